This is an optimization exercise on Yosys and OpenROAD, whose aim is small area and a short achievable clock period, not a production implementation. The RTL was checked by simulation tests, not by an equivalence proof against the original design. The runs stand in the order in which they began. Some may have run side by side, so a run need not build on the results above it, and the first need not be the original design. Some runs may be left out. An edit can pass the tests and still lose a function that they never use. Power is estimated from default activity; no workload was simulated.

==> flow/design.v <==
module hdl_cpu(
	input clock,
	input nreset,
	output [13:0] prog_mem_addra,
	input [31:0] prog_mem_douta,
	input [7:0] prog_mem_doutb,
	output [15:0] addr_in,
	output [11:0] data_in,
	output main_mem_wen,
	input [7:0] main_mem_dout,
	output fb_wena,
	input [11:0] fb_douta,
	output call_stk_wen,
	output [7:0] call_stk_addr,
	output [13:0] call_stk_din,
	input [13:0] call_stk_dout,
	input vblank_int,
	input [7:0] prta_in,
	output [7:0] led,
	output [7:0] prta_out,
	output [7:0] prtb_out
);
	wire call_stk_en;
	wire main_mem_en;
	wire fb_en;
	wire prog_mem_en;
	wire mem_wen;
	wire [11:0] data_out;
	memory_io mem_buffer(
		.call_stk_en(call_stk_en),
		.main_mem_en(main_mem_en),
		.prog_mem_en(prog_mem_en),
		.fb_en(fb_en),
		.mem_wen(mem_wen),
		.data_out(data_out),
		.call_stk_wen(call_stk_wen),
		.main_mem_wen(main_mem_wen),
		.main_mem_dout(main_mem_dout),
		.prog_mem_doutb(prog_mem_doutb),
		.frame_buf_wena(fb_wena),
		.frame_buf_douta(fb_douta)
	);
	wire [71:0] sfr_input;
	wire [111:0] sfr_output;
	assign sfr_input[7:0] = prta_in;
	assign prta_out = sfr_output[103:96];
	assign prtb_out = sfr_output[95:88];
	wire interrupt;
	wire [13:0] interrupt_vector_address;
	wire [3:0] hazard_control_unit_state;
	wire illegal_opcode_exception;
	wire timer_compare_match;
	interrupt_controller int_controller(
		.clock(clock),
		.nreset(nreset),
		.vblank_int(vblank_int),
		.illegal_opcode_exception(illegal_opcode_exception),
		.timer_compare_match(1'b0),
		.hazard_unit_state(hazard_control_unit_state),
		.interrupt(interrupt),
		.int_vec_addr(interrupt_vector_address),
		.control_reg(sfr_output[15:8]),
		.mask_reg(sfr_output[23:16])
	);
	wire ret;
	wire halt;
	wire fetch_stl_req;
	wire dec_stl_req;
	wire take_branch_target;
	wire stall_fetch;
	wire stall_decode;
	wire [3:0] prog_cntr_load_sel;
	wire inst_word_sel;
	wire [31:0] hazard_instruction;
	wire [13:0] hazard_int_addr;
	hazard_control_unit hazard_unit(
		.clock(clock),
		.nreset(nreset),
		.ret(ret),
		.halt(halt),
		.fetch_stl_req(fetch_stl_req),
		.dec_stl_req(dec_stl_req),
		.take_branch_target(take_branch_target),
		.interrupt(interrupt),
		.interrupt_vector_address(interrupt_vector_address),
		.stall_fetch(stall_fetch),
		.stall_decode(stall_decode),
		.prog_cntr_load_sel(prog_cntr_load_sel),
		.inst_word_sel(inst_word_sel),
		.new_inst_word(hazard_instruction),
		.prog_cntr_int_addr(hazard_int_addr),
		.control_state(hazard_control_unit_state)
	);
	timer hardware_timer(
		.clock(clock),
		.nreset(nreset),
		.control_reg(sfr_output[111:104]),
		.timer_compare_value(sfr_output[87:24]),
		.timer_compare_match(timer_compare_match),
		.timer_value(sfr_input[71:8])
	);
	wire [15:0] memwb_data;
	wire [7:0] mem_wb_opcode;
	wire [1:0] reg_file_wen;
	wire mem_wb_reti_bit;
	datapath pipeline(
		.clock(clock),
		.nreset(nreset),
		.mem_wb_opcode(mem_wb_opcode),
		.mem_wb_reti_bit(mem_wb_reti_bit),
		.memwb_data(memwb_data),
		.reg_file_wen_ext(reg_file_wen),
		.prog_cntr_val(prog_mem_addra),
		.mem_fetch_instruction(prog_mem_douta),
		.main_mem_en(main_mem_en),
		.prog_mem_en(prog_mem_en),
		.fb_en(fb_en),
		.call_stk_en(call_stk_en),
		.mem_wen(mem_wen),
		.mem_addr(addr_in),
		.call_stk_addr(call_stk_addr),
		.write_data(data_in),
		.read_data(data_out),
		.call_stk_write_data(call_stk_din),
		.call_stk_read_data(call_stk_dout),
		.stall_fetch(stall_fetch),
		.stall_decode(stall_decode),
		.hazard_prog_cntr_sel(prog_cntr_load_sel),
		.inst_word_sel(inst_word_sel),
		.hazard_inst_word(hazard_instruction),
		.prog_cntr_int_addr(hazard_int_addr),
		.stall_fetch_req(fetch_stl_req),
		.stall_decode_req(dec_stl_req),
		.halt(halt),
		.take_branch_target(take_branch_target),
		.illegal_opcode_exception(illegal_opcode_exception),
		.return_in_pipeline(ret),
		.sfr_file_in(sfr_input),
		.sfr_file_out(sfr_output)
	);
	assign led = sfr_output[7:0];
endmodule
module memory_io(
	input call_stk_en,
	input main_mem_en,
	input prog_mem_en,
	input fb_en,
	input mem_wen,
	output reg [11:0] data_out,
	output call_stk_wen,
	output main_mem_wen,
	input [7:0] main_mem_dout,
	input [7:0] prog_mem_doutb, 	 
	output frame_buf_wena,
	input [11:0] frame_buf_douta
);
	assign call_stk_wen = mem_wen & call_stk_en;
	assign main_mem_wen = mem_wen & main_mem_en;
	assign frame_buf_wena = mem_wen & fb_en;
	always @ (*)
	begin
		if(main_mem_en == 1'b1)
		begin
			data_out[7:0] <= main_mem_dout;
		end
		else if(prog_mem_en == 1'b1)
		begin
			data_out[7:0] <= prog_mem_doutb;
		end
		else if(fb_en == 1'b1)
		begin
			data_out[7:0] <= frame_buf_douta[7:0];
		end
		else
		begin
			data_out[7:0] <= 8'h00;
		end
	end
	always @ (*)
	begin
		if(fb_en == 1'b1)
		begin
			data_out[11:8] <= frame_buf_douta[11:8];
		end
		else
		begin
        		data_out[11:8] <= 4'h0;
		end
	end
endmodule
module interrupt_controller(
	input clock,
	input nreset,
	input vblank_int,
	input illegal_opcode_exception,
	input timer_compare_match,
	input [3:0] hazard_unit_state,
	output reg interrupt,
	output reg [13:0] int_vec_addr,
	input [7:0] control_reg,
	input [7:0] mask_reg
);
	reg vblankint_t;
	reg vblankint_tm1;
	reg ioeint_t;
	reg ioeint_tm1;
	reg tcmint_t;
	reg tcmint_tm1;
	reg state;
	always @ (posedge clock)
	begin
		if(nreset == 1'b0)
		begin
			ioeint_tm1 <= 0;
			ioeint_t <= 0;
			vblankint_tm1 <= 0;
			vblankint_t <= 0;
			tcmint_t <= 0;
			tcmint_tm1 <= 0;
			interrupt <= 0;
			int_vec_addr <= 0;
			state <= 0;
		end
		else
		begin
			ioeint_tm1 = ioeint_t;
			ioeint_t = illegal_opcode_exception;
			vblankint_tm1 = vblankint_t;
			vblankint_t = vblank_int;
			if(control_reg[0] == 1'b1 && state == 1'b0)
			begin
				if(vblankint_t == 1'b1 && vblankint_tm1 == 1'b0 && mask_reg[0] == 1'b1)
				begin
					state <= 1;
					interrupt <= 1;
					int_vec_addr <= 14'h0001;
				end
				else if(ioeint_t == 1'b1 && ioeint_tm1 == 1'b0 && mask_reg[1] == 1'b1)
				begin
					state <= 1;
					interrupt <= 1;
					int_vec_addr <= 14'h0002;
				end
				else if(tcmint_t == 1'b1 && tcmint_t == 1'b0 && mask_reg[2] == 1'b1)
				begin
					state <= 1;
					interrupt <= 1;
					int_vec_addr <= 14'h0003;
				end
				else
				begin
					state <= 0;
					interrupt <= 0;
					int_vec_addr <= 14'h0000;
				end
			end
			else if(control_reg[0] == 1'b1 && state == 1'b1 && hazard_unit_state != 4'b0010)
			begin
				state <= state;
				interrupt <= interrupt;
				int_vec_addr <= int_vec_addr;
			end
			else
			begin
				state <= 0;
				interrupt <= 0;
				int_vec_addr <= 14'h0000;
			end
		end
	end
endmodule
module hazard_control_unit(
	input clock,
	input nreset,
	input ret,
	input halt,
	input fetch_stl_req,
	input dec_stl_req,
	input take_branch_target,
	input interrupt,
	input [13:0] interrupt_vector_address,
	output reg stall_fetch,
	output reg stall_decode,
	output reg [3:0] prog_cntr_load_sel,
	output reg inst_word_sel,
	output reg [31:0] new_inst_word,
	output reg [13:0] prog_cntr_int_addr,
	output [3:0] control_state
);
	reg [3:0] state, next_state;
	always @ (negedge clock)
	begin
		if(nreset == 1'b0)
		begin
			state <= 0;
		end
		else
		begin
			state <= next_state;
		end
	end
	always @ (*)
	begin
		case(state)
			4'h0 :
			begin
				stall_fetch <= 1'b0;
				stall_decode <= 1'b0;
				prog_cntr_load_sel <= 4'b0010;
				inst_word_sel <= 1'b0;
				new_inst_word <= 32'h00000000;
				prog_cntr_int_addr <= 14'h0000;
				if(ret == 1'b1)
				begin
					next_state <= 4'b0101;
				end
				else if(halt == 1'b1)
				begin
					next_state <= 4'b0001;
				end
				else if(take_branch_target == 1'b1)
				begin
					next_state <= 4'b1001;
				end
				else if(fetch_stl_req == 1'b1)
				begin
					next_state <= 4'b0011;
				end
				else if(dec_stl_req == 1'b1)
				begin
					next_state <= 4'b0100;
				end
				else if(interrupt == 1'b1)
				begin
					next_state <= 4'b0010;
				end
				else
				begin
					next_state <= 4'b0000;
				end
			end
			4'h1 :
			begin
				stall_fetch <= 1'b1;
				stall_decode <= 1'b0;
				prog_cntr_load_sel <= 4'b0010;
				inst_word_sel <= 1'b1;
				new_inst_word <= 32'h00000000;
				prog_cntr_int_addr <= 14'h0000;
				if(interrupt == 1'b1)
				begin
					next_state <= 4'b0010;
				end
				else
				begin
					next_state <= 4'b0001;
				end
			end
			4'h2 :
			begin
				stall_fetch <= 1'b0;
				stall_decode <= 1'b0;
				prog_cntr_load_sel <= 4'b0100;
				inst_word_sel <= 1'b1;
				new_inst_word[31:18] <= interrupt_vector_address;
				new_inst_word[17:0] <= 18'h00042;
				prog_cntr_int_addr <= interrupt_vector_address;
				next_state <= 4'b0000;
			end
			4'h3 :
			begin
				stall_fetch <= 1'b1;
				stall_decode <= 1'b0;
				prog_cntr_load_sel <= 4'b0010;
				inst_word_sel <= 1'b1;
				new_inst_word <= 32'h00000000;
				prog_cntr_int_addr <= 14'h0000;
				if(interrupt == 1'b1)
				begin
					next_state <= 4'b0010;
				end
				else
				begin
					next_state <= 4'b0000;
				end
			end
			4'h4 :
			begin
				stall_fetch <= 1'b1;
				stall_decode <= 1'b1;
				prog_cntr_load_sel <= 4'b0010;
				inst_word_sel <= 1'b0;
				new_inst_word <= 32'h00000000;
				prog_cntr_int_addr <= 14'h0000;
				if(interrupt == 1'b1)
				begin
					next_state <= 4'b0010;
				end
				else
				begin
					next_state <= 4'b0000;
				end
			end
			4'h5 :
			begin
				stall_fetch <= 1'b1;
				stall_decode <= 1'b0;
				prog_cntr_load_sel <= 4'b0010;
				inst_word_sel <= 1'b1;
				new_inst_word <= 32'h00000000;
				prog_cntr_int_addr <= 14'h0000;
				next_state <= 4'b0110;
			end
			4'h6 :
			begin
				stall_fetch <= 1'b1;
				stall_decode <= 1'b0;
				prog_cntr_load_sel <= 4'b0010;
				inst_word_sel <= 1'b1;
				new_inst_word <= 32'h00000000;
				prog_cntr_int_addr <= 14'h0000;
				next_state <= 4'b0111;
			end
			4'h7 :
			begin
				stall_fetch <= 1'b1;
				stall_decode <= 1'b0;
				prog_cntr_load_sel <= 4'b0010;
				inst_word_sel <= 1'b1;
				new_inst_word <= 32'h00000000;
				prog_cntr_int_addr <= 14'h0000;
				next_state <= 4'b1000;
			end
			4'h8 :
			begin
				stall_fetch <= 1'b0;
				stall_decode <= 1'b0;
				prog_cntr_load_sel <= 4'b1000;
				inst_word_sel <= 1'b1;
				new_inst_word <= 32'h00000000;
				prog_cntr_int_addr <= 14'h0000;
				next_state <= 4'b0000;
			end
			4'h9 :
			begin
				stall_fetch <= 1'b0;
				stall_decode <= 1'b0;
				prog_cntr_load_sel <= 4'b0001;
				inst_word_sel <= 1'b1;
				new_inst_word <= 32'h00000000;
				prog_cntr_int_addr <= 14'h0000;
				next_state <= 4'b0000;
			end
			default
			begin
				stall_fetch <= 1'b0;
				stall_decode <= 1'b0;
				prog_cntr_load_sel <= 4'b0010;
				inst_word_sel <= 1'b0;
				new_inst_word <= 32'h00000000;
				prog_cntr_int_addr <= 14'h0000;
				next_state <= 4'b0000;
			end
		endcase
	end
	assign control_state = state;
endmodule
module timer(
	input clock,
	input nreset,
	input [7:0] control_reg,  
	input [63:0] timer_compare_value,
	output reg timer_compare_match,
	output reg [63:0] timer_value
);
	wire [63:0] timer_inc;
	always @ (posedge clock)
	begin
		if(nreset == 1'b0 || control_reg[1] == 1'b1)
		begin
			timer_value <= 0;
		end
		else if(control_reg[0] == 1'b1)
		begin
			timer_value <= timer_inc;
		end
		else
		begin
		    timer_value <= timer_value;
		end
		if(timer_value == timer_compare_value)
		begin
			timer_compare_match <= 1'b1;
		end
		else
		begin
			timer_compare_match <= 1'b0;
		end
	end
	assign timer_inc = timer_value + 1;
endmodule
module datapath(
	input clock,
	input nreset,
	output [7:0] mem_wb_opcode,
	output mem_wb_reti_bit,
	output [15:0] memwb_data,
	output [1:0] reg_file_wen_ext,
	output [13:0] prog_cntr_val,
	input [31:0] mem_fetch_instruction,
	output main_mem_en,
	output prog_mem_en,
	output fb_en,
	output call_stk_en,
	output mem_wen,
	output [15:0] mem_addr,
	output [7:0] call_stk_addr,
	output [11:0] write_data,
	input [11:0] read_data,
	output [13:0] call_stk_write_data,
	input [13:0] call_stk_read_data,
	input stall_fetch,
	input stall_decode,
	input [3:0] hazard_prog_cntr_sel,
	input inst_word_sel,
	input [31:0] hazard_inst_word,
	input [13:0] prog_cntr_int_addr,
	output stall_fetch_req,
	output stall_decode_req,
	output halt,
	output take_branch_target,
	output illegal_opcode_exception,
	output return_in_pipeline,
	input [71:0] sfr_file_in,
	output [111:0] sfr_file_out
);
	wire [1:0] reg_file_wen;
	wire [1:0] reg_file_ren;
	wire [15:0] reg_file_rd_data;
	wire [15:0] reg_file_wr_data;
	wire [9:0] reg_file_rd_addr;
	wire [9:0] reg_file_wr_addr;
	register_file reg_file(
		.clock(clock),
		.nreset(nreset),
		.wr_en(reg_file_wen),
		.rd_en(reg_file_ren),
		.wr_addr(reg_file_wr_addr),
		.rd_addr(reg_file_rd_addr),
		.data_in(reg_file_wr_data),
		.data_out(reg_file_rd_data)
	);
	wire [31:0] if_id_inst;
	inst_word_sel_mux fetch_inst_word_sel_mux(
		.sel(inst_word_sel),
		.mem_inst_word(mem_fetch_instruction),
		.hazard_unit_inst_word(hazard_inst_word),
		.inst_word_out(if_id_inst)
	);
	wire [13:0] fetch_return_address;
	wire [13:0] ret_addr_wb;
	fetch fetch_stage(
		.clock(clock),
		.nreset(nreset),
		.stall(stall_fetch),
		.prog_mem_fetch_read_addr(prog_cntr_val),
		.prog_cntr_input_sel(hazard_prog_cntr_sel),
		.branch_target_address(if_id_inst_out[31:18]),
		.interrupt_branch_addr(prog_cntr_int_addr),
		.ret_addr_mem(ret_addr_wb),
		.ret_addr_out(fetch_return_address)
	);
	wire [31:0] if_id_inst_out;
	wire [13:0] if_id_ret_addr;
	wire stall_ifid;
	assign stall_ifid = stall_fetch & ~inst_word_sel;
	if_id if_id_register(
		.clock(clock),
		.nreset(nreset),
		.stall(stall_ifid),
		.instruction_in(if_id_inst),
		.instruction_out(if_id_inst_out),
		.return_addr_in(fetch_return_address),
		.return_addr_out(if_id_ret_addr)
	);
	assign reg_file_rd_addr = if_id_inst_out[17:8];
	wire [31:0] id_ex_instruction_out;
	wire [31:0] ex_mem_instruction_out;
	wire [31:0] mem_wb_instruction_out;
	wire [2:0] alu_flags;
	wire [4:0] alu_top_sel;
	wire [4:0] alu_bot_sel;
	wire [1:0] ex_mem_data_input_sel_dec;
	wire mem_wen_dec;
	wire main_mem_en_dec;
	wire fb_en_dec;
	wire call_stk_en_dec;
	wire prog_mem_en_dec;
	wire [6:0] mem_ptr_ctl_dec;
	wire [1:0] reg_file_wen_dec;
	wire [1:0] sfr_wren_dec;
	wire [15:0] id_ex_data;
	decode decode_stage(
		.clock(clock),
		.nreset(nreset),
		.reg_file_ren(reg_file_ren),
		.reg_file_data_top(reg_file_rd_data[15:8]),
		.reg_file_data_bot(reg_file_rd_data[7:0]),
		.take_branch_target(take_branch_target),
		.instruction_word(if_id_inst_out),
		.id_ex_instruction(id_ex_instruction_out),
		.ex_mem_instruction(ex_mem_instruction_out),
		.alu_flags(alu_flags),
		.alu_top_sel(alu_top_sel),
		.alu_bot_sel(alu_bot_sel),
		.ex_mem_data_input_sel(ex_mem_data_input_sel_dec),
		.mem_wen(mem_wen_decode),
		.main_memory_en(main_mem_en_dec),
		.fb_en(fb_en_dec),
		.call_stack_en(call_stk_en_dec),
		.prog_mem_en(prog_mem_en_dec),
		.mem_ptr_ctl(mem_ptr_ctl_dec),
		.reg_file_wen(reg_file_wen_dec),
		.sfr_file_wren(sfr_wren_dec),
		.id_ex_data_top(id_ex_data[15:8]),
		.id_ex_data_bot(id_ex_data[7:0]),
		.stall_fetch(stall_fetch_req),
		.stall_decode(stall_decode_req),
		.halt(halt),
		.illegal_opcode_exception(illegal_opcode_exception),
		.return_in_pipeline(return_in_pipeline)
	);
	wire [4:0] alu_top_sel_out;
	wire [4:0] alu_bot_sel_out;
	wire mem_wen_id_ex;
	wire main_mem_en_idex;
	wire fb_en_idex;
	wire call_stk_en_idex;
	wire prog_mem_en_idex;
	wire [6:0] mem_ptr_ctl_idex;
	wire call_stk_addr_sel_idex;
	wire stk_addr_sel_idex;
	wire [1:0] ex_mem_data_input_sel_idex;
	wire [1:0] reg_file_wen_idex;
	wire [1:0] sfr_wren_idex;
	wire [15:0] id_ex_data_out;
	wire [13:0] ret_addr_idex;
	id_ex id_ex_register(
		.clock(clock),
		.nreset(nreset),
		.stall(stall_decode),
		.alu_top_select_in(alu_top_sel),
		.alu_top_select_out(alu_top_sel_out),
		.alu_bot_select_in(alu_bot_sel),
		.alu_bot_select_out(alu_bot_sel_out),
		.id_ex_top_in(id_ex_data[15:8]),
		.id_ex_top_out(id_ex_data_out[15:8]),
		.id_ex_bot_in(id_ex_data[7:0]),
		.id_ex_bot_out(id_ex_data_out[7:0]),
		.instruction_in(if_id_inst_out),
		.instruction_out(id_ex_instruction_out),
		.mem_wen_in(mem_wen_decode),
		.mem_wen_out(mem_wen_id_ex),
		.main_memory_enable_in(main_mem_en_dec),
		.main_memory_enable_out(main_mem_en_idex),
		.frame_buffer_enable_in(fb_en_dec),
		.frame_buffer_enable_out(fb_en_idex),
		.call_stack_enable_in(call_stk_en_dec),
		.call_stack_enable_out(call_stk_en_idex),
		.prog_mem_enable_in(prog_mem_en_dec),
		.prog_mem_enable_out(prog_mem_en_idex),
		.mem_ptr_ctl_in(mem_ptr_ctl_dec),
		.mem_ptr_ctl_out(mem_ptr_ctl_idex),
		.stk_addr_sel_in(mem_ptr_ctl_dec[1]),
		.stk_addr_sel_out(stk_addr_sel_idex),
		.call_stk_addr_sel_in(mem_ptr_ctl_dec[2]),
		.call_stk_addr_sel_out(call_stk_addr_sel_idex),
		.ex_mem_data_input_sel_in(ex_mem_data_input_sel_dec),
		.ex_mem_data_input_sel_out(ex_mem_data_input_sel_idex),
		.reg_file_wen_in(reg_file_wen_dec),
		.reg_file_wen_out(reg_file_wen_idex),
		.sfr_file_wren_in(sfr_wren_dec),
		.sfr_file_wren_out(sfr_wren_idex),
		.call_addr_in(if_id_ret_addr),
		.call_addr_out(ret_addr_idex)
	);
	wire [15:0] ex_mem_data_out;
	wire [15:0] execute_data_out;
	wire [4:0] sfr_input_sel_ex;
	wire [4:0] mem_str_data_sel_top_ex;
	wire [4:0] mem_str_data_sel_bot_ex;
	wire [3:0] mem_wb_data_sel_top_ex;
	wire [6:0] mem_wb_data_sel_bot_ex;
	execute execute_stage(
		.clock(clock),
		.nreset(nreset),
		.alu_top_sel(alu_top_sel_out),
		.alu_bot_sel(alu_bot_sel_out),
		.data_in_top(id_ex_data_out[15:8]),
		.data_in_bot(id_ex_data_out[7:0]),
		.instruction(id_ex_instruction_out),
		.ex_mem_data_input_sel(ex_mem_data_input_sel_idex),
		.flags_out(alu_flags),
		.ex_mem_operation(ex_mem_instruction_out),
		.mem_wb_operation(mem_wb_instruction_out),
		.ex_mem_data_top(ex_mem_data_out[15:8]),
		.ex_mem_data_bot(ex_mem_data_out[7:0]),
		.mem_wb_data_top(mem_wb_data_out[15:8]),  
		.mem_wb_data_bot(mem_wb_data_out[7:0]),
		.data_out_top(execute_data_out[15:8]),
		.data_out_bot(execute_data_out[7:0]),
		.sfr_input_sel(sfr_input_sel_ex),
		.mem_str_data_sel_top(mem_str_data_sel_top_ex),
		.mem_str_data_sel_bot(mem_str_data_sel_bot_ex),
		.mem_wb_data_sel_top(mem_wb_data_sel_top_ex),
		.mem_wb_data_sel_bot(mem_wb_data_sel_bot_ex)
	);
	wire [6:0] mem_ptr_ctl_exmem;
	wire call_stk_addr_sel_exmem;
	wire stk_addr_sel_exmem;
	wire [1:0] reg_file_wen_exmem;
	wire [1:0] sfr_wren_exmem;
	wire [4:0] sfr_input_sel_exmem;
	wire [4:0] mem_str_data_sel_top_exmem;
	wire [4:0] mem_str_data_sel_bot_exmem;
	wire [3:0] mem_wb_data_sel_top_exmem;
	wire [6:0] mem_wb_data_sel_bot_exmem;
	ex_mem ex_mem_register(
		.clock(clock),
		.nreset(nreset),
		.data_top_in(execute_data_out[15:8]),
		.data_top_out(ex_mem_data_out[15:8]),
		.data_bot_in(execute_data_out[7:0]),
		.data_bot_out(ex_mem_data_out[7:0]),
		.instruction_in(id_ex_instruction_out),
		.instruction_out(ex_mem_instruction_out),
		.mem_wen_in(mem_wen_id_ex),
		.mem_wen_out(mem_wen),
		.main_memory_enable_in(main_mem_en_idex),
		.main_memory_enable_out(main_mem_en),
		.frame_buffer_enable_in(fb_en_idex),
		.frame_buffer_enable_out(fb_en),
		.call_stack_enable_in(call_stk_en_idex),
		.call_stack_enable_out(call_stk_en),
		.prog_mem_enable_in(prog_mem_en_idex),
		.prog_mem_enable_out(prog_mem_en),
		.mem_ptr_ctl_in(mem_ptr_ctl_idex),
		.mem_ptr_ctl_out(mem_ptr_ctl_exmem),
		.call_stk_addr_sel_in(call_stk_addr_sel_idex),
		.call_stk_addr_sel_out(call_stk_addr_sel_exmem),
		.stk_addr_sel_in(stk_addr_sel_idex),
		.stk_addr_sel_out(stk_addr_sel_exmem),
		.mem_wb_data_sel_top_in(mem_wb_data_sel_top_ex),
		.mem_wb_data_sel_top_out(mem_wb_data_sel_top_exmem),
		.mem_wb_data_sel_bot_in(mem_wb_data_sel_bot_ex),
		.mem_wb_data_sel_bot_out(mem_wb_data_sel_bot_exmem),
		.sfr_file_input_sel_in(sfr_input_sel_ex),
		.sfr_file_input_sel_out(sfr_input_sel_exmem),
		.mem_str_data_sel_top_in(mem_str_data_sel_top_ex),
		.mem_str_data_sel_top_out(mem_str_data_sel_top_exmem),
		.mem_str_data_sel_bot_in(mem_str_data_sel_bot_ex),
		.mem_str_data_sel_bot_out(mem_str_data_sel_bot_exmem),
		.reg_file_wen_in(reg_file_wen_idex),
		.reg_file_wen_out(reg_file_wen_exmem),
		.sfr_file_wren_in(sfr_wren_idex),
		.sfr_file_wren_out(sfr_wren_exmem),
		.call_addr_in(ret_addr_idex),
		.call_addr_out(call_stk_write_data)
	);
	wire [15:0] memory_data_out;
	wire [15:0] mem_wb_tm1_data_out;
	memory memory_stage(
		.clock(clock),
		.nreset(nreset),
		.data_in_top(ex_mem_data_out[15:8]),
		.data_in_bot(ex_mem_data_out[7:0]),
		.instruction(ex_mem_instruction_out),
		.mem_wb_data_input_sel_top(mem_wb_data_sel_top_exmem),
		.mem_wb_data_input_sel_bot(mem_wb_data_sel_bot_exmem),
		.sfr_file_input_sel(sfr_input_sel_exmem),
		.mem_ptr_ctl(mem_ptr_ctl_exmem),
		.call_stk_addr_sel(call_stk_addr_sel_exmem),
		.stk_addr_sel(stk_addr_sel_exmem),
		.mem_str_data_input_sel_top(mem_str_data_sel_top_exmem),
		.mem_str_data_input_sel_bot(mem_str_data_sel_bot_exmem),
		.sfr_file_wren(sfr_wren_exmem),
		.data_out_top(memory_data_out[15:8]),
		.data_out_bot(memory_data_out[7:0]),
		.mem_wb_top(mem_wb_data_out[15:8]),
		.mem_wb_bot(mem_wb_data_out[7:0]),
		.mem_wb_tm1_top(mem_wb_tm1_data_out[15:8]),
		.mem_wb_tm1_bot(mem_wb_tm1_data_out[7:0]),
		.address(mem_addr),
		.call_stack_ptr(call_stk_addr),
		.mem_read_data(read_data),
		.mem_write_data(write_data),
		.sfr_file_in(sfr_file_in), 					 
		.sfr_file_out(sfr_file_out)
	);
	wire [15:0] mem_wb_data_out;
	mem_wb mem_wb_register(
		.clock(clock),
		.nreset(nreset),
		.data_top_in(memory_data_out[15:8]),
		.data_top_out(mem_wb_data_out[15:8]),
		.data_bot_in(memory_data_out[7:0]),
		.data_bot_out(mem_wb_data_out[7:0]),
		.data_tm1_top(mem_wb_tm1_data_out[15:8]),
		.data_tm1_bot(mem_wb_tm1_data_out[7:0]),
		.instruction_in(ex_mem_instruction_out),
		.instruction_out(mem_wb_instruction_out),
		.reg_file_wen_in(reg_file_wen_exmem),
		.reg_file_wen_out(reg_file_wen),
		.ret_addr_in(call_stk_read_data), 				 
		.ret_addr_out(ret_addr_wb)
	);
	assign reg_file_wr_data = mem_wb_data_out;
	assign memwb_data = mem_wb_data_out;
	assign reg_file_wen_ext = reg_file_wen; 
	assign reg_file_wr_addr = mem_wb_instruction_out[17:8];
	assign mem_wb_opcode = mem_wb_instruction_out[7:0];
	assign mem_wb_reti_bit = mem_wb_instruction_out[20];
endmodule
module register_file(
	input clock,
	input nreset,
	input [1:0] wr_en,
	input [1:0] rd_en,
	input [9:0] wr_addr,
	input [9:0] rd_addr,
	input [15:0] data_in,
	output [15:0] data_out
);
	integer i;
	reg [7:0] reg_file [0:31];
	always @ (negedge clock)
	begin
		if(nreset == 1'b0)
		begin
			for(i=0;i<32;i=i+1)
			begin
				reg_file[i] <= 0;
			end
		end
		else
		begin
			if(wr_en[0] == 1'b1)
			begin
				reg_file[wr_addr[4:0]] <= data_in[7:0];
			end
			if(wr_en[1] == 1'b1)
			begin
				reg_file[wr_addr[9:5]] <= data_in[15:8];
			end
		end
	end
	assign data_out[7:0] = rd_en[0] ? reg_file[rd_addr[4:0]] : 8'h00;
	assign data_out[15:8] = rd_en[1] ? reg_file[rd_addr[9:5]] : 8'h00;
endmodule
module inst_word_sel_mux(
	input sel,
	input [31:0] mem_inst_word,
	input [31:0] hazard_unit_inst_word,
	output reg [31:0] inst_word_out
);
	always @ (*)
	begin
		if(sel == 1'b1)
		begin
			inst_word_out <= hazard_unit_inst_word;
		end
		else
		begin
			inst_word_out <= mem_inst_word;
		end
	end
endmodule
module fetch(
	input clock,
	input nreset,
	input stall,
	output [13:0] prog_mem_fetch_read_addr,
	input [3:0] prog_cntr_input_sel,   		 
	input [13:0] branch_target_address,
	input [13:0] interrupt_branch_addr,
	input [13:0] ret_addr_mem,
	output [13:0] ret_addr_out
);
	wire [13:0] next_prog_cntr;
	wire [13:0] prog_cntr_load_val;
	prog_cntr_input_sel_mux	input_mux(
		.sel_signals(prog_cntr_input_sel),
		.next_prog_cntr(next_prog_cntr),
		.branch_target_addr(branch_target_address),
		.int_branch_addr(interrupt_branch_addr),
		.ret_addr(ret_addr_mem),
		.prog_cntr_load_val(prog_cntr_load_val)
	);
	program_counter prog_cntr(
		.clock(clock),
		.nreset(nreset),
		.stall(stall),
		.load_value(prog_cntr_load_val),
		.next_prog_cntr(next_prog_cntr),
		.prog_mem_addr_fetch(prog_mem_fetch_read_addr)
	);
	assign ret_addr_out = next_prog_cntr;
endmodule
module prog_cntr_input_sel_mux(
	input [3:0] sel_signals,
	input [13:0] next_prog_cntr,
	input [13:0] branch_target_addr,
	input [13:0] int_branch_addr,
	input [13:0] ret_addr,
	output reg [13:0] prog_cntr_load_val
);
	always @ (*)
	begin
		if(sel_signals == 4'b0001)
		begin
			prog_cntr_load_val <= branch_target_addr;
		end
		else if(sel_signals == 4'b0010)
		begin
			prog_cntr_load_val <= next_prog_cntr;
		end
		else if(sel_signals == 4'b0100)
		begin
			prog_cntr_load_val <= int_branch_addr;
		end
		else if(sel_signals == 4'b1000)
		begin
			prog_cntr_load_val <= ret_addr;
		end
		else
		begin
			prog_cntr_load_val <= next_prog_cntr;
		end
	end
endmodule
module program_counter(
	input clock,
	input nreset,
	input stall,
	input [13:0] load_value,
	output [13:0] next_prog_cntr,
	output [13:0] prog_mem_addr_fetch
);
	reg [13:0] value;
	wire [13:0] next_value;
	always @ (posedge clock)
	begin
		if(nreset == 1'b0)
		begin
			value <= 0;
		end
		else if(stall == 1'b0)
		begin
			value <= load_value;
		end
		else
		begin
			value <= value;
		end
	end
    assign next_value = value + 1;
    assign next_prog_cntr = next_value;
	assign prog_mem_addr_fetch = value;
endmodule
module if_id(
	input clock,
	input nreset,
	input stall,
	input [31:0] instruction_in,
	output reg [31:0] instruction_out,
	input [13:0] return_addr_in,
	output reg [13:0] return_addr_out
);
	always @ (posedge clock)
	begin
		if(nreset == 1'b0)
		begin
			instruction_out <= 32'h00000000;
			return_addr_out <= 0;
		end
		else if(stall == 1'b0)
		begin
			instruction_out <= instruction_in;
			return_addr_out <= return_addr_in;
		end
	end
endmodule
module decode(
	input clock,
	input nreset,
	output [1:0] reg_file_ren,
	input [7:0] reg_file_data_top,
	input [7:0] reg_file_data_bot,
	output take_branch_target,
	input [31:0] instruction_word,
	input [31:0] id_ex_instruction,
	input [31:0] ex_mem_instruction,
	input [2:0] alu_flags,
	output [4:0] alu_top_sel,
	output [4:0] alu_bot_sel,
	output [1:0] ex_mem_data_input_sel,
	output mem_wen,
	output main_memory_en,
	output fb_en,
	output call_stack_en,
	output prog_mem_en,
	output [6:0] mem_ptr_ctl,
	output [1:0] reg_file_wen,
	output [1:0] sfr_file_wren,
	output [7:0] id_ex_data_top,
	output [7:0] id_ex_data_bot,
	output stall_fetch,
	output stall_decode,
	output halt,
	output illegal_opcode_exception,
	output return_in_pipeline					 
);
	wire idex_data_sel;
	decode_logic inst_decoder(
		.instruction(instruction_word),
		.reg_file_ren(reg_file_ren),
		.id_ex_data_input_sel(idex_data_sel),
		.ex_mem_data_input_sel(ex_mem_data_input_sel),
		.main_memory_enable(main_memory_en),
		.frame_buffer_enable(fb_en),
		.call_stack_enable(call_stack_en),
		.prog_mem_enable(prog_mem_en),
		.mem_ptr_ctl(mem_ptr_ctl),
		.sfr_wren(sfr_file_wren),
		.mem_wen(mem_wen),
		.reg_file_wen(reg_file_wen),
		.return_in_pipeline(return_in_pipeline),
		.stall_fetch(stall_fetch),
		.illegal_opcode_exception(illegal_opcode_exception),
		.halt(halt)
	);
	branch_resolution_logic branch_resolver(
		.operation(instruction_word),
		.flags(alu_flags),
		.take_branch_target(take_branch_target)
	);
	alu_forwarding_logic forward_alu(
		.instruction(instruction_word),
		.ex_mem_instruction(ex_mem_instruction),
		.id_ex_instruction(id_ex_instruction),
		.alu_top_sel(alu_top_sel),
		.alu_bot_sel(alu_bot_sel),
		.stall_decode(stall_decode)
	);
	id_ex_data_input_mux id_ex_mux(
		.sel_signal(idex_data_sel),
		.immeadiate_data(instruction_word[31:24]),
		.reg_file_top(reg_file_data_top),
		.reg_file_bot(reg_file_data_bot),
		.id_ex_data_input_top(id_ex_data_top),
		.id_ex_data_input_bot(id_ex_data_bot)
	);
endmodule
module decode_logic(
	input [31:0] instruction,
	output reg [1:0] reg_file_ren,
	output reg id_ex_data_input_sel,
	output reg [1:0] ex_mem_data_input_sel,
	output reg main_memory_enable,
	output reg frame_buffer_enable,
	output reg call_stack_enable,
	output reg prog_mem_enable,
	output reg [6:0] mem_ptr_ctl,
	output reg [1:0] sfr_wren,
	output reg mem_wen,
	output reg [1:0] reg_file_wen,
	output reg return_in_pipeline, 			 
	output reg stall_fetch, 			 
	output reg illegal_opcode_exception, 		 
	output reg halt 
);
	always @ (*)
	begin
		case(instruction[7:0])
			8'h00 :
			begin
				reg_file_ren <= 2'b00;
				id_ex_data_input_sel <= 1'b0;
				ex_mem_data_input_sel <= 2'b00;
				main_memory_enable <= 1'b0;
				frame_buffer_enable <= 1'b0;
				call_stack_enable <= 1'b0;
				prog_mem_enable <= 1'b0;
				mem_ptr_ctl <= 7'b0000000;
				sfr_wren <= 2'b00;
				mem_wen <= 1'b0;
				reg_file_wen <= 2'b00;
				return_in_pipeline <= 1'b0;
				stall_fetch <= 1'b0;
				illegal_opcode_exception <= 1'b0;
				halt <= 1'b0;
			end
			8'hBC :
			begin
				reg_file_ren <= 2'b01; 			 
				id_ex_data_input_sel <= 1'b1; 		 
				ex_mem_data_input_sel <= 2'b10; 	 
				main_memory_enable <= 1'b0; 		 
				frame_buffer_enable <= 1'b0;
				call_stack_enable <= 1'b0;
				prog_mem_enable <= 1'b0;
				mem_ptr_ctl <= 7'b0000000;
				sfr_wren <= 2'b00;
				mem_wen <= 1'b0;
				reg_file_wen[0] <= instruction[21];
				reg_file_wen[1] <= 0;
				return_in_pipeline <= 1'b0;
				stall_fetch <= 1'b0;
				illegal_opcode_exception <= 1'b0;
				halt <= 1'b0;
			end
			8'h80 :
			begin
				reg_file_ren <= 2'b11;
				id_ex_data_input_sel <= 1'b0; 		 
				ex_mem_data_input_sel <= 2'b10; 	 
				main_memory_enable <= 1'b0; 		 
				frame_buffer_enable <= 1'b0;
				call_stack_enable <= 1'b0;
				prog_mem_enable <= 1'b0;
				mem_ptr_ctl <= 7'b0000000;
				sfr_wren <= 2'b00;
				mem_wen <= 1'b0;
				reg_file_wen[0] <= instruction[21];
				reg_file_wen[1] <= 0;
				return_in_pipeline <= 1'b0;
				stall_fetch <= 1'b0;
				illegal_opcode_exception <= 1'b0;
				halt <= 1'b0;
			end
			8'h8E :
			begin
				reg_file_ren <= 2'b11;
				id_ex_data_input_sel <= 1'b0; 		 
				ex_mem_data_input_sel <= 2'b11; 	 
				main_memory_enable <= 1'b0; 		 
				frame_buffer_enable <= 1'b0;
				call_stack_enable <= 1'b0;
				prog_mem_enable <= 1'b0;
				mem_ptr_ctl <= 7'b0000000;
				sfr_wren <= 2'b00;
				mem_wen <= 1'b0;
				reg_file_wen[0] <= instruction[21];
				reg_file_wen[1] <= instruction[21];
				return_in_pipeline <= 1'b0;
				stall_fetch <= 1'b0;
				illegal_opcode_exception <= 1'b0;
				halt <= 1'b0;
			end
			8'h9E :
			begin
				reg_file_ren <= 2'b01;
				id_ex_data_input_sel <= 1'b1; 		 
				ex_mem_data_input_sel <= 2'b11; 	 
				main_memory_enable <= 1'b0; 		 
				frame_buffer_enable <= 1'b0;
				call_stack_enable <= 1'b0;
				prog_mem_enable <= 1'b0;
				mem_ptr_ctl <= 7'b0000000;
				sfr_wren <= 2'b00;
				mem_wen <= 1'b0;
				reg_file_wen[0] <= instruction[21];
				reg_file_wen[1] <= instruction[21];
				return_in_pipeline <= 1'b0;
				stall_fetch <= 1'b0;
				illegal_opcode_exception <= 1'b0;
				halt <= 1'b0;
			end
			8'h97 :
			begin
				reg_file_ren <= 2'b11;
				id_ex_data_input_sel <= 1'b0; 		 
				ex_mem_data_input_sel <= 2'b10; 	 
				main_memory_enable <= 1'b0; 		 
				frame_buffer_enable <= 1'b0;
				call_stack_enable <= 1'b0;
				prog_mem_enable <= 1'b0;
				mem_ptr_ctl <= 7'b0000000;
				sfr_wren <= 2'b00;
				mem_wen <= 1'b0;
				reg_file_wen[0] <= instruction[21];
				reg_file_wen[1] <= 0;
				return_in_pipeline <= 1'b0;
				stall_fetch <= 1'b0;
				illegal_opcode_exception <= 1'b0;
				halt <= 1'b0;
			end
			8'h9B :
			begin
				reg_file_ren <= 2'b01;
				id_ex_data_input_sel <= 1'b1; 		 
				ex_mem_data_input_sel <= 2'b10; 	 
				main_memory_enable <= 1'b0; 		 
				frame_buffer_enable <= 1'b0;
				call_stack_enable <= 1'b0;
				prog_mem_enable <= 1'b0;
				mem_ptr_ctl <= 7'b0000000;
				sfr_wren <= 2'b00;
				mem_wen <= 1'b0;
				reg_file_wen[0] <= instruction[21];
				reg_file_wen[1] <= 0;
				return_in_pipeline <= 1'b0;
				stall_fetch <= 1'b0;
				illegal_opcode_exception <= 1'b0;
				halt <= 1'b0;
			end
			8'hA5 :
			begin
				reg_file_ren <= 2'b01;
				id_ex_data_input_sel <= 1'b0; 		 
				ex_mem_data_input_sel <= 2'b10; 	 
				main_memory_enable <= 1'b0; 		 
				frame_buffer_enable <= 1'b0;
				call_stack_enable <= 1'b0;
				prog_mem_enable <= 1'b0;
				mem_ptr_ctl <= 7'b0000000;
				sfr_wren <= 2'b00;
				mem_wen <= 1'b0;
				reg_file_wen[0] <= instruction[21];
				reg_file_wen[1] <= 0;
				return_in_pipeline <= 1'b0;
				stall_fetch <= 1'b0;
				illegal_opcode_exception <= 1'b0;
				halt <= 1'b0;
			end
			8'hFB :
			begin
				reg_file_ren <= 2'b00;
				id_ex_data_input_sel <= 1'b0;
				ex_mem_data_input_sel <= 2'b00;
				main_memory_enable <= instruction[20];  		 
				frame_buffer_enable <= ~instruction[20];
				call_stack_enable <= 1'b0;
				prog_mem_enable <= 1'b0;
				case(instruction[19:18])
					2'b00 :
					begin
						mem_ptr_ctl <= 7'b0000010; 				 
					end
					2'b01 :
					begin
						if(instruction[22] == 1'b1)
						begin
							mem_ptr_ctl <= 7'b0010000;  			 
						end
						else
						begin
							mem_ptr_ctl <= 7'b0000000;
						end
					end
					2'b10 :
					begin
						if(instruction[22] == 1'b1)
						begin
							mem_ptr_ctl <= 7'b0100000;  			 
						end
						else
						begin
							mem_ptr_ctl <= 7'b0000000;
						end
					end
					2'b11 :
					begin
						if(instruction[22] == 1'b1)
						begin
							mem_ptr_ctl <= 7'b1000000; 			 
						end
						else
						begin
							mem_ptr_ctl <= 7'b0000000;
						end
					end
				endcase
				sfr_wren <= 2'b00;
				mem_wen <= 1'b0;
				reg_file_wen[0] <= instruction[21];  					 
				reg_file_wen[1] <= (~instruction[20] & instruction[21]);  		 
				return_in_pipeline <= 1'b0;
				stall_fetch <= 1'b0;
				illegal_opcode_exception <= 1'b0;
				halt <= 1'b0;
			end
			8'hC6 :
			begin
				reg_file_ren[0] <= ~instruction[20];  					 
				reg_file_ren[1] <= 1'b1;  						 
				id_ex_data_input_sel <= 1'b0;
				ex_mem_data_input_sel <= 2'b00;
				main_memory_enable <= instruction[20];  		 
				frame_buffer_enable <= ~instruction[20];
				call_stack_enable <= 1'b0;
				prog_mem_enable <= 1'b0;
				case(instruction[19:18])
					2'b00 :
					begin
						mem_ptr_ctl <= 7'b0000001; 				 
					end
					2'b01 :
					begin
						if(instruction[22] == 1'b1)
						begin
							mem_ptr_ctl <= 7'b0010000;  			 
						end
						else
						begin
							mem_ptr_ctl <= 7'b0000000;
						end
					end
					2'b10 :
					begin
						if(instruction[22] == 1'b1)
						begin
							mem_ptr_ctl <= 7'b0100000;  			 
						end
						else
						begin
							mem_ptr_ctl <= 7'b0000000;
						end
					end
					2'b11 :
					begin
						if(instruction[22] == 1'b1)
						begin
							mem_ptr_ctl <= 7'b1000000; 			 
						end
						else
						begin
							mem_ptr_ctl <= 7'b0000000;
						end
					end
				endcase
				sfr_wren <= 2'b00;
				mem_wen <= 1'b1;
				reg_file_wen <= 2'b00;
				return_in_pipeline <= 1'b0;
				stall_fetch <= 1'b0;
				illegal_opcode_exception <= 1'b0;
				halt <= 1'b0;
			end
			8'hF8 :
			begin
				reg_file_ren <= 2'b00;
				id_ex_data_input_sel <= 1'b1; 		 
				ex_mem_data_input_sel <= 2'b00; 	 
				main_memory_enable <= 1'b0; 		 
				frame_buffer_enable <= 1'b0;
				call_stack_enable <= 1'b0;
				prog_mem_enable <= 1'b0;
				mem_ptr_ctl <= 7'b0000000;
				sfr_wren <= 2'b00;
				mem_wen <= 1'b0;
				reg_file_wen[0] <= instruction[21];
				reg_file_wen[1] <= 1'b0;
				return_in_pipeline <= 1'b0;
				stall_fetch <= 1'b0;
				illegal_opcode_exception <= 1'b0;
				halt <= 1'b0;
			end
			8'h9C :
			begin
				if(instruction[19:18] == 2'b00)
				begin
					reg_file_ren <= 2'b10; 		 
					sfr_wren <= 2'b00;
					reg_file_wen <= 2'b01;  		 
				end
				else if(instruction[19:18] == 2'b10)
				begin
					reg_file_ren <= 2'b00; 		 
					sfr_wren <= 2'b10;
					reg_file_wen <= 2'b01;  		 
				end
				else if(instruction[19:18] == 2'b01)
				begin
					reg_file_ren <= 2'b10; 		 
					sfr_wren <= 2'b01;
					reg_file_wen <= 2'b00;  		 
				end
				else
				begin
					reg_file_ren <= 2'b00; 		 
					sfr_wren <= 2'b00;
					reg_file_wen <= 2'b00;  		 
				end
				id_ex_data_input_sel <= 1'b0; 		 
				ex_mem_data_input_sel <= 2'b00; 	 
				main_memory_enable <= 1'b0; 		 
				frame_buffer_enable <= 1'b0;
				call_stack_enable <= 1'b0;
				prog_mem_enable <= 1'b0;
				mem_ptr_ctl <= 7'b0000000;
				mem_wen <= 1'b0;
				return_in_pipeline <= 1'b0;
				stall_fetch <= 1'b0;
				illegal_opcode_exception <= 1'b0;
				halt <= 1'b0;
			end
			8'h38 :
			begin
				reg_file_ren <= 2'b00;
				id_ex_data_input_sel <= 1'b0;
				ex_mem_data_input_sel <= 2'b00;
				main_memory_enable <= 1'b0;
				frame_buffer_enable <= 1'b0;
				call_stack_enable <= 1'b0;
				prog_mem_enable <= 1'b0;
				mem_ptr_ctl <= 7'b0000000;
				sfr_wren <= 2'b00;
				mem_wen <= 1'b0;
				reg_file_wen <= 2'b00;
				return_in_pipeline <= 1'b0;
				stall_fetch <= 1'b0;
				illegal_opcode_exception <= 1'b0;
				halt <= 1'b0;
			end
			8'h42 :
			begin
				reg_file_ren <= 2'b00;
				id_ex_data_input_sel <= 1'b0;
				ex_mem_data_input_sel <= 2'b00;
				main_memory_enable <= 1'b0;
				frame_buffer_enable <= 1'b0;
				call_stack_enable <= 1'b1;
				prog_mem_enable <= 1'b0;
				mem_ptr_ctl <= 7'b0001000;  			 
				sfr_wren <= 2'b00;
				mem_wen <= 1'b1;
				reg_file_wen <= 2'b00;
				return_in_pipeline <= 1'b0;
				stall_fetch <= 1'b1; 				 
				illegal_opcode_exception <= 1'b0;
				halt <= 1'b0;
			end
			8'h43 :
			begin
				reg_file_ren <= 2'b00;
				id_ex_data_input_sel <= 1'b0;
				ex_mem_data_input_sel <= 2'b00;
				main_memory_enable <= 1'b0;
				frame_buffer_enable <= 1'b0;
				call_stack_enable <= 1'b1;
				prog_mem_enable <= 1'b0;
				mem_ptr_ctl <= 7'b0000100;  			 
				sfr_wren <= 2'b00;
				mem_wen <= 1'b0;
				reg_file_wen <= 2'b00;
				return_in_pipeline <= 1'b1;
				stall_fetch <= 1'b0;
				illegal_opcode_exception <= 1'b0;
				halt <= 1'b0;
			end
			8'hF9 :
			begin
				reg_file_ren <= 2'b00;
				id_ex_data_input_sel <= 1'b0;  			 
				ex_mem_data_input_sel <= 2'b00; 		 
				main_memory_enable <= 1'b0;
				frame_buffer_enable <= 1'b0;
				call_stack_enable <= 1'b0;
				prog_mem_enable <= 1'b1;
				if(instruction[19:18] == 2'b01)
				begin
					if(instruction[22] == 1'b1)
					begin
						mem_ptr_ctl <= 7'b0010000; 		 
					end
					else
					begin
						mem_ptr_ctl <= 7'b0000000;
					end
				end
				else if(instruction[19:18] == 2'b10)
				begin
					if(instruction[22] == 1'b1)
					begin
						mem_ptr_ctl <= 7'b0100000; 		 
					end
					else
					begin
						mem_ptr_ctl <= 7'b0000000;
					end
				end
				else if(instruction[19:18] == 2'b11)
				begin
					if(instruction[22] == 1'b1)
					begin
						mem_ptr_ctl <= 7'b1000000; 		 
					end
					else
					begin
						mem_ptr_ctl <= 7'b0000000;
					end
				end
				else
				begin
					if(instruction[22] == 1'b1)
					begin
						mem_ptr_ctl <= 7'b0000000;  		 
					end
					else
					begin
						mem_ptr_ctl <= 7'b0000000;
					end
				end
				sfr_wren <= 2'b00;
				mem_wen <= 1'b0;
				reg_file_wen[0] <= instruction[21];
				reg_file_wen[1] <= 0;
				return_in_pipeline <= 1'b0;
				stall_fetch <= 1'b0;
				illegal_opcode_exception <= 1'b0;
				halt <= 1'b0;
			end
			8'h1F :
			begin
				reg_file_ren <= 2'b00;
				id_ex_data_input_sel <= 1'b0;
				ex_mem_data_input_sel <= 2'b00;
				main_memory_enable <= 1'b0;
				frame_buffer_enable <= 1'b0;
				call_stack_enable <= 1'b0;
				prog_mem_enable <= 1'b0;
				mem_ptr_ctl <= 7'b0000000;
				sfr_wren <= 2'b00;
				mem_wen <= 1'b0;
				reg_file_wen <= 2'b00;
				return_in_pipeline <= 1'b0;
				stall_fetch <= 1'b0;
				illegal_opcode_exception <= 1'b0;
				halt <= 1'b1;
			end
			default
			begin
				reg_file_ren <= 2'b00;
				id_ex_data_input_sel <= 1'b0;
				ex_mem_data_input_sel <= 2'b00;
				main_memory_enable <= 1'b0;
				frame_buffer_enable <= 1'b0;
				call_stack_enable <= 1'b0;
				prog_mem_enable <= 1'b0;
				mem_ptr_ctl <= 7'b0000000;
				sfr_wren <= 2'b00;
				mem_wen <= 1'b0;
				reg_file_wen <= 2'b00;
				return_in_pipeline <= 1'b0;
				stall_fetch <= 1'b0;
				illegal_opcode_exception <= 1'b1;
				halt <= 1'b0;
			end
		endcase
	end
endmodule
module branch_resolution_logic(
	input [31:0] operation,
	input [2:0] flags,
	output reg take_branch_target
);
	always @ (*)
	begin
		if(operation[7:0] == 8'b00111000)
		begin
			if(operation[9:8] == 2'b01)
			begin
				if(flags[2] == 1'b1 && operation[10] == 1'b1)
				begin
					take_branch_target <= 1;
				end
				else if(flags[2] == 1'b0 && operation[10] == 1'b0)
				begin
					take_branch_target <= 1;
				end
				else
				begin
					take_branch_target <= 0;
				end
			end
			else if(operation[9:8] == 2'b10)
			begin
				if(flags[0] == 1'b1 && operation[10] == 1'b1)
				begin
					take_branch_target <= 1;
				end
				else if(flags[0] == 1'b0 && operation[10] == 1'b0)
				begin
					take_branch_target <= 1;
				end
				else
				begin
					take_branch_target <= 0;
				end
			end
			else if(operation[9:8] == 2'b11)
			begin
				if(flags[1] == 1'b1 && operation[10] == 1'b1)
				begin
					take_branch_target <= 1;
				end
				else if(flags[1] == 1'b0 && operation[10] == 1'b0)
				begin
					take_branch_target <= 1;
				end
				else
				begin
					take_branch_target <= 0;
				end
			end
			else
			begin
				take_branch_target <= 1;
			end
		end
		else if(operation[7:0] == 8'h42)
		begin
			take_branch_target <= 1;
		end
		else
		begin
			take_branch_target <= 0;
		end
	end
endmodule
module alu_forwarding_logic(
		input [31:0] instruction,
		input [31:0] ex_mem_instruction,
		input [31:0] id_ex_instruction,
		output reg [4:0] alu_top_sel,
		output reg [4:0] alu_bot_sel,
		output reg stall_decode
);
	always @ (*)
	begin
		alu_top_sel <= 5'b00001;
		alu_bot_sel <= 5'b00001;
		stall_decode <= 1'b0;
		case(instruction[7:0])
			8'hBC, 8'h9E, 8'h9B, 8'hA5 :
			begin
				if(id_ex_instruction[7:0] == 8'hFB)
				begin
					if(id_ex_instruction[20] == 1'b1)
					begin
						if(instruction[12:8] == id_ex_instruction[12:8])
						begin
							alu_top_sel <= 5'b10000;
							alu_bot_sel <= 5'b00001;
							stall_decode <= 1'b1;
						end
						else
						begin
							alu_top_sel <= 5'b00001;
							alu_bot_sel <= 5'b00001;
							stall_decode <= 1'b0;
						end
					end
					else
					begin
						if(instruction[12:8] == id_ex_instruction[12:8])
						begin
							alu_top_sel <= 5'b10000;
							alu_bot_sel <= 5'b00001;
							stall_decode <= 1'b1;
						end
						else if(instruction[12:8] == id_ex_instruction[17:13])
						begin
							alu_top_sel <= 5'b01000;
							alu_bot_sel <= 5'b00001;
							stall_decode <= 1'b1;
						end
						else
						begin
							alu_top_sel <= 5'b00001;
							alu_bot_sel <= 5'b00001;
							stall_decode <= 1'b0;
						end
					end
				end
				else if(id_ex_instruction[7:0] == 8'hF8)
				begin
					if(instruction[12:8] == id_ex_instruction[12:8])
					begin
						alu_top_sel <= 5'b00100;
						alu_bot_sel <= 5'b00001;
						stall_decode <= 1'b0;
					end
					else
					begin
						alu_top_sel <= 5'b00001;
						alu_bot_sel <= 5'b00001;
						stall_decode <= 1'b0;
					end
				end
				else if(id_ex_instruction[7:0] == 8'hF9)
				begin
					if(instruction[12:8] == id_ex_instruction[12:8])
					begin
						alu_top_sel <= 5'b10000;
						alu_bot_sel <= 5'b00001;
						stall_decode <= 1'b1;
					end
					else
					begin
						alu_top_sel <= 5'b00001;
						alu_bot_sel <= 5'b00001;
						stall_decode <= 1'b0;
					end
				end
				else if( id_ex_instruction[7:0] == 8'h9C && id_ex_instruction[19:18] == 2'b10)
				begin
					if(instruction[12:8] == id_ex_instruction[12:8])
					begin
						alu_top_sel <= 5'b10000;
						alu_bot_sel <= 5'b00001;
						stall_decode <= 1'b1;
					end
					else
					begin
						alu_top_sel <= 5'b00001;
						alu_bot_sel <= 5'b00001;
						stall_decode <= 1'b0;
					end
				end
				else if( id_ex_instruction[7:0] == 8'h9C && id_ex_instruction[19:18] == 2'b00)
				begin
					if(instruction[12:8] == id_ex_instruction[12:8])
					begin
						alu_top_sel <= 5'b00100;
						alu_bot_sel <= 5'b00001;
						stall_decode <= 1'b0;
					end
					else
					begin
						alu_top_sel <= 5'b00001;
						alu_bot_sel <= 5'b00001;
						stall_decode <= 1'b0;
					end
				end
				else if(id_ex_instruction[7:0] == 8'hBC && id_ex_instruction[21] == 1'b1)
				begin
					if(instruction[12:8] == id_ex_instruction[12:8])
					begin
						alu_top_sel <= 5'b00100;
						alu_bot_sel <= 5'b00001;
						stall_decode <= 1'b0;
					end
					else
					begin
						alu_top_sel <= 5'b00001;
						alu_bot_sel <= 5'b00001;
						stall_decode <= 1'b0;
					end
				end
				else if(id_ex_instruction[7:0] == 8'h80 && id_ex_instruction[21] == 1'b1)
				begin
					if(instruction[12:8] == id_ex_instruction[12:8])
					begin
						alu_top_sel <= 5'b00100;
						alu_bot_sel <= 5'b00001;
						stall_decode <= 1'b0;
					end
					else
					begin
						alu_top_sel <= 5'b00001;
						alu_bot_sel <= 5'b00001;
						stall_decode <= 1'b0;
					end
				end
				else if(id_ex_instruction[7:0] == 8'h8E || id_ex_instruction[7:0] == 8'h9E)
				begin
					if(instruction[12:8] == id_ex_instruction[12:8])
					begin
						alu_top_sel <= 5'b00100;
						alu_bot_sel <= 5'b00001;
						stall_decode <= 1'b0;
					end
					else if(instruction[12:8] == id_ex_instruction[17:13])
					begin
						alu_top_sel <= 5'b00010;
						alu_bot_sel <= 5'b00001;
						stall_decode <= 1'b0;
					end
					else
					begin
						alu_top_sel <= 5'b00001;
						alu_bot_sel <= 5'b00001;
						stall_decode <= 1'b0;
					end
				end
				else if(id_ex_instruction[7:0] == 8'h97)
				begin
					if(instruction[12:8] == id_ex_instruction[12:8])
					begin
						alu_top_sel <= 5'b00100;
						alu_bot_sel <= 5'b00001;
						stall_decode <= 1'b0;
					end
					else
					begin
						alu_top_sel <= 5'b00001;
						alu_bot_sel <= 5'b00001;
						stall_decode <= 1'b0;
					end
				end
				else if(id_ex_instruction[7:0] == 8'h9B)
				begin
					if(instruction[12:8] == id_ex_instruction[12:8])
					begin
						alu_top_sel <= 5'b00100;
						alu_bot_sel <= 5'b00001;
						stall_decode <= 1'b0;
					end
					else
					begin
						alu_top_sel <= 5'b00001;
						alu_bot_sel <= 5'b00001;
						stall_decode <= 1'b0;
					end
				end
				else if(id_ex_instruction[7:0] == 8'hA5)
				begin
					if(instruction[12:8] == id_ex_instruction[12:8])
					begin
						alu_top_sel <= 5'b00100;
						alu_bot_sel <= 5'b00001;
						stall_decode <= 1'b0;
					end
					else
					begin
						alu_top_sel <= 5'b00001;
						alu_bot_sel <= 5'b00001;
						stall_decode <= 1'b0;
					end
				end
				else if(ex_mem_instruction[7:0] == 8'hFB)
				begin
					if(ex_mem_instruction[20] == 1'b1)
					begin
						if(instruction[12:8] == ex_mem_instruction[12:8])
						begin
							alu_top_sel <= 5'b10000;
							alu_bot_sel <= 5'b00001;
							stall_decode <= 1'b0;
						end
						else
						begin
							alu_top_sel <= 5'b00001;
							alu_bot_sel <= 5'b00001;
							stall_decode <= 1'b0;
						end
					end
					else
					begin
						if(instruction[12:8] == ex_mem_instruction[12:8])
						begin
							alu_top_sel <= 5'b10000;
							alu_bot_sel <= 5'b00001;
							stall_decode <= 1'b0;
						end
						else if(instruction[12:8] == ex_mem_instruction[17:13])
						begin
							alu_top_sel <= 5'b01000;
							alu_bot_sel <= 5'b00001;
							stall_decode <= 1'b0;
						end
						else
						begin
							alu_top_sel <= 5'b00001;
							alu_bot_sel <= 5'b00001;
							stall_decode <= 1'b0;
						end
					end
				end
				else if(ex_mem_instruction[7:0] == 8'hF8)
				begin
					if(instruction[12:8] == ex_mem_instruction[12:8])
					begin
						alu_top_sel <= 5'b10000;
						alu_bot_sel <= 5'b00001;
						stall_decode <= 1'b0;
					end
					else
					begin
						alu_top_sel <= 5'b00001;
						alu_bot_sel <= 5'b00001;
						stall_decode <= 1'b0;
					end
				end
				else if(ex_mem_instruction[7:0] == 8'hF9)
				begin
					if(instruction[12:8] == ex_mem_instruction[12:8])
					begin
						alu_top_sel <= 5'b10000;
						alu_bot_sel <= 5'b00001;
						stall_decode <= 1'b0;
					end
					else
					begin
						alu_top_sel <= 5'b00001;
						alu_bot_sel <= 5'b00001;
						stall_decode <= 1'b0;
					end
				end
				else if( ex_mem_instruction[7:0] == 8'h9C && (ex_mem_instruction[19:18] == 2'b10 || ex_mem_instruction[19:18] == 2'b00))
				begin
					if(instruction[12:8] == ex_mem_instruction[12:8])
					begin
						alu_top_sel <= 5'b10000;
						alu_bot_sel <= 5'b00001;
						stall_decode <= 1'b0;
					end
					else
					begin
						alu_top_sel <= 5'b00001;
						alu_bot_sel <= 5'b00001;
						stall_decode <= 1'b0;
					end
				end
				else
				begin
					alu_top_sel <= 5'b00001;
					alu_bot_sel <= 5'b00001;
					stall_decode <= 1'b0;
				end
			end
			8'h80, 8'h8E, 8'h97 :
			begin
				if(id_ex_instruction[7:0] == 8'hFB)
				begin
					if(id_ex_instruction[20] == 1'b1)
					begin
						if(instruction[12:8] == id_ex_instruction[12:8])
						begin
							alu_top_sel <= 5'b10000;
							alu_bot_sel <= 5'b00001;
							stall_decode <= 1'b1;
						end
						else if(instruction[17:13] == id_ex_instruction[12:8])
						begin
							alu_top_sel <= 5'b00001;
							alu_bot_sel <= 5'b10000;
							stall_decode <= 1'b1;
						end
						else
						begin
							alu_top_sel <= 5'b00001;
							alu_bot_sel <= 5'b00001;
							stall_decode <= 1'b0;
						end
					end
					else
					begin
						if(instruction[12:8] == id_ex_instruction[12:8])
						begin
							if(instruction[17:13] == id_ex_instruction[17:13])
							begin
								alu_top_sel <= 5'b10000;
								alu_bot_sel <= 5'b01000;
								stall_decode <= 1'b1;
							end
							else
							begin
								alu_top_sel <= 5'b10000;
								alu_bot_sel <= 5'b00001;
								stall_decode <= 1'b1;
							end
						end
						else if(instruction[12:8] == id_ex_instruction[17:13])
						begin
							if(instruction[17:13] == id_ex_instruction[12:8])
							begin
								alu_top_sel <= 5'b10000;
								alu_bot_sel <= 5'b01000;
								stall_decode <= 1'b1;
							end
							else
							begin
								alu_top_sel <= 5'b01000;
								alu_bot_sel <= 5'b00001;
								stall_decode <= 1'b1;
							end
						end
						else if(instruction[17:13] == id_ex_instruction[12:8])
						begin
							alu_top_sel <= 5'b00001;
							alu_bot_sel <= 5'b10000;
							stall_decode <= 1'b1;
						end
						else if(instruction[17:13] == id_ex_instruction[17:13])
						begin
							alu_top_sel <= 5'b00001;
							alu_bot_sel <= 5'b01000;
							stall_decode <= 1'b1;
						end
						else
						begin
							alu_top_sel <= 5'b00001;
							alu_bot_sel <= 5'b00001;
							stall_decode <= 1'b0;
						end
					end
				end
				else if(id_ex_instruction[7:0] == 8'hF8)
				begin
					if(instruction[12:8] == id_ex_instruction[12:8])
					begin
						alu_top_sel <= 5'b00100;
						alu_bot_sel <= 5'b00001;
						stall_decode <= 1'b0;
					end
					else if(instruction[17:13] == id_ex_instruction[12:8])
					begin
						alu_top_sel <= 5'b00001;
						alu_bot_sel <= 5'b00100;
						stall_decode <= 1'b0;
					end
					else
					begin
						alu_top_sel <= 5'b00001;
						alu_bot_sel <= 5'b00001;
						stall_decode <= 1'b0;
					end
				end
				else if(id_ex_instruction[7:0] == 8'hF9)
				begin
					if(instruction[12:8] == id_ex_instruction[12:8])
					begin
						alu_top_sel <= 5'b10000;
						alu_bot_sel <= 5'b00001;
						stall_decode <= 1'b1;
					end
					else if(instruction[17:13] == id_ex_instruction[12:8])
					begin
						alu_top_sel <= 5'b00001;
						alu_bot_sel <= 5'b01000;
						stall_decode <= 1'b1;
					end
					else
					begin
						alu_top_sel <= 5'b00001;
						alu_bot_sel <= 5'b00001;
						stall_decode <= 1'b0;
					end
				end
				else if( id_ex_instruction[7:0] == 8'h9C && id_ex_instruction[19:18] == 2'b10)
				begin
					if(instruction[12:8] == id_ex_instruction[12:8])
					begin
						alu_top_sel <= 5'b10000;
						alu_bot_sel <= 5'b00001;
						stall_decode <= 1'b1;
					end
					else if (instruction[17:13] == id_ex_instruction[12:8])
					begin
						alu_top_sel <= 5'b00001;
						alu_bot_sel <= 5'b10000;
						stall_decode <= 1'b1;
					end
					else
					begin
						alu_top_sel <= 5'b00001;
						alu_bot_sel <= 5'b00001;
						stall_decode <= 1'b0;
					end
				end
				else if( id_ex_instruction[7:0] == 8'h9C && id_ex_instruction[19:18] == 2'b00)
				begin
					if(instruction[12:8] == id_ex_instruction[12:8])
					begin
						alu_top_sel <= 5'b00100;
						alu_bot_sel <= 5'b00001;
						stall_decode <= 1'b0;
					end
					else if (instruction[17:13] == id_ex_instruction[12:8])
					begin
						alu_top_sel <= 5'b00001;
						alu_bot_sel <= 5'b00100;
						stall_decode <= 1'b0;
					end
					else
					begin
						alu_top_sel <= 5'b00001;
						alu_bot_sel <= 5'b00001;
						stall_decode <= 1'b0;
					end
				end
				else if(id_ex_instruction[7:0] == 8'hBC && id_ex_instruction[21] == 1'b1)
				begin
					if(instruction[12:8] == id_ex_instruction[12:8])
					begin
						alu_top_sel <= 5'b00100;
						alu_bot_sel <= 5'b00001;
						stall_decode <= 1'b0;
					end
					else if(instruction[17:13] == id_ex_instruction[12:8])
					begin
						alu_top_sel <= 5'b00001;
						alu_bot_sel <= 5'b00100;
						stall_decode <= 1'b0;
					end
					else
					begin
						alu_top_sel <= 5'b00001;
						alu_bot_sel <= 5'b00001;
						stall_decode <= 1'b0;
					end
				end
				else if(id_ex_instruction[7:0] == 8'h80 && id_ex_instruction[21] == 1'b1)
				begin
					if(instruction[12:8] == id_ex_instruction[12:8])
					begin
						alu_top_sel <= 5'b00100;
						alu_bot_sel <= 5'b00001;
						stall_decode <= 1'b0;
					end
					else if(instruction[17:13] == id_ex_instruction[12:8])
					begin
						alu_top_sel <= 5'b00001;
						alu_bot_sel <= 5'b00100;
						stall_decode <= 1'b0;
					end
					else
					begin
						alu_top_sel <= 5'b00001;
						alu_bot_sel <= 5'b00001;
						stall_decode <= 1'b0;
					end
				end
				else if(id_ex_instruction[7:0] == 8'h8E || id_ex_instruction[7:0] == 8'h9E)
				begin
					if(instruction[12:8] == id_ex_instruction[12:8])
					begin
						if(instruction[17:13] == id_ex_instruction[17:13])
						begin
							alu_top_sel <= 5'b00100;
							alu_bot_sel <= 5'b00010;
							stall_decode <= 1'b0;
						end
						else
						begin
							alu_top_sel <= 5'b00100;
							alu_bot_sel <= 5'b00001;
							stall_decode <= 1'b0;
						end
					end
					else if(instruction[12:8] == id_ex_instruction[17:13])
					begin
						if(instruction[17:13] == id_ex_instruction[12:8])
						begin
							alu_top_sel <= 5'b00010;
							alu_bot_sel <= 5'b00100;
							stall_decode <= 1'b0;
						end
						else
						begin
							alu_top_sel <= 5'b00010;
							alu_bot_sel <= 5'b00001;
							stall_decode <= 1'b0;
						end
					end
					else if(instruction[17:13] == id_ex_instruction[12:8])
					begin
						alu_top_sel <= 5'b00001;
						alu_bot_sel <= 5'b00001;
						stall_decode <= 1'b0;
					end
					else if(instruction[17:13] == id_ex_instruction[17:13])
					begin
					end
					else
					begin
						alu_top_sel <= 5'b00001;
						alu_bot_sel <= 5'b00001;
						stall_decode <= 1'b0;
					end
				end
				else if(id_ex_instruction[7:0] == 8'h97)
				begin
					if(instruction[12:8] == id_ex_instruction[12:8])
					begin
						alu_top_sel <= 5'b00100;
						alu_bot_sel <= 5'b00001;
						stall_decode <= 1'b0;
					end
					else if(instruction[17:13] == id_ex_instruction[12:8])
					begin
						alu_top_sel <= 5'b00001;
						alu_bot_sel <= 5'b00100;
						stall_decode <= 1'b0;
					end
					else
					begin
						alu_top_sel <= 5'b00001;
						alu_bot_sel <= 5'b00001;
						stall_decode <= 1'b0;
					end
				end
				else if(id_ex_instruction[7:0] == 8'h9B)
				begin
					if(instruction[12:8] == id_ex_instruction[12:8])
					begin
						alu_top_sel <= 5'b00100;
						alu_bot_sel <= 5'b00001;
						stall_decode <= 1'b0;
					end
					else if(instruction[17:13] == id_ex_instruction[12:8])
					begin
						alu_top_sel <= 5'b00001;
						alu_bot_sel <= 5'b00100;
						stall_decode <= 1'b0;
					end
					else
					begin
						alu_top_sel <= 5'b00001;
						alu_bot_sel <= 5'b00001;
						stall_decode <= 1'b0;
					end
				end
				else if(id_ex_instruction[7:0] == 8'hA5)
				begin
					if(instruction[12:8] == id_ex_instruction[12:8])
					begin
						alu_top_sel <= 5'b00100;
						alu_bot_sel <= 5'b00001;
						stall_decode <= 1'b0;
					end
					else if(instruction[17:13] == id_ex_instruction[12:8])
					begin
						alu_top_sel <= 5'b00001;
						alu_bot_sel <= 5'b00100;
						stall_decode <= 1'b0;
					end
					else
					begin
						alu_top_sel <= 5'b00001;
						alu_bot_sel <= 5'b00001;
						stall_decode <= 1'b0;
					end
				end
				else if(ex_mem_instruction[7:0] == 8'hFB)
				begin
					if(ex_mem_instruction[20] == 1'b1)
					begin
						if(instruction[12:8] == ex_mem_instruction[12:8])
						begin
							alu_top_sel <= 5'b10000;
							alu_bot_sel <= 5'b00001;
							stall_decode <= 1'b0;
						end
						else if(instruction[17:13] == ex_mem_instruction[12:8])
						begin
							alu_top_sel <= 5'b00001;
							alu_bot_sel <= 5'b10000;
							stall_decode <= 1'b0;
						end
						else
						begin
							alu_top_sel <= 5'b00001;
							alu_bot_sel <= 5'b00001;
							stall_decode <= 1'b0;
						end
					end
					else
					begin
						if(instruction[12:8] == ex_mem_instruction[12:8])
						begin
							if(instruction[17:13] == ex_mem_instruction[17:13])
							begin
								alu_top_sel <= 5'b10000;
								alu_bot_sel <= 5'b01000;
								stall_decode <= 1'b0;
							end
							else
							begin
								alu_top_sel <= 5'b10000;
								alu_bot_sel <= 5'b00001;
								stall_decode <= 1'b0;
							end
						end
						else if(instruction[12:8] == ex_mem_instruction[17:13])
						begin
							if(instruction[17:13] == ex_mem_instruction[12:8])
							begin
								alu_top_sel <= 5'b10000;
								alu_bot_sel <= 5'b01000;
								stall_decode <= 1'b0;
							end
							else
							begin
								alu_top_sel <= 5'b01000;
								alu_bot_sel <= 5'b00001;
								stall_decode <= 1'b0;
							end
						end
						else if(instruction[17:13] == ex_mem_instruction[12:8])
						begin
 							alu_top_sel <= 5'b00001;
							alu_bot_sel <= 5'b10000;
							stall_decode <= 1'b0;
						end
						else if(instruction[17:13] == ex_mem_instruction[17:13])
						begin
							alu_top_sel <= 5'b01000;
							alu_bot_sel <= 5'b00001;
							stall_decode <= 1'b0;
						end
						else
						begin
							alu_top_sel <= 5'b00001;
							alu_bot_sel <= 5'b00001;
							stall_decode <= 1'b0;
						end
					end
				end
				else if(ex_mem_instruction[7:0] == 8'hF8)
				begin
					if(instruction[12:8] == ex_mem_instruction[12:8])
					begin
						alu_top_sel <= 5'b10000;
						alu_bot_sel <= 5'b00001;
						stall_decode <= 1'b0;
					end
					else if(instruction[17:13] == ex_mem_instruction[12:8])
					begin
						alu_top_sel <= 5'b00001;
						alu_bot_sel <= 5'b10000;
						stall_decode <= 1'b0;
					end
					else
					begin
						alu_top_sel <= 5'b00001;
						alu_bot_sel <= 5'b00001;
						stall_decode <= 1'b0;
					end
				end
				else if(ex_mem_instruction[7:0] == 8'hF9)
				begin
					if(instruction[12:8] == ex_mem_instruction[12:8])
					begin
						alu_top_sel <= 5'b10000;
						alu_bot_sel <= 5'b00001;
						stall_decode <= 1'b0;
					end
					else if(instruction[17:13] == ex_mem_instruction[12:8])
					begin
						alu_top_sel <= 5'b00001;
						alu_bot_sel <= 5'b00100;
						stall_decode <= 1'b0;
					end
					else
					begin
						alu_top_sel <= 5'b00001;
						alu_bot_sel <= 5'b00001;
						stall_decode <= 1'b0;
					end
				end
				else if( ex_mem_instruction[7:0] == 8'h9C && (ex_mem_instruction[19:18] == 2'b10 || ex_mem_instruction[19:18] == 2'b00))
				begin
					if(instruction[12:8] == ex_mem_instruction[12:8])
					begin
						alu_top_sel <= 5'b10000;
						alu_bot_sel <= 5'b00001;
						stall_decode <= 1'b0;
					end
					else if(instruction[17:13] == ex_mem_instruction[12:8])
					begin
						alu_top_sel <= 5'b00001;
						alu_bot_sel <= 5'b10000;
						stall_decode <= 1'b0;
					end
					else
					begin
						alu_top_sel <= 5'b00001;
						alu_bot_sel <= 5'b00001;
						stall_decode <= 1'b0;
					end
				end
				else
				begin
					alu_top_sel <= 5'b00001;
					alu_bot_sel <= 5'b00001;
					stall_decode <= 1'b0;
				end
			end
			default
			begin
				alu_top_sel <= 5'b00001;
				alu_bot_sel <= 5'b00001;
				stall_decode <= 1'b0;
			end
		endcase
	end
endmodule
module id_ex_data_input_mux(
		input sel_signal,
		input [7:0] immeadiate_data,
		input [7:0] reg_file_top,
		input [7:0] reg_file_bot,
		output [7:0] id_ex_data_input_top,
		output reg [7:0] id_ex_data_input_bot
);
	always @ (*)
	begin
		if(sel_signal == 1'b1)
		begin
			id_ex_data_input_bot <= immeadiate_data;
		end
		else
		begin
			id_ex_data_input_bot <= reg_file_top;
		end
	end
	assign id_ex_data_input_top = reg_file_bot;
endmodule
module id_ex(
	input clock, 				 
	input nreset, 				 
	input stall,
	input [4:0] alu_top_select_in,  	 
	output reg [4:0] alu_top_select_out,
	input [4:0] alu_bot_select_in, 		 
	output reg [4:0] alu_bot_select_out,
	input [7:0] id_ex_top_in, 		 
	output reg [7:0] id_ex_top_out,
	input [7:0] id_ex_bot_in, 		 
	output reg [7:0] id_ex_bot_out,
	input [31:0] instruction_in, 		 
	output reg [31:0] instruction_out,
	input mem_wen_in, 					 
	output reg mem_wen_out,
	input main_memory_enable_in, 				 
	output reg main_memory_enable_out,
	input frame_buffer_enable_in, 				 
	output reg frame_buffer_enable_out,
	input call_stack_enable_in, 				 
	output reg call_stack_enable_out,
	input prog_mem_enable_in, 				 
	output reg prog_mem_enable_out,
	input [6:0] mem_ptr_ctl_in, 				 
	output reg [6:0] mem_ptr_ctl_out,
	input call_stk_addr_sel_in, 				 
	output reg call_stk_addr_sel_out,
	input stk_addr_sel_in, 					 
	output reg stk_addr_sel_out,
	input [1:0] ex_mem_data_input_sel_in, 			 
	output reg [1:0] ex_mem_data_input_sel_out,
	input [1:0] reg_file_wen_in, 				 
	output reg [1:0] reg_file_wen_out,
	input [1:0] sfr_file_wren_in, 				 
	output reg [1:0] sfr_file_wren_out,
	input [13:0] call_addr_in, 				 
	output reg [13:0] call_addr_out
);
    reg [6:0] mem_ptr_ctl_signals;
	always @ (posedge clock)
	begin
		if(nreset == 1'b0)
			mem_ptr_ctl_signals <= 0;
		else if(stall == 1'b0)
			mem_ptr_ctl_signals <= mem_ptr_ctl_in;
	end
	always @ (posedge clock)
	begin
		if(nreset == 1'b0 || stall == 1'b1)
		begin
			ex_mem_data_input_sel_out <= 0;
			alu_top_select_out <= 0;
			alu_bot_select_out <= 0;
			id_ex_top_out <= 0;
			id_ex_bot_out <= 0;
			instruction_out <= 0;
			mem_wen_out <= 0;
			main_memory_enable_out <= 0;
			frame_buffer_enable_out <= 0;
			call_stack_enable_out <= 0;
			prog_mem_enable_out <= 0;
        		mem_ptr_ctl_out <= 0;
			call_stk_addr_sel_out <= 0;
			stk_addr_sel_out <= 0;
			reg_file_wen_out <= 0;
			sfr_file_wren_out <= 0;
			call_addr_out <= 0;
		end
		else
		begin
			ex_mem_data_input_sel_out <= ex_mem_data_input_sel_in;
			alu_top_select_out <= alu_top_select_in;
			alu_bot_select_out <= alu_bot_select_in;
			id_ex_top_out <= id_ex_top_in;
			id_ex_bot_out <= id_ex_bot_in;
			instruction_out <= instruction_in;
			mem_wen_out <= mem_wen_in;
			main_memory_enable_out <= main_memory_enable_in;
			frame_buffer_enable_out <= frame_buffer_enable_in;
			call_stack_enable_out <= call_stack_enable_in;
			prog_mem_enable_out <= prog_mem_enable_in;
			mem_ptr_ctl_out <= mem_ptr_ctl_signals;
			call_stk_addr_sel_out <= call_stk_addr_sel_in;
			stk_addr_sel_out <= stk_addr_sel_in;
			reg_file_wen_out <= reg_file_wen_in;
			sfr_file_wren_out <= sfr_file_wren_in;
			call_addr_out <= call_addr_in;
		end
	end
endmodule
module execute(
	input clock,
	input nreset,
	input [4:0] alu_top_sel,
	input [4:0] alu_bot_sel,
	input [7:0] data_in_top,
	input [7:0] data_in_bot,
	input [31:0] instruction,
	input [1:0] ex_mem_data_input_sel,
	output [2:0] flags_out,
	input [31:0] ex_mem_operation,
	input [31:0] mem_wb_operation,
	input [7:0] ex_mem_data_top,
	input [7:0] ex_mem_data_bot,
	input [7:0] mem_wb_data_top,  
	input [7:0] mem_wb_data_bot,
	output [7:0] data_out_top,
	output [7:0] data_out_bot,
	output [4:0] sfr_input_sel,
	output [4:0] mem_str_data_sel_top,
	output [4:0] mem_str_data_sel_bot,
	output [3:0] mem_wb_data_sel_top,
	output [6:0] mem_wb_data_sel_bot
);
	wire [7:0] alu_data_in_top;
	wire [7:0] alu_data_in_bot;
	wire [7:0] alu_data_top_inv;
	alu_input_mux alu_mux(
		.alu_input_sel_top(alu_top_sel),
		.alu_input_sel_bot(alu_bot_sel),
		.id_ex_data_top(data_in_top),
		.id_ex_data_bot(data_in_bot),
		.ex_mem_top(ex_mem_data_top),
		.ex_mem_bot(ex_mem_data_bot),
		.mem_wb_top(mem_wb_data_top),
		.mem_wb_bot(mem_wb_data_bot),
		.alu_data_input_top(alu_data_in_top),
		.alu_data_input_bot(alu_data_in_bot)
	);
	assign alu_data_top_inv[0] = (instruction[20] & ~alu_data_in_top[0]) | (alu_data_in_top[0] & ~instruction[20]);
	assign alu_data_top_inv[1] = (instruction[20] & ~alu_data_in_top[1]) | (alu_data_in_top[1] & ~instruction[20]);
	assign alu_data_top_inv[2] = (instruction[20] & ~alu_data_in_top[2]) | (alu_data_in_top[2] & ~instruction[20]);
	assign alu_data_top_inv[3] = (instruction[20] & ~alu_data_in_top[3]) | (alu_data_in_top[3] & ~instruction[20]);
	assign alu_data_top_inv[4] = (instruction[20] & ~alu_data_in_top[4]) | (alu_data_in_top[4] & ~instruction[20]);
	assign alu_data_top_inv[5] = (instruction[20] & ~alu_data_in_top[5]) | (alu_data_in_top[5] & ~instruction[20]);
	assign alu_data_top_inv[6] = (instruction[20] & ~alu_data_in_top[6]) | (alu_data_in_top[6] & ~instruction[20]);
	assign alu_data_top_inv[7] = (instruction[20] & ~alu_data_in_top[7]) | (alu_data_in_top[7] & ~instruction[20]);
	wire [15:0] alu_out;
	wire [2:0] alu_flags_out;
	alu alu(
		.clock(clock),
		.nreset(nreset),
		.alu_operation_select(instruction[18]),
		.alu_operation(instruction[1:0]),
		.top_operand(alu_data_top_inv),
		.bottom_operand(alu_data_in_bot),
		.alu_flags(alu_flags_out),
		.alu_out(alu_out)
	);
	assign flags_out = alu_flags_out;
	ex_mem_data_input_mux ex_mem_input_mux(
		.sel_signals(ex_mem_data_input_sel),
		.id_ex_top(data_in_top),
		.id_ex_bot(data_in_bot),
		.alu_res_top(alu_out[15:8]),
		.alu_res_bot(alu_out[7:0]),
		.ex_data_out_top(data_out_top),
		.ex_data_out_bot(data_out_bot)
	);
	memory_forwarding_logic mem_frwd(
		.instruction(instruction),
		.ex_mem_instruction(ex_mem_operation),
		.mem_wb_instruction(mem_wb_operation),
		.sfr_input_sel(sfr_input_sel),
		.mem_wb_data_sel_top(mem_wb_data_sel_top),
		.mem_wb_data_sel_bot(mem_wb_data_sel_bot),
		.mem_write_data_sel_top(mem_str_data_sel_top),
		.mem_write_data_sel_bot(mem_str_data_sel_bot)
	);
	wire [2:0] cur_flags;
	flags_register flags_reg(
		.clock(clock),
		.nreset(nreset),
		.new_flags(alu_flags_out),
		.cur_flags(cur_flags)
	);
endmodule
module alu_input_mux(
	input [4:0] alu_input_sel_top,
	input [4:0] alu_input_sel_bot,
	input [7:0] id_ex_data_top,
	input [7:0] id_ex_data_bot,
	input [7:0] ex_mem_top,
	input [7:0] ex_mem_bot,
	input [7:0] mem_wb_top,
	input [7:0] mem_wb_bot,
	output reg [7:0] alu_data_input_top,
	output reg [7:0] alu_data_input_bot
);
	always @ (*)
	begin
		if(alu_input_sel_top == 5'b00001)
		begin
			alu_data_input_top <= id_ex_data_top;
		end
		else if(alu_input_sel_top == 5'b00010)
		begin
			alu_data_input_top <= ex_mem_top;
		end
		else if(alu_input_sel_top == 5'b00100)
		begin
			alu_data_input_top <= ex_mem_bot;
		end
		else if(alu_input_sel_top == 5'b01000)
		begin
			alu_data_input_top <= mem_wb_top;
		end
		else if(alu_input_sel_top == 5'b10000)
		begin
			alu_data_input_top <= mem_wb_bot;
		end
		else
		begin
			alu_data_input_top <= 8'h00;
		end
	end
	always @ (*)
	begin
		if(alu_input_sel_bot == 5'b00001)
		begin
			alu_data_input_bot <= id_ex_data_bot;
		end
		else if(alu_input_sel_bot == 5'b00010)
		begin
			alu_data_input_bot <= ex_mem_top;
		end
		else if(alu_input_sel_bot == 5'b00100)
		begin
			alu_data_input_bot <= ex_mem_bot;
		end
		else if(alu_input_sel_bot == 5'b01000)
		begin
			alu_data_input_bot <= mem_wb_top;
		end
		else if(alu_input_sel_bot == 5'b10000)
		begin
			alu_data_input_bot <= mem_wb_bot;
		end
		else
		begin
			alu_data_input_bot <= 8'h00;
		end
	end
endmodule
module alu(
	input clock,
	input nreset,
	input alu_operation_select,
	input [1:0] alu_operation,
	input [7:0] top_operand,
	input [7:0] bottom_operand,
	output [2:0] alu_flags,
	output [15:0] alu_out
	);
	wire [3:0] fu_oe;
	wire [2:0] add_flags, mul_flags, shf_flags, bit_flags;
	wire [7:0] add_result, shf_result, bit_result;
	wire [15:0] mul_result;
	assign alu_flags = add_flags | mul_flags | shf_flags | bit_flags;
	assign alu_out = mul_result | {8'h00, add_result | shf_result | bit_result};
	adder add_unit(
		.clock(clock),
		.nreset(nreset),
		.add_sub(alu_operation_select),
		.oe(fu_oe[0]),
		.primary_operand(top_operand),
		.secondary_operand(bottom_operand),
		.flags(add_flags),
		.result(add_result)
		);
	multiplier multiply_unit(
		.clock(clock),
		.nreset(nreset),
		.oe(fu_oe[1]),
		.primary_operand(top_operand),
		.secondary_operand(bottom_operand),
		.flags(mul_flags),
		.mult_out(mul_result)
		);
	bit_shifter shifter(
		.clock(clock),
		.nreset(nreset),
		.oe(fu_oe[2]),
		.right_left(alu_operation_select),
		.primary_operand(top_operand),
		.flags(shf_flags),
		.result(shf_result)
		);
	bitwise_logic_unit bitwise(
		.clock(clock),
		.nreset(nreset),
		.oe(fu_oe[3]),
		.and_or(alu_operation_select),
		.primary_operand(top_operand),
		.secondary_operand(bottom_operand),
		.flags(bit_flags),
		.result(bit_result)
		);
	assign fu_oe[0] = ~alu_operation[0] & ~alu_operation[1];
	assign fu_oe[1] = ~alu_operation[0] & alu_operation[1];
	assign fu_oe[2] = alu_operation[0] & ~alu_operation[1];
	assign fu_oe[3] = alu_operation[0] & alu_operation[1];
endmodule
module adder(
	input clock,
	input nreset,
	input add_sub,
	input oe,
	input [7:0] primary_operand,
	input [7:0] secondary_operand,
	output [2:0] flags,
	output [7:0] result
);
	wire [2:0] flag_result;
	reg [8:0] value;
	always @ (*)
	begin
		if(add_sub == 1'b1)
		begin
			value <= primary_operand + secondary_operand;
		end
		else
		begin
			value <= primary_operand - secondary_operand;
		end
	end
    assign flag_result[0] = (value[7:0] == 8'h00) ? 1'b1 : 1'b0;
    assign flag_result[1] = value[7] ? 1'b1 : 1'b0;
    assign flag_result[2] = value[8];
	assign flags = oe ? flag_result : 3'b000;
	assign result = oe ? value[7:0] : 8'h00;
endmodule
module multiplier(
	input clock,
	input nreset,
	input [7:0] primary_operand,
	input [7:0] secondary_operand,
	input oe,
	output [2:0] flags,
	output [15:0] mult_out
);
	reg [15:0] result;
	wire [2:0] flags_result;
	always @ (*)
	begin
		result <= primary_operand * secondary_operand;
	end
    assign flags_result[0] = (result == 16'h0000) ? 1'b1 : 1'b0;
    assign flags_result[1] = result[15] ? 1'b1 : 1'b0;
    assign flags_result[2] = 0;
	assign flags = oe ? flags_result : 3'b000;
	assign mult_out = oe ? result : 16'h0000;  
endmodule
module bit_shifter(
	input clock,
	input nreset,
	inout oe,
	input right_left,
	input [7:0] primary_operand,
	output [2:0] flags,
	output [7:0] result
);
    integer Index;
	wire [2:0] flags_value;
	reg [7:0] value;
	always @ (*)
	begin
		if(right_left == 1'b1)
		begin
			value[6:0] <= primary_operand[7:1];
			value[7] <= 1'b0;
		end
		else
		begin
			value[7:1] <= primary_operand[6:0];
			value[0] <= 1'b0;
		end
	end
    assign flags_value[0] = (value[7:0] == 8'h00) ? 1'b1 : 1'b0;
    assign flags_value[1] = value[7] ? 1'b1 : 1'b0;
    assign flags_value[2] = (primary_operand[7] & ~right_left) | (primary_operand[0] & right_left);
	assign result = oe ? value : 8'h00;
	assign flags = oe ? flags_value : 3'b000;
endmodule
module bitwise_logic_unit(
		input clock,
		input nreset,
		input oe,
		input and_or,
		input [7:0] primary_operand,
		input [7:0] secondary_operand,
		output [2:0] flags,
		output [7:0] result
);
	reg [7:0] value;
	wire [2:0] flags_result;
	always @ (*)
	begin
		if(and_or == 1'b1)
		begin
			value = primary_operand & secondary_operand;
		end
		else
		begin
			value = primary_operand | secondary_operand;
		end
	end
    assign flags_result[0] = (value == 8'h00) ? 1'b1 : 1'b0;
    assign flags_result[1] = value[7] ? 1'b1 : 1'b0;
    assign flags_result[2] = 0;   
	assign result = oe ? value : 8'h00;
	assign flags = oe ? flags_result : 3'b000;
endmodule
module ex_mem_data_input_mux(
	input [1:0] sel_signals, 		 
	input [7:0] id_ex_top,
	input [7:0] id_ex_bot,
	input [7:0] alu_res_top,
	input [7:0] alu_res_bot,
	output reg [7:0] ex_data_out_top,
	output reg [7:0] ex_data_out_bot
);
	always @ (*)
	begin
		if(sel_signals[0] == 1'b1)
		begin
			ex_data_out_top <= alu_res_top;
		end
		else
		begin
			ex_data_out_top <= id_ex_top;
		end
	end
	always @ (*)
	begin
		if(sel_signals[1] == 1'b1)
		begin
			ex_data_out_bot <= alu_res_bot;
		end
		else
		begin
			ex_data_out_bot <= id_ex_bot;
		end
	end
endmodule
module flags_register(
	input clock,
	input nreset,
	input [2:0] new_flags,
	output reg [2:0] cur_flags
);
	always @ (posedge clock)
	begin
		if(nreset == 1'b0)
		begin
			cur_flags <= 0;
		end
		else
		begin
			cur_flags <= new_flags;  
		end
	end
endmodule
module memory_forwarding_logic(
	input [31:0] instruction,
	input [31:0] ex_mem_instruction,
	input [31:0] mem_wb_instruction,
	output reg [4:0] sfr_input_sel,
	output reg [3:0] mem_wb_data_sel_top,
	output reg [6:0] mem_wb_data_sel_bot,
	output reg [4:0] mem_write_data_sel_top,
	output reg [4:0] mem_write_data_sel_bot
);
	always @ (*)
	begin
		case(instruction[7:0])
			8'hFB :
			begin
				sfr_input_sel <= 5'b00001;
				mem_write_data_sel_top <= 5'b00001;
				mem_write_data_sel_bot <= 5'b00001;
				mem_wb_data_sel_top <= 4'b0010;  		 
				mem_wb_data_sel_bot <= 7'b0000100;
			end
			8'hF9 :
			begin
				sfr_input_sel <= 5'b00001;
				mem_write_data_sel_top <= 5'b00001;
				mem_write_data_sel_bot <= 5'b00001;
				mem_wb_data_sel_top <= 4'b0001;  		 
				mem_wb_data_sel_bot <= 7'b0000100;
			end
			8'hC6 :
			begin
				if(instruction[20] == 1'b1)
				begin
					if((ex_mem_instruction[7:0] == 8'hBC) || (ex_mem_instruction[7:0] == 8'h80) || (ex_mem_instruction[7:0] == 8'h97) || (ex_mem_instruction[7:0] == 8'h9B) || (ex_mem_instruction[7:0] == 8'hA5) || (ex_mem_instruction[7:0] == 8'hFB && ex_mem_instruction[20] == 1'b1) || (ex_mem_instruction[7:0] == 8'hF9) || (ex_mem_instruction[7:0] == 8'hF8) || (ex_mem_instruction[7:0] == 8'h9C && ex_mem_instruction[19:18] == 2'b00) || (ex_mem_instruction[7:0] == 8'h9C && ex_mem_instruction[19:18] == 2'b10))
					begin
						if(instruction[17:13] == ex_mem_instruction[12:8])
						begin
							sfr_input_sel <= 5'b00001;
							mem_write_data_sel_top <= 5'b00001;
							mem_write_data_sel_bot <= 5'b00100;
							mem_wb_data_sel_top <= 4'b0001;  		 
							mem_wb_data_sel_bot <= 7'b0000010;
						end
						else
						begin
							sfr_input_sel <= 5'b00001;
							mem_write_data_sel_top <= 5'b00001;
							mem_write_data_sel_bot <= 5'b00001;
							mem_wb_data_sel_top <= 4'b0001;  		 
							mem_wb_data_sel_bot <= 7'b0000010;
						end
					end
					else if((ex_mem_instruction[7:0] == 8'hFB && ex_mem_instruction[20] == 1'b0) || (ex_mem_instruction[7:0] ==  8'h8E) || (ex_mem_instruction[7:0] == 8'h9E))
					begin
						if(instruction[17:13] == ex_mem_instruction[12:8])
						begin
  							sfr_input_sel <= 5'b00001;
							mem_write_data_sel_top <= 5'b00001;
							mem_write_data_sel_bot <= 5'b00100;
							mem_wb_data_sel_top <= 4'b0001;  		 
							mem_wb_data_sel_bot <= 7'b0000010;
						end
						else if(instruction[17:13] == ex_mem_instruction[17:13])
						begin
							sfr_input_sel <= 5'b00001;
							mem_write_data_sel_top <= 5'b00001;
							mem_write_data_sel_bot <= 5'b00010;
							mem_wb_data_sel_top <= 4'b0001;  		 
							mem_wb_data_sel_bot <= 7'b0000010;
						end
						else
						begin
							sfr_input_sel <= 5'b00001;
							mem_write_data_sel_top <= 5'b00001;
							mem_write_data_sel_bot <= 5'b00001;
							mem_wb_data_sel_top <= 4'b0001;  		 
							mem_wb_data_sel_bot <= 7'b0000010;
						end
					end
					else if((mem_wb_instruction[7:0] == 8'hBC) || (mem_wb_instruction[7:0] == 8'h80) || (mem_wb_instruction[7:0] == 8'h97) || (mem_wb_instruction[7:0] == 8'h9B) || (mem_wb_instruction[7:0] == 8'hA5) || (mem_wb_instruction[7:0] == 8'hFB && mem_wb_instruction[20] == 1'b1) || (mem_wb_instruction[7:0] == 8'hF9) || (mem_wb_instruction[7:0] == 8'hF8) || (mem_wb_instruction[7:0] == 8'h9C && mem_wb_instruction[19:18] == 2'b00) || (mem_wb_instruction[7:0] == 8'h9C && mem_wb_instruction[19:18] == 2'b10))
					begin
						if(instruction[17:13] == mem_wb_instruction[12:8])
						begin
							sfr_input_sel <= 5'b00001;
							mem_write_data_sel_top <= 5'b00001;
							mem_write_data_sel_bot <= 5'b10000;
							mem_wb_data_sel_top <= 4'b0001;  		 
							mem_wb_data_sel_bot <= 7'b0000010;
						end
						else
						begin
							sfr_input_sel <= 5'b00001;
							mem_write_data_sel_top <= 5'b00001;
							mem_write_data_sel_bot <= 5'b00001;
							mem_wb_data_sel_top <= 4'b0001;  		 
							mem_wb_data_sel_bot <= 7'b0000010;
						end
					end
					else if((mem_wb_instruction[7:0] == 8'hFB && mem_wb_instruction[20] == 1'b0) || (mem_wb_instruction[7:0] ==  8'h8E) || (mem_wb_instruction[7:0] == 8'h9E))
					begin
						if(instruction[17:13] == mem_wb_instruction[12:8])
						begin
							sfr_input_sel <= 5'b00001;
							mem_write_data_sel_top <= 5'b00001;
							mem_write_data_sel_bot <= 5'b10000;
							mem_wb_data_sel_top <= 4'b0001;  		 
							mem_wb_data_sel_bot <= 7'b0000010;
						end
						else if(instruction[17:13] == mem_wb_instruction[17:13])
						begin
							sfr_input_sel <= 5'b00001;
							mem_write_data_sel_top <= 5'b00001;
							mem_write_data_sel_bot <= 5'b01000;
							mem_wb_data_sel_top <= 4'b0001;  		 
							mem_wb_data_sel_bot <= 7'b0000010;
						end
						else
						begin
							sfr_input_sel <= 5'b00001;
							mem_write_data_sel_top <= 5'b00001;
							mem_write_data_sel_bot <= 5'b00001;
							mem_wb_data_sel_top <= 4'b0001;  		 
							mem_wb_data_sel_bot <= 7'b0000010;
						end
					end
					else
					begin
						sfr_input_sel <= 5'b00001;
						mem_write_data_sel_top <= 5'b00001;
						mem_write_data_sel_bot <= 5'b00001;
						mem_wb_data_sel_top <= 4'b0001;  		 
						mem_wb_data_sel_bot <= 7'b0000010;
					end
				end
				else
				begin
					if((ex_mem_instruction[7:0] == 8'hBC) || (ex_mem_instruction[7:0] == 8'h80) || (ex_mem_instruction[7:0] == 8'h97) || (ex_mem_instruction[7:0] == 8'h9B) || (ex_mem_instruction[7:0] == 8'hA5) || (ex_mem_instruction[7:0] == 8'hFB && ex_mem_instruction[20] == 1'b1) || (ex_mem_instruction[7:0] == 8'hF9) || (ex_mem_instruction[7:0] == 8'hF8) || (ex_mem_instruction[7:0] == 8'h9C && ex_mem_instruction[19:18] == 2'b00) || (ex_mem_instruction[7:0] == 8'h9C && ex_mem_instruction[19:18] == 2'b10))
					begin
						if(instruction[12:8] == ex_mem_instruction[12:8])
						begin
							sfr_input_sel <= 5'b00001;
							mem_write_data_sel_top <= 5'b00001;
							mem_write_data_sel_bot <= 5'b00100;
							mem_wb_data_sel_top <= 4'b0001;  		 
							mem_wb_data_sel_bot <= 7'b0000010;
						end
						else if(instruction[17:13] == ex_mem_instruction[12:8])
						begin
							sfr_input_sel <= 5'b00001;
							mem_write_data_sel_top <= 5'b00100;
							mem_write_data_sel_bot <= 5'b00001;
							mem_wb_data_sel_top <= 4'b0001;  		 
							mem_wb_data_sel_bot <= 7'b0000010;
						end
						else
						begin
							sfr_input_sel <= 5'b00001;
							mem_write_data_sel_top <= 5'b00001;
							mem_write_data_sel_bot <= 5'b00001;
							mem_wb_data_sel_top <= 4'b0001;  		 
							mem_wb_data_sel_bot <= 7'b0000010;
						end
					end
					else if((ex_mem_instruction[7:0] == 8'hFB && ex_mem_instruction[20] == 1'b0) || (ex_mem_instruction[7:0] ==  8'h8E) || (ex_mem_instruction[7:0] == 8'h9E))
					begin
						if(instruction[12:8] == ex_mem_instruction[12:8])
						begin
							if(instruction[17:13] == ex_mem_instruction[17:13])
							begin
								sfr_input_sel <= 5'b00001;
								mem_write_data_sel_top <= 5'b00010;
								mem_write_data_sel_bot <= 5'b00100;
								mem_wb_data_sel_top <= 4'b0001;  		 
								mem_wb_data_sel_bot <= 7'b0000010;
							end
							else
							begin
								sfr_input_sel <= 5'b00001;
								mem_write_data_sel_top <= 5'b00001;
								mem_write_data_sel_bot <= 5'b00100;
								mem_wb_data_sel_top <= 4'b0001;  		 
								mem_wb_data_sel_bot <= 7'b0000010;
							end
						end
						else if(instruction[12:8] == ex_mem_instruction[17:13])
						begin
							if(instruction[17:13] == ex_mem_instruction[12:8])
							begin
								sfr_input_sel <= 5'b00001;
								mem_write_data_sel_top <= 5'b00100;
								mem_write_data_sel_bot <= 5'b00010;
								mem_wb_data_sel_top <= 4'b0001;  		 
								mem_wb_data_sel_bot <= 7'b0000010;
							end
							else
							begin
								sfr_input_sel <= 5'b00001;
								mem_write_data_sel_top <= 5'b00001;
								mem_write_data_sel_bot <= 5'b00010;
								mem_wb_data_sel_top <= 4'b0001;  		 
								mem_wb_data_sel_bot <= 7'b0000010;
							end
						end
						else if(instruction[17:13] == ex_mem_instruction[12:8])
						begin
							sfr_input_sel <= 5'b00001;
							mem_write_data_sel_top <= 5'b00100;
							mem_write_data_sel_bot <= 5'b00001;
							mem_wb_data_sel_top <= 4'b0001;  		 
							mem_wb_data_sel_bot <= 7'b0000010;
						end
						else if(instruction[17:13] == ex_mem_instruction[17:13])
						begin
							sfr_input_sel <= 5'b00001;
							mem_write_data_sel_top <= 5'b00010;
							mem_write_data_sel_bot <= 5'b00001;
							mem_wb_data_sel_top <= 4'b0001;  		 
							mem_wb_data_sel_bot <= 7'b0000010;
						end
						else
						begin
							sfr_input_sel <= 5'b00001;
							mem_write_data_sel_top <= 5'b00001;
							mem_write_data_sel_bot <= 5'b00001;
							mem_wb_data_sel_top <= 4'b0001;  		 
							mem_wb_data_sel_bot <= 7'b0000010;
						end
					end
					else if((mem_wb_instruction[7:0] == 8'hBC) || (mem_wb_instruction[7:0] == 8'h80) || (mem_wb_instruction[7:0] == 8'h97) || (mem_wb_instruction[7:0] == 8'h9B) || (mem_wb_instruction[7:0] == 8'hA5) || (mem_wb_instruction[7:0] == 8'hFB && mem_wb_instruction[20] == 1'b1) || (mem_wb_instruction[7:0] == 8'hF9) || (mem_wb_instruction[7:0] == 8'hF8) || (mem_wb_instruction[7:0] == 8'h9C && mem_wb_instruction[19:18] == 2'b00) || (mem_wb_instruction[7:0] == 8'h9C && mem_wb_instruction[19:18] == 2'b10))
					begin
					    if(instruction[12:8] == mem_wb_instruction[12:8])
						begin
							sfr_input_sel <= 5'b00001;
							mem_write_data_sel_top <= 5'b00001;
							mem_write_data_sel_bot <= 5'b10000;
							mem_wb_data_sel_top <= 4'b0001;  		 
							mem_wb_data_sel_bot <= 7'b0000010;
						end
						else if(instruction[17:13] == mem_wb_instruction[12:8])
						begin
							sfr_input_sel <= 5'b00001;
							mem_write_data_sel_top <= 5'b10000;
							mem_write_data_sel_bot <= 5'b00001;
							mem_wb_data_sel_top <= 4'b0001;  		 
							mem_wb_data_sel_bot <= 7'b0000010;
						end
						else
						begin
							sfr_input_sel <= 5'b00001;
							mem_write_data_sel_top <= 5'b00001;
							mem_write_data_sel_bot <= 5'b00001;
							mem_wb_data_sel_top <= 4'b0001;  		 
							mem_wb_data_sel_bot <= 7'b0000010;
						end
					end
					else if((mem_wb_instruction[7:0] == 8'hFB && mem_wb_instruction[20] == 1'b0) || (mem_wb_instruction[7:0] ==  8'h8E) || (mem_wb_instruction[7:0] == 8'h9E))
					begin
						if(instruction[12:8] == mem_wb_instruction[12:8])
						begin
							if(instruction[17:13] == mem_wb_instruction[17:13])
							begin
								sfr_input_sel <= 5'b00001;
								mem_write_data_sel_top <= 5'b01000;
								mem_write_data_sel_bot <= 5'b10000;
								mem_wb_data_sel_top <= 4'b0001;  		 
								mem_wb_data_sel_bot <= 7'b0000010;
							end
							else
							begin
								sfr_input_sel <= 5'b00001;
								mem_write_data_sel_top <= 5'b00001;
								mem_write_data_sel_bot <= 5'b10000;
								mem_wb_data_sel_top <= 4'b0001;  		 
								mem_wb_data_sel_bot <= 7'b0000010;
							end
						end
						else if(instruction[12:8] == mem_wb_instruction[17:13])
						begin
							if(instruction[17:13] == mem_wb_instruction[12:8])
							begin
								sfr_input_sel <= 5'b00001;
								mem_write_data_sel_top <= 5'b10001;
								mem_write_data_sel_bot <= 5'b01000;
								mem_wb_data_sel_top <= 4'b0001;  		 
								mem_wb_data_sel_bot <= 7'b0000010;
							end
							else
							begin
								sfr_input_sel <= 5'b00001;
								mem_write_data_sel_top <= 5'b00001;
								mem_write_data_sel_bot <= 5'b01000;
								mem_wb_data_sel_top <= 4'b0001;  		 
								mem_wb_data_sel_bot <= 7'b0000010;
							end
						end
						else if(instruction[17:13] == mem_wb_instruction[12:8])
						begin
							sfr_input_sel <= 5'b00001;
							mem_write_data_sel_top <= 5'b10000;
							mem_write_data_sel_bot <= 5'b00001;
							mem_wb_data_sel_top <= 4'b0001;  		 
							mem_wb_data_sel_bot <= 7'b0000010;
						end
						else if(instruction[17:13] == mem_wb_instruction[17:13])
						begin
							sfr_input_sel <= 5'b00001;
							mem_write_data_sel_top <= 5'b00001;
							mem_write_data_sel_bot <= 5'b10000;
							mem_wb_data_sel_top <= 4'b0001;  		 
							mem_wb_data_sel_bot <= 7'b0000010;
						end
						else
						begin
							sfr_input_sel <= 5'b00001;
							mem_write_data_sel_top <= 5'b00001;
							mem_write_data_sel_bot <= 5'b00001;
							mem_wb_data_sel_top <= 4'b0001;  		 
							mem_wb_data_sel_bot <= 7'b0000010;
						end
					end
					else
					begin
						sfr_input_sel <= 5'b00001;
						mem_write_data_sel_top <= 5'b00001;
						mem_write_data_sel_bot <= 5'b00001;
						mem_wb_data_sel_top <= 4'b0001;  		 
						mem_wb_data_sel_bot <= 7'b0000010;
					end
				end
			end
			8'h9C :
			begin
				if(instruction[19:18] == 2'b10)
				begin
					sfr_input_sel <= 5'b00001;
					mem_write_data_sel_top <= 5'b00001;
					mem_write_data_sel_bot <= 5'b00001;
					mem_wb_data_sel_top <= 4'b0001;  		 
					mem_wb_data_sel_bot <= 7'b0000001; 		 
				end
				else if(instruction[19:18] == 2'b01)
				begin
					if((ex_mem_instruction[7:0] == 8'hBC) || (ex_mem_instruction[7:0] == 8'h80) || (ex_mem_instruction[7:0] == 8'h97) || (ex_mem_instruction[7:0] == 8'h9B) || (ex_mem_instruction[7:0] == 8'hA5) || (ex_mem_instruction[7:0] == 8'hFB && ex_mem_instruction[20] == 1'b1) || (ex_mem_instruction[7:0] == 8'hF9) || (ex_mem_instruction[7:0] == 8'hF8) || (ex_mem_instruction[7:0] == 8'h9C && ex_mem_instruction[19:18] == 2'b00) || (ex_mem_instruction[7:0] == 8'h9C && ex_mem_instruction[19:18] == 2'b10))
					begin
						if(instruction[17:13] == ex_mem_instruction[12:8])
						begin
							sfr_input_sel <= 5'b00100;
							mem_write_data_sel_top <= 5'b00001;
							mem_write_data_sel_bot <= 5'b00001;
							mem_wb_data_sel_top <= 4'b0001;  		 
							mem_wb_data_sel_bot <= 7'b0000010;
						end
						else
						begin
							sfr_input_sel <= 5'b00001;
							mem_write_data_sel_top <= 5'b00001;
							mem_write_data_sel_bot <= 5'b00001;
							mem_wb_data_sel_top <= 4'b0001;  		 
							mem_wb_data_sel_bot <= 7'b0000010;
						end
					end
					else if((ex_mem_instruction[7:0] == 8'hFB && ex_mem_instruction[20] == 1'b0) || (ex_mem_instruction[7:0] ==  8'h8E) || (ex_mem_instruction[7:0] == 8'h9E))
					begin
						if(instruction[17:13] == ex_mem_instruction[12:8])
						begin
							sfr_input_sel <= 5'b00100;
							mem_write_data_sel_top <= 5'b00001;
							mem_write_data_sel_bot <= 5'b00001;
							mem_wb_data_sel_top <= 4'b0001;  		 
							mem_wb_data_sel_bot <= 7'b0000010;
						end
						else if(instruction[17:13] == ex_mem_instruction[17:13])
						begin
							sfr_input_sel <= 5'b00010;
							mem_write_data_sel_top <= 5'b00001;
							mem_write_data_sel_bot <= 5'b00001;
							mem_wb_data_sel_top <= 4'b0001;  		 
							mem_wb_data_sel_bot <= 7'b0000010;
						end
						else
						begin
							sfr_input_sel <= 5'b00001;
							mem_write_data_sel_top <= 5'b00001;
							mem_write_data_sel_bot <= 5'b00001;
							mem_wb_data_sel_top <= 4'b0001;  		 
							mem_wb_data_sel_bot <= 7'b0000010;
						end
					end
					else if((mem_wb_instruction[7:0] == 8'hBC) || (mem_wb_instruction[7:0] == 8'h80) || (mem_wb_instruction[7:0] == 8'h97) || (mem_wb_instruction[7:0] == 8'h9B) || (mem_wb_instruction[7:0] == 8'hA5) || (mem_wb_instruction[7:0] == 8'hFB && mem_wb_instruction[20] == 1'b1) || (mem_wb_instruction[7:0] == 8'hF9) || (mem_wb_instruction[7:0] == 8'hF8) || (mem_wb_instruction[7:0] == 8'h9C && mem_wb_instruction[19:18] == 2'b00) || (mem_wb_instruction[7:0] == 8'h9C && mem_wb_instruction[19:18] == 2'b10))
					begin
						if(instruction[17:13] == mem_wb_instruction[12:8])
						begin
							sfr_input_sel <= 5'b10000;
							mem_write_data_sel_top <= 5'b00001;
							mem_write_data_sel_bot <= 5'b00001;
							mem_wb_data_sel_top <= 4'b0001;  		 
							mem_wb_data_sel_bot <= 7'b0000010;
						end
						else
						begin
							sfr_input_sel <= 5'b00001;
							mem_write_data_sel_top <= 5'b00001;
							mem_write_data_sel_bot <= 5'b00001;
							mem_wb_data_sel_top <= 4'b0001;  		 
							mem_wb_data_sel_bot <= 7'b0000010;
						end
					end
					else if((mem_wb_instruction[7:0] == 8'hFB && mem_wb_instruction[20] == 1'b0) || (mem_wb_instruction[7:0] ==  8'h8E) || (mem_wb_instruction[7:0] == 8'h9E))
					begin
						if(instruction[17:13] == mem_wb_instruction[12:8])
						begin
							sfr_input_sel <= 5'b10000;
							mem_write_data_sel_top <= 5'b00001;
							mem_write_data_sel_bot <= 5'b00001;
							mem_wb_data_sel_top <= 4'b0001;  		 
							mem_wb_data_sel_bot <= 7'b0000010;
						end
						else if(instruction[17:13] == mem_wb_instruction[17:13])
						begin
							sfr_input_sel <= 5'b01000;
							mem_write_data_sel_top <= 5'b00001;
							mem_write_data_sel_bot <= 5'b00001;
							mem_wb_data_sel_top <= 4'b0001;  		 
							mem_wb_data_sel_bot <= 7'b0000010;
						end
						else
						begin
							sfr_input_sel <= 5'b00001;
							mem_write_data_sel_top <= 5'b00001;
							mem_write_data_sel_bot <= 5'b00001;
							mem_wb_data_sel_top <= 4'b0001;  		 
							mem_wb_data_sel_bot <= 7'b0000010;
						end
					end
					else
					begin
						sfr_input_sel <= 5'b00001;
						mem_write_data_sel_top <= 5'b00001;
						mem_write_data_sel_bot <= 5'b00001;
						mem_wb_data_sel_top <= 4'b0001;  		 
						mem_wb_data_sel_bot <= 7'b0000010;
					end
				end
				else if(instruction[19:18] == 2'b00)
				begin
					if((ex_mem_instruction[7:0] == 8'hBC) || (ex_mem_instruction[7:0] == 8'h80) || (ex_mem_instruction[7:0] == 8'h97) || (ex_mem_instruction[7:0] == 8'h9B) || (ex_mem_instruction[7:0] == 8'hA5) || (ex_mem_instruction[7:0] == 8'hFB && ex_mem_instruction[20] == 1'b1) || (ex_mem_instruction[7:0] == 8'hF9) || (ex_mem_instruction[7:0] == 8'hF8) || (ex_mem_instruction[7:0] == 8'h9C && ex_mem_instruction[19:18] == 2'b00) || (ex_mem_instruction[7:0] == 8'h9C && ex_mem_instruction[19:18] == 2'b10))
					begin
						if(instruction[17:13] == ex_mem_instruction[12:8])
						begin
							sfr_input_sel <= 5'b00001;
							mem_write_data_sel_top <= 5'b00001;
							mem_write_data_sel_bot <= 5'b00001;
							mem_wb_data_sel_top <= 4'b0001;  		 
							mem_wb_data_sel_bot <= 7'b0010000;
						end
						else
						begin
							sfr_input_sel <= 5'b00001;
							mem_write_data_sel_top <= 5'b00001;
							mem_write_data_sel_bot <= 5'b00001;
							mem_wb_data_sel_top <= 4'b0001;  		 
							mem_wb_data_sel_bot <= 7'b0000010;
						end
					end
					else if((ex_mem_instruction[7:0] == 8'hFB && ex_mem_instruction[20] == 1'b0) || (ex_mem_instruction[7:0] ==  8'h8E) || (ex_mem_instruction[7:0] == 8'h9E))
					begin
						if(instruction[17:13] == ex_mem_instruction[12:8])
						begin
							sfr_input_sel <= 5'b00001;
							mem_write_data_sel_top <= 5'b00001;
							mem_write_data_sel_bot <= 5'b00001;
							mem_wb_data_sel_top <= 4'b0001;  		 
							mem_wb_data_sel_bot <= 7'b0010000;
						end
						else if(instruction[17:13] == ex_mem_instruction[17:13])
						begin
							sfr_input_sel <= 5'b00001;
							mem_write_data_sel_top <= 5'b00001;
							mem_write_data_sel_bot <= 5'b00001;
							mem_wb_data_sel_top <= 4'b0001;  		 
							mem_wb_data_sel_bot <= 7'b0001000;
						end
						else
						begin
							sfr_input_sel <= 5'b00001;
							mem_write_data_sel_top <= 5'b00001;
							mem_write_data_sel_bot <= 5'b00001;
							mem_wb_data_sel_top <= 4'b0001;  		 
							mem_wb_data_sel_bot <= 7'b0000010;
						end
					end
					else if((mem_wb_instruction[7:0] == 8'hBC) || (mem_wb_instruction[7:0] == 8'h80) || (mem_wb_instruction[7:0] == 8'h97) || (mem_wb_instruction[7:0] == 8'h9B) || (mem_wb_instruction[7:0] == 8'hA5) || (mem_wb_instruction[7:0] == 8'hFB && mem_wb_instruction[20] == 1'b1) || (mem_wb_instruction[7:0] == 8'hF9) || (mem_wb_instruction[7:0] == 8'hF8) || (mem_wb_instruction[7:0] == 8'h9C && mem_wb_instruction[19:18] == 2'b00) || (mem_wb_instruction[7:0] == 8'h9C && mem_wb_instruction[19:18] == 2'b10))
					begin
						if(instruction[17:13] == mem_wb_instruction[12:8])
						begin
							sfr_input_sel <= 5'b00001;
							mem_write_data_sel_top <= 5'b00001;
							mem_write_data_sel_bot <= 5'b00001;
							mem_wb_data_sel_top <= 4'b0001;  		 
							mem_wb_data_sel_bot <= 7'b1000000;
						end
						else
						begin
							sfr_input_sel <= 5'b00001;
							mem_write_data_sel_top <= 5'b00001;
							mem_write_data_sel_bot <= 5'b00001;
							mem_wb_data_sel_top <= 4'b0001;  		 
							mem_wb_data_sel_bot <= 7'b0000010;
						end
					end
					else if((mem_wb_instruction[7:0] == 8'hFB && mem_wb_instruction[20] == 1'b0) || (mem_wb_instruction[7:0] ==  8'h8E) || (mem_wb_instruction[7:0] == 8'h9E))
					begin
						if(instruction[17:13] == mem_wb_instruction[12:8])
						begin
							sfr_input_sel <= 5'b00001;
							mem_write_data_sel_top <= 5'b00001;
							mem_write_data_sel_bot <= 5'b00001;
							mem_wb_data_sel_top <= 4'b0001;  		 
							mem_wb_data_sel_bot <= 7'b1000000;
						end
						else if(instruction[17:13] == mem_wb_instruction[17:13])
						begin
							sfr_input_sel <= 5'b00001;
							mem_write_data_sel_top <= 5'b00001;
							mem_write_data_sel_bot <= 5'b00001;
							mem_wb_data_sel_top <= 4'b0001;  		 
							mem_wb_data_sel_bot <= 7'b0100000;
						end
						else
						begin
							sfr_input_sel <= 5'b00001;
							mem_write_data_sel_top <= 5'b00001;
							mem_write_data_sel_bot <= 5'b00001;
							mem_wb_data_sel_top <= 4'b0001;  		 
							mem_wb_data_sel_bot <= 7'b0000010;
						end
					end
					else
					begin
						sfr_input_sel <= 5'b00001;
						mem_write_data_sel_top <= 5'b00001;
						mem_write_data_sel_bot <= 5'b00001;
						mem_wb_data_sel_top <= 4'b0001;  		 
						mem_wb_data_sel_bot <= 7'b0000010;
					end
				end
				else
				begin
					sfr_input_sel <= 5'b00001;
					mem_write_data_sel_top <= 5'b00001;
					mem_write_data_sel_bot <= 5'b00001;
					mem_wb_data_sel_top <= 4'b0001;  		 
					mem_wb_data_sel_bot <= 7'b0000010;
				end
			end
			default
			begin
				sfr_input_sel <= 5'b00001;
				mem_write_data_sel_top <= 5'b00001;
				mem_write_data_sel_bot <= 5'b00001;
				mem_wb_data_sel_top <= 4'b0001;  		 
				mem_wb_data_sel_bot <= 7'b0000010;
			end
		endcase
	end
endmodule
module ex_mem(
	input clock, 				 
	input nreset, 				 
	input [7:0] data_top_in, 		 
	output reg [7:0] data_top_out,
	input [7:0] data_bot_in, 		 
	output reg [7:0] data_bot_out,
	input [31:0] instruction_in, 		 
	output reg [31:0] instruction_out,
	input mem_wen_in,
	output reg mem_wen_out,
	input main_memory_enable_in, 		 
	output reg main_memory_enable_out,
	input frame_buffer_enable_in, 		 
	output reg frame_buffer_enable_out,
	input call_stack_enable_in, 		 
	output reg call_stack_enable_out,  		 
	input prog_mem_enable_in, 		 
	output reg prog_mem_enable_out,
	input [6:0] mem_ptr_ctl_in, 			 
	output reg [6:0] mem_ptr_ctl_out,
	input call_stk_addr_sel_in, 		 
	output reg call_stk_addr_sel_out,
	input stk_addr_sel_in, 			 
	output reg stk_addr_sel_out,
	input [3:0] mem_wb_data_sel_top_in, 	 
	output reg [3:0] mem_wb_data_sel_top_out,
	input [6:0] mem_wb_data_sel_bot_in, 	 
	output reg [6:0] mem_wb_data_sel_bot_out,
	input [4:0] sfr_file_input_sel_in, 		 
	output reg [4:0] sfr_file_input_sel_out,
	input [4:0] mem_str_data_sel_top_in,  	 
	output reg [4:0] mem_str_data_sel_top_out,
	input [4:0] mem_str_data_sel_bot_in, 	 
	output reg [4:0] mem_str_data_sel_bot_out,
	input [1:0] reg_file_wen_in, 			 
	output reg [1:0] reg_file_wen_out,
	input [1:0] sfr_file_wren_in, 			 
	output reg [1:0] sfr_file_wren_out,
	input [13:0] call_addr_in, 		 
	output reg [13:0] call_addr_out
);
	always @ (posedge clock)
	begin
		if(nreset == 1'b0)
		begin
			data_top_out <= 0;
			data_bot_out <= 0;
			instruction_out <= 0;
			mem_wen_out <= 0;
			main_memory_enable_out <= 0;
			frame_buffer_enable_out <= 0;
			call_stack_enable_out <= 0;
			prog_mem_enable_out <= 0;
			mem_ptr_ctl_out <= 0;
			call_stk_addr_sel_out <= 0;
			stk_addr_sel_out <= 0;
			mem_wb_data_sel_top_out <= 0;
			mem_wb_data_sel_bot_out <= 0;
			mem_str_data_sel_top_out <= 0;
			mem_str_data_sel_bot_out <= 0;
			sfr_file_input_sel_out <= 0;
			sfr_file_wren_out <= 0;
			reg_file_wen_out <= 0;
			call_addr_out <= 0;
		end
		else
		begin
			data_top_out <= data_top_in;
			data_bot_out <= data_bot_in;
			instruction_out <= instruction_in;
			mem_wen_out <= mem_wen_in;
			main_memory_enable_out <= main_memory_enable_in;
			frame_buffer_enable_out <= frame_buffer_enable_in;
			call_stack_enable_out <= call_stack_enable_in;
			prog_mem_enable_out <= prog_mem_enable_in;
			mem_ptr_ctl_out <= mem_ptr_ctl_in;
			call_stk_addr_sel_out <= call_stk_addr_sel_in;
			stk_addr_sel_out <= stk_addr_sel_in;
			mem_wb_data_sel_top_out <= mem_wb_data_sel_top_in;
			mem_wb_data_sel_bot_out <= mem_wb_data_sel_bot_in;
			mem_str_data_sel_top_out <= mem_str_data_sel_top_in;
			mem_str_data_sel_bot_out <= mem_str_data_sel_bot_in;
			sfr_file_input_sel_out <= sfr_file_input_sel_in;
			sfr_file_wren_out <= sfr_file_wren_in;
			reg_file_wen_out <= reg_file_wen_in;
			call_addr_out <= call_addr_in;
		end
	end
endmodule
module memory(
	input clock,
	input nreset,
	input [7:0] data_in_top,
	input [7:0] data_in_bot,
	input [31:0] instruction,
	input [3:0] mem_wb_data_input_sel_top,
	input [6:0] mem_wb_data_input_sel_bot,
	input [4:0] sfr_file_input_sel,
	input [6:0] mem_ptr_ctl,
	input call_stk_addr_sel,
	input stk_addr_sel,
	input [4:0] mem_str_data_input_sel_top,
	input [4:0] mem_str_data_input_sel_bot,
	input [1:0] sfr_file_wren,
	output [7:0] data_out_top,
	output [7:0] data_out_bot,
	input [7:0] mem_wb_top,
	input [7:0] mem_wb_bot,
	input [7:0] mem_wb_tm1_top,
	input [7:0] mem_wb_tm1_bot,
	output [15:0] address,
	output [7:0] call_stack_ptr,
	input [11:0] mem_read_data, 		 
	output [11:0] mem_write_data,
	input [71:0] sfr_file_in,
	output [111:0] sfr_file_out
);
	wire [7:0] sfr_input;
	sfr_sel_mux sfr_in_sel(
		.sel_signals(sfr_file_input_sel),
		.ex_mem_data_bot(data_in_bot),
		.mem_wb_data_top(mem_wb_top),
		.mem_wb_data_bot(mem_wb_bot),
		.mem_wb_tm1_data_top(mem_wb_tm1_top),
		.mem_wb_tm1_data_bot(mem_wb_tm1_bot),
		.sfr_data_input(sfr_input)
	);
	wire [7:0] sfr_output;
	wire [15:0] x_ptr;
	wire [15:0] y_ptr;
	wire [15:0] z_ptr;
	wire [15:0] stack_ptr;
	sfr_file sf_reg_file(
		.clock(clock),
		.nreset(nreset),
		.mem_ptr_ctl_signals(mem_ptr_ctl), 	 
		.call_stk_addr_sel(call_stk_addr_sel),
		.stk_addr_sel(stk_addr_sel),
		.wren(sfr_file_wren),
		.wr_addr(instruction[12:8]),
		.write_data(sfr_input),
		.rd_addr(instruction[17:13]),
		.read_data(sfr_output),
		.stack_ptr(stack_ptr),
		.x_ptr(x_ptr),
		.y_ptr(y_ptr),
		.z_ptr(z_ptr),
		.call_stk_ptr(call_stack_ptr),
		.sfr_file_in(sfr_file_in),
		.sfr_file_out(sfr_file_out)
	);
	mem_str_data_sel_mux mem_data_in_mux(
		.sel_signal_top(mem_str_data_input_sel_top),
		.sel_signal_bot(mem_str_data_input_sel_bot),
		.ex_mem_data_top(data_in_top),
		.ex_mem_data_bot(data_in_bot),
		.mem_wb_data_top(mem_wb_top),		 
		.mem_wb_data_bot(mem_wb_bot),
		.mem_wb_tm1_data_top(mem_wb_tm1_top),
		.mem_wb_tm1_data_bot(mem_wb_tm1_bot),
		.mem_data(mem_write_data)
	);
	mem_addr_sel_mux mem_addr_in_mux(
		.sel_signals(instruction[19:18]),
		.x_ptr(x_ptr),
		.y_ptr(y_ptr),
		.z_ptr(z_ptr),
		.stack_ptr(stack_ptr),
		.mem_addr(address)
	);
	mem_wb_data_input_mux mem_wb_input_mux(
			.sel_signals_top(mem_wb_data_input_sel_top),
			.sel_signals_bot(mem_wb_data_input_sel_bot),
			.sfr_data(sfr_output),
			.ex_mem_data_top(data_in_top),
			.ex_mem_data_bot(data_in_bot),
			.ld_res_top(mem_read_data[11:8]),
			.ld_res_bot(mem_read_data[7:0]),
			.mem_wb_top(mem_wb_top),
			.mem_wb_bot(mem_wb_bot),
			.mem_wb_tm1_top(mem_wb_tm1_top),
			.mem_wb_tm1_bot(mem_wb_tm1_bot),
			.mem_data_out_top(data_out_top),
			.mem_data_out_bot(data_out_bot)
		);
endmodule
module mem_addr_sel_mux(
	input [1:0] sel_signals,
	input [15:0] x_ptr,
	input [15:0] y_ptr,
	input [15:0] z_ptr,
	input [15:0] stack_ptr,
	output reg [15:0] mem_addr
);
	always @(*)
	begin
		if(sel_signals == 2'b00)
		begin
			mem_addr <= stack_ptr;
		end
		else if(sel_signals == 2'b01)
		begin
			mem_addr <= x_ptr;
		end
		else if(sel_signals == 2'b10)
		begin
			mem_addr <= y_ptr;
		end
		else
		begin
			mem_addr <= z_ptr;
		end
	end
endmodule
module mem_str_data_sel_mux(
	input [4:0] sel_signal_top,
	input [4:0] sel_signal_bot,
	input [7:0] ex_mem_data_top,
	input [7:0] ex_mem_data_bot,
	input [7:0] mem_wb_data_top,
	input [7:0] mem_wb_data_bot,
	input [7:0] mem_wb_tm1_data_top,
	input [7:0] mem_wb_tm1_data_bot,
	output reg [11:0] mem_data
);
	always @ (*)
	begin
		if(sel_signal_top == 5'b00001)
		begin
			mem_data[11:8] <= ex_mem_data_top[3:0];
		end
		else if(sel_signal_top == 5'b00010)
		begin
			mem_data[11:8] <= mem_wb_data_top[3:0];
		end
		else if(sel_signal_top == 5'b00100)
		begin
			mem_data[11:8] <= mem_wb_data_bot[3:0];
		end
		else if(sel_signal_top == 5'b01000)
		begin
			mem_data[11:8] <= mem_wb_tm1_data_top[3:0];
		end
		else if(sel_signal_top == 5'b10000)
		begin
			mem_data[11:8] <= mem_wb_tm1_data_bot[3:0];
		end
		else
		begin
			mem_data[11:8] <= 0;
		end
	end
	always @ (*)
	begin
		if(sel_signal_bot == 5'b00001)
		begin
			mem_data[7:0] <= ex_mem_data_bot;
		end
		else if(sel_signal_bot == 5'b00010)
		begin
			mem_data[7:0] <= mem_wb_data_top;
		end
		else if(sel_signal_bot == 5'b00100)
		begin
			mem_data[7:0] <= mem_wb_data_bot;
		end
		else if(sel_signal_bot == 5'b01000)
		begin
			mem_data[7:0] <= mem_wb_tm1_data_top;
		end
		else if(sel_signal_bot == 5'b10000)
		begin
			mem_data[7:0] <= mem_wb_tm1_data_bot;
		end
		else
		begin
			mem_data[7:0] <= 0;
		end
	end
endmodule
module mem_wb_data_input_mux(
	input [3:0] sel_signals_top,
	input [6:0] sel_signals_bot,
	input [7:0] sfr_data, 			 
	input [7:0] ex_mem_data_top,
	input [7:0] ex_mem_data_bot,
	input [3:0] ld_res_top,
	input [7:0] ld_res_bot,
	input [7:0] mem_wb_top,
	input [7:0] mem_wb_bot,
	input [7:0] mem_wb_tm1_top,
	input [7:0] mem_wb_tm1_bot,
	output reg [7:0] mem_data_out_top,
	output reg [7:0] mem_data_out_bot
);
	always @ (*)
	begin
		if(sel_signals_top == 4'b0001)
		begin
			mem_data_out_top <= ex_mem_data_top;
		end
		else if(sel_signals_top == 4'b0010)
		begin
			mem_data_out_top[3:0] <= ld_res_top;
			mem_data_out_top[7:4] <= 4'h0;
		end
		else if(sel_signals_top == 4'b0100)
		begin
			mem_data_out_top <= mem_wb_tm1_top;
		end
		else if(sel_signals_top == 4'b1000)
		begin
			mem_data_out_top <= mem_wb_tm1_bot;
		end
		else
		begin
			mem_data_out_top <= 8'h00;
		end
	end
	always @ (*)
	begin
		if(sel_signals_bot == 7'b0000001)
		begin
			mem_data_out_bot <= sfr_data;
		end
		else if(sel_signals_bot == 7'b0000010)
		begin
			mem_data_out_bot <= ex_mem_data_bot;
		end
		else if(sel_signals_bot == 7'b0000100)
		begin
			mem_data_out_bot <= ld_res_bot;
		end
		else if(sel_signals_bot == 7'b0001000)
		begin
			mem_data_out_bot <= mem_wb_top;
		end
		else if(sel_signals_bot == 7'b0010000)
		begin
			mem_data_out_bot <= mem_wb_bot;
		end
		else if(sel_signals_bot == 7'b0100000)
		begin
			mem_data_out_bot <= mem_wb_tm1_top;
		end
		else if(sel_signals_bot == 7'b1000000)
		begin
			mem_data_out_bot <= mem_wb_tm1_bot;
		end
		else
		begin
			mem_data_out_bot <= 8'h00;
		end
	end
endmodule
module sfr_file(
	input clock,
	input nreset,
	input [6:0] mem_ptr_ctl_signals,  	 
	input call_stk_addr_sel,
	input stk_addr_sel,
	input [1:0] wren,
	input [4:0] wr_addr,
	input [7:0] write_data,
	input [4:0] rd_addr,
	output [7:0] read_data,
	output [15:0] stack_ptr,
	output [15:0] x_ptr,
	output [15:0] y_ptr,
	output [15:0] z_ptr,
	output [7:0] call_stk_ptr,
	input [71:0] sfr_file_in,
	output [111:0] sfr_file_out
);
	integer i;
	reg [7:0] sfr_array [0:31];
	reg [7:0] out_data;
	wire [15:0] x_intermediate;
	assign x_intermediate[15:8] = sfr_array[3];
	assign x_intermediate[7:0] = sfr_array[2];
	wire [15:0] x_inc;
	wire [15:0] y_intermediate;
	assign y_intermediate[15:8] = sfr_array[5];
	assign y_intermediate[7:0] = sfr_array[4];
	wire [15:0] y_inc;
	wire [15:0] z_intermediate;
	assign z_intermediate[15:8] = sfr_array[7];
	assign z_intermediate[7:0] = sfr_array[6];
	wire [15:0] z_inc;
	wire [15:0] stk_ptr_intermediate;
	assign stk_ptr_intermediate[15:8] = sfr_array[1];
	assign stk_ptr_intermediate[7:0] = sfr_array[0];
	wire [15:0] stk_ptr_dec;
	wire [15:0] stk_ptr_inc;
	wire [7:0] call_stk_inc;
	wire [7:0] call_stk_dec;
	always @ (negedge clock)
	begin
		if(nreset == 1'b0)
		begin
			for(i=0;i<32;i=i+1)
			begin
				sfr_array[i] <= 0;
			end
			out_data <= 8'h00;
		end
		else
		begin
			if(wren[0] == 1'b1)
			begin
				sfr_array[wr_addr] <= write_data;
			end
			else
			begin
				if(mem_ptr_ctl_signals == 7'b0000010 && wren[0] == 1'b0)
				begin
					sfr_array[0] <= stk_ptr_inc[7:0];
					sfr_array[1] <= stk_ptr_inc[15:8];
				end
				else if(mem_ptr_ctl_signals == 7'b0000001 && wren[0] == 1'b0)
				begin
					sfr_array[0] <= stk_ptr_dec[7:0];
					sfr_array[1] <= stk_ptr_dec[15:8];
				end
				else if(mem_ptr_ctl_signals == 7'b0000100 && wren[0] == 1'b0)
				begin
					sfr_array[9] <= call_stk_dec;
				end
				else if(mem_ptr_ctl_signals == 7'b0001000 && wren[0] == 1'b0)
				begin
					sfr_array[9] <= call_stk_inc;
				end
				else if(mem_ptr_ctl_signals == 7'b0010000 && wren[0] == 1'b0)
				begin
					sfr_array[2] <= x_inc[7:0];
					sfr_array[3] <= x_inc[15:8];
				end
				else if(mem_ptr_ctl_signals == 7'b0100000 && wren[0] == 1'b0)
				begin
					sfr_array[4] <= y_inc[7:0];
					sfr_array[5] <= y_inc[15:8];
				end
				else if(mem_ptr_ctl_signals == 7'b1000000 && wren[0] == 1'b0)
				begin
					sfr_array[6] <= z_inc[7:0];
					sfr_array[7] <= z_inc[15:8];
				end
				sfr_array[23] <= sfr_file_in[7:0]; 	 
				sfr_array[24] <= sfr_file_in[15:8]; 	 
				sfr_array[25] <= sfr_file_in[23:16]; 	 
				sfr_array[26] <= sfr_file_in[31:24]; 	 
				sfr_array[27] <= sfr_file_in[39:32]; 	 
				sfr_array[28] <= sfr_file_in[47:40]; 	 
				sfr_array[29] <= sfr_file_in[55:48]; 	 
				sfr_array[30] <= sfr_file_in[63:56]; 	 
				sfr_array[31] <= sfr_file_in[71:64]; 	 
			end
			if(wren[1] == 1'b1)
			begin
				out_data <= sfr_array[rd_addr];
			end
			else
			begin
				out_data <= 8'h00;
			end
		end
	end
	assign stack_ptr[7:0] = stk_addr_sel ? stk_ptr_inc : sfr_array[0];
	assign stack_ptr[15:8] = stk_addr_sel ? stk_ptr_inc : sfr_array[1];
	assign x_ptr[7:0] = sfr_array[2];
	assign x_ptr[15:8] = sfr_array[3];
	assign y_ptr[7:0] = sfr_array[4];
	assign y_ptr[15:8] = sfr_array[5];
	assign z_ptr[7:0] = sfr_array[6];
	assign z_ptr[15:8] = sfr_array[7];
	assign x_inc = x_intermediate + 1;
	assign y_inc = y_intermediate + 1;
	assign z_inc = z_intermediate + 1;
	assign stk_ptr_inc = stk_ptr_intermediate + 1;
	assign stk_ptr_dec = stk_ptr_intermediate - 1;
	assign call_stk_inc = sfr_array[9] + 1;
	assign call_stk_dec = sfr_array[9] - 1;
	assign call_stk_ptr = call_stk_addr_sel ? call_stk_dec : sfr_array[9];
	assign sfr_file_out[7:0] = sfr_array[10]; 	 
	assign sfr_file_out[15:8] = sfr_array[11];
	assign sfr_file_out[23:16] = sfr_array[12];
	assign sfr_file_out[31:24] = sfr_array[13]; 	 
	assign sfr_file_out[40:32] = sfr_array[14]; 	 
	assign sfr_file_out[48:41] = sfr_array[15]; 	 
	assign sfr_file_out[56:49] = sfr_array[16]; 	 
	assign sfr_file_out[63:57] = sfr_array[17]; 	 
	assign sfr_file_out[71:64] = sfr_array[18]; 	 
	assign sfr_file_out[79:72] = sfr_array[19]; 	 
	assign sfr_file_out[87:80] = sfr_array[20]; 	 
	assign sfr_file_out[95:88] = sfr_array[21];
	assign sfr_file_out[103:96] = sfr_array[22]; 	 
	assign sfr_file_out[111:104] = sfr_array[8]; 	 
	assign read_data = out_data;
endmodule
module sfr_sel_mux(
	input [4:0] sel_signals,
	input [7:0] ex_mem_data_bot,
	input [7:0] mem_wb_data_top,
	input [7:0] mem_wb_data_bot,
	input [7:0] mem_wb_tm1_data_top,
	input [7:0] mem_wb_tm1_data_bot,
	output reg [7:0] sfr_data_input
);
	always @ (*)
	begin
		if(sel_signals == 5'b00001)
		begin
			sfr_data_input <= ex_mem_data_bot;
		end
		else if(sel_signals == 5'b00010)
		begin
			sfr_data_input <= mem_wb_data_top;
		end
		else if(sel_signals == 5'b00100)
		begin
			sfr_data_input <= mem_wb_data_bot;
		end
		else if(sel_signals == 5'b01000)
		begin
			sfr_data_input <= mem_wb_tm1_data_top;
		end
		else if(sel_signals == 5'b10000)
		begin
			sfr_data_input <= mem_wb_tm1_data_bot;
		end
		else
		begin
			sfr_data_input <= 8'h00;
		end
	end
endmodule
module mem_wb(
	input clock, 				 
	input nreset, 				 
	input [7:0] data_top_in, 		 
	output reg [7:0] data_top_out,
	input [7:0] data_bot_in, 		 
	output reg [7:0] data_bot_out,
	output reg [7:0] data_tm1_top,
	output reg [7:0] data_tm1_bot,
	input [31:0] instruction_in, 		 
	output reg [31:0] instruction_out,
	input [1:0] reg_file_wen_in, 			 
	output reg [1:0] reg_file_wen_out,
	input [13:0] ret_addr_in, 			 
	output reg [13:0] ret_addr_out
);
	always @ (posedge clock)
	begin
		if(nreset == 1'b0)
		begin
			data_top_out <= 0;
			data_bot_out <= 0;
			instruction_out <= 0;
			reg_file_wen_out <= 0;
			ret_addr_out <= 0;
			data_tm1_top <= 0;
			data_tm1_bot <= 0;
		end
		else
		begin
			data_top_out <= data_top_in;
			data_bot_out <= data_bot_in;
			instruction_out <= instruction_in;
			reg_file_wen_out <= reg_file_wen_in;
			ret_addr_out <= ret_addr_in;
			data_tm1_top <= data_top_out;
			data_tm1_bot <= data_bot_out;
		end
	end
endmodule
==> flow/run.sh <==
#!/bin/bash
# synth_recipe.tcl (not shown) runs the flow's synth.tcl, then flattens the netlist and writes it again
# the make line also repeats each setting of config.mk as NAME=value (left out here)
make -C /OpenROAD-flow-scripts/flow DESIGN_CONFIG=/design/flow/config.mk WORK_HOME=/design/flow/orfs CLKGATE_MAP_FILE= SYNTH_SCRIPT=/design/flow/synth_recipe.tcl finish
==> flow/config.mk <==
export PLATFORM = sky130hd
export DESIGN_NAME = hdl_cpu
export DESIGN_NICKNAME = hdl_cpu
export VERILOG_FILES = /design/flow/design.v
export SDC_FILE = /design/flow/constraint.sdc
export NUM_CORES = 4
export LEC_CHECK = 0
export CAP_MARGIN = 20
export CORE_MARGIN = 2
export CORE_UTILIZATION = 40
export SLEW_MARGIN = 20
==> flow/constraint.sdc <==
create_clock -name core_clock -period 20.0 [get_ports {clock}]
set_input_delay 4.0000 -clock core_clock [delete_from_list [all_inputs] [get_ports {clock}]]
set_output_delay 4.0000 -clock core_clock [all_outputs]
set_load 0.01 [all_outputs]
==> summary.txt, run 1 <==
Worst hold path
  • Hold crit path type: flop to flop

Synthesis
  • Synth Instances: 4576
  • Number of distinct library cells after synthesis: 88
  • Mean Syn Cell Area: ~11 sq um
  • Synth Area in Compound Gates: 14.1%
  • Synth top area share: 31.0%
  • Post-synthesis mux area share: 12.5%
  • Most used DFF post-synth: edfxtp_1
  • Post-Synth Adder-Cell Area: approximately 2.9%
  • Number of synthesized flops with an enable pin: 512
  • Commonest cells in the netlist: 518 x nor2_1, 512 x edfxtp_1, 393 x nand2_1
  • Asr flop ratio synth: 0%
  • Synth Warn #: 30
  • Most common cell in the netlist: nor2_1
  • Largest family of logic cells by synthesized area: simple AND/OR/NAND/NOR gates
  • Area leader, netlist: edfxtp_1
  • Post-Synth Simple-Gate Area: 15.6%
  • Seq/Total Area, Yosys: ~47%
  • Syn Nets: 4753
  • Synthesized flop and latch total: 903
  • XOR/XNOR Fraction of Synth Area: 4.67%
  • Syn Std Cell Area: just under 50000 sq um
  • Leading post-synthesis cells by cell area: edfxtp_1 31%, dfxtp_1 16%, mux4_2 12%

Clock network
  • Clk buf depth: 3
  • # resized after CTS: 0
  • CTS Hold Bufs: 0
  • Htree depth: 3
  • Clock Sinks: 903
  • CTS tree: done
  • Post-CTS Setup Inserts: 0
  • Root Buffer: clkbuf_16
  • CTS buffer count: between 90 and 100
  • Reg clk slew, reported paths: 0.06 ns
  • Clock Latency Late Sink: 0.74 ns

Worst setup path
  • Worst R2R Setup Slack: 2.46 ns
  • Worst setup EP type: primary output
  • Worst setup SP type: flop
  • CP Max Fanout: 9
  • CP max stage delay: 0.63 ns
  • Crit-path slowest cell: edfxtp_1
  • Worst path cell trace: ha_1 -> nand3_1 -> nor2_1 -> nand2_1 -> xnor2_1 -> mux4_2 -> clkdlybuf4s50_1
  • Worst EP arrival: around 14 ns
  • CP Buf/Inv Count: 1
  • Setup Crit Path Kind: flop to primary output
  • CP delay by family, top: simple AND/OR/NAND/NOR gates
  • Required @ worst endpoint: 16.00 ns

STA
  • Final worst slack: 2.23 ns
  • Fin. Hold Viols: 0
  • Unrepaired setup endpoints after global routing: no
  • Fin Clk Skew: 0.0805 ns
  • Slew Limit Fails: 0
  • Slew headroom: between 10% and 20%
  • Final setup vio count: 0
  • Total negative slack: 0 ns
  • Slew @ Worst Pin: roughly 1.3 ns

Floorplanning
  • # rows: 129
  • Die Ht: 356 um
  • Core ar.: roughly 120000 sq um
  • Overall die width: 356 um
  • DIE AREA: about 130000 sq um
  • Starting Density: 40.2%
  • # IOs: 176

GRT
  • Largest net degree at the start of global routing: 142
  • First-pass GRT wire length: 250000 um
  • Number of global-route vias before repair: 39500
  • GRT Util Overall: between 20% and 30%
  • Antenna violations before repair: 6
  • Total gr overflow: 0

Drt
  • Initial DRT Pass Iterations: 9
  • Final ANT Viol Nets: 0
  • # DRC: 0
  • Drt initial violations: 4838
  • WL/cell: between 20 and 25 um
  • Routed WL: roughly 170000 um
  • Post-DR vias/cell: 6.03
  • Routed vias: slightly above 40000

Pwr
  • P_leak: 22.8 nW
  • Pwr Density: around 83 nW/um^2
  • Peak supply drop: a little under 80 uV

Run
  • Maxcap violations: 0

Place
  • Setup slack at placement: 2.00 ns
  • I/O Buffers: 175
  • Global placement routability congestion: 0.925
  • Final HPWL DP: 115000 um
  • Placed cells: a little over 6000

Outcome
  • Outcome: finished clean

Final layout
  • Util after Layout: 47.1%
  • Fraction of layout cells with a size suffix above 1: 10.8%
  • Syn-to-layout area delta: 17.2%
  • Cell Count, Final, Fillers Out: 6814
  • Fill cells: between 10000 and 15000
  • Nets: 5270
==> logic make-up after synthesis <==
group | Yosys count
fa+ha+maj | 92
flops | 903
mux | 297
simple gates | 1589
xor+xnor | 254
buf+inv | 459
compound gates | 982
==> worst paths after layout <==
| kind | start | to | cells past startpoint |
|---|---|---|---|
| setup reg to reg | pipeline.mem_wb_register.data_top_out[7]$_SDFF_PN0_ | hazard_unit.state[1]$_SDFF_NN0_ | 21 |
| setup / recovery | pipeline.memory_stage.sf_reg_file.sfr_array[0][0]$_DFFE_NP_ | addr_in[6] | 7 |
| hold / removal | pipeline.id_ex_register.call_addr_out[0]$_SDFF_PP0_ | pipeline.ex_mem_register.call_addr_out[0]$_SDFF_PN0_ | 1 |
| hold reg to reg | pipeline.id_ex_register.call_addr_out[0]$_SDFF_PP0_ | pipeline.ex_mem_register.call_addr_out[0]$_SDFF_PN0_ | 1 |
==> power by group <==
group | switching [mW] | leakage (nW) | internal [mW] | total, mW
Combinational | 0.236 | 9.70 | 0.179 | 0.414
Clock | 1.11 | 4.45 | 1.24 | 2.35
Sequential | 0.0623 | 8.61 | 2.01 | 2.08
Total | 1.41 | 22.8 | 3.43 | 4.84
==> final cells by class <==
| class | count | area, sq um | area share [%] |
|---|---|---|---|
| repair buffers | 242 | 2270 | 3.91 |
| flip-flops and latches | 903 | 23200 | 40.0 |
| clock inverters | 584 | 2660 | 4.57 |
| well taps | 1637 | 2050 | 3.53 |
| clock buffers | 124 | 2720 | 4.67 |
| multi-input cells | 3214 | 24800 | 42.6 |
| inverters | 109 | 409 | 0.704 |
| diodes | 1 | 2.50 | 0.00431 |
==> cell usage in the layout (no fill, tap or decap), drive strengths merged, types with 33 or more instances in the layout <==
cell type and instances:
clkdlybuf4s50 174, mux4 256, fa 37, xnor2 129, xor2 125, clkbuf 124
o21ai 178, o22ai 79, buf 68, edfxtp 512, nand4 41, and2 125
and3 102, nand3 99, inv 644, nand3b 38, dfxtp 391, nor3 66
nor2 519, or3 33, nand2 393, a21oi 146, ha 55, a22oi 86
a22o 286
==> through the flow <==
step | area, sq um | hold WS, ns | power, mW
floorplan | 49600 | 0.412 | 2.50
global placement | 52700 | 0.415 | 2.66
CTS | 58100 | 0.429 | 4.86
detailed placement | 52700 | 0.418 | 2.67
global route | 58100 | 0.444 | 5.04
finish | 58100 | 0.424 | 4.84
==> worst reg2reg max path: cells and delay by family, from the launching register on <==
kind / cells / cell delay [ns]
adders and majority gates: 5 / 2.45
AOI/OAI and AO/OA: 6 / 1.74
and+or+nand+nor: 6 / 1.70
DFF: 1 / 0.84
buffers and inverters: 2 / 0.49
xor gates and xnor gates: 1 / 0.18
muxes: 1 / 0.09
==> routing by layer <==
metal,vias up,global-route usage (%),share of wire [%]
met2,2347,39.9,45
met5,-,0,0.012
met4,4,10.4,3.6
met1,20200,35.7,41
li1,18200,-,-
met3,363,6.26,11
==> flip-flops by register name (all words and copies together) (netlist names), 8 cells and up <==
signal                                       cells
pipeline.ex_mem_register.data_top_out            8
pipeline.if_id_register.instruction_out         32
pipeline.memory_stage.sf_reg_file.out_data       8
pipeline.mem_wb_register.data_tm1_top            8
pipeline.ex_mem_register.data_bot_out            8
pipeline.id_ex_register.id_ex_top_out            8
pipeline.mem_wb_register.data_bot_out            8
pipeline.mem_wb_register.data_tm1_bot            8
pipeline.reg_file.reg_file                     256
pipeline.id_ex_register.id_ex_bot_out            8
pipeline.mem_wb_register.data_top_out            8
pipeline.memory_stage.sf_reg_file.sfr_array    256
pipeline.ex_mem_register.call_addr_out          14
pipeline.mem_wb_register.ret_addr_out           14
pipeline.if_id_register.return_addr_out         14
hardware_timer.timer_value                      64
pipeline.fetch_stage.prog_cntr.value            14
pipeline.id_ex_register.instruction_out         22
pipeline.mem_wb_register.instruction_out        20
pipeline.ex_mem_register.instruction_out        21
pipeline.id_ex_register.call_addr_out           14
==> run 2, diff against run 1 <==
--- a/flow/design.v
+++ b/flow/design.v
@@ -22,2 +22,10 @@
 );
+	reg nreset_d;
+	reg [7:0] prta_d;
+	always @ (posedge clock)
+	begin
+		nreset_d <= nreset;
+		prta_d <= prta_in;
+	end
+	wire [23:0] sfr_ctrl_next;
 	wire call_stk_en;
@@ -44,3 +52,3 @@
 	wire [111:0] sfr_output;
-	assign sfr_input[7:0] = prta_in;
+	assign sfr_input[7:0] = prta_d;
 	assign prta_out = sfr_output[103:96];
@@ -61,4 +69,4 @@
 		.int_vec_addr(interrupt_vector_address),
-		.control_reg(sfr_output[15:8]),
-		.mask_reg(sfr_output[23:16])
+		.control_reg(sfr_ctrl_next[15:8]),
+		.mask_reg(sfr_ctrl_next[23:16])
 	);
@@ -78,2 +86,3 @@
 		.nreset(nreset),
+		.nreset_d(nreset_d),
 		.ret(ret),
@@ -96,3 +105,3 @@
 		.nreset(nreset),
-		.control_reg(sfr_output[111:104]),
+		.control_reg(sfr_ctrl_next[7:0]),
 		.timer_compare_value(sfr_output[87:24]),
@@ -108,2 +117,4 @@
 		.nreset(nreset),
+		.nreset_d(nreset_d),
+		.sfr_ctrl_next(sfr_ctrl_next),
 		.mem_wb_opcode(mem_wb_opcode),
@@ -274,2 +285,3 @@
 	input nreset,
+	input nreset_d,
 	input ret,
@@ -289,13 +301,24 @@
 );
-	reg [3:0] state, next_state;
-	always @ (negedge clock)
+	reg [3:0] state_q, next_state;
+	wire [3:0] state = nreset_d ? next_state : 4'h0;
+	always @ (posedge clock)
+		state_q <= state;
+	always @ (*)
 	begin
-		if(nreset == 1'b0)
-		begin
-			state <= 0;
-		end
-		else
-		begin
-			state <= next_state;
-		end
+		case(state_q)
+			4'h0 :
+				if(ret) next_state = 4'h5;
+				else if(halt) next_state = 4'h1;
+				else if(take_branch_target) next_state = 4'h9;
+				else if(fetch_stl_req) next_state = 4'h3;
+				else if(dec_stl_req) next_state = 4'h4;
+				else if(interrupt) next_state = 4'h2;
+				else next_state = 4'h0;
+			4'h1 : next_state = interrupt ? 4'h2 : 4'h1;
+			4'h3, 4'h4 : next_state = interrupt ? 4'h2 : 4'h0;
+			4'h5 : next_state = 4'h6;
+			4'h6 : next_state = 4'h7;
+			4'h7 : next_state = 4'h8;
+			default : next_state = 4'h0;
+		endcase
 	end
@@ -303,56 +326,13 @@
 	begin
+		stall_fetch = 1'b0;
+		stall_decode = 1'b0;
+		prog_cntr_load_sel = 4'b0010;
+		inst_word_sel = 1'b0;
+		new_inst_word = 32'h00000000;
+		prog_cntr_int_addr = 14'h0000;
 		case(state)
-			4'h0 :
-			begin
-				stall_fetch <= 1'b0;
-				stall_decode <= 1'b0;
-				prog_cntr_load_sel <= 4'b0010;
-				inst_word_sel <= 1'b0;
-				new_inst_word <= 32'h00000000;
-				prog_cntr_int_addr <= 14'h0000;
-				if(ret == 1'b1)
-				begin
-					next_state <= 4'b0101;
-				end
-				else if(halt == 1'b1)
-				begin
-					next_state <= 4'b0001;
-				end
-				else if(take_branch_target == 1'b1)
-				begin
-					next_state <= 4'b1001;
-				end
-				else if(fetch_stl_req == 1'b1)
-				begin
-					next_state <= 4'b0011;
-				end
-				else if(dec_stl_req == 1'b1)
-				begin
-					next_state <= 4'b0100;
-				end
-				else if(interrupt == 1'b1)
-				begin
-					next_state <= 4'b0010;
-				end
-				else
-				begin
-					next_state <= 4'b0000;
-				end
-			end
-			4'h1 :
+			4'h1, 4'h3, 4'h5, 4'h6, 4'h7 :
 			begin
-				stall_fetch <= 1'b1;
-				stall_decode <= 1'b0;
-				prog_cntr_load_sel <= 4'b0010;
-				inst_word_sel <= 1'b1;
-				new_inst_word <= 32'h00000000;
-				prog_cntr_int_addr <= 14'h0000;
-				if(interrupt == 1'b1)
-				begin
-					next_state <= 4'b0010;
-				end
-				else
-				begin
-					next_state <= 4'b0001;
-				end
+				stall_fetch = 1'b1;
+				inst_word_sel = 1'b1;
 			end
@@ -360,27 +340,6 @@
 			begin
-				stall_fetch <= 1'b0;
-				stall_decode <= 1'b0;
-				prog_cntr_load_sel <= 4'b0100;
-				inst_word_sel <= 1'b1;
-				new_inst_word[31:18] <= interrupt_vector_address;
-				new_inst_word[17:0] <= 18'h00042;
-				prog_cntr_int_addr <= interrupt_vector_address;
-				next_state <= 4'b0000;
-			end
-			4'h3 :
-			begin
-				stall_fetch <= 1'b1;
-				stall_decode <= 1'b0;
-				prog_cntr_load_sel <= 4'b0010;
-				inst_word_sel <= 1'b1;
-				new_inst_word <= 32'h00000000;
-				prog_cntr_int_addr <= 14'h0000;
-				if(interrupt == 1'b1)
-				begin
-					next_state <= 4'b0010;
-				end
-				else
-				begin
-					next_state <= 4'b0000;
-				end
+				prog_cntr_load_sel = 4'b0100;
+				inst_word_sel = 1'b1;
+				new_inst_word = {interrupt_vector_address, 18'h00042};
+				prog_cntr_int_addr = interrupt_vector_address;
 			end
@@ -388,46 +347,4 @@
 			begin
-				stall_fetch <= 1'b1;
-				stall_decode <= 1'b1;
-				prog_cntr_load_sel <= 4'b0010;
-				inst_word_sel <= 1'b0;
-				new_inst_word <= 32'h00000000;
-				prog_cntr_int_addr <= 14'h0000;
-				if(interrupt == 1'b1)
-				begin
-					next_state <= 4'b0010;
-				end
-				else
-				begin
-					next_state <= 4'b0000;
-				end
-			end
-			4'h5 :
-			begin
-				stall_fetch <= 1'b1;
-				stall_decode <= 1'b0;
-				prog_cntr_load_sel <= 4'b0010;
-				inst_word_sel <= 1'b1;
-				new_inst_word <= 32'h00000000;
-				prog_cntr_int_addr <= 14'h0000;
-				next_state <= 4'b0110;
-			end
-			4'h6 :
-			begin
-				stall_fetch <= 1'b1;
-				stall_decode <= 1'b0;
-				prog_cntr_load_sel <= 4'b0010;
-				inst_word_sel <= 1'b1;
-				new_inst_word <= 32'h00000000;
-				prog_cntr_int_addr <= 14'h0000;
-				next_state <= 4'b0111;
-			end
-			4'h7 :
-			begin
-				stall_fetch <= 1'b1;
-				stall_decode <= 1'b0;
-				prog_cntr_load_sel <= 4'b0010;
-				inst_word_sel <= 1'b1;
-				new_inst_word <= 32'h00000000;
-				prog_cntr_int_addr <= 14'h0000;
-				next_state <= 4'b1000;
+				stall_fetch = 1'b1;
+				stall_decode = 1'b1;
 			end
@@ -435,9 +352,4 @@
 			begin
-				stall_fetch <= 1'b0;
-				stall_decode <= 1'b0;
-				prog_cntr_load_sel <= 4'b1000;
-				inst_word_sel <= 1'b1;
-				new_inst_word <= 32'h00000000;
-				prog_cntr_int_addr <= 14'h0000;
-				next_state <= 4'b0000;
+				prog_cntr_load_sel = 4'b1000;
+				inst_word_sel = 1'b1;
 			end
@@ -445,20 +357,6 @@
 			begin
-				stall_fetch <= 1'b0;
-				stall_decode <= 1'b0;
-				prog_cntr_load_sel <= 4'b0001;
-				inst_word_sel <= 1'b1;
-				new_inst_word <= 32'h00000000;
-				prog_cntr_int_addr <= 14'h0000;
-				next_state <= 4'b0000;
-			end
-			default
-			begin
-				stall_fetch <= 1'b0;
-				stall_decode <= 1'b0;
-				prog_cntr_load_sel <= 4'b0010;
-				inst_word_sel <= 1'b0;
-				new_inst_word <= 32'h00000000;
-				prog_cntr_int_addr <= 14'h0000;
-				next_state <= 4'b0000;
+				prog_cntr_load_sel = 4'b0001;
+				inst_word_sel = 1'b1;
 			end
+			default : ;
 		endcase
@@ -504,2 +402,4 @@
 	input nreset,
+	input nreset_d,
+	output [23:0] sfr_ctrl_next,
 	output [7:0] mem_wb_opcode,
@@ -537,2 +437,3 @@
 	wire [1:0] reg_file_wen;
+	wire [1:0] reg_file_wen_exmem;
 	wire [1:0] reg_file_ren;
@@ -545,3 +446,3 @@
 		.nreset(nreset),
-		.wr_en(reg_file_wen),
+		.wr_en(reg_file_wen_exmem),
 		.rd_en(reg_file_ren),
@@ -720,3 +621,2 @@
 	wire stk_addr_sel_exmem;
-	wire [1:0] reg_file_wen_exmem;
 	wire [1:0] sfr_wren_exmem;
@@ -797,3 +697,5 @@
 		.sfr_file_in(sfr_file_in), 					 
-		.sfr_file_out(sfr_file_out)
+		.sfr_file_out(sfr_file_out),
+		.nreset_d(nreset_d),
+		.sfr_ctrl_next(sfr_ctrl_next)
 	);
@@ -816,6 +718,6 @@
 	);
-	assign reg_file_wr_data = mem_wb_data_out;
+	assign reg_file_wr_data = memory_data_out;
 	assign memwb_data = mem_wb_data_out;
 	assign reg_file_wen_ext = reg_file_wen; 
-	assign reg_file_wr_addr = mem_wb_instruction_out[17:8];
+	assign reg_file_wr_addr = ex_mem_instruction_out[17:8];
 	assign mem_wb_opcode = mem_wb_instruction_out[7:0];
@@ -835,3 +737,3 @@
 	reg [7:0] reg_file [0:31];
-	always @ (negedge clock)
+	always @ (posedge clock)
 	begin
@@ -3545,2 +3447,4 @@
 	input nreset,
+	input nreset_d,
+	output [23:0] sfr_ctrl_next,
 	input [7:0] data_in_top,
@@ -3588,2 +3492,3 @@
 		.nreset(nreset),
+		.nreset_d(nreset_d),
 		.mem_ptr_ctl_signals(mem_ptr_ctl), 	 
@@ -3602,3 +3507,4 @@
 		.sfr_file_in(sfr_file_in),
-		.sfr_file_out(sfr_file_out)
+		.sfr_file_out(sfr_file_out),
+		.ctrl_next(sfr_ctrl_next)
 	);
@@ -3811,2 +3717,3 @@
 	input nreset,
+	input nreset_d,
 	input [6:0] mem_ptr_ctl_signals,  	 
@@ -3825,3 +3732,4 @@
 	input [71:0] sfr_file_in,
-	output [111:0] sfr_file_out
+	output [111:0] sfr_file_out,
+	output [23:0] ctrl_next
 );
@@ -3829,3 +3737,2 @@
 	reg [7:0] sfr_array [0:31];
-	reg [7:0] out_data;
 	wire [15:0] x_intermediate;
@@ -3849,5 +3756,5 @@
 	wire [7:0] call_stk_dec;
-	always @ (negedge clock)
+	always @ (posedge clock)
 	begin
-		if(nreset == 1'b0)
+		if(nreset_d == 1'b0)
 		begin
@@ -3857,3 +3764,2 @@
 			end
-			out_data <= 8'h00;
 		end
@@ -3910,10 +3816,2 @@
 			end
-			if(wren[1] == 1'b1)
-			begin
-				out_data <= sfr_array[rd_addr];
-			end
-			else
-			begin
-				out_data <= 8'h00;
-			end
 		end
@@ -3950,3 +3848,6 @@
 	assign sfr_file_out[111:104] = sfr_array[8]; 	 
-	assign read_data = out_data;
+	assign read_data = wren[1] ? sfr_array[rd_addr] : 8'h00;
+	assign ctrl_next[7:0] = ~nreset_d ? 8'h00 : (wren[0] && wr_addr == 5'd8) ? write_data : sfr_array[8];
+	assign ctrl_next[15:8] = ~nreset_d ? 8'h00 : (wren[0] && wr_addr == 5'd11) ? write_data : sfr_array[11];
+	assign ctrl_next[23:16] = ~nreset_d ? 8'h00 : (wren[0] && wr_addr == 5'd12) ? write_data : sfr_array[12];
 endmodule
==> summary.txt, run 2 <==
Worst setup path
  • Worst Setup SP: pipeline.id_ex_register.instruction_out[20]$_SDFF_PP0_
  • CP Buf/Inv Count: 3
  • Setup Crit Path Kind: flop to flop
  • FF-to-FF Start: pipeline.id_ex_register.instruction_out[20]$_SDFF_PP0_
  • Required @ worst endpoint: 20.69 ns
  • CP delay by family, top: simple AND/OR/NAND/NOR gates
  • CP max stage delay: 0.77 ns
  • Worst setup SP type: flop
  • Crit-path slowest cell: dfxtp_1
  • CP Max Fanout: 48
  • CP dominant cell by count: fa_1
  • Worst EP arrival: 10.53 ns
  • Worst setup EP type: flop

Drt
  • Drt initial violations: 5086
  • Final ANT Viol Nets: 0
  • WL/cell: 27.1 um
  • Routed WL: 172000 um
  • # DRC: 0
  • Routed vias: slightly below 40000
  • Initial DRT Pass Iterations: 7
  • Post-DR vias/cell: 6.26

Floorplanning
  • # IOs: 176
  • # rows: 128
  • DIE AREA: 126000 sq um
  • Core ar.: between 100000 and 150000 sq um
  • Starting Density: 40.4%
  • Overall die width: between 300 and 400 um
  • Die Ht: 355 um

GRT
  • Number of global-route vias before repair: 37500
  • GRT Util Overall: 26.7%
  • First-pass GRT wire length: 252000 um
  • Largest net degree at the start of global routing: between 80 and 90
  • Antenna violations before repair: 4
  • Total gr overflow: 0

Clock network
  • Clock Sinks: 907
  • Clk buf depth: 3
  • Htree depth: 3
  • # resized after CTS: 0
  • Root Buffer: clkbuf_16
  • CTS Hold Bufs: 0
  • CTS buffer count: 101
  • Reg clk slew, reported paths: 0.06 ns
  • Clock Latency Late Sink: approximately 0.76 ns
  • Post-CTS Setup Inserts: 0
  • CTS tree: done

Synthesis
  • Synth Instances: 4602
  • Synthesized flop and latch total: 907
  • Synth top area share: roughly 31%
  • Asr flop ratio synth: 0%
  • Synth Warn #: 31
  • Area leader, netlist: edfxtp_1
  • Most common cell in the netlist: edfxtp_1
  • Syn Nets: 4779
  • Seq/Total Area, Yosys: a little under half
  • Number of synthesized flops with an enable pin: 512
  • Commonest cells in the netlist: 512 x edfxtp_1, 461 x nor2_1, 409 x nand2_1
  • Most used DFF post-synth: edfxtp_1
  • Mean Syn Cell Area: 10.7 sq um
  • Number of distinct library cells after synthesis: 107
  • Syn Std Cell Area: 49200 sq um
  • Leading post-synthesis cells by cell area: edfxtp_1 31%, dfxtp_1 16%, mux4_2 11%

STA
  • Post-layout min period: slightly below 10 ns
  • Slew Limit Fails: 0
  • Unrepaired setup endpoints after global routing: no
  • Final setup vio count: 0
  • Slew @ Worst Pin: 1.17 ns
  • Total negative slack: 0 ns
  • Tcrit/Tclk final: 49.2%
  • Slew headroom: roughly 21%
  • Fin Clk Skew: 0.0570 ns
  • Highest clock rate: 0.102 GHz
  • Fin. Hold Viols: 0

Final layout
  • Commonest non-fill, non-tap cell in the layout: edfxtp_1
  • Util after Layout: 46.1%
  • Top flop regs: pipeline.memory_stage.sf_reg_file.sfr_array x256, pipeline.reg_file.reg_file x256, hardware_timer.timer_value x64
  • Fraction of layout cells with a size suffix above 1: 13.3%
  • Fill cells: 11200
  • Syn-to-layout area delta: 14.2%
  • Commonest cells after routing, fill and taps aside: 512 x edfxtp_1, 460 x nor2_1, 408 x nand2_1, 388 x dfxtp_1, 334 x o22ai_1
  • Ant diodes: 0
  • Post-route cell area: between 50000 and 60000 sq um
  • Nets: 4805

Place
  • I/O Buffers: 175
  • Final HPWL DP: ~120000 um
  • Placed Area: ~53000 sq um
  • Global placement routability congestion: 0.972

Pwr
  • Share of power burned in registers: 46.1%
  • P_leak: 19.5 nW
  • Pint: 3.34 mW
  • Pwr Density: 80.4 nW/um^2
  • Comb pwr share: a little over a tenth
  • Clk network pwr share: 43.5%
  • Peak supply drop: a little over 70 uV
  • Psw: around 1.2 mW
  • Sw Ratio: about a quarter

Outcome
  • Outcome: finished clean

Worst hold path
  • Hold Crit Start: pipeline.id_ex_register.mem_wen_out$_SDFF_PP0_
  • Hold crit path type: flop to flop

Run
  • Maxcap violations: 0
==> run 2: cell types whose count changed after synthesis, moves of 17 or more <==
cell / delta
nor2_1: -57
nand3_1: +62
o22ai_1: +259
xnor2_1: +17
clkbuf_1: -22
a22o_1: -257
a211oi_1: -20
nand3b_1: -20
==> run 2: power groups by stage <==
stage,sequential [mW],clock (mW),combinational (mW)
floorplan,2.07,0,0.314
global placement,2.12,0,0.457
detailed placement,2.12,0,0.459
CTS,2.08,1.98,0.461
global route,2.09,2.06,0.497
finish,2.08,1.97,0.468
==> run 2: area by class of cell <==
cell class	instances	area, sq um	area share [%]
flip-flops and latches	907	23300	41.5
clock buffers	130	2850	5.08
clock inverters	62	682	1.21
multi-input cells	3241	24500	43.6
well taps	1625	2030	3.62
inverters	118	443	0.788
repair buffers	259	2380	4.24
==> run 2: stage by stage <==
| stage | hold slack (ns) | power (mW) | cells | worst slack (ns) |
|---|---|---|---|---|
| floorplan | 0.412 | 2.39 | 4602 | 12.33 |
| global placement | 0.417 | 2.57 | 6150 | 10.52 |
| detailed placement | 0.419 | 2.58 | 6150 | 10.29 |
| CTS | 0.432 | 4.52 | 6342 | 10.27 |
| global route | 0.445 | 4.64 | 6342 | 9.61 |
| finish | 0.431 | 4.52 | 6342 | 10.16 |
==> run 2: cells by family (layout without fill, tap and decap cells) <==
kind of cell,after synthesis,in the layout,synth area share [%]
fa+ha+maj,93,93,2.93
buf+inv,454,569,3.60
compound gates,960,960,12.8
xor+xnor,257,257,4.59
flops,907,907,47.3
simple gates,1626,1626,16.3
mux,305,305,12.4
==> run 2: per-layer routing <==
metal	GRT usage, %	vias to the layer above	part of all wire, %
li1	-	17400	-
met4	9.96	6	3.8
met5	0	-	0.017
met3	6.24	330	11
met1	36.8	19700	40
met2	41.1	2318	45
==> run 2: worst paths after layout <==
path                                                                  to  slack, ns  cells after the start
min                      pipeline.ex_mem_register.mem_wen_out$_SDFF_PN0_       0.43                      1
max reg2reg  pipeline.id_ex_register.mem_ptr_ctl_signals[1]$_SDFFE_PN0N_      10.16                     25
min reg2reg              pipeline.ex_mem_register.mem_wen_out$_SDFF_PN0_       0.43                      1
max          pipeline.id_ex_register.mem_ptr_ctl_signals[1]$_SDFFE_PN0N_      10.16                     25
==> run 3, diff against run 2 <==
--- a/flow/design.v
+++ b/flow/design.v
@@ -72,2 +72,4 @@
 	);
+	wire [10:0] if_id_inst_low;
+	wire [2:0] alu_flags;
 	wire ret;
@@ -87,7 +89,5 @@
 		.nreset_d(nreset_d),
-		.ret(ret),
-		.halt(halt),
-		.fetch_stl_req(fetch_stl_req),
+		.if_id_inst(if_id_inst_low),
+		.alu_flags(alu_flags),
 		.dec_stl_req(dec_stl_req),
-		.take_branch_target(take_branch_target),
 		.interrupt(interrupt),
@@ -119,2 +119,4 @@
 		.sfr_ctrl_next(sfr_ctrl_next),
+		.if_id_inst_low(if_id_inst_low),
+		.alu_flags_out(alu_flags),
 		.mem_wb_opcode(mem_wb_opcode),
@@ -286,7 +288,5 @@
 	input nreset_d,
-	input ret,
-	input halt,
-	input fetch_stl_req,
+	input [10:0] if_id_inst,
+	input [2:0] alu_flags,
 	input dec_stl_req,
-	input take_branch_target,
 	input interrupt,
@@ -301,4 +301,6 @@
 );
-	reg [3:0] state_q, next_state;
-	wire [3:0] state = nreset_d ? next_state : 4'h0;
+	reg [3:0] state_q;
+	reg [3:0] base_state;
+	reg cond;
+	wire [7:0] op = if_id_inst[7:0];
 	always @ (posedge clock)
@@ -309,15 +311,14 @@
 			4'h0 :
-				if(ret) next_state = 4'h5;
-				else if(halt) next_state = 4'h1;
-				else if(take_branch_target) next_state = 4'h9;
-				else if(fetch_stl_req) next_state = 4'h3;
-				else if(dec_stl_req) next_state = 4'h4;
-				else if(interrupt) next_state = 4'h2;
-				else next_state = 4'h0;
-			4'h1 : next_state = interrupt ? 4'h2 : 4'h1;
-			4'h3, 4'h4 : next_state = interrupt ? 4'h2 : 4'h0;
-			4'h5 : next_state = 4'h6;
-			4'h6 : next_state = 4'h7;
-			4'h7 : next_state = 4'h8;
-			default : next_state = 4'h0;
+				if(op == 8'h43) base_state = 4'h5;
+				else if(op == 8'h1F) base_state = 4'h1;
+				else if(op == 8'h42) base_state = 4'h9;
+				else if(dec_stl_req) base_state = 4'h4;
+				else if(interrupt) base_state = 4'h2;
+				else base_state = 4'h0;
+			4'h1 : base_state = interrupt ? 4'h2 : 4'h1;
+			4'h3, 4'h4 : base_state = interrupt ? 4'h2 : 4'h0;
+			4'h5 : base_state = 4'h6;
+			4'h6 : base_state = 4'h7;
+			4'h7 : base_state = 4'h8;
+			default : base_state = 4'h0;
 		endcase
@@ -326,2 +327,13 @@
 	begin
+		case(if_id_inst[9:8])
+			2'b00 : cond = 1'b1;
+			2'b01 : cond = alu_flags[2] == if_id_inst[10];
+			2'b10 : cond = alu_flags[0] == if_id_inst[10];
+			default : cond = alu_flags[1] == if_id_inst[10];
+		endcase
+	end
+	wire take = (state_q == 4'h0) && (op == 8'h38) && cond;
+	wire [3:0] state = ~nreset_d ? 4'h0 : take ? 4'h9 : base_state;
+	always @ (*)
+	begin
 		stall_fetch = 1'b0;
@@ -404,2 +416,4 @@
 	output [23:0] sfr_ctrl_next,
+	output [10:0] if_id_inst_low,
+	output [2:0] alu_flags_out,
 	output [7:0] mem_wb_opcode,
@@ -438,2 +452,4 @@
 	wire [1:0] reg_file_wen_exmem;
+	wire [15:0] execute_data_out;
+	wire [15:0] memory_data_out;
 	wire [1:0] reg_file_ren;
@@ -588,3 +604,31 @@
 	wire [15:0] ex_mem_data_out;
-	wire [15:0] execute_data_out;
+	wire [7:0] alu_opa_next;
+	wire [7:0] alu_opb_next;
+	alu_input_mux alu_mux_next(
+		.alu_input_sel_top(alu_top_sel),
+		.alu_input_sel_bot(alu_bot_sel),
+		.id_ex_data_top(id_ex_data[15:8]),
+		.id_ex_data_bot(id_ex_data[7:0]),
+		.ex_mem_top(execute_data_out[15:8]),
+		.ex_mem_bot(execute_data_out[7:0]),
+		.mem_wb_top(memory_data_out[15:8]),
+		.mem_wb_bot(memory_data_out[7:0]),
+		.alu_data_input_top(alu_opa_next),
+		.alu_data_input_bot(alu_opb_next)
+	);
+	reg [7:0] alu_opa;
+	reg [7:0] alu_opb;
+	always @ (posedge clock)
+	begin
+		if(nreset == 1'b0 || stall_decode == 1'b1)
+		begin
+			alu_opa <= 8'h00;
+			alu_opb <= 8'h00;
+		end
+		else
+		begin
+			alu_opa <= alu_opa_next ^ {8{if_id_inst_out[20]}};
+			alu_opb <= alu_opb_next;
+		end
+	end
 	wire [4:0] sfr_input_sel_ex;
@@ -597,4 +641,4 @@
 		.nreset(nreset),
-		.alu_top_sel(alu_top_sel_out),
-		.alu_bot_sel(alu_bot_sel_out),
+		.alu_opa(alu_opa),
+		.alu_opb(alu_opb),
 		.data_in_top(id_ex_data_out[15:8]),
@@ -669,3 +713,2 @@
 	);
-	wire [15:0] memory_data_out;
 	wire [15:0] mem_wb_tm1_data_out;
@@ -718,2 +761,4 @@
 	);
+	assign if_id_inst_low = if_id_inst_out[10:0];
+	assign alu_flags_out = alu_flags;
 	assign reg_file_wr_data = memory_data_out;
@@ -758,4 +803,15 @@
 	end
-	assign data_out[7:0] = rd_en[0] ? reg_file[rd_addr[4:0]] : 8'h00;
-	assign data_out[15:8] = rd_en[1] ? reg_file[rd_addr[9:5]] : 8'h00;
+	reg [7:0] rd_bot, rd_top;
+	always @ (*)
+	begin
+		rd_bot = 8'h00;
+		rd_top = 8'h00;
+		for(i=0;i<32;i=i+1)
+		begin
+			rd_bot = rd_bot | (reg_file[i] & {8{rd_en[0] && rd_addr[4:0] == i}});
+			rd_top = rd_top | (reg_file[i] & {8{rd_en[1] && rd_addr[9:5] == i}});
+		end
+	end
+	assign data_out[7:0] = rd_bot;
+	assign data_out[15:8] = rd_top;
 endmodule
@@ -2418,4 +2474,4 @@
 	input nreset,
-	input [4:0] alu_top_sel,
-	input [4:0] alu_bot_sel,
+	input [7:0] alu_opa,
+	input [7:0] alu_opb,
 	input [7:0] data_in_top,
@@ -2442,22 +2498,5 @@
 	wire [7:0] alu_data_top_inv;
-	alu_input_mux alu_mux(
-		.alu_input_sel_top(alu_top_sel),
-		.alu_input_sel_bot(alu_bot_sel),
-		.id_ex_data_top(data_in_top),
-		.id_ex_data_bot(data_in_bot),
-		.ex_mem_top(ex_mem_data_top),
-		.ex_mem_bot(ex_mem_data_bot),
-		.mem_wb_top(mem_wb_data_top),
-		.mem_wb_bot(mem_wb_data_bot),
-		.alu_data_input_top(alu_data_in_top),
-		.alu_data_input_bot(alu_data_in_bot)
-	);
-	assign alu_data_top_inv[0] = (instruction[20] & ~alu_data_in_top[0]) | (alu_data_in_top[0] & ~instruction[20]);
-	assign alu_data_top_inv[1] = (instruction[20] & ~alu_data_in_top[1]) | (alu_data_in_top[1] & ~instruction[20]);
-	assign alu_data_top_inv[2] = (instruction[20] & ~alu_data_in_top[2]) | (alu_data_in_top[2] & ~instruction[20]);
-	assign alu_data_top_inv[3] = (instruction[20] & ~alu_data_in_top[3]) | (alu_data_in_top[3] & ~instruction[20]);
-	assign alu_data_top_inv[4] = (instruction[20] & ~alu_data_in_top[4]) | (alu_data_in_top[4] & ~instruction[20]);
-	assign alu_data_top_inv[5] = (instruction[20] & ~alu_data_in_top[5]) | (alu_data_in_top[5] & ~instruction[20]);
-	assign alu_data_top_inv[6] = (instruction[20] & ~alu_data_in_top[6]) | (alu_data_in_top[6] & ~instruction[20]);
-	assign alu_data_top_inv[7] = (instruction[20] & ~alu_data_in_top[7]) | (alu_data_in_top[7] & ~instruction[20]);
+	assign alu_data_in_top = alu_opa;
+	assign alu_data_in_bot = alu_opb;
+	assign alu_data_top_inv = alu_data_in_top;
 	wire [15:0] alu_out;
@@ -2668,5 +2707,11 @@
 	wire [2:0] flags_result;
+	wire [15:0] product;
+	multiplier_core mul_core(
+		.a(primary_operand),
+		.b(secondary_operand),
+		.p(product)
+	);
 	always @ (*)
 	begin
-		result <= primary_operand * secondary_operand;
+		result = product;
 	end
@@ -2678,2 +2723,159 @@
 endmodule
+module multiplier_core(
+	input [7:0] a,
+	input [7:0] b,
+	output [15:0] p
+);
+	wire pp_0_0 = a[0] & b[0];
+	wire pp_0_1 = a[1] & b[0];
+	wire pp_0_2 = a[2] & b[0];
+	wire pp_0_3 = a[3] & b[0];
+	wire pp_0_4 = a[4] & b[0];
+	wire pp_0_5 = a[5] & b[0];
+	wire pp_0_6 = a[6] & b[0];
+	wire pp_0_7 = a[7] & b[0];
+	wire pp_1_0 = a[0] & b[1];
+	wire pp_1_1 = a[1] & b[1];
+	wire pp_1_2 = a[2] & b[1];
+	wire pp_1_3 = a[3] & b[1];
+	wire pp_1_4 = a[4] & b[1];
+	wire pp_1_5 = a[5] & b[1];
+	wire pp_1_6 = a[6] & b[1];
+	wire pp_1_7 = a[7] & b[1];
+	wire pp_2_0 = a[0] & b[2];
+	wire pp_2_1 = a[1] & b[2];
+	wire pp_2_2 = a[2] & b[2];
+	wire pp_2_3 = a[3] & b[2];
+	wire pp_2_4 = a[4] & b[2];
+	wire pp_2_5 = a[5] & b[2];
+	wire pp_2_6 = a[6] & b[2];
+	wire pp_2_7 = a[7] & b[2];
+	wire pp_3_0 = a[0] & b[3];
+	wire pp_3_1 = a[1] & b[3];
+	wire pp_3_2 = a[2] & b[3];
+	wire pp_3_3 = a[3] & b[3];
+	wire pp_3_4 = a[4] & b[3];
+	wire pp_3_5 = a[5] & b[3];
+	wire pp_3_6 = a[6] & b[3];
+	wire pp_3_7 = a[7] & b[3];
+	wire pp_4_0 = a[0] & b[4];
+	wire pp_4_1 = a[1] & b[4];
+	wire pp_4_2 = a[2] & b[4];
+	wire pp_4_3 = a[3] & b[4];
+	wire pp_4_4 = a[4] & b[4];
+	wire pp_4_5 = a[5] & b[4];
+	wire pp_4_6 = a[6] & b[4];
+	wire pp_4_7 = a[7] & b[4];
+	wire pp_5_0 = a[0] & b[5];
+	wire pp_5_1 = a[1] & b[5];
+	wire pp_5_2 = a[2] & b[5];
+	wire pp_5_3 = a[3] & b[5];
+	wire pp_5_4 = a[4] & b[5];
+	wire pp_5_5 = a[5] & b[5];
+	wire pp_5_6 = a[6] & b[5];
+	wire pp_5_7 = a[7] & b[5];
+	wire pp_6_0 = a[0] & b[6];
+	wire pp_6_1 = a[1] & b[6];
+	wire pp_6_2 = a[2] & b[6];
+	wire pp_6_3 = a[3] & b[6];
+	wire pp_6_4 = a[4] & b[6];
+	wire pp_6_5 = a[5] & b[6];
+	wire pp_6_6 = a[6] & b[6];
+	wire pp_6_7 = a[7] & b[6];
+	wire pp_7_0 = a[0] & b[7];
+	wire pp_7_1 = a[1] & b[7];
+	wire pp_7_2 = a[2] & b[7];
+	wire pp_7_3 = a[3] & b[7];
+	wire pp_7_4 = a[4] & b[7];
+	wire pp_7_5 = a[5] & b[7];
+	wire pp_7_6 = a[6] & b[7];
+	wire pp_7_7 = a[7] & b[7];
+	wire s1 = pp_0_6 ^ pp_1_5;
+	wire c2 = pp_0_6 & pp_1_5;
+	wire s3 = pp_0_7 ^ pp_1_6 ^ pp_2_5;
+	wire c4 = (pp_0_7 & pp_1_6) | (pp_0_7 & pp_2_5) | (pp_1_6 & pp_2_5);
+	wire s5 = pp_3_4 ^ pp_4_3;
+	wire c6 = pp_3_4 & pp_4_3;
+	wire s7 = pp_1_7 ^ pp_2_6 ^ pp_3_5;
+	wire c8 = (pp_1_7 & pp_2_6) | (pp_1_7 & pp_3_5) | (pp_2_6 & pp_3_5);
+	wire s9 = pp_4_4 ^ pp_5_3;
+	wire c10 = pp_4_4 & pp_5_3;
+	wire s11 = pp_2_7 ^ pp_3_6 ^ pp_4_5;
+	wire c12 = (pp_2_7 & pp_3_6) | (pp_2_7 & pp_4_5) | (pp_3_6 & pp_4_5);
+	wire s13 = pp_0_4 ^ pp_1_3;
+	wire c14 = pp_0_4 & pp_1_3;
+	wire s15 = pp_0_5 ^ pp_1_4 ^ pp_2_3;
+	wire c16 = (pp_0_5 & pp_1_4) | (pp_0_5 & pp_2_3) | (pp_1_4 & pp_2_3);
+	wire s17 = pp_3_2 ^ pp_4_1;
+	wire c18 = pp_3_2 & pp_4_1;
+	wire s19 = pp_2_4 ^ pp_3_3 ^ pp_4_2;
+	wire c20 = (pp_2_4 & pp_3_3) | (pp_2_4 & pp_4_2) | (pp_3_3 & pp_4_2);
+	wire s21 = pp_5_1 ^ pp_6_0 ^ s1;
+	wire c22 = (pp_5_1 & pp_6_0) | (pp_5_1 & s1) | (pp_6_0 & s1);
+	wire s23 = pp_5_2 ^ pp_6_1 ^ pp_7_0;
+	wire c24 = (pp_5_2 & pp_6_1) | (pp_5_2 & pp_7_0) | (pp_6_1 & pp_7_0);
+	wire s25 = s3 ^ s5 ^ c2;
+	wire c26 = (s3 & s5) | (s3 & c2) | (s5 & c2);
+	wire s27 = pp_6_2 ^ pp_7_1 ^ s7;
+	wire c28 = (pp_6_2 & pp_7_1) | (pp_6_2 & s7) | (pp_7_1 & s7);
+	wire s29 = s9 ^ c4 ^ c6;
+	wire c30 = (s9 & c4) | (s9 & c6) | (c4 & c6);
+	wire s31 = pp_5_4 ^ pp_6_3 ^ pp_7_2;
+	wire c32 = (pp_5_4 & pp_6_3) | (pp_5_4 & pp_7_2) | (pp_6_3 & pp_7_2);
+	wire s33 = s11 ^ c8 ^ c10;
+	wire c34 = (s11 & c8) | (s11 & c10) | (c8 & c10);
+	wire s35 = pp_3_7 ^ pp_4_6 ^ pp_5_5;
+	wire c36 = (pp_3_7 & pp_4_6) | (pp_3_7 & pp_5_5) | (pp_4_6 & pp_5_5);
+	wire s37 = pp_6_4 ^ pp_7_3 ^ c12;
+	wire c38 = (pp_6_4 & pp_7_3) | (pp_6_4 & c12) | (pp_7_3 & c12);
+	wire s39 = pp_4_7 ^ pp_5_6 ^ pp_6_5;
+	wire c40 = (pp_4_7 & pp_5_6) | (pp_4_7 & pp_6_5) | (pp_5_6 & pp_6_5);
+	wire s41 = pp_0_3 ^ pp_1_2;
+	wire c42 = pp_0_3 & pp_1_2;
+	wire s43 = pp_2_2 ^ pp_3_1 ^ pp_4_0;
+	wire c44 = (pp_2_2 & pp_3_1) | (pp_2_2 & pp_4_0) | (pp_3_1 & pp_4_0);
+	wire s45 = pp_5_0 ^ s15 ^ s17;
+	wire c46 = (pp_5_0 & s15) | (pp_5_0 & s17) | (s15 & s17);
+	wire s47 = s19 ^ s21 ^ c16;
+	wire c48 = (s19 & s21) | (s19 & c16) | (s21 & c16);
+	wire s49 = s23 ^ s25 ^ c20;
+	wire c50 = (s23 & s25) | (s23 & c20) | (s25 & c20);
+	wire s51 = s27 ^ s29 ^ c24;
+	wire c52 = (s27 & s29) | (s27 & c24) | (s29 & c24);
+	wire s53 = s31 ^ s33 ^ c28;
+	wire c54 = (s31 & s33) | (s31 & c28) | (s33 & c28);
+	wire s55 = s35 ^ s37 ^ c32;
+	wire c56 = (s35 & s37) | (s35 & c32) | (s37 & c32);
+	wire s57 = pp_7_4 ^ s39 ^ c36;
+	wire c58 = (pp_7_4 & s39) | (pp_7_4 & c36) | (s39 & c36);
+	wire s59 = pp_5_7 ^ pp_6_6 ^ pp_7_5;
+	wire c60 = (pp_5_7 & pp_6_6) | (pp_5_7 & pp_7_5) | (pp_6_6 & pp_7_5);
+	wire s61 = pp_0_2 ^ pp_1_1;
+	wire c62 = pp_0_2 & pp_1_1;
+	wire s63 = pp_2_1 ^ pp_3_0 ^ s41;
+	wire c64 = (pp_2_1 & pp_3_0) | (pp_2_1 & s41) | (pp_3_0 & s41);
+	wire s65 = s13 ^ s43 ^ c42;
+	wire c66 = (s13 & s43) | (s13 & c42) | (s43 & c42);
+	wire s67 = c14 ^ s45 ^ c44;
+	wire c68 = (c14 & s45) | (c14 & c44) | (s45 & c44);
+	wire s69 = c18 ^ s47 ^ c46;
+	wire c70 = (c18 & s47) | (c18 & c46) | (s47 & c46);
+	wire s71 = c22 ^ s49 ^ c48;
+	wire c72 = (c22 & s49) | (c22 & c48) | (s49 & c48);
+	wire s73 = c26 ^ s51 ^ c50;
+	wire c74 = (c26 & s51) | (c26 & c50) | (s51 & c50);
+	wire s75 = c30 ^ s53 ^ c52;
+	wire c76 = (c30 & s53) | (c30 & c52) | (s53 & c52);
+	wire s77 = c34 ^ s55 ^ c54;
+	wire c78 = (c34 & s55) | (c34 & c54) | (s55 & c54);
+	wire s79 = c38 ^ s57 ^ c56;
+	wire c80 = (c38 & s57) | (c38 & c56) | (s57 & c56);
+	wire s81 = c40 ^ s59 ^ c58;
+	wire c82 = (c40 & s59) | (c40 & c58) | (s59 & c58);
+	wire s83 = pp_6_7 ^ pp_7_6 ^ c60;
+	wire c84 = (pp_6_7 & pp_7_6) | (pp_6_7 & c60) | (pp_7_6 & c60);
+	wire [15:0] row_a = {1'b0, pp_7_7, s83, s81, s79, s77, s75, s73, s71, s69, s67, s65, s63, pp_2_0, pp_0_1, pp_0_0};
+	wire [15:0] row_b = {1'b0, c84, c82, c80, c78, c76, c74, c72, c70, c68, c66, c64, c62, s61, pp_1_0, 1'b0};
+	assign p = row_a + row_b;
+endmodule
 module bit_shifter(
@@ -3848,3 +4050,10 @@
 	assign sfr_file_out[111:104] = sfr_array[8]; 	 
-	assign read_data = wren[1] ? sfr_array[rd_addr] : 8'h00;
+	reg [7:0] rd_data;
+	always @ (*)
+	begin
+		rd_data = 8'h00;
+		for(i=0;i<32;i=i+1)
+			rd_data = rd_data | (sfr_array[i] & {8{wren[1] && rd_addr == i}});
+	end
+	assign read_data = rd_data;
 	assign ctrl_next[7:0] = ~nreset_d ? 8'h00 : (wren[0] && wr_addr == 5'd8) ? write_data : sfr_array[8];
==> summary.txt, run 3 <==
Drt
  • Routed vias: 46000
  • Post-DR vias/cell: about 6.7
  • # DRC: 0
  • Routed WL: 239000 um
  • WL/cell: 34.9 um
  • Initial DRT Pass Iterations: 8
  • Drt initial violations: slightly above 7000
  • Final ANT Viol Nets: 0

STA
  • Final setup vio count: 0
  • Unrepaired setup endpoints after global routing: no
  • Slew Limit Fails: 0
  • Highest clock rate: 0.130 GHz
  • Slew headroom: 10.0%
  • Post-layout min period: 7.72 ns
  • Fin Clk Skew: 0.0721 ns
  • Fin. Hold Viols: 0
  • Tcrit/Tclk final: 38.6%
  • Slew @ Worst Pin: 1.34 ns
  • Total negative slack: 0 ns

Synthesis
  • Synth top area share: 31.4%
  • Mean Syn Cell Area: a little under 10 sq um
  • Seq/Total Area, Yosys: 47.6%
  • Area leader, netlist: edfxtp_1
  • Synth Instances: slightly above 5000
  • Number of distinct library cells after synthesis: 99
  • Most used DFF post-synth: edfxtp_1
  • Most common cell in the netlist: nor2_1
  • Number of synthesized flops with an enable pin: 512
  • Syn Std Cell Area: 48900 sq um
  • Asr flop ratio synth: 0%
  • Syn Nets: around 5300
  • Synth Warn #: 32
  • Leading post-synthesis cells by cell area: edfxtp_1 31%, dfxtp_1 16%, o22ai_1 4.4%
  • Commonest cells in the netlist: 530 x nor2_1, 512 x edfxtp_1, 396 x dfxtp_1
  • Synthesized flop and latch total: 908

Floorplanning
  • Starting Density: between 40% and 50%
  • # rows: 128
  • Die Ht: roughly 350 um
  • Core ar.: 122000 sq um
  • Overall die width: around 350 um
  • DIE AREA: 125000 sq um
  • # IOs: roughly 180

Outcome
  • Outcome: finished clean

GRT
  • Number of global-route vias before repair: 42500
  • First-pass GRT wire length: between 300000 and 400000 um
  • Total gr overflow: 0
  • GRT Util Overall: 36.9%
  • Antenna violations before repair: 10
  • Largest net degree at the start of global routing: 68

Worst setup path
  • CP Buf/Inv Count: 2
  • Setup Crit Path Kind: flop to primary output
  • Required @ worst endpoint: between 15 and 20 ns
  • CP delay by family, top: simple AND/OR/NAND/NOR gates
  • CP max stage delay: 0.67 ns
  • Worst EP arrival: 3.72 ns
  • Worst setup EP type: primary output
  • Worst path cell trace: inv_1 -> ha_1 -> nor3b_1 -> nand2_1 -> nor3_1 -> xor2_1 -> clkdlybuf4s50_1
  • CP Max Fanout: 7
  • Worst setup SP type: flop
  • Crit-path slowest cell: clkdlybuf4s50_1

Final layout
  • Syn-to-layout area delta: 14.5%
  • Sequential Area: 23300 sq um
  • Commonest cells after routing, fill and taps aside: 517 x nor2_1, 512 x edfxtp_1, 396 x dfxtp_1, 364 x nand2_1, 346 x o22ai_1
  • Fraction of layout cells with a size suffix above 1: 8.10%
  • Fill cells: 11500
  • Post-route cell area: 56000 sq um
  • Multi-input logic area: about 24000 sq um
  • Nets: 5294
  • Commonest non-fill, non-tap cell in the layout: nor2_1
  • Top flop regs: pipeline.memory_stage.sf_reg_file.sfr_array x256, pipeline.reg_file.reg_file x256, hardware_timer.timer_value x64

Run
  • Maxcap violations: 0

Place
  • Final HPWL DP: 176000 um
  • I/O Buffers: 175
  • Placed Area: approximately 53000 sq um
  • Global placement routability congestion: approximately 1.1

Clock network
  • Reg clk slew, reported paths: ~0.070 ns
  • CTS buffer count: 100
  • Clk buf depth: 3
  • CTS tree: done
  • Post-CTS Setup Inserts: 0
  • Htree depth: 3
  • Clock Latency Late Sink: 0.75 ns
  • Root Buffer: clkbuf_16
  • Clock Sinks: slightly above 900
  • # resized after CTS: 0
  • CTS Hold Bufs: 0

Pwr
  • Peak supply drop: 73.0 uV
  • Pwr Density: around 77 nW/um^2
  • P_leak: ~20 nW
  • Tot Pwr: 4.32 mW

Worst hold path
  • Hold crit path type: flop to flop
-- run 3: layer usage --
layer | global-route usage, % | part of all wire [%] | up-vias
met2 | 54.4 | 43 | 3164
met1 | 50.2 | 40 | 22900
met5 | 0 | 0.034 | -
met4 | 18.8 | 5.7 | 14
met3 | 8.90 | 11 | 590
li1 | - | - | 19400
-- run 3: worst register-to-register path, stage by stage, from the launching register on --
cell and delay [ns]:
dfxtp_1 0.73, nand2_1 0.19, fa_1 0.53, fa_1 0.58, fa_1 0.44, fa_1 0.51
inv_1 0.04, ha_1 0.32, a21o_1 0.21, a221o_1 0.31, a41oi_2 0.22, o21bai_1 0.12
nor4b_1 0.49, o211ai_2 0.13, o221a_4 0.27, and4_4 0.21, nor3_1 0.29, and2_2 0.62
a22o_1 0.25
-- run 3: final timing paths --
check / start / endpoint / slack [ns] / depth (start not counted)
setup / recovery: flop / call_stk_addr[6] / 12.28 / 7
hold / removal: pipeline.id_ex_register.call_addr_out[11]$_SDFF_PP0_ / pipeline.ex_mem_register.call_addr_out[11]$_SDFF_PN0_ / 0.42 / 1
setup reg to reg: pipeline.alu_opb[3]$_SDFF_PP0_ / pipeline.if_id_register.instruction_out[12]$_SDFFE_PN0N_ / 13.45 / 18
hold reg to reg: pipeline.id_ex_register.call_addr_out[11]$_SDFF_PP0_ / pipeline.ex_mem_register.call_addr_out[11]$_SDFF_PN0_ / 0.42 / 1
-- run 3: final cells by class --
| cell class | count | share of cell area (%) |
|---|---|---|
| clock inverters | 44 | 0.914 |
| flip-flops and latches | 908 | 41.6 |
| diodes | 4 | 0.0179 |
| inverters | 101 | 0.677 |
| clock buffers | 140 | 5.20 |
| repair buffers | 302 | 4.84 |
| well taps | 1625 | 3.63 |
| multi-input cells | 3715 | 43.1 |
-- run 3: logic make-up (layout without fill, tap and decap cells) --
group	Yosys count	in the layout	share of synthesized area [%]
simple gates	1974	1974	20.3
compound gates	1358	1358	19.6
flops	908	908	47.6
buf+inv	466	587	3.68
xor+xnor	249	249	4.46
fa+ha+maj	82	82	2.66
mux	52	52	1.67
other cells	0	4	0
-- run 3: power breakdown --
group          total, mW  switching, mW  leakage [nW]  internal, mW
Sequential          2.11         0.0908          8.64          2.01
Combinational      0.266          0.171          9.22        0.0949
Clock               1.95          0.832          1.67          1.11
-- run 3: metrics by stage --
stage	worst slack (ns)	cells	util, %	hold WS (ns)
after floorplan	14.00	5089	-	0.412
after global placement	12.96	6649	43.2	0.418
after detailed placement	12.94	6649	43.2	0.418
after CTS	12.27	6833	46.0	0.423
after global routing	11.97	6835	46.1	0.434
final	12.28	6839	46.1	0.420
==> run 4, diff against run 3 <==
--- a/flow/design.v
+++ b/flow/design.v
@@ -742,3 +742,9 @@
 		.nreset_d(nreset_d),
-		.sfr_ctrl_next(sfr_ctrl_next)
+		.sfr_ctrl_next(sfr_ctrl_next),
+		.addr_sel_next(id_ex_instruction_out[19:18]),
+		.stk_addr_sel_next(stk_addr_sel_idex),
+		.call_stk_addr_sel_next(call_stk_addr_sel_idex),
+		.mem_str_data_input_sel_top_next(mem_str_data_sel_top_ex),
+		.mem_str_data_input_sel_bot_next(mem_str_data_sel_bot_ex),
+		.ex_mem_data_next(execute_data_out)
 	);
@@ -3651,2 +3657,8 @@
 	output [23:0] sfr_ctrl_next,
+	input [1:0] addr_sel_next,
+	input stk_addr_sel_next,
+	input call_stk_addr_sel_next,
+	input [4:0] mem_str_data_input_sel_top_next,
+	input [4:0] mem_str_data_input_sel_bot_next,
+	input [15:0] ex_mem_data_next,
 	input [7:0] data_in_top,
@@ -3691,2 +3703,3 @@
 	wire [15:0] stack_ptr;
+	wire [71:0] ptr_next;
 	sfr_file sf_reg_file(
@@ -3707,3 +3720,4 @@
 		.z_ptr(z_ptr),
-		.call_stk_ptr(call_stack_ptr),
+		.call_stk_ptr(),
+		.ptr_next(ptr_next),
 		.sfr_file_in(sfr_file_in),
@@ -3721,3 +3735,3 @@
 		.mem_wb_tm1_data_bot(mem_wb_tm1_bot),
-		.mem_data(mem_write_data)
+		.mem_data()
 	);
@@ -3729,3 +3743,3 @@
 		.stack_ptr(stack_ptr),
-		.mem_addr(address)
+		.mem_addr()
 	);
@@ -3746,2 +3760,38 @@
 		);
+	wire [7:0] stk_ptr_inc_next = ptr_next[7:0] + 8'd1;
+	wire [15:0] stack_ptr_next = stk_addr_sel_next ? {stk_ptr_inc_next, stk_ptr_inc_next} : ptr_next[15:0];
+	wire [15:0] address_next;
+	mem_addr_sel_mux mem_addr_next_mux(
+		.sel_signals(addr_sel_next),
+		.x_ptr(ptr_next[31:16]),
+		.y_ptr(ptr_next[47:32]),
+		.z_ptr(ptr_next[63:48]),
+		.stack_ptr(stack_ptr_next),
+		.mem_addr(address_next)
+	);
+	wire [7:0] call_stack_ptr_next = call_stk_addr_sel_next ? ptr_next[71:64] - 8'd1 : ptr_next[71:64];
+	wire [11:0] mem_write_data_next;
+	mem_str_data_sel_mux mem_data_next_mux(
+		.sel_signal_top(mem_str_data_input_sel_top_next),
+		.sel_signal_bot(mem_str_data_input_sel_bot_next),
+		.ex_mem_data_top(ex_mem_data_next[15:8]),
+		.ex_mem_data_bot(ex_mem_data_next[7:0]),
+		.mem_wb_data_top(data_out_top),
+		.mem_wb_data_bot(data_out_bot),
+		.mem_wb_tm1_data_top(mem_wb_top),
+		.mem_wb_tm1_data_bot(mem_wb_bot),
+		.mem_data(mem_write_data_next)
+	);
+	reg [15:0] address_q;
+	reg [7:0] call_stack_ptr_q;
+	reg [11:0] mem_write_data_q;
+	always @ (posedge clock)
+	begin
+		address_q <= address_next;
+		call_stack_ptr_q <= call_stack_ptr_next;
+		mem_write_data_q <= mem_write_data_next;
+	end
+	assign address = address_q;
+	assign call_stack_ptr = call_stack_ptr_q;
+	assign mem_write_data = mem_write_data_q;
 endmodule
@@ -3935,3 +3985,4 @@
 	output [111:0] sfr_file_out,
-	output [23:0] ctrl_next
+	output [23:0] ctrl_next,
+	output [71:0] ptr_next
 );
@@ -3958,10 +4009,12 @@
 	wire [7:0] call_stk_dec;
-	always @ (posedge clock)
+	reg [7:0] sfr_next [0:31];
+	always @ (*)
 	begin
-		if(nreset_d == 1'b0)
+		for(i=0;i<32;i=i+1)
+			sfr_next[i] = sfr_array[i];
+		if(wren[0] == 1'b1)
 		begin
 			for(i=0;i<32;i=i+1)
-			begin
-				sfr_array[i] <= 0;
-			end
+				if(wr_addr == i)
+					sfr_next[i] = write_data;
 		end
@@ -3969,53 +4022,51 @@
 		begin
-			if(wren[0] == 1'b1)
-			begin
-				sfr_array[wr_addr] <= write_data;
-			end
-			else
-			begin
-				if(mem_ptr_ctl_signals == 7'b0000010 && wren[0] == 1'b0)
-				begin
-					sfr_array[0] <= stk_ptr_inc[7:0];
-					sfr_array[1] <= stk_ptr_inc[15:8];
-				end
-				else if(mem_ptr_ctl_signals == 7'b0000001 && wren[0] == 1'b0)
-				begin
-					sfr_array[0] <= stk_ptr_dec[7:0];
-					sfr_array[1] <= stk_ptr_dec[15:8];
-				end
-				else if(mem_ptr_ctl_signals == 7'b0000100 && wren[0] == 1'b0)
+			case(mem_ptr_ctl_signals)
+				7'b0000010 :
 				begin
-					sfr_array[9] <= call_stk_dec;
+					sfr_next[0] = stk_ptr_inc[7:0];
+					sfr_next[1] = stk_ptr_inc[15:8];
 				end
-				else if(mem_ptr_ctl_signals == 7'b0001000 && wren[0] == 1'b0)
+				7'b0000001 :
 				begin
-					sfr_array[9] <= call_stk_inc;
+					sfr_next[0] = stk_ptr_dec[7:0];
+					sfr_next[1] = stk_ptr_dec[15:8];
 				end
-				else if(mem_ptr_ctl_signals == 7'b0010000 && wren[0] == 1'b0)
+				7'b0000100 : sfr_next[9] = call_stk_dec;
+				7'b0001000 : sfr_next[9] = call_stk_inc;
+				7'b0010000 :
 				begin
-					sfr_array[2] <= x_inc[7:0];
-					sfr_array[3] <= x_inc[15:8];
+					sfr_next[2] = x_inc[7:0];
+					sfr_next[3] = x_inc[15:8];
 				end
-				else if(mem_ptr_ctl_signals == 7'b0100000 && wren[0] == 1'b0)
+				7'b0100000 :
 				begin
-					sfr_array[4] <= y_inc[7:0];
-					sfr_array[5] <= y_inc[15:8];
+					sfr_next[4] = y_inc[7:0];
+					sfr_next[5] = y_inc[15:8];
 				end
-				else if(mem_ptr_ctl_signals == 7'b1000000 && wren[0] == 1'b0)
+				7'b1000000 :
 				begin
-					sfr_array[6] <= z_inc[7:0];
-					sfr_array[7] <= z_inc[15:8];
+					sfr_next[6] = z_inc[7:0];
+					sfr_next[7] = z_inc[15:8];
 				end
-				sfr_array[23] <= sfr_file_in[7:0]; 	 
-				sfr_array[24] <= sfr_file_in[15:8]; 	 
-				sfr_array[25] <= sfr_file_in[23:16]; 	 
-				sfr_array[26] <= sfr_file_in[31:24]; 	 
-				sfr_array[27] <= sfr_file_in[39:32]; 	 
-				sfr_array[28] <= sfr_file_in[47:40]; 	 
-				sfr_array[29] <= sfr_file_in[55:48]; 	 
-				sfr_array[30] <= sfr_file_in[63:56]; 	 
-				sfr_array[31] <= sfr_file_in[71:64]; 	 
-			end
+				default : ;
+			endcase
+			sfr_next[23] = sfr_file_in[7:0]; 	 
+			sfr_next[24] = sfr_file_in[15:8]; 	 
+			sfr_next[25] = sfr_file_in[23:16]; 	 
+			sfr_next[26] = sfr_file_in[31:24]; 	 
+			sfr_next[27] = sfr_file_in[39:32]; 	 
+			sfr_next[28] = sfr_file_in[47:40]; 	 
+			sfr_next[29] = sfr_file_in[55:48]; 	 
+			sfr_next[30] = sfr_file_in[63:56]; 	 
+			sfr_next[31] = sfr_file_in[71:64]; 	 
 		end
+		if(nreset_d == 1'b0)
+			for(i=0;i<32;i=i+1)
+				sfr_next[i] = 8'h00;
 	end
+	always @ (posedge clock)
+		for(i=0;i<32;i=i+1)
+			sfr_array[i] <= sfr_next[i];
+	assign ptr_next = {sfr_next[9], sfr_next[7], sfr_next[6], sfr_next[5], sfr_next[4], sfr_next[3], sfr_next[2], sfr_next[1], sfr_next[0]};
+	assign ctrl_next = {sfr_next[12], sfr_next[11], sfr_next[8]};
 	assign stack_ptr[7:0] = stk_addr_sel ? stk_ptr_inc : sfr_array[0];
@@ -4058,5 +4109,2 @@
 	assign read_data = rd_data;
-	assign ctrl_next[7:0] = ~nreset_d ? 8'h00 : (wren[0] && wr_addr == 5'd8) ? write_data : sfr_array[8];
-	assign ctrl_next[15:8] = ~nreset_d ? 8'h00 : (wren[0] && wr_addr == 5'd11) ? write_data : sfr_array[11];
-	assign ctrl_next[23:16] = ~nreset_d ? 8'h00 : (wren[0] && wr_addr == 5'd12) ? write_data : sfr_array[12];
 endmodule
==> summary.txt, run 4 <==
Clock network
  • Reg clk slew, reported paths: 0.06 ns
  • CTS Hold Bufs: 0
  • Htree depth: 3
  • CTS tree: done
  • Post-CTS Setup Inserts: 0
  • CTS buffer count: about 100
  • Root Buffer: clkbuf_16
  • Clk buf depth: 3
  • # resized after CTS: 0
  • Clock Latency Late Sink: 0.75 ns
  • Clock Sinks: between 900 and 1000

STA
  • Slew headroom: 13.6%
  • Tcrit/Tclk final: 37.3%
  • Slew Limit Fails: 0
  • Post-layout min period: 7.46 ns
  • Fin Clk Skew: 0.0446 ns
  • Unrepaired setup endpoints after global routing: no
  • Hold Slack: around 0.42 ns
  • Highest clock rate: 0.134 GHz
  • Fin. Hold Viols: 0
  • Slew @ Worst Pin: ~1.3 ns
  • Final worst slack: about 13 ns
  • Total negative slack: 0 ns
  • Final setup vio count: 0

Floorplanning
  • # rows: 129
  • Overall die width: approximately 360 um
  • Starting Density: 40.2%
  • # IOs: around 180
  • DIE AREA: 127000 sq um
  • Die Ht: 356 um
  • Core ar.: 123000 sq um

Worst setup path
  • FF-to-FF path depth: 22
  • Setup Crit Path Kind: flop to flop
  • FF-to-FF Start: pipeline.alu_opa[7]$_SDFF_PP0_
  • Worst setup EP type: flop
  • R2R Path End: pipeline.if_id_register.instruction_out[9]$_SDFFE_PN0N_
  • Worst EP arrival: 8.12 ns
  • CP Max Fanout: 29
  • Worst Setup SP: pipeline.alu_opa[7]$_SDFF_PP0_
  • Worst R2R Setup Slack: 12.54 ns
  • Critical Path End: pipeline.if_id_register.instruction_out[9]$_SDFFE_PN0N_
  • Required @ worst endpoint: just over 20 ns
  • Worst setup SP type: flop

Drt
  • Drt initial violations: approximately 7700
  • Met3 wire length: a little under 30000 um
  • Final ANT Viol Nets: 0
  • # DRC: 0
  • Routed vias: 48800
  • Post-DR vias/cell: 6.61
  • WL/cell: 33.6 um
  • Wire length on met2: 104000 um
  • WL met1: 99500 um
  • Initial DRT Pass Iterations: 7
  • DR top layer: met5
  • Routed WL: 248000 um

Synthesis
  • Synth top area share: 27.3%
  • Seq/Total Area, Yosys: 42.8%
  • Syn Std Cell Area: 49500 sq um
  • Number of synthesized flops with an enable pin: 256
  • Synth Instances: 5625
  • Commonest cells in the netlist: 716 x nor2_1, 675 x dfxtp_1, 406 x nand2_1
  • Syn Nets: just under 6000
  • Synthesized flop and latch total: roughly 930
  • Most common cell in the netlist: nor2_1
  • Number of distinct library cells after synthesis: around 100
  • Asr flop ratio synth: 0%
  • Leading post-synthesis cells by cell area: dfxtp_1 27%, edfxtp_1 16%, nor2_1 5.4%
  • Area leader, netlist: dfxtp_1
  • Mean Syn Cell Area: 8.80 sq um
  • Synth Warn #: 35
  • Most used DFF post-synth: dfxtp_1

Outcome
  • Outcome: finished clean

Pwr
  • Peak supply drop: between 70 and 80 uV
  • P_leak: between 15 and 20 nW
  • Pwr Density: 72.8 nW/um^2

GRT
  • Total gr overflow: 0
  • Largest net degree at the start of global routing: 130
  • Antenna violations before repair: 10
  • GRT Util Overall: 38.0%
  • Number of global-route vias before repair: 44500
  • First-pass GRT wire length: between 300000 and 400000 um

Place
  • Global placement routability congestion: 1.10
  • Placed cells: 7189
  • Setup slack at placement: 12.59 ns
  • I/O Buffers: around 180
  • Final HPWL DP: 180000 um

Worst hold path
  • Hold crit path type: flop to flop

Final layout
  • Fraction of layout cells with a size suffix above 1: 7.90%
  • Nets: 5829
  • Util after Layout: 46.0%
  • Fill cells: roughly 12000
  • Cell Count, Final, Fillers Out: 7375
  • Sequential Area: 21200 sq um
  • Commonest non-fill, non-tap cell in the layout: nor2_1
  • Syn-to-layout area delta: 14.4%
  • Multi-input logic area: between 20000 and 30000 sq um
  • Commonest cells after routing, fill and taps aside: 709 x nor2_1, 673 x dfxtp_1, 406 x nand2_1, 281 x o22ai_1, 256 x edfxtp_1
  • Top flop regs: pipeline.memory_stage.sf_reg_file.sfr_array x256, pipeline.reg_file.reg_file x256, hardware_timer.timer_value x64

Run
  • Maxcap violations: 0
[run 4: cell types whose count changed in the layout (fill, tap and decap cells not counted), sizes merged, moves of 50 or more]
| cell | change |
|---|---|
| dfxtp | +279 |
| edfxtp | -256 |
| nor2 | +185 |
| a211oi | +139 |
| mux2i | +83 |
| a22oi | -79 |
| o22ai | -64 |
| nand3 | -58 |
| a21oi | +56 |
| a22o | -51 |
| a221oi | +50 |
[run 4: worst min path at each step]
stage,slack (ns),startpoint,depth (start not counted),endpoint
2_1_floorplan,0.41,pipeline.id_ex_register.mem_ptr_ctl_signals[3]$_SDFFE_PN0N_,2,pipeline.id_ex_register.mem_ptr_ctl_out[3]$_SDFF_PP0_
3_3_place_gp,0.41,pipeline.id_ex_register.call_addr_out[12]$_SDFF_PP0_,1,pipeline.ex_mem_register.call_addr_out[12]$_SDFF_PN0_
3_5_place_dp,0.42,pipeline.id_ex_register.call_addr_out[4]$_SDFF_PP0_,1,pipeline.ex_mem_register.call_addr_out[4]$_SDFF_PN0_
4_1_cts,0.43,pipeline.id_ex_register.call_addr_out[4]$_SDFF_PP0_,1,pipeline.ex_mem_register.call_addr_out[4]$_SDFF_PN0_
5_1_grt,0.45,pipeline.id_ex_register.sfr_file_wren_out[0]$_SDFF_PP0_,1,pipeline.ex_mem_register.sfr_file_wren_out[0]$_SDFF_PN0_
6_report,0.42,pipeline.id_ex_register.mem_wen_out$_SDFF_PP0_,1,pipeline.ex_mem_register.mem_wen_out$_SDFF_PN0_
[run 4: stage by stage]
| stage | total power, mW | area (sq um) |
|---|---|---|
| floorplan | 2.16 | 49500 |
| global placement | 2.29 | 53400 |
| detailed placement | 2.29 | 53400 |
| CTS | 4.12 | 56600 |
| global route | 4.22 | 56700 |
| finish | 4.13 | 56700 |
[run 4: area by class of cell]
cell class | count | share of cell area, %
tap | 1637 | 3.61
inverter | 141 | 0.947
multi-input combinational | 4141 | 47.1
antenna | 1 | 0.00442
clock buffer | 148 | 5.16
clock inverter | 36 | 0.492
timing repair buffer | 340 | 5.30
sequential | 931 | 37.4
[run 4: critical path, stage by stage (launching register included)]
cell	delay (ns)
dfxtp_1	0.49
and2_1	0.28
fa_1	0.54
inv_1	0.06
fa_1	0.48
inv_1	0.06
fa_1	0.56
inv_1	0.06
fa_1	0.50
inv_1	0.04
ha_1	0.37
a21oi_1	0.15
o21ai_0	0.44
and2_1	0.20
a211oi_1	0.06
nor4_1	0.43
nand3_1	0.30
a21oi_1	0.25
mux2_2	0.38
o22ai_2	0.77
and4b_1	0.38
buf_4	0.35
a22o_1	0.20
[run 4: cell families (layout without fill, tap and decap cells)]
logic type | count (synthesis) | after routing | share of synthesized area, %
compound gates | 1551 | 1551 | 22.1
buf+inv | 553 | 665 | 4.30
mux | 126 | 126 | 2.95
simple gates | 2157 | 2157 | 21.2
flops | 931 | 931 | 42.8
other cells | 0 | 1 | 0
xor+xnor | 218 | 218 | 3.86
fa+ha+maj | 89 | 89 | 2.82
[run 4: where the power goes]
group	internal, mW	leakage (nW)	switching (mW)	total [mW]
registers	1.97	8.11	0.0752	2.05
logic	0.0755	10.2	0.146	0.221
clock network	1.04	1.58	0.821	1.86
[run 4: per-layer routing]
| layer | vias up | GRT usage, % |
|---|---|---|
| met5 | - | 0 |
| met4 | 10 | 19.8 |
| met3 | 637 | 9.73 |
| met2 | 3220 | 55.7 |
| met1 | 23800 | 51.4 |
| li1 | 21000 | - |
==> run 5, diff against run 4 <==
--- a/flow/design.v
+++ b/flow/design.v
@@ -75,2 +75,3 @@
 	wire ret;
+	wire take_branch;
 	wire halt;
@@ -100,3 +101,4 @@
 		.prog_cntr_int_addr(hazard_int_addr),
-		.control_state(hazard_control_unit_state)
+		.control_state(hazard_control_unit_state),
+		.take_branch(take_branch)
 	);
@@ -139,2 +141,3 @@
 		.stall_fetch(stall_fetch),
+		.take_branch(take_branch),
 		.stall_decode(stall_decode),
@@ -299,3 +302,4 @@
 	output reg [13:0] prog_cntr_int_addr,
-	output [3:0] control_state
+	output [3:0] control_state,
+	output take_branch
 );
@@ -336,2 +340,4 @@
 	wire [3:0] state = ~nreset_d ? 4'h0 : take ? 4'h9 : base_state;
+	wire [3:0] base_eff = ~nreset_d ? 4'h0 : base_state;
+	assign take_branch = nreset_d & take;
 	always @ (*)
@@ -344,3 +350,3 @@
 		prog_cntr_int_addr = 14'h0000;
-		case(state)
+		case(base_eff)
 			4'h1, 4'h3, 4'h5, 4'h6, 4'h7 :
@@ -436,2 +442,3 @@
 	input stall_fetch,
+	input take_branch,
 	input stall_decode,
@@ -482,2 +489,3 @@
 		.stall(stall_fetch),
+		.take(take_branch),
 		.prog_mem_fetch_read_addr(prog_cntr_val),
@@ -497,2 +505,3 @@
 		.stall(stall_ifid),
+		.take(take_branch),
 		.instruction_in(if_id_inst),
@@ -845,2 +854,3 @@
 	input stall,
+	input take,
 	output [13:0] prog_mem_fetch_read_addr,
@@ -866,2 +876,4 @@
 		.stall(stall),
+		.take(take),
+		.branch_target(branch_target_address),
 		.load_value(prog_cntr_load_val),
@@ -908,2 +920,4 @@
 	input stall,
+	input take,
+	input [13:0] branch_target,
 	input [13:0] load_value,
@@ -920,2 +934,6 @@
 		end
+		else if(take == 1'b1)
+		begin
+			value <= branch_target;
+		end
 		else if(stall == 1'b0)
@@ -937,2 +955,3 @@
 	input stall,
+	input take,
 	input [31:0] instruction_in,
@@ -949,2 +968,7 @@
 		end
+		else if(take == 1'b1)
+		begin
+			instruction_out <= 32'h00000000;
+			return_addr_out <= return_addr_in;
+		end
 		else if(stall == 1'b0)
@@ -2561,53 +2585,4 @@
 	begin
-		if(alu_input_sel_top == 5'b00001)
-		begin
-			alu_data_input_top <= id_ex_data_top;
-		end
-		else if(alu_input_sel_top == 5'b00010)
-		begin
-			alu_data_input_top <= ex_mem_top;
-		end
-		else if(alu_input_sel_top == 5'b00100)
-		begin
-			alu_data_input_top <= ex_mem_bot;
-		end
-		else if(alu_input_sel_top == 5'b01000)
-		begin
-			alu_data_input_top <= mem_wb_top;
-		end
-		else if(alu_input_sel_top == 5'b10000)
-		begin
-			alu_data_input_top <= mem_wb_bot;
-		end
-		else
-		begin
-			alu_data_input_top <= 8'h00;
-		end
-	end
-	always @ (*)
-	begin
-		if(alu_input_sel_bot == 5'b00001)
-		begin
-			alu_data_input_bot <= id_ex_data_bot;
-		end
-		else if(alu_input_sel_bot == 5'b00010)
-		begin
-			alu_data_input_bot <= ex_mem_top;
-		end
-		else if(alu_input_sel_bot == 5'b00100)
-		begin
-			alu_data_input_bot <= ex_mem_bot;
-		end
-		else if(alu_input_sel_bot == 5'b01000)
-		begin
-			alu_data_input_bot <= mem_wb_top;
-		end
-		else if(alu_input_sel_bot == 5'b10000)
-		begin
-			alu_data_input_bot <= mem_wb_bot;
-		end
-		else
-		begin
-			alu_data_input_bot <= 8'h00;
-		end
+		alu_data_input_top = ({8{alu_input_sel_top[0]}} & id_ex_data_top) | ({8{alu_input_sel_top[1]}} & ex_mem_top) | ({8{alu_input_sel_top[2]}} & ex_mem_bot) | ({8{alu_input_sel_top[3]}} & mem_wb_top) | ({8{alu_input_sel_top[4]}} & mem_wb_bot);
+		alu_data_input_bot = ({8{alu_input_sel_bot[0]}} & id_ex_data_bot) | ({8{alu_input_sel_bot[1]}} & ex_mem_top) | ({8{alu_input_sel_bot[2]}} & ex_mem_bot) | ({8{alu_input_sel_bot[3]}} & mem_wb_top) | ({8{alu_input_sel_bot[4]}} & mem_wb_bot);
 	end
@@ -2696,3 +2671,5 @@
 	end
-    assign flag_result[0] = (value[7:0] == 8'h00) ? 1'b1 : 1'b0;
+    wire [7:0] sum_xor = primary_operand ^ secondary_operand;
+    wire [7:0] sum_or = primary_operand | secondary_operand;
+    assign flag_result[0] = add_sub ? (sum_xor == {sum_or[6:0], 1'b0}) : (primary_operand == secondary_operand);
     assign flag_result[1] = value[7] ? 1'b1 : 1'b0;
@@ -2723,3 +2700,3 @@
 	end
-    assign flags_result[0] = (result == 16'h0000) ? 1'b1 : 1'b0;
+    assign flags_result[0] = (primary_operand == 8'h00) || (secondary_operand == 8'h00);
     assign flags_result[1] = result[15] ? 1'b1 : 1'b0;
@@ -3836,55 +3813,7 @@
 );
+	wire [4:0] sel_top = (sel_signal_top == 5'b10001) ? 5'b00000 : sel_signal_top;
 	always @ (*)
 	begin
-		if(sel_signal_top == 5'b00001)
-		begin
-			mem_data[11:8] <= ex_mem_data_top[3:0];
-		end
-		else if(sel_signal_top == 5'b00010)
-		begin
-			mem_data[11:8] <= mem_wb_data_top[3:0];
-		end
-		else if(sel_signal_top == 5'b00100)
-		begin
-			mem_data[11:8] <= mem_wb_data_bot[3:0];
-		end
-		else if(sel_signal_top == 5'b01000)
-		begin
-			mem_data[11:8] <= mem_wb_tm1_data_top[3:0];
-		end
-		else if(sel_signal_top == 5'b10000)
-		begin
-			mem_data[11:8] <= mem_wb_tm1_data_bot[3:0];
-		end
-		else
-		begin
-			mem_data[11:8] <= 0;
-		end
-	end
-	always @ (*)
-	begin
-		if(sel_signal_bot == 5'b00001)
-		begin
-			mem_data[7:0] <= ex_mem_data_bot;
-		end
-		else if(sel_signal_bot == 5'b00010)
-		begin
-			mem_data[7:0] <= mem_wb_data_top;
-		end
-		else if(sel_signal_bot == 5'b00100)
-		begin
-			mem_data[7:0] <= mem_wb_data_bot;
-		end
-		else if(sel_signal_bot == 5'b01000)
-		begin
-			mem_data[7:0] <= mem_wb_tm1_data_top;
-		end
-		else if(sel_signal_bot == 5'b10000)
-		begin
-			mem_data[7:0] <= mem_wb_tm1_data_bot;
-		end
-		else
-		begin
-			mem_data[7:0] <= 0;
-		end
+		mem_data[11:8] = ({4{sel_top[0]}} & ex_mem_data_top[3:0]) | ({4{sel_top[1]}} & mem_wb_data_top[3:0]) | ({4{sel_top[2]}} & mem_wb_data_bot[3:0]) | ({4{sel_top[3]}} & mem_wb_tm1_data_top[3:0]) | ({4{sel_top[4]}} & mem_wb_tm1_data_bot[3:0]);
+		mem_data[7:0] = ({8{sel_signal_bot[0]}} & ex_mem_data_bot) | ({8{sel_signal_bot[1]}} & mem_wb_data_top) | ({8{sel_signal_bot[2]}} & mem_wb_data_bot) | ({8{sel_signal_bot[3]}} & mem_wb_tm1_data_top) | ({8{sel_signal_bot[4]}} & mem_wb_tm1_data_bot);
 	end
@@ -3908,58 +3837,4 @@
 	begin
-		if(sel_signals_top == 4'b0001)
-		begin
-			mem_data_out_top <= ex_mem_data_top;
-		end
-		else if(sel_signals_top == 4'b0010)
-		begin
-			mem_data_out_top[3:0] <= ld_res_top;
-			mem_data_out_top[7:4] <= 4'h0;
-		end
-		else if(sel_signals_top == 4'b0100)
-		begin
-			mem_data_out_top <= mem_wb_tm1_top;
-		end
-		else if(sel_signals_top == 4'b1000)
-		begin
-			mem_data_out_top <= mem_wb_tm1_bot;
-		end
-		else
-		begin
-			mem_data_out_top <= 8'h00;
-		end
-	end
-	always @ (*)
-	begin
-		if(sel_signals_bot == 7'b0000001)
-		begin
-			mem_data_out_bot <= sfr_data;
-		end
-		else if(sel_signals_bot == 7'b0000010)
-		begin
-			mem_data_out_bot <= ex_mem_data_bot;
-		end
-		else if(sel_signals_bot == 7'b0000100)
-		begin
-			mem_data_out_bot <= ld_res_bot;
-		end
-		else if(sel_signals_bot == 7'b0001000)
-		begin
-			mem_data_out_bot <= mem_wb_top;
-		end
-		else if(sel_signals_bot == 7'b0010000)
-		begin
-			mem_data_out_bot <= mem_wb_bot;
-		end
-		else if(sel_signals_bot == 7'b0100000)
-		begin
-			mem_data_out_bot <= mem_wb_tm1_top;
-		end
-		else if(sel_signals_bot == 7'b1000000)
-		begin
-			mem_data_out_bot <= mem_wb_tm1_bot;
-		end
-		else
-		begin
-			mem_data_out_bot <= 8'h00;
-		end
+		mem_data_out_top = ({8{sel_signals_top[0]}} & ex_mem_data_top) | ({8{sel_signals_top[1]}} & {4'h0, ld_res_top}) | ({8{sel_signals_top[2]}} & mem_wb_tm1_top) | ({8{sel_signals_top[3]}} & mem_wb_tm1_bot);
+		mem_data_out_bot = ({8{sel_signals_bot[0]}} & sfr_data) | ({8{sel_signals_bot[1]}} & ex_mem_data_bot) | ({8{sel_signals_bot[2]}} & ld_res_bot) | ({8{sel_signals_bot[3]}} & mem_wb_top) | ({8{sel_signals_bot[4]}} & mem_wb_bot) | ({8{sel_signals_bot[5]}} & mem_wb_tm1_top) | ({8{sel_signals_bot[6]}} & mem_wb_tm1_bot);
 	end
@@ -4009,2 +3884,15 @@
 	wire [7:0] call_stk_dec;
+	reg [15:0] ptr_src;
+	always @ (*)
+	begin
+		case(mem_ptr_ctl_signals)
+			7'b0000100, 7'b0001000 : ptr_src = {8'h00, sfr_array[9]};
+			7'b0010000 : ptr_src = {sfr_array[3], sfr_array[2]};
+			7'b0100000 : ptr_src = {sfr_array[5], sfr_array[4]};
+			7'b1000000 : ptr_src = {sfr_array[7], sfr_array[6]};
+			default : ptr_src = {sfr_array[1], sfr_array[0]};
+		endcase
+	end
+	wire ptr_dec = (mem_ptr_ctl_signals == 7'b0000001) || (mem_ptr_ctl_signals == 7'b0000100);
+	wire [15:0] ptr_res = ((ptr_src ^ {16{ptr_dec}}) + 16'd1) ^ {16{ptr_dec}};
 	reg [7:0] sfr_next [0:31];
@@ -4023,18 +3911,12 @@
 			case(mem_ptr_ctl_signals)
-				7'b0000010 :
+				7'b0000010, 7'b0000001 :
 				begin
-					sfr_next[0] = stk_ptr_inc[7:0];
-					sfr_next[1] = stk_ptr_inc[15:8];
+					sfr_next[0] = ptr_res[7:0];
+					sfr_next[1] = ptr_res[15:8];
 				end
-				7'b0000001 :
-				begin
-					sfr_next[0] = stk_ptr_dec[7:0];
-					sfr_next[1] = stk_ptr_dec[15:8];
-				end
-				7'b0000100 : sfr_next[9] = call_stk_dec;
-				7'b0001000 : sfr_next[9] = call_stk_inc;
+				7'b0000100, 7'b0001000 : sfr_next[9] = ptr_res[7:0];
 				7'b0010000 :
 				begin
-					sfr_next[2] = x_inc[7:0];
-					sfr_next[3] = x_inc[15:8];
+					sfr_next[2] = ptr_res[7:0];
+					sfr_next[3] = ptr_res[15:8];
 				end
@@ -4042,4 +3924,4 @@
 				begin
-					sfr_next[4] = y_inc[7:0];
-					sfr_next[5] = y_inc[15:8];
+					sfr_next[4] = ptr_res[7:0];
+					sfr_next[5] = ptr_res[15:8];
 				end
@@ -4047,4 +3929,4 @@
 				begin
-					sfr_next[6] = z_inc[7:0];
-					sfr_next[7] = z_inc[15:8];
+					sfr_next[6] = ptr_res[7:0];
+					sfr_next[7] = ptr_res[15:8];
 				end
@@ -4120,28 +4002,3 @@
 	always @ (*)
-	begin
-		if(sel_signals == 5'b00001)
-		begin
-			sfr_data_input <= ex_mem_data_bot;
-		end
-		else if(sel_signals == 5'b00010)
-		begin
-			sfr_data_input <= mem_wb_data_top;
-		end
-		else if(sel_signals == 5'b00100)
-		begin
-			sfr_data_input <= mem_wb_data_bot;
-		end
-		else if(sel_signals == 5'b01000)
-		begin
-			sfr_data_input <= mem_wb_tm1_data_top;
-		end
-		else if(sel_signals == 5'b10000)
-		begin
-			sfr_data_input <= mem_wb_tm1_data_bot;
-		end
-		else
-		begin
-			sfr_data_input <= 8'h00;
-		end
-	end
+		sfr_data_input = ({8{sel_signals[0]}} & ex_mem_data_bot) | ({8{sel_signals[1]}} & mem_wb_data_top) | ({8{sel_signals[2]}} & mem_wb_data_bot) | ({8{sel_signals[3]}} & mem_wb_tm1_data_top) | ({8{sel_signals[4]}} & mem_wb_tm1_data_bot);
 endmodule
==> summary.txt, run 5 <==
Outcome
  • Outcome: finished clean

Final layout
  • Commonest non-fill, non-tap cell in the layout: dfxtp_1
  • Syn-to-layout area delta: 15.2%
  • Fraction of layout cells with a size suffix above 1: 8.13%
  • Nets: 5580
  • Post-route cell area: 55500 sq um
  • Commonest cells after routing, fill and taps aside: 671 x dfxtp_1, 541 x nor2_1, 484 x nand2_1, 300 x o22ai_1, 259 x a21oi_1
  • Fill cells: about 12000
  • Top flop regs: pipeline.memory_stage.sf_reg_file.sfr_array x256, pipeline.reg_file.reg_file x256, hardware_timer.timer_value x64

Synthesis
  • Synthesized flop and latch total: ~930
  • Leading post-synthesis cells by cell area: dfxtp_1 28%, edfxtp_1 16%, nor2_1 4.3%
  • Mean Syn Cell Area: 8.99 sq um
  • Seq/Total Area, Yosys: 44.0%
  • Asr flop ratio synth: 0%
  • Most used DFF post-synth: dfxtp_1
  • Area leader, netlist: dfxtp_1
  • Synth Warn #: 35
  • Syn Std Cell Area: 48200 sq um
  • Synth Instances: 5356
  • Most common cell in the netlist: dfxtp_1
  • Number of distinct library cells after synthesis: around 110
  • Syn Nets: 5533
  • Synth top area share: roughly 28%
  • Commonest cells in the netlist: 675 x dfxtp_1, 546 x nor2_1, 484 x nand2_1
  • Number of synthesized flops with an enable pin: 256

Worst setup path
  • Worst R2R Setup Slack: 13.20 ns
  • Worst setup SP type: input port
  • CP dominant cell by count: buf_4
  • R2R Path End: pipeline.fetch_stage.prog_cntr.value[9]$_SDFFE_PN0P_
  • Worst setup EP type: flop
  • CP Max Fanout: 120
  • CP max stage delay: 0.92 ns
  • Worst Setup SP: nreset
  • Crit-path slowest cell: buf_4
  • Worst path cell trace: buf_4 -> buf_4 -> inv_2 -> buf_4 -> nor2_1 -> nand2_1 -> mux2i_1
  • FF-to-FF path depth: 20
  • Required @ worst endpoint: 20.61 ns
  • FF-to-FF Start: pipeline.alu_opb[1]$_SDFF_PP0_
  • Setup Crit Path Kind: input port to flop
  • Critical Path End: pipeline.alu_opa[4]$_SDFF_PP0_
  • Worst EP arrival: 7.48 ns

GRT
  • First-pass GRT wire length: 333000 um
  • GRT Util Overall: 37.6%
  • Total gr overflow: 0
  • Largest net degree at the start of global routing: 121
  • Antenna violations before repair: 9
  • Number of global-route vias before repair: 44000

STA
  • Unrepaired setup endpoints after global routing: no
  • Slew headroom: between 10% and 20%
  • Total negative slack: 0 ns
  • Tcrit/Tclk final: between 30 and 40%
  • Fin. Hold Viols: 0
  • Slew @ Worst Pin: approximately 1.2 ns
  • Fin Clk Skew: 0.0245 ns
  • Hold Slack: ~0.42 ns
  • Final setup vio count: 0
  • Highest clock rate: roughly 0.15 GHz
  • Slew Limit Fails: 0
  • Post-layout min period: roughly 6.9 ns

Drt
  • Post-DR vias/cell: 6.73
  • Drt initial violations: 7578
  • Routed WL: 239000 um
  • Routed vias: 47800
  • WL/cell: 33.7 um
  • Initial DRT Pass Iterations: 10
  • Final ANT Viol Nets: 0
  • # DRC: 0

Floorplanning
  • Overall die width: 351 um
  • Die Ht: 351 um
  • # IOs: ~180
  • DIE AREA: ~120000 sq um
  • Core ar.: 120000 sq um
  • # rows: 127
  • Starting Density: 40.2%

Clock network
  • Clock Sinks: 931
  • CTS Hold Bufs: 0
  • Post-CTS Setup Inserts: 0
  • # resized after CTS: 0
  • Htree depth: 3
  • Reg clk slew, reported paths: ~0.060 ns
  • CTS tree: done
  • Root Buffer: clkbuf_16
  • Clk buf depth: 3
  • CTS buffer count: a little over 100
  • Clock Latency Late Sink: around 0.7 ns

Pwr
  • P_leak: approximately 19 nW
  • Peak supply drop: ~80 uV
  • Pwr Density: 78.2 nW/um^2

Place
  • Final HPWL DP: 173000 um
  • I/O Buffers: 175
  • Global placement routability congestion: 1.07
  • Placed Area: 51800 sq um

Run
  • Maxcap violations: 0

Worst hold path
  • Hold crit path type: flop to flop
==> run 5: cells by family after synthesis <==
| family | share of synthesized area (%) |
|---|---|
| flops | 44.0 |
| simple gates | 18.6 |
| buf+inv | 4.10 |
| xor+xnor | 3.77 |
| mux | 1.91 |
| compound gates | 24.6 |
| fa+ha+maj | 2.98 |
==> run 5: how the worst min path moves through the flow <==
stage | startpoint | endpoint | cells past startpoint
5_1_grt | pipeline.id_ex_register.call_addr_out[9]$_SDFF_PP0_ | pipeline.ex_mem_register.call_addr_out[9]$_SDFF_PN0_ | 1
3_3_place_gp | pipeline.id_ex_register.mem_wen_out$_SDFF_PP0_ | pipeline.ex_mem_register.mem_wen_out$_SDFF_PN0_ | 1
3_5_place_dp | pipeline.id_ex_register.call_addr_out[10]$_SDFF_PP0_ | pipeline.ex_mem_register.call_addr_out[10]$_SDFF_PN0_ | 1
6_report | pipeline.id_ex_register.call_addr_out[2]$_SDFF_PP0_ | pipeline.ex_mem_register.call_addr_out[2]$_SDFF_PN0_ | 1
2_1_floorplan | pipeline.id_ex_register.call_addr_out[0]$_SDFF_PP0_ | pipeline.ex_mem_register.call_addr_out[0]$_SDFF_PN0_ | 1
4_1_cts | pipeline.id_ex_register.mem_wen_out$_SDFF_PP0_ | pipeline.ex_mem_register.mem_wen_out$_SDFF_PN0_ | 1
==> run 5: critical path, delay by kind of cell <==
family                 cells  cell delay [ns]
buffers and inverters      4             1.98
and+or+nand+nor            2             1.14
muxes                      1             0.27
==> run 5: final cells by class <==
class,instances,area [sq um],share of cell area (%)
Clock inverter,38,552,0.994
Antenna cell,3,7.51,0.0135
Timing Repair Buffer,320,2840,5.11
Multi-Input combinational cell,3910,25300,45.6
Sequential cell,931,21200,38.2
Clock buffer,151,3080,5.55
Tap cell,1612,2020,3.63
Inverter,137,519,0.936
==> run 5: through the flow <==
stage / instances / power [mW] / util (%) / worst slack (ns)
floorplan: 5356 / 2.18 / - / 14.13
global placement: 6909 / 2.31 / 43.3 / 12.62
detailed placement: 6909 / 2.31 / 43.3 / 12.48
CTS: 7098 / 4.33 / 46.4 / 13.22
global route: 7099 / 4.43 / 46.4 / 12.85
finish: 7102 / 4.34 / 46.4 / 13.13
==> run 5: layer usage <==
layer / GRT usage (%) / up-vias / wire, um
met2: 54.8 / 3435 / 99400
met3: 9.93 / 840 / 28500
met4: 24.9 / 8 / 19600
met5: 0 / - / 214
li1: - / 20300 / -
met1: 48.9 / 23200 / 91800
==> run 5: power by group <==
group	switching, mW	leakage, nW	internal [mW]
clock network	0.837	1.78	1.21
registers	0.0631	8.11	1.97
logic	0.172	9.37	0.0827
==> run 6, diff against run 5 <==
--- a/flow/design.v
+++ b/flow/design.v
@@ -468,3 +468,3 @@
 		.clock(clock),
-		.nreset(nreset),
+		.nreset(nreset_d),
 		.wr_en(reg_file_wen_exmem),
==> flow/flow/run.sh (new file) <==
#!/bin/bash
# Own layout flow: the standard ORFS flow (standard.sh, all steps from
# synthesis to finish) with these changes:
#  - the ports are buffered by sky130_fd_sc_hd__buf_2;
#  - clock tree synthesis uses clkbuf_16 sink clusters of up to 20 flip-flops
#    and inserts no dummy loads;
#  - timing repair aims for 14.5 ns of setup slack (the standard flow allows up
#    to 5 ns); the constraints (constraint.sdc) are not changed;
#  - core utilization 50 %.
# make's full output goes to flow_make.log in this folder; ORFS writes each
# step's own log under orfs/logs/.
set -euo pipefail
bash standard.sh \
  CORE_UTILIZATION=50 \
  SETUP_SLACK_MARGIN=14.5 \
  BUFFER_PORTS_ARGS="-buffer_cell sky130_fd_sc_hd__buf_2" \
  CTS_ARGS="-sink_clustering_enable -repair_clock_nets -dont_use_dummy_load -buf_list sky130_fd_sc_hd__clkbuf_16 -sink_clustering_size 20 -sink_clustering_max_diameter 80" \
  finish > flow_make.log 2>&1
==> flow/standard.sh (new file) <==
#!/bin/bash
# synth_recipe.tcl (not shown) runs the flow's synth.tcl, then flattens the netlist and writes it again
# the make line also repeats each setting of config.mk as NAME=value (left out here)
make -C /OpenROAD-flow-scripts/flow DESIGN_CONFIG=/design/flow/config.mk WORK_HOME=/design/flow/orfs CLKGATE_MAP_FILE= SYNTH_SCRIPT=/design/flow/synth_recipe.tcl "${@:-finish}"
removed: flow/run.sh
==> summary.txt, run 6 <==
Final layout
  • Commonest cells after routing, fill and taps aside: 657 x dfxtp_1, 525 x nand2_1, 493 x nor2_1, 306 x o22ai_1, 272 x a22oi_1
  • Nets: 5481
  • Commonest non-fill, non-tap cell in the layout: dfxtp_1
  • Util after Layout: between 50% and 60%
  • Syn-to-layout area delta: 9.63%
  • Top flop regs: pipeline.memory_stage.sf_reg_file.sfr_array x256, pipeline.reg_file.reg_file x256, hardware_timer.timer_value x64
  • Fraction of layout cells with a size suffix above 1: 11.7%
  • Ant diodes: 0

Drt
  • Initial DRT Pass Iterations: 9
  • Post-DR vias/cell: 7.14
  • Final ANT Viol Nets: 0
  • Drt initial violations: 8488
  • # DRC: 0
  • WL/cell: approximately 35 um
  • Routed vias: 46900
  • Routed WL: 227000 um

Worst setup path
  • Worst EP arrival: 6.18 ns
  • Setup Crit Path Kind: flop to flop
  • CP Buf/Inv Count: 4
  • FF-to-FF path depth: 21
  • Required @ worst endpoint: around 21 ns
  • Worst Setup SP: pipeline.alu_opa[7]$_SDFF_PP0_
  • Worst R2R Setup Slack: between 10 and 15 ns
  • Worst path cell trace: inv_6 -> nor2_4 -> fa_1 -> fa_1 -> inv_2 -> fa_1 -> inv_2 -> fa_1 -> ha_4 -> o21a_1 -> o21ai_2 -> a221o_1 -> a211o_1 -> a21oi_4 -> a311oi_2 -> xor2_2 -> o311ai_4 -> buf_6 -> nand2_4 -> or4_4 -> a41oi_2
  • CP dominant cell by count: fa_1
  • Worst setup EP type: flop
  • Worst path depth: 21
  • CP delay by family, top: adder cells
  • Crit-path slowest cell: fa_1
  • R2R Path End: pipeline.fetch_stage.prog_cntr.value[0]$_SDFFE_PN0P_
  • FF-to-FF Start: pipeline.alu_opa[7]$_SDFF_PP0_
  • CP Max Fanout: 7
  • Critical Path End: pipeline.fetch_stage.prog_cntr.value[0]$_SDFFE_PN0P_
  • CP max stage delay: 0.53 ns
  • Worst setup SP type: flop

Synthesis
  • Leading post-synthesis cells by cell area: dfxtp_1 28%, edfxtp_1 16%, a22oi_1 4.3%
  • Synthesized flop and latch total: 931
  • Most common cell in the netlist: dfxtp_1
  • Synth Instances: 5272
  • Most used DFF post-synth: dfxtp_1
  • Seq/Total Area, Yosys: between 40% and 50%
  • Mean Syn Cell Area: ~9 sq um
  • Syn Std Cell Area: 47700 sq um
  • Synth top area share: 28.3%
  • Asr flop ratio synth: 0%
  • Number of distinct library cells after synthesis: 110
  • Synth Warn #: 35
  • Area leader, netlist: dfxtp_1
  • Commonest cells in the netlist: 675 x dfxtp_1, 529 x nand2_1, 508 x nor2_1
  • Number of synthesized flops with an enable pin: ~260
  • Syn Nets: approximately 5400

Clock network
  • Reg clk slew, reported paths: about 0.090 ns
  • Clock Latency Late Sink: approximately 0.74 ns
  • CTS buffer count: 57
  • Clock Sinks: between 900 and 1000
  • CTS tree: done
  • Clk buf depth: 3
  • Root Buffer: clkbuf_16
  • Htree depth: 2

GRT
  • Number of global-route vias before repair: around 43000
  • GRT Util Overall: 44.4%
  • Antenna violations before repair: 8
  • First-pass GRT wire length: 316000 um
  • Largest net degree at the start of global routing: 72
  • Total gr overflow: 0

Pwr
  • Share of power burned in registers: around 59%
  • Comb pwr share: 7.2%
  • P_leak: approximately 18 nW
  • Clk network pwr share: approximately 34%
  • Psw: 0.889 mW
  • Peak supply drop: 79.9 uV
  • Pint: 2.55 mW
  • Sw Ratio: 25.8%
  • Pwr Density: between 60 and 70 nW/um^2

Floorplanning
  • # IOs: around 180
  • Core ar.: 94700 sq um
  • Overall die width: 313 um
  • # rows: 113
  • Die Ht: 313 um
  • DIE AREA: 97900 sq um
  • Starting Density: 50.4%

STA
  • Final worst slack: 14.45 ns
  • Post-layout min period: 5.55 ns
  • Total negative slack: 0 ns
  • Highest clock rate: approximately 0.18 GHz
  • Unrepaired setup endpoints after global routing: yes
  • Slew @ Worst Pin: 1.24 ns
  • Fin. Hold Viols: 0
  • Hold Slack: 0.435 ns
  • Slew Limit Fails: 0
  • Tcrit/Tclk final: 27.8%
  • Slew headroom: roughly 17%
  • Fin Clk Skew: 0.0789 ns
  • Final setup vio count: 0

Place
  • Setup slack at placement: 13.42 ns
  • I/O Buffers: 175
  • Final HPWL DP: between 150000 and 200000 um
  • Global placement routability congestion: between 1 and 1.5

Worst hold path
  • Hold crit path type: flop to flop

Run
  • Maxcap violations: 0

Outcome
  • Outcome: finished clean
run 6: what timing repair did:
action / CTS / global route
resized for setup: 56 / 61
cloned: 0 / 6
hold buffers: 0 / 0
endpoints found under the setup margin: 58 / 75
pin swaps: 14 / 17
setup buffers: 20 / 11
run 6: through the flow:
stage	cells	power (mW)	area (sq um)
floorplan	5272	2.18	47700
global placement	6472	2.30	50100
global route	6567	3.51	52300
detailed placement	6472	2.30	50100
CTS	6549	3.41	51900
finish	6567	3.44	52300
run 6: layer usage:
metal,vias up,track usage [%],routed length (um)
met5,-,0,78
met2,3682,65.2,94200
met4,10,27.1,18100
li1,19800,-,-
met1,22600,57.8,84600
met3,833,13.1,29900
run 6: logic make-up after synthesis:
logic type	count (synthesis)	share of synthesized area, %
AND/OR/NAND/NOR	1858	18.7
AO/OA/AOI/OAI	1628	24.1
flip-flops	931	44.4
buffers and inverters	489	4.03
XOR/XNOR	214	4.02
adder cells (fa/ha/maj)	92	3.01
multiplexers	60	1.70
run 6: power groups by stage:
stage,combinational [mW],clock [mW],sequential [mW]
6_report,0.247,1.16,2.03
5_1_grt,0.258,1.22,2.03
4_1_cts,0.232,1.15,2.02
3_5_place_dp,0.228,0,2.07
3_3_place_gp,0.227,0,2.07
2_1_floorplan,0.154,0,2.03
run 6: worst min-delay path by stage:
| stage | endpoint | startpoint | slack, ns | depth (start not counted) |
|---|---|---|---|---|
| floorplan | pipeline.id_ex_register.stk_addr_sel_out$_SDFF_PP0_ | pipeline.if_id_register.instruction_out[18]$_SDFFE_PP0N_ | 0.41 | 1 |
| global placement | pipeline.ex_mem_register.call_addr_out[3]$_SDFF_PN0_ | pipeline.id_ex_register.call_addr_out[3]$_SDFF_PP0_ | 0.41 | 1 |
| detailed placement | pipeline.ex_mem_register.call_addr_out[6]$_SDFF_PN0_ | pipeline.id_ex_register.call_addr_out[6]$_SDFF_PP0_ | 0.42 | 1 |
| CTS | pipeline.ex_mem_register.call_addr_out[11]$_SDFF_PN0_ | pipeline.id_ex_register.call_addr_out[11]$_SDFF_PP0_ | 0.44 | 1 |
| global route | pipeline.ex_mem_register.sfr_file_wren_out[0]$_SDFF_PN0_ | pipeline.id_ex_register.sfr_file_wren_out[0]$_SDFF_PP0_ | 0.45 | 1 |
| finish | pipeline.ex_mem_register.prog_mem_enable_out$_SDFF_PN0_ | pipeline.id_ex_register.prog_mem_enable_out$_SDFF_PP0_ | 0.43 | 1 |
run 6: area by class of cell:
class / instances / area [sq um]
Clock buffer: 57 / 1430
Fill cell: 8766 / 42400
Inverter: 119 / 495
Multi-Input combinational cell: 3854 / 25300
Sequential cell: 931 / 21200
Tap cell: 1265 / 1580
Timing Repair Buffer: 341 / 2250
==> run 7, diff against run 6 <==
--- a/flow/flow/run.sh
+++ b/flow/flow/run.sh
@@ -4,3 +4,3 @@
 #  - the ports are buffered by sky130_fd_sc_hd__buf_2;
-#  - clock tree synthesis uses clkbuf_16 sink clusters of up to 20 flip-flops
+#  - clock tree synthesis uses clkbuf_8 sink clusters of up to 14 flip-flops
 #    and inserts no dummy loads;
@@ -16,3 +16,3 @@
   BUFFER_PORTS_ARGS="-buffer_cell sky130_fd_sc_hd__buf_2" \
-  CTS_ARGS="-sink_clustering_enable -repair_clock_nets -dont_use_dummy_load -buf_list sky130_fd_sc_hd__clkbuf_16 -sink_clustering_size 20 -sink_clustering_max_diameter 80" \
+  CTS_ARGS="-sink_clustering_enable -repair_clock_nets -dont_use_dummy_load -buf_list sky130_fd_sc_hd__clkbuf_8 -sink_clustering_size 14 -sink_clustering_max_diameter 65" \
   finish > flow_make.log 2>&1
==> summary.txt, run 7 <==
Pwr
  • Pwr Density: between 60 and 70 nW/um^2
  • P_leak: 18.0 nW
  • Peak supply drop: 53.9 uV
  • Tot Pwr: approximately 3.3 mW

Synthesis
  • Commonest cells in the netlist: 675 x dfxtp_1, 529 x nand2_1, 508 x nor2_1
  • Most common cell in the netlist: dfxtp_1
  • Syn Nets: 5449
  • Seq/Total Area, Yosys: between 40 and 50%
  • Mean Syn Cell Area: 9.05 sq um
  • Most used DFF post-synth: dfxtp_1
  • Asr flop ratio synth: 0%
  • Number of distinct library cells after synthesis: 110
  • Synthesized flop and latch total: 931
  • Synth Instances: 5272
  • Syn Std Cell Area: 47700 sq um
  • Leading post-synthesis cells by cell area: dfxtp_1 28%, edfxtp_1 16%, a22oi_1 4.3%
  • Synth top area share: 28.3%
  • Area leader, netlist: dfxtp_1
  • Synth Warn #: 35
  • Number of synthesized flops with an enable pin: approximately 260

Worst hold path
  • Hold crit path type: flop to flop
  • Hold Crit Start: pipeline.id_ex_register.call_addr_out[13]$_SDFF_PP0_

Final layout
  • Fraction of layout cells with a size suffix above 1: 12.1%
  • Syn-to-layout area delta: 8.97%
  • Top flop regs: pipeline.memory_stage.sf_reg_file.sfr_array x256, pipeline.reg_file.reg_file x256, hardware_timer.timer_value x64
  • Commonest cells after routing, fill and taps aside: 652 x dfxtp_1, 525 x nand2_1, 494 x nor2_1, 306 x o22ai_1, 273 x a22oi_1
  • Commonest non-fill, non-tap cell in the layout: dfxtp_1
  • Nets: about 5500

Drt
  • Initial DRT Pass Iterations: 9
  • Drt initial violations: 8041
  • # DRC: 0
  • Post-DR vias/cell: 7.12
  • WL/cell: approximately 34 um
  • Final ANT Viol Nets: 0
  • Routed vias: 47000
  • Routed WL: 227000 um

STA
  • Total negative slack: 0 ns
  • Fin. Hold Viols: 0
  • Slew Limit Fails: 0
  • Fin Clk Skew: 0.0836 ns
  • Slew @ Worst Pin: 1.25 ns
  • Final worst slack: approximately 14 ns
  • Tcrit/Tclk final: 27.9%
  • Final setup vio count: 0
  • Unrepaired setup endpoints after global routing: yes
  • Highest clock rate: 0.179 GHz
  • Post-layout min period: 5.57 ns
  • Slew headroom: 16.1%
  • Hold Slack: ~0.38 ns

Clock network
  • Reg clk slew, reported paths: approximately 0.1 ns
  • CTS Hold Bufs: 0
  • Htree depth: 3
  • CTS tree: done
  • Clock Latency Late Sink: 0.80 ns
  • Root Buffer: clkbuf_8
  • CTS buffer count: 86
  • Clock Sinks: roughly 930
  • Clk buf depth: 3

Place
  • Global placement routability congestion: roughly 1.1
  • I/O Buffers: about 180
  • Final HPWL DP: 162000 um
  • Setup slack at placement: 13.42 ns

Worst setup path
  • Worst Setup SP: pipeline.alu_opa[7]$_SDFF_PP0_
  • Required @ worst endpoint: roughly 21 ns
  • CP Max Fanout: 6
  • Setup Crit Path Kind: flop to flop
  • Worst setup SP type: flop
  • Worst EP arrival: 6.25 ns
  • Worst setup EP type: flop
  • FF-to-FF Start: pipeline.alu_opa[7]$_SDFF_PP0_

Outcome
  • Outcome: finished clean

Floorplanning
  • # rows: around 110
  • Starting Density: 50.4%
  • DIE AREA: slightly below 100000 sq um
  • Die Ht: 313 um
  • Overall die width: 313 um
  • Core ar.: 94700 sq um
  • # IOs: 176

GRT
  • Largest net degree at the start of global routing: 72
  • First-pass GRT wire length: 317000 um
  • GRT Util Overall: 44.7%
  • Total gr overflow: 0
  • Number of global-route vias before repair: 43000
  • Antenna violations before repair: 9

Run
  • Maxcap violations: 0
==> run 7: final timing paths <==
| path | endpoint | slack, ns | cells after the start |
|---|---|---|---|
| hold / removal | pipeline.ex_mem_register.call_addr_out[13]$_SDFF_PN0_ | 0.38 | 1 |
| setup / recovery | pipeline.fetch_stage.prog_cntr.value[0]$_SDFFE_PN0P_ | 14.43 | 21 |
| setup reg to reg | pipeline.fetch_stage.prog_cntr.value[0]$_SDFFE_PN0P_ | 14.43 | 21 |
| hold reg to reg | pipeline.ex_mem_register.call_addr_out[13]$_SDFF_PN0_ | 0.38 | 1 |
==> run 7: repair_timing <==
item / CTS / global route
resized for setup: 60 / 43
cloned: 0 / 3
pin swaps: 14 / 2
buffers inserted: 26 / 6
endpoints found under the setup margin: 61 / 62
==> run 7: layer usage <==
| layer | GRT usage (%) | up-vias | routed length (um) |
|---|---|---|---|
| met1 | 57.5 | 22500 | 84100 |
| li1 | - | 19800 | - |
| met3 | 14.5 | 856 | 30800 |
| met4 | 27.1 | 6 | 17500 |
| met5 | 1.06 | - | 205 |
| met2 | 65.2 | 3756 | 94200 |
==> run 7: cell families (layout without fill, tap and decap cells) <==
family | count (synthesis) | count (layout) | share of synthesized area, %
DFF | 931 | 931 | 44.4
xor gates and xnor gates | 214 | 214 | 4.02
adders and majority gates | 92 | 92 | 3.01
muxes | 60 | 60 | 1.70
and+or+nand+nor | 1858 | 1858 | 18.7
other | 0 | 6 | 0
buffers and inverters | 489 | 545 | 4.03
AOI/OAI and AO/OA | 1628 | 1628 | 24.1
==> run 7: report_power, final <==
part	switching (mW)	internal [mW]
registers	0.0641	1.97
clock network	0.664	0.383
logic	0.165	0.0805
==> run 7: area by class of cell <==
class | instances | area [sq um]
fill | 8807 | 42700
multi-input combinational | 3852 | 25300
sequential | 931 | 21300
timing repair buffer | 340 | 2200
tap | 1265 | 1580
clock buffer | 86 | 1180
inverter | 119 | 498
antenna | 6 | 15.0
==> run 7: critical path, cell delays in order (launching register included) <==
cell and delay (ns):
dfxtp_4 0.37, inv_6 0.07, nor2_4 0.04, fa_1 0.50
fa_1 0.51, inv_1 0.05, fa_1 0.49, inv_2 0.04
fa_1 0.49, ha_4 0.29, o21a_1 0.15, o21ai_2 0.07
a221o_1 0.36, a211o_1 0.34, a21oi_4 0.23, a311oi_2 0.11
xor2_2 0.20, o311ai_4 0.25, buf_6 0.19, nand2_4 0.05
or4_4 0.53, a41oi_2 0.12
==> run 7: per-stage QoR <==
stage / utilization (%) / cells / area (sq um)
global placement: 52.9 / 6472 / 50100
finish: 54.9 / 6599 / 52000
global route: 54.9 / 6595 / 52000
floorplan: - / 5272 / 47700
detailed placement: 52.9 / 6472 / 50100
CTS: 54.6 / 6584 / 51700
==> run 8, diff against run 7 <==
==> flow/flow/run.sh (replaced) <==
#!/bin/bash
# Own layout flow: the standard ORFS flow (standard.sh, all steps from
# synthesis to finish) with these changes:
#  - the ports are buffered by sky130_fd_sc_hd__buf_2;
#  - clock tree synthesis uses clkbuf_16 sink clusters of up to 20 flip-flops
#    and inserts no dummy loads;
#  - timing repair aims for 14.6 ns of setup slack (the standard flow allows up
#    to 5 ns); the constraints (constraint.sdc) are not changed;
#  - core utilization 50 %.
# make's full output goes to flow_make.log in this folder; ORFS writes each
# step's own log under orfs/logs/.
set -euo pipefail
bash standard.sh \
  CORE_UTILIZATION=50 \
  SETUP_SLACK_MARGIN=14.6 \
  BUFFER_PORTS_ARGS="-buffer_cell sky130_fd_sc_hd__buf_2" \
  CTS_ARGS="-sink_clustering_enable -repair_clock_nets -dont_use_dummy_load -buf_list sky130_fd_sc_hd__clkbuf_16 -sink_clustering_size 20 -sink_clustering_max_diameter 80" \
  finish > flow_make.log 2>&1
==> summary.txt, run 8 <==
Drt
  • Drt initial violations: 7723
  • Routed vias: 46800
  • Post-DR vias/cell: between 7 and 8
  • Routed WL: 228000 um
  • WL/cell: 34.6 um
  • Final ANT Viol Nets: 0
  • # DRC: 0
  • Initial DRT Pass Iterations: 11

Pwr
  • Clk network pwr share: 33.7%
  • Comb pwr share: 7.1%
  • Pwr Density: approximately 66 nW/um^2
  • Pint: 2.55 mW
  • P_leak: 18.2 nW
  • Psw: 0.892 mW
  • Peak supply drop: around 67 uV
  • Sw Ratio: 25.9%
  • Share of power burned in registers: about three fifths

Place
  • Global placement routability congestion: 1.09
  • I/O Buffers: 175
  • Placed cells: 6473
  • Final HPWL DP: 163000 um

Worst setup path
  • CP Buf/Inv Count: 4
  • FF-to-FF Start: pipeline.alu_opb[5]$_SDFF_PP0_
  • Worst path cell trace: inv_1 -> nor2_1 -> ha_1 -> fa_1 -> inv_1 -> fa_1 -> inv_1 -> fa_1 -> ha_4 -> nor4_1 -> a221o_1 -> a211o_1 -> a21oi_4 -> a311oi_4 -> xor2_2 -> o311ai_4 -> buf_12 -> nand2_4 -> or4_4 -> a41oi_2
  • Setup Crit Path Kind: flop to flop
  • CP delay by family, top: adder cells
  • Worst Setup SP: pipeline.alu_opb[5]$_SDFF_PP0_
  • Worst setup SP type: flop
  • Crit-path slowest cell: fa_1
  • Worst EP arrival: between 6 and 7 ns
  • CP Max Fanout: 8
  • Required @ worst endpoint: 20.59 ns
  • Worst setup EP type: flop
  • CP max stage delay: roughly 0.54 ns

Synthesis
  • Seq/Total Area, Yosys: 44.4%
  • Synth Instances: 5272
  • Syn Std Cell Area: approximately 48000 sq um
  • Number of distinct library cells after synthesis: 110
  • Mean Syn Cell Area: 9.05 sq um
  • Synthesized flop and latch total: 931
  • Most used DFF post-synth: dfxtp_1
  • Synth Warn #: 35
  • Number of synthesized flops with an enable pin: 256
  • Commonest cells in the netlist: 675 x dfxtp_1, 529 x nand2_1, 508 x nor2_1
  • Asr flop ratio synth: 0%
  • Leading post-synthesis cells by cell area: dfxtp_1 28%, edfxtp_1 16%, a22oi_1 4.3%
  • Area leader, netlist: dfxtp_1
  • Most common cell in the netlist: dfxtp_1
  • Syn Nets: 5449
  • Synth top area share: 28.3%

Clock network
  • Clock Sinks: between 900 and 1000
  • Root Buffer: clkbuf_16
  • CTS tree: done
  • CTS buffer count: 57
  • Clk buf depth: 3
  • Clock Latency Late Sink: 0.74 ns
  • CTS Hold Bufs: 0
  • Reg clk slew, reported paths: 0.09 ns
  • Htree depth: 2

Outcome
  • Outcome: finished clean

Run
  • Maxcap violations: 0

GRT
  • Largest net degree at the start of global routing: 108
  • Antenna violations before repair: 2
  • Total gr overflow: 0
  • Number of global-route vias before repair: 42800
  • First-pass GRT wire length: 319000 um
  • GRT Util Overall: between 40 and 50%

STA
  • Hold Slack: around 0.44 ns
  • Post-layout min period: 5.68 ns
  • Unrepaired setup endpoints after global routing: yes
  • Total negative slack: 0 ns
  • Slew @ Worst Pin: between 1 and 1.5 ns
  • Fin Clk Skew: 0.110 ns
  • Fin. Hold Viols: 0
  • Tcrit/Tclk final: 28.4%
  • Highest clock rate: 0.176 GHz
  • Final setup vio count: 0
  • Slew headroom: 17.9%
  • Slew Limit Fails: 0

Worst hold path
  • Hold Crit Start: pipeline.id_ex_register.call_stack_enable_out$_SDFF_PP0_
  • Hold crit path type: flop to flop

Floorplanning
  • Die Ht: 313 um
  • # rows: between 100 and 150
  • Core ar.: 94700 sq um
  • # IOs: 176
  • DIE AREA: just under 100000 sq um
  • Overall die width: 313 um
  • Starting Density: 50.4%

Final layout
  • Fraction of layout cells with a size suffix above 1: 12.2%
  • Commonest cells after routing, fill and taps aside: 649 x dfxtp_1, 525 x nand2_1, 489 x nor2_1, 306 x o22ai_1, 273 x a22oi_1
  • Nets: 5485
  • Syn-to-layout area delta: 9.97%
  • Top flop regs: pipeline.memory_stage.sf_reg_file.sfr_array x256, pipeline.reg_file.reg_file x256, hardware_timer.timer_value x64
  • Cell Count, Final, Fillers Out: about 6600
  • Commonest non-fill, non-tap cell in the layout: dfxtp_1
run 8: cell counts after synthesis:
Identical to the previous run, type by type.
run 8: cell type report:
type | count | area (sq um)
antenna | 3 | 7.51
multi-input combinational | 3856 | 25400
sequential | 931 | 21300
inverter | 119 | 505
clock buffer | 57 | 1430
fill | 8613 | 42200
timing repair buffer | 343 | 2290
tap | 1265 | 1580
run 8: power groups by stage:
| stage | Sequential, mW | Combinational (mW) | Clock [mW] |
|---|---|---|---|
| 3_5_place_dp | 2.07 | 0.223 | 0 |
| 3_3_place_gp | 2.07 | 0.223 | 0 |
| 6_report | 2.04 | 0.244 | 1.16 |
| 4_1_cts | 2.03 | 0.230 | 1.15 |
| 2_1_floorplan | 2.03 | 0.154 | 0 |
| 5_1_grt | 2.04 | 0.256 | 1.21 |
run 8: stage by stage:
step	setup WS (ns)	instance area, sq um	total power, mW	utilization (%)
after floorplan	14.58	47800	2.18	-
after global placement	13.51	50100	2.30	52.9
after detailed placement	13.61	50100	2.30	52.9
after CTS	14.51	52100	3.41	55.0
after global routing	14.14	52500	3.51	55.4
final	14.32	52500	3.44	55.4
run 8: logic make-up (layout without fill, tap and decap cells):
| logic type | after synthesis | after routing | synth area share, % |
|---|---|---|---|
| buf+inv | 489 | 519 | 4.03 |
| xor+xnor | 214 | 214 | 4.02 |
| flops | 931 | 931 | 44.4 |
| compound gates | 1628 | 1628 | 24.1 |
| mux | 60 | 60 | 1.70 |
| fa+ha+maj | 92 | 92 | 3.01 |
| other cells | 0 | 3 | 0 |
| simple gates | 1858 | 1862 | 18.7 |
run 8: path summary, 6_finish.rpt:
kind | endpoint | slack [ns] | cells past startpoint
max | pipeline.fetch_stage.prog_cntr.value[0]$_SDFFE_PN0P_ | 14.32 | 20
min reg2reg | pipeline.ex_mem_register.call_stack_enable_out$_SDFF_PN0_ | 0.44 | 1
min | pipeline.ex_mem_register.call_stack_enable_out$_SDFF_PN0_ | 0.44 | 1
max reg2reg | pipeline.fetch_stage.prog_cntr.value[0]$_SDFFE_PN0P_ | 14.32 | 20
run 8: timing repair:
| action | 4_1_cts | 5_1_grt |
|---|---|---|
| endpoints found under the setup margin | 70 | 84 |
| setup buffers | 26 | 8 |
| cloned | 4 | 1 |
| pin swaps | 25 | 22 |
| resized for setup | 69 | 83 |
run 8: layer usage:
metal	part of all wire [%]	track usage, %	wire length, um
met1	37	58.1	84700
met2	41	65.1	93900
met3	14	14.0	30800
met4	8.0	27.8	18300
met5	0.0053	0	12
==> run 9, diff against run 8 <==
--- a/flow/flow/run.sh
+++ b/flow/flow/run.sh
@@ -4,3 +4,3 @@
 #  - the ports are buffered by sky130_fd_sc_hd__buf_2;
-#  - clock tree synthesis uses clkbuf_16 sink clusters of up to 20 flip-flops
+#  - clock tree synthesis uses clkbuf_8 sink clusters of up to 14 flip-flops
 #    and inserts no dummy loads;
@@ -16,3 +16,3 @@
   BUFFER_PORTS_ARGS="-buffer_cell sky130_fd_sc_hd__buf_2" \
-  CTS_ARGS="-sink_clustering_enable -repair_clock_nets -dont_use_dummy_load -buf_list sky130_fd_sc_hd__clkbuf_16 -sink_clustering_size 20 -sink_clustering_max_diameter 80" \
+  CTS_ARGS="-sink_clustering_enable -repair_clock_nets -dont_use_dummy_load -buf_list sky130_fd_sc_hd__clkbuf_8 -sink_clustering_size 14 -sink_clustering_max_diameter 65" \
   finish > flow_make.log 2>&1
==> summary.txt, run 9 <==
Outcome
  • Outcome: finished clean

Final layout
  • Post-route cell area: 52200 sq um
  • Top flop regs: pipeline.memory_stage.sf_reg_file.sfr_array x256, pipeline.reg_file.reg_file x256, hardware_timer.timer_value x64
  • Nets: 5509
  • Commonest non-fill, non-tap cell in the layout: dfxtp_1
  • Cell Count, Final, Fillers Out: 6602
  • Commonest cells after routing, fill and taps aside: 637 x dfxtp_1, 524 x nand2_1, 492 x nor2_1, 306 x o22ai_1, 272 x a22oi_1
  • Fraction of layout cells with a size suffix above 1: 12.9%
  • Syn-to-layout area delta: 9.46%

Pwr
  • Pwr Density: between 60 and 70 nW/um^2
  • P_leak: 18.1 nW
  • Comb pwr share: 7.3%
  • Tot Pwr: 3.31 mW
  • Peak supply drop: 67.8 uV
  • Share of power burned in registers: 61.5%
  • Sw Ratio: a little over a quarter
  • Psw: 0.886 mW
  • Pint: 2.43 mW
  • Clk network pwr share: 31.2%

GRT
  • Total gr overflow: 0
  • GRT Util Overall: 45.0%
  • First-pass GRT wire length: between 300000 and 400000 um
  • Number of global-route vias before repair: 43000
  • Antenna violations before repair: 9
  • Largest net degree at the start of global routing: 108

Floorplanning
  • Core ar.: 94700 sq um
  • Overall die width: about 310 um
  • Starting Density: around half
  • Die Ht: ~310 um
  • # rows: 113
  • DIE AREA: 97900 sq um
  • # IOs: 176

Place
  • I/O Buffers: 175
  • Final HPWL DP: 163000 um
  • Placed cells: 6473
  • Placed Area: between 50000 and 60000 sq um
  • Global placement routability congestion: 1.09

Drt
  • Initial DRT Pass Iterations: 9
  • Drt initial violations: 8016
  • Routed WL: 228000 um
  • Post-DR vias/cell: just over 7
  • WL/cell: 34.5 um
  • Routed vias: 47000
  • # DRC: 0
  • Final ANT Viol Nets: 0

Worst setup path
  • CP delay by family, top: adder cells
  • CP Buf/Inv Count: 4
  • Setup Crit Path Kind: flop to flop
  • Crit-path slowest cell: fa_1
  • CP dominant cell by count: fa_1
  • Worst path cell trace: inv_6 -> nor2_4 -> fa_1 -> fa_1 -> inv_2 -> fa_1 -> inv_1 -> fa_1 -> ha_4 -> o21a_1 -> o21ai_2 -> a221o_1 -> a211o_1 -> a21oi_4 -> a311oi_4 -> xor2_2 -> o311ai_4 -> buf_12 -> nand2_4 -> or4_4 -> a41oi_2
  • CP Max Fanout: 6
  • Worst EP arrival: 6.29 ns
  • Worst setup EP type: flop
  • Required @ worst endpoint: 20.66 ns
  • Worst setup SP type: flop
  • CP max stage delay: 0.53 ns

STA
  • Slew headroom: 12.0%
  • Highest clock rate: approximately 0.18 GHz
  • Unrepaired setup endpoints after global routing: yes
  • Tcrit/Tclk final: 28.1%
  • Slew @ Worst Pin: 1.32 ns
  • Post-layout min period: ~5.6 ns
  • Hold Slack: 0.395 ns
  • Slew Limit Fails: 0
  • Total negative slack: 0 ns
  • Fin Clk Skew: 0.116 ns
  • Fin. Hold Viols: 0
  • Final setup vio count: 0

Synthesis
  • Area leader, netlist: dfxtp_1
  • Commonest cells in the netlist: 675 x dfxtp_1, 529 x nand2_1, 508 x nor2_1
  • Mean Syn Cell Area: 9.05 sq um
  • Asr flop ratio synth: 0%
  • Synth Instances: between 5000 and 6000
  • Most used DFF post-synth: dfxtp_1
  • Leading post-synthesis cells by cell area: dfxtp_1 28%, edfxtp_1 16%, a22oi_1 4.3%
  • Number of synthesized flops with an enable pin: 256
  • Syn Nets: 5449
  • Number of distinct library cells after synthesis: 110
  • Synthesized flop and latch total: 931
  • Syn Std Cell Area: 47700 sq um
  • Synth top area share: 28.3%
  • Seq/Total Area, Yosys: 44.4%
  • Synth Warn #: 35
  • Most common cell in the netlist: dfxtp_1

Clock network
  • Root Buffer: clkbuf_8
  • CTS buffer count: 85
  • Htree depth: 3
  • Reg clk slew, reported paths: 0.09 ns
  • CTS tree: done
  • Clock Sinks: roughly 930
  • Clock Latency Late Sink: 0.82 ns
  • CTS Hold Bufs: 0
  • Clk buf depth: 3

Run
  • Maxcap violations: 0

Worst hold path
  • Hold crit path type: flop to flop
run 9: layout make-up:
cell class	instances	area (sq um)
Fill cell	8673	42500
Multi-Input combinational cell	3856	25400
Sequential cell	931	21300
Timing Repair Buffer	339	2250
Tap cell	1265	1580
Clock buffer	85	1170
Inverter	119	498
Antenna cell	7	17.5
run 9: path summary, 6_finish.rpt:
| check | startpoint | to | slack [ns] | depth (start not counted) |
|---|---|---|---|---|
| worst max register to register | pipeline.alu_opa[6]$_SDFF_PP0_ | pipeline.fetch_stage.prog_cntr.value[0]$_SDFFE_PN0P_ | 14.37 | 21 |
| worst max-delay path | pipeline.alu_opa[6]$_SDFF_PP0_ | pipeline.fetch_stage.prog_cntr.value[0]$_SDFFE_PN0P_ | 14.37 | 21 |
| worst min-delay path | pipeline.id_ex_register.frame_buffer_enable_out$_SDFF_PP0_ | pipeline.ex_mem_register.frame_buffer_enable_out$_SDFF_PN0_ | 0.39 | 1 |
| worst min register to register | pipeline.id_ex_register.frame_buffer_enable_out$_SDFF_PP0_ | pipeline.ex_mem_register.frame_buffer_enable_out$_SDFF_PN0_ | 0.39 | 1 |
run 9: repair_timing:
item | 4_1_cts | 5_1_grt
resized for setup | 94 | 72
setup endpoints to repair | 77 | 79
buffers inserted | 24 | 7
pin swaps | 23 | 13
gates cloned | 4 | 0
endpoints found under the hold margin | 0 | 0
run 9: power groups by stage:
stage	clock network, mW	registers, mW	logic (mW)
after CTS	1.03	2.03	0.230
after detailed placement	0	2.07	0.223
after global routing	1.09	2.04	0.255
final	1.03	2.04	0.243
after global placement	0	2.07	0.223
after floorplan	0	2.03	0.154
run 9: routing by layer:
metal  GRT usage (%)  part of all wire [%]  vias up
met2            65.7                    41     3803
li1                -                     -    19800
met3            13.8                    14      801
met4            27.2                   7.8        6
met5               0                 0.022        -
met1            58.5                    37    22600
run 9: logic make-up after synthesis:
logic type	count (synthesis)	share of synthesized area, %
simple gates	1858	18.7
compound gates	1628	24.1
flops	931	44.4
buf+inv	489	4.03
xor+xnor	214	4.02
fa+ha+maj	92	3.01
mux	60	1.70
run 9: stage by stage:
stage,utilization (%),setup slack (ns)
after floorplan,-,14.58
after global placement,52.9,13.51
after detailed placement,52.9,13.61
after CTS,54.7,14.44
after global routing,55.1,14.18
final,55.1,14.37

==> what the ideal ports hide <==
The results above use ideal ports. As a check the final layouts listed here were re-extracted and re-timed, cells and wires unchanged.
Step 1 assumes that a clkbuf_16 drives the clock port and a buf_2 every other input.
Step 2 times the ports against the registers' clock, not the clock port: input delays grow and output delays shrink by t, the midpoint of the rising clock arrivals with the driver on.
Slacks: no drivers / after step 1 / after step 2; pairs: no drivers / after step 1.
run | shift t [ns] | slack for setup (ns) | worst setup path after step 2
run 2 | 0.805 | 10.163 / 10.163 / 10.163 | register to register
run 3 | 0.797 | 12.284 / 12.202 / 12.881 | input to register
run 4 | 0.799 | 12.537 / 12.537 / 12.537 | register to register
run 5 | 0.780 | 13.129 / 13.183 / 12.403 | input to register
run 6 | 0.774 | 14.449 / 14.449 / 13.818 | input to register
run 7 | 0.840 | 14.429 / 14.429 / 13.704 | input to register
run 8 | 0.762 | 14.316 / 14.316 / 13.880 | input to register
run 9 | 0.832 | 14.370 / 14.370 / 13.825 | input to register
After both steps setup and hold are still met in every run listed. For run 5, which loses most, drivers alone change the setup slack by +0.054 ns; drivers and shift together by -0.726 ns.
